Source: an optimization exercise on an open RTL-to-GDS flow (aim: small area). Production flows keep margins and buffers that such runs may drop.
Only simulation tests tie the RTL to the original design; equivalence was not proved.
Runs are listed by start time; runs that overlapped did not see each other's results, and the first one shown may already differ from the original design.
Some runs may be left out. An edit can pass the tests and still lose a function that they never use.
Power is estimated from default activity; no workload was simulated.

==> design/flow/design.v <==
`timescale 1ns / 1ps
	module clock_divider( input CLK, input [15:0] IN, input RST, output OUT_CLK, output TICK);
		reg [15:0] Counter;
		reg OUT;
		always @(posedge CLK)
			begin
				if (RST)
					begin
						OUT<= 0;
						Counter<=0;
					end
				else
					begin
						Counter<= Counter+1;
						if ( Counter == IN) 
						begin
							Counter<=0;
							OUT<=~ OUT;
						end
					end
			end
		assign OUT_CLK = OUT;
		assign TICK = (Counter == IN) & ~OUT;
	endmodule
`timescale 1ns / 1ps
module transmiter( input CLK, input RST, input [7:0] DATA, output TX, output flag); 
	reg [3:0] Count;	
	wire [15:0] IN = 16'd199; 
	reg TX_register;
	reg k;
	wire Div_CLK;
	wire Div_TICK;
	clock_divider CD1( CLK, IN, RST, Div_CLK, Div_TICK);
	always @(posedge CLK)
		begin
			if (RST)
				begin
					Count<=0;
					TX_register<=1;
					k<=0;
				end
			else if (Div_TICK)
				begin
					case (Count)
						4'b0000 : begin TX_register <= 0;Count<= Count +4'b0001;k<=1; end
						4'b0001 : begin TX_register <= DATA[0];Count<= Count +4'b0001;k<=0; end
						4'b0010 : begin TX_register <= DATA[1];Count<= Count +4'b0001;k<=0; end
						4'b0011 : begin TX_register <= DATA[2];Count<= Count +4'b0001;k<=0; end
						4'b0100 : begin TX_register <= DATA[3];Count<= Count +4'b0001;k<=0; end
						4'b0101 : begin TX_register <= DATA[4];Count<= Count +4'b0001;k<=0; end
						4'b0110 : begin TX_register <= DATA[5];Count<= Count +4'b0001;k<=0; end
						4'b0111 : begin TX_register <= DATA[6];Count<= Count +4'b0001;k<=0; end
						4'b1000 : begin TX_register <= DATA[7];Count<= Count +4'b0001;k<=0; end
						4'b1001 : begin TX_register <= 1;Count <= 0;k<=0;  end
						default : ;
					endcase
				end
		end
		assign TX = TX_register;
		assign flag=k;	
endmodule
`timescale 1ns / 1ps
module UART_Receiver #(parameter g_CLKS_PER_BIT = 400) (
    input        i_Clk,
    input        i_Rst,
    input        i_RX_Serial,
    output       o_RX_DV,
    output [7:0] o_RX_Byte
    );
  localparam [2:0] s_Idle         = 3'd0,
                   s_RX_Start_Bit = 3'd1,
                   s_RX_Data_Bits = 3'd2,
                   s_RX_Stop_Bit  = 3'd3,
                   s_Cleanup      = 3'd4;
  reg [2:0] r_SM_Main;
  reg       r_RX_Data_R;
  reg       r_RX_Data;
  reg [8:0] r_Clk_Count;
  reg [2:0] r_Bit_Index;
  reg [7:0] r_RX_Byte;
  reg       r_RX_DV;
  always @(posedge i_Clk) begin
    if (i_Rst) begin
      r_RX_Data_R <= 1'b0;
      r_RX_Data   <= 1'b0;
    end else begin
      r_RX_Data_R <= i_RX_Serial;
      r_RX_Data   <= r_RX_Data_R;
    end
  end
  always @(posedge i_Clk) begin
    if (i_Rst) begin
      r_SM_Main   <= s_Idle;
      r_Clk_Count <= 0;
      r_Bit_Index <= 0;
      r_RX_Byte   <= 8'b0;
      r_RX_DV     <= 1'b0;
    end else begin
      case (r_SM_Main)
        s_Idle: begin
          r_RX_DV     <= 1'b0;
          r_Clk_Count <= 0;
          r_Bit_Index <= 0;
          if (r_RX_Data == 1'b0)
            r_SM_Main <= s_RX_Start_Bit;
          else
            r_SM_Main <= s_Idle;
        end
        s_RX_Start_Bit: begin
          if (r_Clk_Count == (g_CLKS_PER_BIT-1)/2) begin
            if (r_RX_Data == 1'b0) begin
              r_Clk_Count <= 0;
              r_SM_Main   <= s_RX_Data_Bits;
            end else
              r_SM_Main   <= s_Idle;
          end else begin
            r_Clk_Count <= r_Clk_Count + 1'b1;
            r_SM_Main   <= s_RX_Start_Bit;
          end
        end
        s_RX_Data_Bits: begin
          if (r_Clk_Count < g_CLKS_PER_BIT-1) begin
            r_Clk_Count <= r_Clk_Count + 1'b1;
            r_SM_Main   <= s_RX_Data_Bits;
          end else begin
            r_Clk_Count            <= 0;
            r_RX_Byte[r_Bit_Index] <= r_RX_Data;
            if (r_Bit_Index < 7) begin
              r_Bit_Index <= r_Bit_Index + 1'b1;
              r_SM_Main   <= s_RX_Data_Bits;
            end else begin
              r_Bit_Index <= 0;
              r_SM_Main   <= s_RX_Stop_Bit;
            end
          end
        end
        s_RX_Stop_Bit: begin
          if (r_Clk_Count < g_CLKS_PER_BIT-1) begin
            r_Clk_Count <= r_Clk_Count + 1'b1;
            r_SM_Main   <= s_RX_Stop_Bit;
          end else begin
            r_RX_DV     <= 1'b1;
            r_Clk_Count <= 0;
            r_SM_Main   <= s_Cleanup;
          end
        end
        s_Cleanup: begin
          r_SM_Main <= s_Idle;
          r_RX_DV   <= 1'b0;
        end
        default: r_SM_Main <= s_Idle;
      endcase
    end
  end
  assign o_RX_DV   = r_RX_DV;
  assign o_RX_Byte = r_RX_Byte;
endmodule
`timescale 1ns / 1ps
module speed4motor( serial, received, clk, rst, rst_n, Motor1, Motor2, Motor3, Motor4 );
input clk;
input rst;
input rst_n;
input received;
input wire [7 : 0] serial;
output  [7 : 0] Motor1 ;
output  [7 : 0] Motor2 ;
output  [7 : 0] Motor3 ;
output  [7 : 0] Motor4 ;
reg  [7 : 0] motor1 ;
reg  [7 : 0] motor2 ;
reg  [7 : 0] motor3 ;
reg  [7 : 0] motor4 ;
reg [1 : 0] count;
always @ (posedge clk)
	begin
	if (rst)	begin
		motor1 <= 0;
		motor2 <= 0;
		motor3 <= 0;
		motor4 <= 0;
		count <= 0;
		end
	else if (!rst_n)	begin
		motor1 <= 0;
		motor2 <= 0;
		motor3 <= 0;
		motor4 <= 0;
		end
	else	if(received)	begin
			count <= count + 1 ;
			case (count)
				2'b00 : motor1 <= serial ;
				2'b01 : motor2 <= serial ;
				2'b10 : motor3 <= serial ;
				2'b11 : motor4 <= serial ;
			endcase
			end
	end
assign Motor1 = motor1;
assign Motor2 = motor2;
assign Motor3 = motor3;
assign Motor4 = motor4;
endmodule 
`timescale 1ns / 1ps
module txbuffer( Serial, received, clk, rst, rst_n, motor1, motor2, motor3, motor4
    );
input clk;
input rst;
input rst_n;
input received;
reg    [7 : 0] serial;
output  [7 : 0] Serial;
input wire [7 : 0] motor1 ;
input wire [7 : 0] motor2 ;
input wire [7 : 0] motor3 ;
input wire [7 : 0] motor4 ;
reg [1 : 0] count;
always @ (posedge clk)
	begin
	if (rst)	begin
		serial <=0;
		count <= 0;
		end
	else if (!rst_n)	begin
		serial <=0;
		end
	else	if(received)	begin
			case (count)
				2'b00 : serial <= motor1 ;
				2'b01 : serial <= motor2 ;
				2'b10 : serial <= motor3 ;
				2'b11 : serial <= motor4 ;
			endcase
			count <= count + 1 ;
			end
	end
assign Serial=serial;
endmodule
`timescale 1ns / 1ps
module decoder(clk, rst, quadA, quadB, reset, total);
input clk, rst, quadA, quadB, reset;
output [7:0]total;
reg [7:0] count;
reg [7:0] total;
reg [2:0] quadA_delayed, quadB_delayed;
always @(posedge clk)
	if (rst) quadA_delayed <= 3'b0;
	else quadA_delayed <= {quadA_delayed[1:0], quadA};
always @(posedge clk)
	if (rst) quadB_delayed <= 3'b0;
	else quadB_delayed <= {quadB_delayed[1:0], quadB};
wire count_enable = quadA_delayed[1] ^ quadA_delayed[2] ^ quadB_delayed[1] ^ quadB_delayed[2];
	 reg [17:0] ticker ;
	 wire click1 ;
	 wire click2 ;
always @ (posedge clk)
	begin
	 if(rst || !reset)
		ticker <= 0;
	 else if(ticker == 55609) 								 
		ticker <= 0;
	 else 
		ticker <= ticker + 1;
	end
assign click1 = ((ticker == 55608)||(ticker == 55609) ? 1'b1 : 1'b0);  
assign click2 = ((ticker == 0) ? 1'b1 : 1'b0 ) ; 	  
always @ (posedge clk)
	begin
	 if(rst || !reset)	total <= 0 ;
	 else if(click1)	total <= count ;
	end
always @ (posedge clk)
	if(rst || !reset)	count <= 0;
	else if(click2)	count <= 8'b0 ;
	else
begin
  if(count_enable)
  begin
	 count <= count+1;
  end
end
endmodule
`timescale 1ns / 1ps
module pid(Pwm, enc, set_val, clk, rst, rst_n);
	parameter N = 8;
	output [N-1 : 0] Pwm; 
	input [N-1 : 0] enc; 
	input [N-1 : 0] set_val;
	input clk;
	input rst;
	input rst_n;
	reg [N-1 : 0] pwm; 
	localparam signed [N-1 : 0] k1 = 17 ;				 
	localparam signed [N-1 : 0] k2 = 14 ;				 
	localparam signed [N-1 : 0] k3 = 0  ;				 
	reg signed [N-1 : 0] error;
	integer pwm_mid;
	integer pwm_old ;
	integer e_prev1, e_prev2;
	integer actual ;
	integer pid_sum ;
	integer target ;
always @ (posedge clk)
	begin
	 if (rst)
		begin
			target <= 0;
			actual <= 0;
		end
	 else
		begin
	 if(set_val[N-1])
		begin
			target[31 : N-1] <= {(33 - N){1'b1}};
			target[N-2 : 0] <= set_val[N-2 : 0];
		end
	 else
		begin
			target[31 : N-1] <= {(33 - N){1'b0}};
			target[N-2 : 0] <= set_val[N-2 : 0];
		end
	 if(enc[N-1])
		begin
			actual[31 : N-1] <= {(33 - N){1'b1}};
			actual[N-2 : 0] <= enc[N-2 : 0];
		end
	 else
		begin
			actual[31 : N-1] <= {(33 - N){1'b0}};
			actual[N-2 : 0] <= enc[N-2 : 0];
		end
		end
	end
reg [17:0] ticker ;
wire click ;
always @ (posedge clk)
	begin
	 if(rst || !rst_n)	ticker <= 0;
	 else if(ticker == 55609) 								 
		ticker <= 0;
	 else 
		ticker <= ticker + 1;
	end
assign click = ((ticker == 55608)||(ticker == 55609) ? 1'b1 : 1'b0);  
	localparam integer PID_MAX = 8191;
	localparam integer PID_MIN = -8192;
	always @(*) pid_sum = pwm_old + k1*error - k2*e_prev1 + k3*e_prev2;		 
	always @ (posedge clk)
	begin
		if (rst)
		 begin
			error <= 0;
			pwm_old <= 0;
			e_prev1 <= 0;
			e_prev2 <= 0;
			pwm_mid <= 0;
			pwm <= 0;
		 end
		else
		 begin
		error <= target - actual ;
		if (!rst_n)
		 begin
			pwm_old <= 0;
			e_prev1 <= 0;
			e_prev2 <= 0; 
		 end
		else if (click)
		 begin
			e_prev2 <= e_prev1;
			e_prev1 <= error;
			pwm_old <= pwm_mid;
			if (pid_sum > PID_MAX) pwm_mid <= PID_MAX;
			else if (pid_sum < PID_MIN) pwm_mid <= PID_MIN;
			else pwm_mid <= pid_sum;
			if(pwm_mid[31])	pwm <= 0;
			else if(pwm_mid > 127) pwm <= 127;
			else pwm[N-1 : 0] <= pwm_mid[N-1 : 0] ;
		 end
		 end
	end
	assign Pwm = pwm;
endmodule 
`timescale 1ns / 1ps
module zerobit( insignal,outsignal
    );
	 input [7:0]insignal;
	 output  [7:0]outsignal;
assign outsignal={1'b0, insignal[6:0]};
endmodule
`timescale 1ns / 1ps
module directionbit(insignal1,insignal2,pwmout  );
input  [7:0]insignal1;
input  [7:0]insignal2;
output  [7:0]pwmout;
assign pwmout = {insignal1[7], insignal2[6:0]};
endmodule
`timescale 1ns / 1ps
module pwm(en1,clk,ce,rst,lo,cl, out1,dir);
    input      en1,clk,ce,rst,cl;
	 input [7:0]lo;
	 output out1;
	 output dir;
	 reg [7:0] tmp;
	 reg [7:0] tmp_next;
	 wire [6:0]log = lo[6:0];
	 reg k;	
	 always @(*) begin
		  if(tmp==7'b1111111)
          tmp_next = 8'b00000000;
        else
	       tmp_next = tmp + 1'b1;
	 end
		  always@(posedge clk )begin
		  if (rst) begin
		   tmp <= 8'b00000000;
		   k <= 1'b0;
		  end
		  else if (ce)
		  if(en1)
		  if(~cl)
		  begin
		   tmp <= tmp_next;
			 if(tmp_next<log)
			  k<=1;
			 else k<=0;
		end
		end
	assign out1 = k;
   assign dir=lo[7];
 endmodule
`timescale 1ns / 1ps
module clock(inc, rst, outc, tick);
input inc;
input rst;
output outc;
output tick;
reg [7:0] k;
reg m;
always @(posedge inc)
begin
if (rst) begin
k <= 8'b00000000;
m <= 1'b1;
end
else begin
if (k == 8'b10000000)
m <= ~m;
if (k == 8'b11111111)
k <= 8'b00000000;
else
k <= k + 1'b1;
end
end
assign outc = m;
assign tick = (k == 8'b10000000) & ~m;
endmodule
`timescale 1ns / 1ps
module gatedriver(pwm,a,b,c,h,d);
input [2:0]h;
input pwm;
input d;
output [1:0]a;
output [1:0]b;
output [1:0]c;
reg [1:0]k;
reg [1:0]l;
reg [1:0]m;
wire e=h[0];
wire f=h[1];
wire g=h[2];
always@(*) begin
if(pwm) begin
k[0]=((~d&~f)|(e&f)|(d&~e));
k[1]=((~d&e&~f)|(d&~e&f));
l[0]=((~d&~g)|(f&g)|(d&~f));
l[1]=((~d&f&~g)|(d&~f&g));
m[0]=((~d&~e)|(e&g)|(d&~g));
m[1]=((~d&~e&g)|(d&e&~g));
end
else begin
k=2'b01;
l=2'b01;
m=2'b01;
end
end
assign a=k;
assign b=l;
assign c=m;
endmodule
`timescale 1ns / 1ps
module motormodule(clk, rst, en, setvalue, qa, qb, hall, phase_a, phase_b, phase_c, encoder);
input clk;
input rst;
input en;
input [7:0] setvalue;
input qa, qb;
input [2:0] hall;
output [1:0] phase_a;
output [1:0] phase_b;
output [1:0] phase_c;
output [7:0] encoder;
wire [7:0] setmag;
wire [7:0] pid_pwm;
wire [7:0] duty;
wire pwm_tick;
wire pwm_clk;
wire pwm_out;
wire dir;
pid XLXI_1 (.Pwm(pid_pwm), .enc(encoder), .set_val(setmag), .clk(clk), .rst(rst), .rst_n(en));
zerobit XLXI_2 (.insignal(setvalue), .outsignal(setmag));
directionbit XLXI_3 (.insignal1(setvalue), .insignal2(pid_pwm), .pwmout(duty));
pwm XLXI_4 (.en1(en), .clk(clk), .ce(pwm_tick), .rst(rst), .lo(duty), .cl(1'b0), .out1(pwm_out), .dir(dir));
clock XLXI_5 (.inc(clk), .rst(rst), .outc(pwm_clk), .tick(pwm_tick));
gatedriver XLXI_6 (.pwm(pwm_out), .d(dir), .h(hall), .a(phase_a), .b(phase_b), .c(phase_c));
decoder XLXI_7 (.clk(clk), .rst(rst), .quadA(qa), .quadB(qb), .reset(en), .total(encoder));
endmodule
`timescale 1ns / 1ps
module motorpackage(
    input        inc,
    input        rst,
    input        en,
    input        rxin,
    input        q1a, q1b, q2a, q2b, q3a, q3b, q4a, q4b,
    input  [2:0] hall1, hall2, hall3, hall4, hall5,
    output [1:0] a1, b1, c1,
    output [1:0] a2, b2, c2,
    output [1:0] a3, b3, c3,
    output [1:0] a4, b4, c4,
    output [1:0] a5, b5, c5,
    output       tx
    );
wire       rx_dv;
wire [7:0] rx_byte;
wire [7:0] set1, set2, set3, set4;
wire [7:0] enc1, enc2, enc3, enc4;
wire [7:0] tx_data;
wire       tx_flag;
UART_Receiver XLXI_5 (.i_Clk(inc), .i_Rst(rst), .i_RX_Serial(rxin), .o_RX_DV(rx_dv), .o_RX_Byte(rx_byte));
speed4motor XLXI_6 (.serial(rx_byte), .received(rx_dv), .clk(inc), .rst(rst), .rst_n(en),
                    .Motor1(set1), .Motor2(set2), .Motor3(set3), .Motor4(set4));
txbuffer XLXI_11 (.Serial(tx_data), .received(tx_flag), .clk(inc), .rst(rst), .rst_n(en),
                  .motor1(enc1), .motor2(enc2), .motor3(enc3), .motor4(enc4));
transmiter XLXI_13 (.CLK(inc), .RST(rst), .DATA(tx_data), .TX(tx), .flag(tx_flag));
motormodule XLXI_14 (.setvalue(set4), .clk(inc), .rst(rst), .qa(q4a), .qb(q4b), .en(en), .hall(hall4),
                     .phase_a(a4), .phase_b(b4), .phase_c(c4), .encoder(enc4));
motormodule XLXI_15 (.setvalue(set3), .clk(inc), .rst(rst), .qa(q3a), .qb(q3b), .en(en), .hall(hall3),
                     .phase_a(a3), .phase_b(b3), .phase_c(c3), .encoder(enc3));
motormodule XLXI_17 (.setvalue(set2), .clk(inc), .rst(rst), .qa(q2a), .qb(q2b), .en(en), .hall(hall2),
                     .phase_a(a2), .phase_b(b2), .phase_c(c2), .encoder(enc2));
motormodule XLXI_18 (.setvalue(set1), .clk(inc), .rst(rst), .qa(q1a), .qb(q1b), .en(en), .hall(hall1),
                     .phase_a(a1), .phase_b(b1), .phase_c(c1), .encoder(enc1));
gatedriver XLXI_20 (.pwm(1'b1), .d(1'b1), .h(hall5), .a(a5), .b(b5), .c(c5));
endmodule
==> design/flow/run.sh <==
#!/bin/bash
# synth_recipe.tcl (not shown) runs the flow's synth.tcl, then flattens the netlist and writes it again
# the make line also repeats each setting of config.mk as NAME=value (left out here)
make -C /OpenROAD-flow-scripts/flow DESIGN_CONFIG=/design/flow/config.mk WORK_HOME=/design/flow/orfs CLKGATE_MAP_FILE= SYNTH_SCRIPT=/design/flow/synth_recipe.tcl finish
==> design/flow/config.mk <==
export PLATFORM = sky130hd
export DESIGN_NAME = motorpackage
export DESIGN_NICKNAME = motorpackage
export VERILOG_FILES = /design/flow/design.v
export SDC_FILE = /design/flow/constraint.sdc
export NUM_CORES = 4
export LEC_CHECK = 0
export CAP_MARGIN = 20
export CORE_MARGIN = 2
export CORE_UTILIZATION = 40
export SLEW_MARGIN = 20
==> design/flow/constraint.sdc <==
create_clock -name core_clock -period 10.0 [get_ports {inc}]
set_input_delay 2.0000 -clock core_clock [delete_from_list [all_inputs] [get_ports {inc}]]
set_output_delay 2.0000 -clock core_clock [all_outputs]
set_load 0.01 [all_outputs]
==> results.txt, run 1 <==
Vias/cell - 5.10
Later-pin clock latency in the skew report - 680 ps
Synthesized Nets - 7021
Slew headroom - 30.2%
Ys async rst share - 0%
Measured slew at the worst slew-check pin - 1040 ps
Total gr overflow - 0
Post-route ant nets - 0
Setup crit start kind - register
Max H-tree Level - 3
Synthesized cell area - 51600 um^2
Combinational Power Share - 1.9%
Post-Place Cell Area - 53700 um^2
Synth Instances - 6231
Core ar. - 128000 um^2
Max-slew violations - 0
Boundary Pins - 58
Seq pwr share - 46.9%
RSZ-0062 raised after global routing - false
PD cells - 121 nW/um^2
Number of enable flip-flop cells after synthesis - 0
Fin. Hold Viols - 0
Post-CTS Setup Repair Bufs - 0
Worst IR Drop VDD - 170 uV
Global-route usage over all layers - 17.3%
CP max stage cell - or4b_2
Fraction of layout cells with a size suffix above 1 - 4.14%
Max-cap violations - 0
Synth cell types - 86
Layout area overhead - 10.3%
Top FF cell, synth - dfxtp_1
Detailed-placement wirelength estimate - 83300 um
Critical Path Max Stage Delay - 660 ps
Crit path DAT - 9660 ps
Num Clock Sinks - 805
TritonCTS clock tree - built
Initial core utilization - 40.4%
Sequential area share after synthesis - 31.2%
Synth Area per Inst - 8.28 um^2
Psw - 0.00152 W
Worst hold margin - 433 ps
WL final - 114000 um
Clock-pin slew on the worst setup and hold paths - 60 ps
Port Buf Inserts - 57
Die ar. - 132000 um^2
Hold-fix buffers, CTS - 0
Die Height - 363 um
Clock power frac - 51.2%
P_leak - 24.2 nW
Largest net degree at the start of global routing - 178
Power, Total - 0.00689 W
Post-CTS Resized - 0
Cell mode on critical path - ha_1
Setup TNS - 0 ps
# DRC - 0
RD Place Congestion - 0.889
Clock Skew - 35.3 ps
Avg WL per Cell - 14.4 um
Finished Cell Area - 56900 um^2
Pre-antenna DRT Iters - 7
Row cnt - 131
Internal power - 0.00537 W
Initial antenna violation count - 0
Nets - 6977
Seq cells post-synth - 805
Post-layout minimum cycle time - 9110 ps
Non-Filler Instances - 7925
Clock buffer depth - 3
DRT iter0 DRCs - 2223
Filler cells - 12683
Sw frac - 22.1%
CP max FO - 17
Placed cells - 7755
Total CTS buffers - 92
Worst min-delay path category - reg -> reg
Required time of the critical path - 10540 ps
Die width - 363 um
Peak Freq - 0.110 GHz
Final setup fails - 0
Root buffer cell - clkbuf_16
Class of the most critical setup path - reg -> reg
Synth Warn # - 10
Setup crit end kind - register
First-pass GRT wire length - 194000 um
Vias in the first global route - 39282
Tcrit/Tclk final - 91.1%
Status - finished clean
Via count - 40453
-- kinds of logic after synthesis --
group | share of synthesized area [%]
AND/OR/NAND/NOR | 19.9
multiplexers | 1.24
flip-flops | 31.2
buffers and inverters | 6.42
XOR/XNOR | 7.01
adder cells (fa/ha/maj) | 21.1
AO/OA/AOI/OAI | 13.0
-- path summary, 6_finish.rpt --
path / from / slack (ps) / depth (start not counted) / to
max: XLXI_17.XLXI_1.e_prev1[1] / 890 / 34 / XLXI_17.XLXI_1.pwm_mid[25]
min: XLXI_17.XLXI_7.quadB_delayed[0] / 430 / 1 / XLXI_17.XLXI_7.quadB_delayed[1]
max reg2reg: XLXI_17.XLXI_1.e_prev1[1] / 890 / 34 / XLXI_17.XLXI_1.pwm_mid[25]
min reg2reg: XLXI_17.XLXI_7.quadB_delayed[0] / 430 / 1 / XLXI_17.XLXI_7.quadB_delayed[1]
-- worst max-delay path: cells and delay by family (launching register included) --
family / cells / cell delay (ps)
xor+xnor: 1 / 150
flops: 1 / 410
buf+inv: 4 / 870
fa+ha+maj: 8 / 2830
compound gates: 14 / 2880
simple gates: 7 / 1840
-- metrics by stage --
step                setup WS [ps]  util, %
CTS                           931     44.5
global route                  226     44.5
global placement             1120     42.0
floorplan                    1760        -
finish                        886     44.5
detailed placement            965     42.0
-- synthesized netlist by cell type (20+ instances only) --
| master | n | area [um^2] |
|---|---|---|
| dfxtp_1 | 805 | 16100 |
| nand2_1 | 749 | 2810 |
| inv_1 | 659 | 2470 |
| nor2_1 | 591 | 2220 |
| ha_1 | 583 | 7290 |
| a21oi_1 | 486 | 2430 |
| o21ai_0 | 218 | 1090 |
| xor2_1 | 216 | 1890 |
| clkbuf_1 | 205 | 769 |
| xnor2_1 | 197 | 1730 |
| fa_1 | 180 | 3600 |
| nand3_1 | 173 | 866 |
| nor2b_1 | 128 | 801 |
| nor3_1 | 109 | 546 |
| nand4_1 | 80 | 500 |
| o21a_1 | 77 | 578 |
| a21o_1 | 75 | 563 |
| nor4_1 | 58 | 363 |
| mux2i_1 | 54 | 541 |
| and3_1 | 53 | 332 |
| a211oi_1 | 46 | 345 |
| nand2b_1 | 42 | 263 |
| or2_2 | 39 | 244 |
| or3_1 | 32 | 200 |
| and2_1 | 31 | 194 |
| o21bai_1 | 23 | 173 |
| o211ai_1 | 21 | 158 |
| and4_1 | 20 | 175 |
-- per-layer routing --
layer	track usage, %	vias to the layer above	routed length [um]	part of all wire, %
met1	24.0	18836	56600	49
li1	-	20820	-	-
met5	0	-	0	0
met4	4.47	0	2170	1.9
met2	28.5	653	51200	45
met3	2.11	144	4340	3.8
-- power groups by stage --
stage          registers [W]  clock network (W)  logic (W)
2_1_floorplan        0.00330                  0  0.0000863
3_3_place_gp         0.00330                  0   0.000133
3_5_place_dp         0.00330                  0   0.000135
4_1_cts              0.00323            0.00363   0.000136
5_1_grt              0.00323            0.00376   0.000149
6_report             0.00323            0.00353   0.000133
-- area by class of cell --
cell class              count  area [um^2]  share of cell area [%]
inverters                 659         2470                    4.35
flip-flops and latches    805        16100                    28.3
clock inverters            41          587                    1.03
repair buffers             82          783                    1.38
well taps                1662         2080                    3.65
clock buffers             126         2620                    4.61
diodes                      3         7.51                  0.0132
multi-input cells        4547        32200                    56.7
-- cells in the final DEF, fill, tap and decap left out, types with 180 or more instances in the layout --
cell,count
dfxtp_1,805
nand2_1,748
inv_1,658
nor2_1,590
ha_1,583
a21oi_1,484
o21ai_0,218
xor2_1,216
xnor2_1,197
fa_1,180
==> run 2: changes to the inputs <==
==> design/flow/design.v (replaced) <==
`timescale 1ns / 1ps
module motorpackage(
    input        inc,
    input        rst,
    input        en,
    input        rxin,
    input        q1a, q1b, q2a, q2b, q3a, q3b, q4a, q4b,
    input  [2:0] hall1, hall2, hall3, hall4, hall5,
    output [1:0] a1, b1, c1,
    output [1:0] a2, b2, c2,
    output [1:0] a3, b3, c3,
    output [1:0] a4, b4, c4,
    output [1:0] a5, b5, c5,
    output       tx
    );
localparam [2:0] S_IDLE = 3'd0, S_START = 3'd1, S_DATA = 3'd2, S_STOP = 3'd3, S_CLEAN = 3'd4;
reg       rx_r1, rx_r2;
reg [2:0] rx_sm;
reg [8:0] rx_cnt;       
reg [2:0] rx_idx;
reg [7:0] rx_byte;      
wire rx_end = (rx_cnt == 9'd399);
wire rx_dv  = (rx_sm == S_CLEAN);
always @(posedge inc) begin
    if (rst) begin
        rx_r1 <= 1'b0;
        rx_r2 <= 1'b0;
    end else begin
        rx_r1 <= rxin;
        rx_r2 <= rx_r1;
    end
end
always @(posedge inc) begin
    if (rst) begin
        rx_sm  <= S_IDLE;
        rx_cnt <= 9'd0;
        rx_idx <= 3'd0;
    end else begin
        case (rx_sm)
            S_IDLE: begin
                rx_cnt <= 9'd200;
                rx_idx <= 3'd0;
                if (!rx_r2) rx_sm <= S_START;
            end
            S_START: begin
                if (rx_end) begin
                    rx_cnt <= 9'd0;
                    rx_sm  <= rx_r2 ? S_IDLE : S_DATA;
                end else
                    rx_cnt <= rx_cnt + 1'b1;
            end
            S_DATA: begin
                if (rx_end) begin
                    rx_cnt <= 9'd0;
                    rx_idx <= rx_idx + 1'b1;
                    if (rx_idx == 3'd7) rx_sm <= S_STOP;
                end else
                    rx_cnt <= rx_cnt + 1'b1;
            end
            S_STOP: begin
                if (rx_end) begin
                    rx_cnt <= 9'd0;
                    rx_sm  <= S_CLEAN;
                end else
                    rx_cnt <= rx_cnt + 1'b1;
            end
            default: rx_sm <= S_IDLE;
        endcase
    end
end
always @(posedge inc)
    if (rx_sm == S_DATA && rx_end) rx_byte <= {rx_r2, rx_byte[7:1]};
reg [1:0] set_cnt;
reg [3:0] dir;
reg       dv_d;
reg [6:0] spd [0:3];
always @(posedge inc) begin
    if (rst) set_cnt <= 2'd0;
    else if (en && rx_dv) set_cnt <= set_cnt + 1'b1;
end
always @(posedge inc) dv_d <= rx_dv & en & ~rst;
genvar gi;
generate for (gi = 0; gi < 4; gi = gi + 1) begin : g_set
    always @(posedge inc) begin
        if (rst || !en) dir[gi] <= 1'b0;
        else if (rx_dv && set_cnt == gi) dir[gi] <= rx_byte[7];
    end
    always @(posedge inc) begin
        if (rst || !en) spd[gi] <= 7'd0;
        else if (dv_d && set_cnt == ((gi + 1) & 3)) spd[gi] <= rx_byte[6:0];
    end
end endgenerate
reg [15:0] ticker;
always @(posedge inc) begin
    if (rst || !en || ticker == 16'd55609) ticker <= 16'd0;
    else ticker <= ticker + 1'b1;
end
wire click1 = (ticker[15:1] == 15'd27804);    
wire click2 = (ticker == 16'd0);
reg hz;
always @(posedge inc) begin
    if (rst || !en) hz <= 1'b1;
    else if (click1) hz <= 1'b0;
end
reg [8:0] pdiv;
always @(posedge inc) begin
    if (rst) pdiv <= 9'd0;
    else pdiv <= pdiv + 1'b1;
end
wire pstep = (pdiv == 9'd384) & en;
reg  [6:0] ptmp;
wire [6:0] ptmp_next = ptmp + 1'b1;
always @(posedge inc) begin
    if (rst) ptmp <= 7'd0;
    else if (pstep) ptmp <= ptmp_next;
end
wire [7:0] enc1, enc2, enc3, enc4;
wire [3:0] pwm_out;
mp_chan ch1 (.clk(inc), .rst(rst), .en(en), .qa(q1a), .qb(q1b), .spd(spd[0]),
             .click1(click1), .click2(click2), .hz(hz), .pstep(pstep), .ptmp_next(ptmp_next),
             .enc(enc1), .pwm_out(pwm_out[0]));
mp_chan ch2 (.clk(inc), .rst(rst), .en(en), .qa(q2a), .qb(q2b), .spd(spd[1]),
             .click1(click1), .click2(click2), .hz(hz), .pstep(pstep), .ptmp_next(ptmp_next),
             .enc(enc2), .pwm_out(pwm_out[1]));
mp_chan ch3 (.clk(inc), .rst(rst), .en(en), .qa(q3a), .qb(q3b), .spd(spd[2]),
             .click1(click1), .click2(click2), .hz(hz), .pstep(pstep), .ptmp_next(ptmp_next),
             .enc(enc3), .pwm_out(pwm_out[2]));
mp_chan ch4 (.clk(inc), .rst(rst), .en(en), .qa(q4a), .qb(q4b), .spd(spd[3]),
             .click1(click1), .click2(click2), .hz(hz), .pstep(pstep), .ptmp_next(ptmp_next),
             .enc(enc4), .pwm_out(pwm_out[3]));
mp_gate gd1 (.pwm(pwm_out[0]), .d(dir[0]), .h(hall1), .a(a1), .b(b1), .c(c1));
mp_gate gd2 (.pwm(pwm_out[1]), .d(dir[1]), .h(hall2), .a(a2), .b(b2), .c(c2));
mp_gate gd3 (.pwm(pwm_out[2]), .d(dir[2]), .h(hall3), .a(a3), .b(b3), .c(c3));
mp_gate gd4 (.pwm(pwm_out[3]), .d(dir[3]), .h(hall4), .a(a4), .b(b4), .c(c4));
mp_gate gd5 (.pwm(1'b1),       .d(1'b1),   .h(hall5), .a(a5), .b(b5), .c(c5));
reg [8:0] tdiv;
reg [3:0] tcnt;
reg       tx_reg;
reg [7:0] tser;
reg [1:0] tsel;
wire ttick = (tdiv == 9'd199);
wire tflag = (tcnt == 4'd1);
always @(posedge inc) begin
    if (rst || tdiv == 9'd399) tdiv <= 9'd0;
    else tdiv <= tdiv + 1'b1;
end
always @(posedge inc) begin
    if (rst) begin
        tcnt   <= 4'd0;
        tx_reg <= 1'b1;
    end else if (ttick) begin
        case (tcnt)
            4'd0: begin tx_reg <= 1'b0;         tcnt <= 4'd1; end
            4'd1: begin tx_reg <= tser[0];      tcnt <= 4'd2; end
            4'd2: begin tx_reg <= tser[1];      tcnt <= 4'd3; end
            4'd3: begin tx_reg <= tser[2];      tcnt <= 4'd4; end
            4'd4: begin tx_reg <= tser[3];      tcnt <= 4'd5; end
            4'd5: begin tx_reg <= tser[4];      tcnt <= 4'd6; end
            4'd6: begin tx_reg <= tser[5];      tcnt <= 4'd7; end
            4'd7: begin tx_reg <= tser[6];      tcnt <= 4'd8; end
            4'd8: begin tx_reg <= tser[7];      tcnt <= 4'd9; end
            4'd9: begin tx_reg <= 1'b1;         tcnt <= 4'd0; end
            default: ;
        endcase
    end
end
assign tx = tx_reg;
always @(posedge inc) begin
    if (rst) tsel <= 2'd0;
    else if (en && tflag) tsel <= tsel + 1'b1;
end
always @(posedge inc) begin
    if (!en) tser <= 8'd0;
    else if (tflag) begin
        case (tsel)
            2'd0: tser <= enc1;
            2'd1: tser <= enc2;
            2'd2: tser <= enc3;
            default: tser <= enc4;
        endcase
    end
end
endmodule
module mp_chan(
    input        clk,
    input        rst,
    input        en,
    input        qa, qb,
    input  [6:0] spd,         
    input        click1,
    input        click2,
    input        hz,          
    input        pstep,
    input  [6:0] ptmp_next,
    output [7:0] enc,
    output       pwm_out
    );
reg [2:0] qs;
reg [7:0] cnt, tot;
always @(posedge clk) begin
    if (rst) qs <= 3'd0;
    else qs <= {qs[1:0], qa ^ qb};
end
wire cen = qs[1] ^ qs[2];
always @(posedge clk) begin
    if (rst || !en || click2) cnt <= 8'd0;
    else if (cen) cnt <= cnt + 1'b1;
end
always @(posedge clk) begin
    if (rst || !en) tot <= 8'd0;
    else if (click1) tot <= cnt;
end
assign enc = tot;
reg  [7:0]  err;        
reg  [7:0]  ep;         
reg  [13:0] po;         
reg  [13:0] pm;         
always @(posedge clk) err <= {1'b0, spd} - tot;
wire [14:0] e_x  = {{7{err[7]}}, err};
wire [14:0] p_x  = hz ? 15'd0 : {{7{ep[7]}}, ep};
wire [14:0] o_x  = hz ? 15'd0 : {po[13], po};
wire [14:0] sum  = o_x + (e_x << 4) + e_x - (p_x << 4) + (p_x << 1);
wire [13:0] sat  = (sum[14] != sum[13]) ? {sum[14], {13{~sum[14]}}} : sum[13:0];
always @(posedge clk) begin
    if (rst) begin
        po <= 14'd0;
        pm <= 14'd0;
    end else if (en && click1) begin
        po <= pm;
        pm <= sat;
        ep <= err;
    end
end
wire [6:0] duty = po[13] ? 7'd0 : (|po[12:7]) ? 7'd127 : po[6:0];
reg k;
always @(posedge clk) begin
    if (rst) k <= 1'b0;
    else if (pstep) k <= (ptmp_next < duty);
end
assign pwm_out = k;
endmodule
module mp_gate(
    input        pwm,
    input        d,
    input  [2:0] h,
    output [1:0] a,
    output [1:0] b,
    output [1:0] c
    );
wire e = h[0];
wire f = h[1];
wire g = h[2];
assign a = pwm ? {((~d&e&~f)|(d&~e&f)), ((~d&~f)|(e&f)|(d&~e))} : 2'b01;
assign b = pwm ? {((~d&f&~g)|(d&~f&g)), ((~d&~g)|(f&g)|(d&~f))} : 2'b01;
assign c = pwm ? {((~d&~e&g)|(d&e&~g)), ((~d&~e)|(e&g)|(d&~g))} : 2'b01;
endmodule
==> run 2 against run 1 <==
Compared with the run above:
- synthesized cell count is 59% lower
- critical path depth fell by 19
- synthesized area down 57%
==> results.txt, run 2 <==
Largest net degree at the start of global routing - 91
P_leak - 9.64 nW
Core ar. - 55000 um^2
Register Area - 7870 um^2
Tcrit/Tclk final - 59.7%
Vias/cell - 5.09
# DRC - 0
Finished Cell Area - 24800 um^2
Total gr overflow - 0
Synth cell types - 81
Layout area overhead - 11.4%
CP max stage cell - xor2_1
Initial antenna violation count - 0
Cell mode on critical path - fa_1
Nets - 2847
Top-count cell post-synth - dfxtp_1
Crit path DAT - 6430 ps
Total CTS buffers - 41
CP Buf/Inv Count - 3
PD cells - 126 nW/um^2
Most instantiated cells after synthesis - dfxtp_1, nand2_1, inv_1, nor2_1, a21oi_1
Num Clock Sinks - 373
Class of the most critical setup path - reg -> reg
Top FF cell, synth - dfxtp_1
Final Worst Setup Slack - 4030 ps
Max-slew violations - 0
Worst IR Drop VDD - 147 uV
Slew headroom - 30.9%
Post-Synth XOR/XNOR Area - 5.77%
Root buffer cell - clkbuf_16
WL final - 50200 um
Delay-heaviest family, CP - adder cells
Clock Skew - 10.0 ps
Synthesized Nets - 2840
Top cell type's share of synthesized area - 30.0%
Commonest non-fill, non-tap cells in the layout - dfxtp_1, nand2_1, inv_1, nor2_1, a21oi_1
Later-pin clock latency in the skew report - 570 ps
Post-CTS Setup Repair Bufs - 0
Clock buffer depth - 3
Synth Area in Adders - 20.1%
Global-route usage over all layers - 17.8%
Setup crit end kind - register
Initial core utilization - 40.4%
Port Buf Inserts - 57
Ys async rst share - 0%
Synth Area in Simple Gates - 17.0%
Post-Place Cell Area - 23400 um^2
Register name with the most flops - spd
RR Endpoint - ch1.pm[7]
Core Util, Final - 45.0%
Synth Warn # - 4
Final setup fails - 0
Row cnt - 86
Flip-flop count of the largest register after layout - 28
Crit path capture - ch1.pm[7]
Filler cells - 5385
Measured slew at the worst slew-check pin - 1030 ps
Worst path depth - 15
Fin. Hold Viols - 0
Peak Freq - 0.167 GHz
Commonest non-fill, non-tap cell in the layout - dfxtp_1
Place WS - 4060 ps
Crit path cell chain - buf_4 -> inv_2 -> nand2_1 -> inv_1 -> fa_1 -> fa_1 -> fa_1 -> ha_1 -> o21ai_0 -> o211ai_1 -> a31oi_1 -> o21ai_1 -> xor2_1 -> nand2_1 -> a311oi_1
Synth Area per Inst - 8.77 um^2
Largest registers - spd (28), ticker (16)
Beginning of the critical path - hz
Biggest area consumer among synthesized cells - dfxtp_1
First-pass GRT wire length - 83100 um
Fraction of layout cells with a size suffix above 1 - 4.04%
Sequential area share after synthesis - 35.4%
FF-to-FF setup slack - 4030 ps
Avg WL per Cell - 15.1 um
Setup crit start kind - register
Vias in the first global route - 16473
Status - finished clean
Top post-synthesis cells by area - dfxtp_1, fa_1, ha_1
RR Startpoint - hz
Die width - 240 um
Antenna diodes - 0
RD Place Congestion - 0.848
Pre-antenna DRT Iters - 6
Synthesized cell area - 22200 um^2
Critical Path Max Stage Delay - 810 ps
Synth Instances - 2535
Worst r2r path cells - 15
RSZ-0062 raised after global routing - false
DRT iter0 DRCs - 970
Clock-pin slew on the worst setup and hold paths - 60 ps
Post-layout minimum cycle time - 5970 ps
Area of the multi-input gates - 13000 um^2
Boundary Pins - 58
Via count - 16918
Hold wc startpoint - ch3.qs[0]
Mux cell area share after synthesis - 1.14%
Synth Area in Compound Gates - 14.4%
TritonCTS clock tree - built
Largest family of logic cells by synthesized area - adder cells
Max-cap violations - 0
Number of enable flip-flop cells after synthesis - 40
Die ar. - 57500 um^2
CP max FO - 50
Max H-tree Level - 2
Setup TNS - 0 ps
Post-CTS Resized - 0
Detailed-placement wirelength estimate - 37100 um
Required time of the critical path - 10460 ps
Hold-fix buffers, CTS - 0
Seq cells post-synth - 373
Die Height - 240 um
Worst min-delay path category - reg -> reg
Post-route ant nets - 0
==> run 2: changes by cell type after synthesis, moves of 83 or more <==
cell,delta
dfxtp_1,-472
nand2_1,-437
ha_1,-413
inv_1,-403
nor2_1,-360
a21oi_1,-264
xor2_1,-149
clkbuf_1,-136
xnor2_1,-124
o21ai_0,-118
nand3_1,-111
nor3_1,-83
==> run 2: worst min-delay path by stage <==
stage / endpoint / slack [ps] / cells past startpoint
2_1_floorplan: rx_byte[7] / 410 / 0
3_3_place_gp: ch3.qs[1] / 420 / 1
3_5_place_dp: ch3.qs[1] / 420 / 1
4_1_cts: ch3.qs[1] / 440 / 1
5_1_grt: rx_r2 / 460 / 1
6_report: ch3.qs[1] / 440 / 1
==> run 2: layout make-up <==
class | instances | share of cell area [%]
clock buffer | 51 | 4.51
clock inverter | 24 | 0.986
inverter | 257 | 3.90
multi-input combinational | 1802 | 52.4
sequential | 373 | 31.8
tap | 748 | 3.78
timing repair buffer | 67 | 2.60
==> run 2: stage by stage <==
| step | total power, W | cells | hold slack [ps] |
|---|---|---|---|
| floorplan | 0.00159 | 2535 | 409 |
| global placement | 0.00162 | 3247 | 419 |
| detailed placement | 0.00162 | 3247 | 425 |
| CTS | 0.00316 | 3322 | 439 |
| global route | 0.00322 | 3322 | 458 |
| finish | 0.00312 | 3322 | 435 |
==> run 2: where the power goes <==
| group | total, W | internal, W | switching [W] |
|---|---|---|---|
| combinational | 0.0000678 | 0.0000257 | 0.0000421 |
| clock | 0.00153 | 0.000901 | 0.000628 |
| sequential | 0.00152 | 0.00152 | 0.00000521 |
| total | 0.00312 | 0.00244 | 0.000676 |
==> run 2: metal layers <==
| layer | vias up | global-route usage [%] | part of all wire (%) |
|---|---|---|---|
| met5 | - | 0 | 0 |
| met4 | 0 | 4.70 | 2.1 |
| met3 | 58 | 2.49 | 4.1 |
| met2 | 302 | 29.5 | 46 |
| met1 | 8058 | 24.1 | 47 |
| li1 | 8500 | - | - |
==> run 2: worst register-to-register path: stages (launching register included) <==
cell	delay (ps)
dfxtp_1	310
buf_4	440
inv_2	510
nand2_1	290
inv_1	90
fa_1	570
fa_1	450
fa_1	470
ha_1	360
o21ai_0	240
o211ai_1	120
a31oi_1	360
o21ai_1	120
xor2_1	810
nand2_1	350
a311oi_1	380
==> run 2: logic make-up after synthesis <==
group	Yosys count
simple gates	821
buf+inv	360
flops	373
mux	24
xor+xnor	143
compound gates	519
fa+ha+maj	295
==> run 3: changes to the inputs <==
--- a/design/flow/config.mk
+++ b/design/flow/config.mk
@@ -8,4 +8,6 @@
 export CAP_MARGIN = 20
 export CORE_MARGIN = 2
 export CORE_UTILIZATION = 40
+export CTS_BUF_LIST = sky130_fd_sc_hd__clkbuf_2 sky130_fd_sc_hd__clkbuf_4
+export CTS_CLUSTER_SIZE = 30
 export SLEW_MARGIN = 20
==> run 3 against run 2 <==
Compared with the run above:
- still clean on timing, DRC and antenna
- synthesized cell count is the same
- sequential power is essentially flat
- die area is the same
- combinational power is essentially flat
- via count grew 1.8%
- register-to-register slack is essentially flat
- critical endpoint unchanged
==> results.txt, run 3 <==
Top-count cell post-synth - dfxtp_1
Total gr overflow - 0
Measured slew at the worst slew-check pin - 1030 ps
Clock Skew - 55.0 ps
Clock buffer depth - 3
First-pass GRT wire length - 83700 um
Number of enable flip-flop cells after synthesis - 40
Synth Warn # - 4
P_leak - 9.71 nW
Flip-flop count of the largest register after layout - 28
Row cnt - 86
Port Buf Inserts - 57
Die width - 240 um
Peak Freq - 0.168 GHz
Worst hold margin - 435 ps
Status - finished clean
Top FF cell, synth - dfxtp_1
TritonCTS clock tree - built
WL final - 50700 um
Largest net degree at the start of global routing - 91
# DRC - 0
Top post-synthesis cells by area - dfxtp_1, fa_1, ha_1
Setup crit start kind - register
Via count - 17229
Initial core utilization - 40.4%
Post-route ant nets - 0
Sequential area share after synthesis - 35.4%
Most instantiated cells after synthesis - dfxtp_1, nand2_1, inv_1, nor2_1, a21oi_1
RSZ-0062 raised after global routing - false
Biggest area consumer among synthesized cells - dfxtp_1
RD Place Congestion - 0.848
PD cells - 118 nW/um^2
Fraction of layout cells with a size suffix above 1 - 7.21%
Initial antenna violation count - 2
Worst IR Drop VDD - 106 uV
Detailed-placement wirelength estimate - 37100 um
Final setup fails - 0
Vias in the first global route - 16930
Crit path DAT - 6700 ps
Power, Total - 0.00290 W
Max-slew violations - 0
Pre-antenna DRT Iters - 8
Critical Path Max Stage Delay - 810 ps
Cell mode on critical path - fa_1
Synth Instances - 2535
Layout area overhead - 10.9%
Post-layout minimum cycle time - 5970 ps
Required time of the critical path - 10730 ps
Core ar. - 55000 um^2
Commonest non-fill, non-tap cells in the layout - dfxtp_1, nand2_1, inv_1, nor2_1, a21oi_1
CP Buf/Inv Count - 3
Later-pin clock latency in the skew report - 840 ps
Synth cell types - 81
Commonest non-fill, non-tap cell in the layout - dfxtp_1
Root buffer cell - clkbuf_4
Num Clock Sinks - 373
Slew headroom - 31.3%
Ys async rst share - 0%
Largest registers - spd (28), ticker (16)
Post-CTS Resized - 0
Fin. Hold Viols - 0
Die ar. - 57500 um^2
Avg WL per Cell - 14.8 um
CP max stage cell - xor2_1
Class of the most critical setup path - reg -> reg
Total CTS buffers - 97
Seq cells post-synth - 373
Delay-heaviest family, CP - adder cells
Crit path cell chain - buf_4 -> inv_2 -> nand2_1 -> inv_1 -> fa_1 -> fa_1 -> fa_1 -> ha_1 -> o21ai_0 -> o211ai_1 -> a31oi_1 -> o21ai_1 -> xor2_1 -> nand2_1 -> a311oi_1
Top cell type's share of synthesized area - 30.0%
Post-CTS Setup Repair Bufs - 0
Synth Area per Inst - 8.77 um^2
DRT iter0 DRCs - 972
Nets - 2903
Synthesized cell area - 22200 um^2
Tcrit/Tclk final - 59.7%
Synthesized Nets - 2840
Register name with the most flops - spd
Max H-tree Level - 3
CP max FO - 50
Clock-pin slew on the worst setup and hold paths - 70 ps
Global-route usage over all layers - 18.0%
Setup TNS - 0 ps
Worst min-delay path category - reg -> reg
Die Height - 240 um
Hold-fix buffers, CTS - 0
Setup crit end kind - register
Boundary Pins - 58
Max-cap violations - 0
Vias/cell - 5.03
## run 3: cells by family after synthesis
| kind of cell | count (synthesis) | synth area share (%) |
|---|---|---|
| simple gates | 821 | 17.0 |
| xor+xnor | 143 | 5.77 |
| compound gates | 519 | 14.4 |
| flops | 373 | 35.4 |
| buf+inv | 360 | 6.28 |
| fa+ha+maj | 295 | 20.1 |
| mux | 24 | 1.14 |
## run 3: power breakdown
part | internal, W | switching, W
clock network | 0.000676 | 0.000634
logic | 0.0000257 | 0.0000421
registers | 0.00152 | 0.00000525
## run 3: routing by layer
metal / vias up / GRT usage (%) / part of all wire, %
met5: - / 0 / 0
met4: 0 / 5.70 / 2.2
met3: 82 / 3.53 / 4.4
met2: 308 / 29.6 / 46
met1: 8162 / 23.8 / 47
li1: 8677 / - / -
## run 3: path summary, 6_finish.rpt
path                                 from   endpoint  slack (ps)  depth (start not counted)
worst max-delay path                   hz  ch1.pm[7]        4030                         15
worst min-delay path            ch3.qs[0]  ch3.qs[1]         440                          1
worst max register to register         hz  ch1.pm[7]        4030                         15
worst min register to register  ch3.qs[0]  ch3.qs[1]         440                          1
## run 3: final cells by class
class	instances	area, um^2
sequential	373	7870
timing repair buffer	67	643
antenna	4	10.0
multi-input combinational	1802	13000
inverter	257	965
fill	5448	30300
clock inverter	35	178
tap	748	936
clock buffer	141	1060
## run 3: per-stage QoR
step | setup slack [ps] | area (um^2) | util (%) | instances
2_1_floorplan | 5220 | 22200 | - | 2535
3_3_place_gp | 4230 | 23400 | 42.5 | 3247
3_5_place_dp | 4060 | 23400 | 42.5 | 3247
4_1_cts | 4030 | 24600 | 44.8 | 3423
5_1_grt | 3470 | 24600 | 44.8 | 3427
6_report | 4030 | 24600 | 44.8 | 3427
==> run 4: changes to the inputs <==
--- a/design/flow/config.mk
+++ b/design/flow/config.mk
@@ -8,6 +8,5 @@
 export CAP_MARGIN = 20
 export CORE_MARGIN = 2
 export CORE_UTILIZATION = 40
-export CTS_BUF_LIST = sky130_fd_sc_hd__clkbuf_2 sky130_fd_sc_hd__clkbuf_4
-export CTS_CLUSTER_SIZE = 30
+export CTS_BUF_LIST = sky130_fd_sc_hd__clkbuf_4
 export SLEW_MARGIN = 20
==> run 4 against run 3 <==
Compared with the run above:
- hold slack unchanged
- sequential power about the same
- clock power about the same
- global-route usage unchanged
- clock skew unchanged
- combinational power about the same
- critical path type unchanged
- critical endpoint unchanged
- largest power group unchanged
- highest routed layer unchanged
==> results.txt, run 4 <==
Status - finished clean
Worst IR Drop VDD - 106 uV
Die width - 240 um
First-pass GRT wire length - 83700 um
P_leak - 9.71 nW
# DRC - 0
Crit path DAT - 6700 ps
Measured slew at the worst slew-check pin - 1030 ps
Die Height - 240 um
Finished Cell Area - 24600 um^2
Fin. Hold Viols - 0
Biggest area consumer among synthesized cells - dfxtp_1
Nets - 2903
Initial antenna violation count - 2
Via count - 17229
Worst min-delay path category - reg -> reg
Sequential area share after synthesis - 35.4%
Place WS - 4060 ps
Row cnt - 86
Required time of the critical path - 10730 ps
Largest registers - spd (28), ticker (16)
Core ar. - 55000 um^2
Seq cells post-synth - 373
TritonCTS clock tree - built
Pre-antenna DRT Iters - 8
Num Clock Sinks - 373
Filler cells - 5448
Setup crit start kind - register
Boundary Pins - 58
Clock Skew - 55.0 ps
Synthesized cell area - 22200 um^2
Later-pin clock latency in the skew report - 840 ps
Top cell type's share of synthesized area - 30.0%
Top FF cell, synth - dfxtp_1
Post-route ant nets - 0
Detailed-placement wirelength estimate - 37100 um
Setup crit end kind - register
Clock buffer depth - 3
Total gr overflow - 0
Tcrit/Tclk final - 59.7%
Commonest non-fill, non-tap cells in the layout - dfxtp_1, nand2_1, inv_1, nor2_1, a21oi_1
Most instantiated cells after synthesis - dfxtp_1, nand2_1, inv_1, nor2_1, a21oi_1
Register name with the most flops - spd
Max H-tree Level - 3
Register Area - 7870 um^2
CP max FO - 50
RD Place Congestion - 0.848
Synth Warn # - 4
Initial core utilization - 40.4%
Synth Instances - 2535
Area of the multi-input gates - 13000 um^2
Post-CTS Setup Repair Bufs - 0
Avg WL per Cell - 14.8 um
Top post-synthesis cells by area - dfxtp_1, fa_1, ha_1
Core Util, Final - 44.8%
Post-layout minimum cycle time - 5970 ps
Peak Freq - 0.168 GHz
Largest net degree at the start of global routing - 91
WL final - 50700 um
Clock-pin slew on the worst setup and hold paths - 70 ps
Synth cell types - 81
Post-Place Cell Area - 23400 um^2
Final setup fails - 0
Global-route usage over all layers - 18.0%
DRT iter0 DRCs - 972
Fraction of layout cells with a size suffix above 1 - 7.21%
Slew headroom - 31.3%
Total CTS buffers - 97
Vias/cell - 5.03
Commonest non-fill, non-tap cell in the layout - dfxtp_1
Setup TNS - 0 ps
PD cells - 118 nW/um^2
Vias in the first global route - 16930
Number of enable flip-flop cells after synthesis - 40
Post-CTS Resized - 0
Ys async rst share - 0%
Port Buf Inserts - 57
Max-slew violations - 0
Final Worst Setup Slack - 4030 ps
Die ar. - 57500 um^2
Flip-flop count of the largest register after layout - 28
Top-count cell post-synth - dfxtp_1
Layout area overhead - 10.9%
Synth Area per Inst - 8.77 um^2
Class of the most critical setup path - reg -> reg
Max-cap violations - 0
Root buffer cell - clkbuf_4
RSZ-0062 raised after global routing - false
Hold-fix buffers, CTS - 0
Synthesized Nets - 2840
run 4: cell counts in the layout (fill, tap and decap cells not counted):
No cell type changed its count.
run 4: layer usage:
metal | routed length (um) | up-vias | GRT usage [%]
li1 | - | 8677 | -
met1 | 23800 | 8162 | 23.8
met2 | 23500 | 308 | 29.6
met3 | 2230 | 82 | 3.53
met4 | 1140 | 0 | 5.70
met5 | 0 | - | 0
run 4: cell families (layout without fill, tap and decap cells):
group / Yosys count / after routing / share of synthesized area (%)
XOR/XNOR: 143 / 143 / 5.77
flip-flops: 373 / 373 / 35.4
other: 0 / 4 / 0
adder cells (fa/ha/maj): 295 / 295 / 20.1
AND/OR/NAND/NOR: 821 / 821 / 17.0
multiplexers: 24 / 24 / 1.14
AO/OA/AOI/OAI: 519 / 519 / 14.4
buffers and inverters: 360 / 500 / 6.28
run 4: cell type report:
cell class | instances | area share (%)
Antenna cell | 4 | 0.0406
Clock buffer | 141 | 4.30
Clock inverter | 35 | 0.721
Inverter | 257 | 3.92
Multi-Input combinational cell | 1802 | 52.7
Sequential cell | 373 | 31.9
Tap cell | 748 | 3.80
Timing Repair Buffer | 67 | 2.61
run 4: final timing paths:
path | slack (ps) | end | startpoint | cells past startpoint
worst max register to register | 4030 | ch1.pm[7] | hz | 15
worst min register to register | 440 | ch3.qs[1] | ch3.qs[0] | 1
worst min-delay path | 440 | ch3.qs[1] | ch3.qs[0] | 1
worst max-delay path | 4030 | ch1.pm[7] | hz | 15
run 4: critical path, cell delays in order, from the launching register on:
cell	delay, ps
dfxtp_1	310
buf_4	440
inv_2	500
nand2_1	270
inv_1	90
fa_1	570
fa_1	450
fa_1	470
ha_1	360
o21ai_0	250
o211ai_1	120
a31oi_1	370
o21ai_1	120
xor2_1	810
nand2_1	340
a311oi_1	370
run 4: where the power goes:
group	internal (W)	switching, W	total [W]
logic	0.0000257	0.0000421	0.0000678
registers	0.00152	0.00000525	0.00152
clock network	0.000676	0.000634	0.00131
run 4: metrics by stage:
stage | power [W] | std cells | hold WS, ps
3_3_place_gp | 0.00162 | 3247 | 419
5_1_grt | 0.00303 | 3427 | 457
4_1_cts | 0.00295 | 3423 | 439
2_1_floorplan | 0.00159 | 2535 | 409
3_5_place_dp | 0.00162 | 3247 | 425
6_report | 0.00290 | 3427 | 435
==> run 5: changes to the inputs <==
--- a/design/flow/design.v
+++ b/design/flow/design.v
@@ -19,7 +19,8 @@
 reg [8:0] rx_cnt;       
 reg [2:0] rx_idx;
 reg [7:0] rx_byte;      
-wire rx_end = (rx_cnt == 9'd399);
+wire rx_end = (rx_cnt == 9'h1a8);                          
+wire [8:0] rx_cnt_step = {rx_cnt[7:0], ~(rx_cnt[8] ^ rx_cnt[4])};
 wire rx_dv  = (rx_sm == S_CLEAN);
 always @(posedge inc) begin
     if (rst) begin
@@ -33,12 +34,10 @@
 always @(posedge inc) begin
     if (rst) begin
         rx_sm  <= S_IDLE;
-        rx_cnt <= 9'd0;
-        rx_idx <= 3'd0;
     end else begin
         case (rx_sm)
             S_IDLE: begin
-                rx_cnt <= 9'd200;
+                rx_cnt <= 9'h1d4;                           
                 rx_idx <= 3'd0;
                 if (!rx_r2) rx_sm <= S_START;
             end
@@ -47,7 +46,7 @@
                     rx_cnt <= 9'd0;
                     rx_sm  <= rx_r2 ? S_IDLE : S_DATA;
                 end else
-                    rx_cnt <= rx_cnt + 1'b1;
+                    rx_cnt <= rx_cnt_step;
             end
             S_DATA: begin
                 if (rx_end) begin
@@ -55,14 +54,14 @@
                     rx_idx <= rx_idx + 1'b1;
                     if (rx_idx == 3'd7) rx_sm <= S_STOP;
                 end else
-                    rx_cnt <= rx_cnt + 1'b1;
+                    rx_cnt <= rx_cnt_step;
             end
             S_STOP: begin
                 if (rx_end) begin
                     rx_cnt <= 9'd0;
                     rx_sm  <= S_CLEAN;
                 end else
-                    rx_cnt <= rx_cnt + 1'b1;
+                    rx_cnt <= rx_cnt_step;
             end
             default: rx_sm <= S_IDLE;
         endcase
@@ -91,12 +90,18 @@
     end
 end endgenerate
 reg [15:0] ticker;
-always @(posedge inc) begin
-    if (rst || !en || ticker == 16'd55609) ticker <= 16'd0;
-    else ticker <= ticker + 1'b1;
-end
-wire click1 = (ticker[15:1] == 15'd27804);    
-wire click2 = (ticker == 16'd0);
+reg        tk_last, tk_first;
+wire       tk_pre = (ticker == 16'h812f);                   
+always @(posedge inc) begin
+    if (rst || !en || tk_last) ticker <= 16'd0;
+    else ticker <= {ticker[14:0], ~(ticker[15] ^ ticker[14] ^ ticker[12] ^ ticker[3])};
+end
+always @(posedge inc) begin
+    tk_last  <= tk_pre & en & ~rst;
+    tk_first <= rst | ~en | tk_last;
+end
+wire click1 = tk_pre | tk_last;    
+wire click2 = tk_first;            
 reg hz;
 always @(posedge inc) begin
     if (rst || !en) hz <= 1'b1;
@@ -105,9 +110,9 @@
 reg [8:0] pdiv;
 always @(posedge inc) begin
     if (rst) pdiv <= 9'd0;
-    else pdiv <= pdiv + 1'b1;
-end
-wire pstep = (pdiv == 9'd384) & en;
+    else pdiv <= {pdiv[7:0], ~(pdiv[8] ^ pdiv[4]) ^ (&pdiv[7:0])};    
+end
+wire pstep = (pdiv == 9'h0ab) & en;                        
 reg  [6:0] ptmp;
 wire [6:0] ptmp_next = ptmp + 1'b1;
 always @(posedge inc) begin
@@ -138,11 +143,12 @@
 reg       tx_reg;
 reg [7:0] tser;
 reg [1:0] tsel;
-wire ttick = (tdiv == 9'd199);
+wire ttick = (tdiv == 9'h1a8);         
 wire tflag = (tcnt == 4'd1);
 always @(posedge inc) begin
-    if (rst || tdiv == 9'd399) tdiv <= 9'd0;
-    else tdiv <= tdiv + 1'b1;
+    if (rst) tdiv <= 9'h1d4;               
+    else if (ttick) tdiv <= 9'd0;
+    else tdiv <= {tdiv[7:0], ~(tdiv[8] ^ tdiv[4])};
 end
 always @(posedge inc) begin
     if (rst) begin
@@ -215,11 +221,22 @@
 reg  [7:0]  ep;         
 reg  [13:0] po;         
 reg  [13:0] pm;         
-always @(posedge clk) err <= {1'b0, spd} - tot;
-wire [14:0] e_x  = {{7{err[7]}}, err};
-wire [14:0] p_x  = hz ? 15'd0 : {{7{ep[7]}}, ep};
-wire [14:0] o_x  = hz ? 15'd0 : {po[13], po};
-wire [14:0] sum  = o_x + (e_x << 4) + e_x - (p_x << 4) + (p_x << 1);
+wire [7:0] err_n;
+mp_rca #(8) u_err (.a({1'b0, spd}), .b(~tot), .ci(1'b1), .s(err_n));
+always @(posedge clk) err <= err_n;
+wire [7:0]  p_m = hz ? 8'd0 : ep;
+wire [13:0] o_m = hz ? 14'd0 : po;
+wire [8:0]  t1;
+wire [9:0]  t2;
+mp_rca #(9)  u_t1 (.a({err[7], err}), .b(~{p_m[7], p_m}), .ci(1'b1), .s(t1));
+mp_rca #(10) u_t2 (.a({{2{err[7]}}, err}), .b({p_m[7], p_m, 1'b0}), .ci(1'b0), .s(t2));
+wire [14:0] cx = {o_m[13], o_m};
+wire [14:0] cy = {{2{t1[8]}}, t1, 4'b0};
+wire [14:0] cz = {{5{t2[9]}}, t2};
+wire [14:0] cs = cx ^ cy ^ cz;
+wire [14:0] cc = (cx & cy) | (cz & (cx ^ cy));
+wire [14:0] sum;
+mp_rca #(15) u_sum (.a(cs), .b({cc[13:0], 1'b0}), .ci(1'b0), .s(sum));
 wire [13:0] sat  = (sum[14] != sum[13]) ? {sum[14], {13{~sum[14]}}} : sum[13:0];
 always @(posedge clk) begin
     if (rst) begin
@@ -254,3 +271,17 @@
 assign b = pwm ? {((~d&f&~g)|(d&~f&g)), ((~d&~g)|(f&g)|(d&~f))} : 2'b01;
 assign c = pwm ? {((~d&~e&g)|(d&e&~g)), ((~d&~e)|(e&g)|(d&~g))} : 2'b01;
 endmodule
+module mp_rca #(parameter W = 8) (
+    input  [W-1:0] a,
+    input  [W-1:0] b,
+    input          ci,
+    output [W-1:0] s
+    );
+wire [W:0] c;
+assign c[0] = ci;
+genvar i;
+generate for (i = 0; i < W; i = i + 1) begin : g_bit
+    assign s[i]   = a[i] ^ b[i] ^ c[i];
+    assign c[i+1] = (a[i] & b[i]) | (c[i] & (a[i] ^ b[i]));
+end endgenerate
+endmodule
==> run 5 against run 4 <==
Compared with the run above:
- non-clock buffer count up 7
- power grew 1.4%
- global-route usage up 0.21 points
- critical path depth is 11 higher
- sequential share of layout area is 2.9 points higher
- synthesized area fell by 7.0%
- die area down 6.9%
- design area fell by 6.5%
- first-iteration DRC count fell by 8.3%
- core utilization grew 0.20 points
- synthesized cell count is 13% lower
- final cell count decreased by 12%
==> results.txt, run 5 <==
P_leak - 8.85 nW
Top cell type's share of synthesized area - 31.3%
CP max stage cell - dfxtp_2
Hold Crit Endpoint - tdiv[7]
Post-CTS Setup Repair Bufs - 0
Die ar. - 53500 um^2
Top post-synthesis cells by area - dfxtp_1, fa_1, edfxtp_1
RR Endpoint - ch3.pm[4]
Top FF cell, synth - dfxtp_1
Avg WL per Cell - 15.7 um
Seq cells post-synth - 375
RR Startpoint - hz
Largest registers - spd (28), ticker (16)
Pre-antenna DRT Iters - 5
Detailed-placement wirelength estimate - 32600 um
Max H-tree Level - 3
Layout area overhead - 11.5%
First-pass GRT wire length - 79100 um
Power, Total - 0.00294 W
Largest net degree at the start of global routing - 105
Critical Path Max Stage Delay - 620 ps
Port Buf Inserts - 57
M1 WL - 22100 um
Clock buffer depth - 3
Most instantiated cells after synthesis - dfxtp_1, inv_1, a21oi_1, fa_1, nand2_1
Worst min-delay path category - reg -> reg
Synth Warn # - 4
Commonest non-fill, non-tap cell in the layout - dfxtp_1
Crit path DAT - 9080 ps
Global-route usage over all layers - 18.2%
Initial antenna violation count - 3
Later-pin clock latency in the skew report - 870 ps
Die Height - 231 um
Fin. Hold Viols - 0
Synth cell types - 58
Synthesized cell area - 20700 um^2
Clock-pin slew on the worst setup and hold paths - 70 ps
Peak Freq - 0.119 GHz
CP max FO - 64
DRT iter0 DRCs - 891
Hold depth - 1
Post-route ant nets - 0
WL final - 47300 um
Commonest non-fill, non-tap cells in the layout - dfxtp_1, inv_1, a21oi_1, fa_1, nand2_1
Clock Skew - 46.8 ps
Delay-heaviest family, CP - adder cells
Ys async rst share - 0%
Measured slew at the worst slew-check pin - 1080 ps
Root buffer cell - clkbuf_4
Post-layout minimum cycle time - 8390 ps
PD cells - 128 nW/um^2
CP Buf/Inv Count - 6
Cell mode on critical path - fa_1
Setup TNS - 0 ps
Post-CTS Resized - 0
Fraction of layout cells with a size suffix above 1 - 8.42%
Hold wc startpoint - tdiv[6]
Biggest area consumer among synthesized cells - dfxtp_1
Slew headroom - 28.2%
Die width - 231 um
Synthesized Nets - 2462
Number of enable flip-flop cells after synthesis - 52
Top-count cell post-synth - dfxtp_1
Max-slew violations - 0
RSZ-0062 raised after global routing - false
Tcrit/Tclk final - 83.9%
WL met2 - 22000 um
Vias in the first global route - 15685
Worst r2r path cells - 26
Num Clock Sinks - 375
Flip-flop count of the largest register after layout - 28
TritonCTS clock tree - built
Nets - 2506
FF-to-FF setup slack - 1610 ps
Status - finished clean
Sequential area share after synthesis - 38.8%
RD Place Congestion - 0.819
Setup crit start kind - register
WL met3 - 2130 um
Boundary Pins - 58
Final setup fails - 0
Filler cells - 4906
Core ar. - 51200 um^2
# DRC - 0
Via count - 15464
Worst IR Drop VDD - 82.5 uV
Initial core utilization - 40.4%
Synth Instances - 2203
Hold-fix buffers, CTS - 0
Class of the most critical setup path - reg -> reg
Vias/cell - 5.13
Total gr overflow - 0
Max-cap violations - 0
Top Metal Used - met4
Setup crit end kind - register
Total CTS buffers - 101
Synth Area per Inst - 9.38 um^2
Register name with the most flops - spd
Required time of the critical path - 10680 ps
Row cnt - 83
-- run 5: cell types whose count changed in the layout (fill, tap and decap cells not counted), sizes merged, moves of 30 or more --
cell / delta
fa: +48
nand3: +77
xnor2: -30
xor2: -36
nor2: -158
nand2: -161
nand2b: +35
a211oi: -31
o21ai: +38
inv: -32
ha: -94
o31ai: +50
-- run 5: kinds of logic after synthesis --
group | Yosys count | share of synthesized area [%]
buffers and inverters | 359 | 6.58
multiplexers | 8 | 0.393
AO/OA/AOI/OAI | 484 | 13.3
XOR/XNOR | 80 | 3.66
AND/OR/NAND/NOR | 635 | 16.0
flip-flops | 375 | 38.8
adder cells (fa/ha/maj) | 262 | 21.2
-- run 5: worst max path at each step --
| stage | start | end | slack, ps | cells past startpoint |
|---|---|---|---|---|
| floorplan | hz | ch4.pm[12] | 2110 | 26 |
| global placement | hz | ch4.pm[9] | 1320 | 24 |
| detailed placement | hz | ch4.pm[10] | 1600 | 24 |
| CTS | hz | ch4.pm[9] | 1570 | 24 |
| global route | hz | ch2.pm[3] | 1120 | 26 |
| finish | hz | ch3.pm[4] | 1610 | 26 |
-- run 5: through the flow --
stage | area, um^2 | worst slack (ps) | hold WS [ps] | cells | util (%)
after detailed placement | 21700 | 1600 | 423 | 2823 | 42.5
after global routing | 23000 | 1120 | 460 | 3013 | 45.0
after global placement | 21700 | 1320 | 416 | 2823 | 42.4
after floorplan | 20700 | 2110 | 409 | 2203 | -
final | 23000 | 1610 | 434 | 3014 | 45.0
after CTS | 23000 | 1570 | 433 | 3007 | 44.9
-- run 5: metal layers --
metal	up-vias	GRT usage, %
met5	-	0
met4	0	6.27
met3	94	3.57
met2	295	29.5
met1	7533	24.3
li1	7542	-
-- run 5: power breakdown --
group / internal [W] / switching [W] / total, W / leakage (nW)
Sequential: 0.00153 / 0.00000477 / 0.00154 / 3.09
Clock: 0.000664 / 0.000670 / 0.00133 / 0.755
Combinational: 0.0000260 / 0.0000415 / 0.0000675 / 5.01
Total: 0.00222 / 0.000716 / 0.00294 / 8.85
-- run 5: area by class of cell --
type / count / area, um^2 / area share, %
Antenna cell: 6 / 15.0 / 0.0652
Clock buffer: 143 / 1070 / 4.66
Inverter: 226 / 848 / 3.68
Sequential cell: 375 / 8030 / 34.8
Tap cell: 680 / 851 / 3.69
Timing Repair Buffer: 74 / 728 / 3.16
Multi-Input combinational cell: 1469 / 11300 / 49.1
Clock inverter: 41 / 183 / 0.793
==> run 6: changes to the inputs <==
==> design/flow/flow/run.sh (new file) <==
#!/bin/bash
# Standard layout, with clock tree synthesis told not to add dummy loads.
set -e
cp standard.sh standard_copy.txt
export CTS_ARGS="-sink_clustering_enable -repair_clock_nets -buf_list sky130_fd_sc_hd__clkbuf_4 -dont_use_dummy_load"
bash standard.sh > standard.log 2>&1
==> design/flow/standard.sh (new file) <==
#!/bin/bash
# synth_recipe.tcl (not shown) runs the flow's synth.tcl, then flattens the netlist and writes it again
# the make line also repeats each setting of config.mk as NAME=value (left out here)
make -C /OpenROAD-flow-scripts/flow DESIGN_CONFIG=/design/flow/config.mk WORK_HOME=/design/flow/orfs CLKGATE_MAP_FILE= SYNTH_SCRIPT=/design/flow/synth_recipe.tcl "${@:-finish}"
removed: design/flow/run.sh
==> run 6 against run 5 <==
Compared with the run above:
- global-route usage fell by 0.14 points
- maximum frequency barely moved
- via count shrank 0.62%
- synthesized area unchanged
- count of clock-buffer cells in the layout fell by 42
- first-iteration DRC count rose by 8.1%
- design area fell by 2.2%
- sequential share of layout area increased by 0.78 points
- still clean on timing, DRC and antenna
- setup slack worse by 1.2 ps
- routed wire length decreased by 0.75%
- non-clock buffer count unchanged
- largest power group unchanged
==> results.txt, run 6 <==
Commonest non-fill, non-tap cells in the layout - dfxtp_1, inv_1, a21oi_1, fa_1, nand2_1
Die ar. - 53500 um^2
Delay-heaviest family, CP - adder cells
Synthesized Nets - 2462
Clock buffer depth - 3
Number of enable flip-flop cells after synthesis - 52
Setup crit end kind - register
Max-cap violations - 0
Largest registers - spd (28), ticker (16)
Nets - 2506
Biggest area consumer among synthesized cells - dfxtp_1
Fraction of layout cells with a size suffix above 1 - 6.28%
Seq cells post-synth - 375
Later-pin clock latency in the skew report - 850 ps
WL final - 46900 um
Peak Freq - 0.119 GHz
RD Place Congestion - 0.819
PD cells - 116 nW/um^2
Post-layout minimum cycle time - 8390 ps
Worst min-delay path category - reg -> reg
Fin. Hold Viols - 0
Critical Path Max Stage Delay - 620 ps
Row cnt - 83
Tcrit/Tclk final - 83.9%
# DRC - 0
Layout area overhead - 9.06%
Worst r2r path cells - 26
CP max FO - 64
Top post-synthesis cells by area - dfxtp_1, fa_1, edfxtp_1
Total gr overflow - 0
Worst path depth - 26
Via count - 15368
Vias in the first global route - 15518
Num Clock Sinks - 375
P_leak - 8.56 nW
RSZ-0062 raised after global routing - false
Worst IR Drop VDD - 79.1 uV
CP Buf/Inv Count - 6
Most instantiated cells after synthesis - dfxtp_1, inv_1, a21oi_1, fa_1, nand2_1
Register name with the most flops - spd
Detailed-placement wirelength estimate - 32600 um
Crit path DAT - 9030 ps
Top FF cell, synth - dfxtp_1
Max H-tree Level - 3
Synth Warn # - 4
Required time of the critical path - 10630 ps
Status - finished clean
Vias/cell - 5.25
First-pass GRT wire length - 78500 um
Final setup fails - 0
Max-slew violations - 0
Global-route usage over all layers - 18.1%
Post-CTS Resized - 0
TritonCTS clock tree - built
Avg WL per Cell - 16.0 um
Flip-flop count of the largest register after layout - 28
Die width - 231 um
Post-route ant nets - 0
Post-CTS Setup Repair Bufs - 0
Synth Area per Inst - 9.38 um^2
Top-count cell post-synth - dfxtp_1
Port Buf Inserts - 57
Slew headroom - 28.8%
Synth Instances - 2203
Commonest non-fill, non-tap cell in the layout - dfxtp_1
Measured slew at the worst slew-check pin - 1070 ps
Total CTS buffers - 101
Synthesized cell area - 20700 um^2
Ys async rst share - 0%
Setup TNS - 0 ps
Power, Total - 0.00262 W
Initial core utilization - 40.4%
Cell mode on critical path - fa_1
Largest net degree at the start of global routing - 105
Synth cell types - 58
Hold-fix buffers, CTS - 0
Clock Skew - 101 ps
DRT iter0 DRCs - 963
Core ar. - 51200 um^2
CP max stage cell - dfxtp_2
Sequential area share after synthesis - 38.8%
Root buffer cell - clkbuf_4
Boundary Pins - 58
Die Height - 231 um
Hold depth - 1
Filler cells - 4922
Clock-pin slew on the worst setup and hold paths - 70 ps
Setup crit start kind - register
Pre-antenna DRT Iters - 6
Class of the most critical setup path - reg -> reg
Top cell type's share of synthesized area - 31.3%
Initial antenna violation count - 3
==> run 6: area by class of cell <==
cell class | instances | area [um^2] | share of cell area [%]
multi-input cells | 1469 | 11300 | 50.2
repair buffers | 74 | 728 | 3.23
clock buffers | 101 | 758 | 3.36
inverters | 226 | 848 | 3.76
well taps | 680 | 851 | 3.77
flip-flops and latches | 375 | 8030 | 35.6
diodes | 4 | 10.0 | 0.0444
==> run 6: report_power, final <==
part / internal (W) / leakage [nW] / switching [W]
sequential: 0.00154 / 3.09 / 0.00000475
clock: 0.000453 / 0.465 / 0.000562
combinational: 0.0000260 / 5.01 / 0.0000416
==> run 6: final timing paths <==
| check | startpoint | end | slack [ps] |
|---|---|---|---|
| worst max register to register | hz | ch3.pm[4] | 1610 |
| worst max-delay path | hz | ch3.pm[4] | 1610 |
| worst min register to register | tdiv[6] | tdiv[7] | 420 |
| worst min-delay path | tdiv[6] | tdiv[7] | 420 |
==> run 6: per-stage QoR <==
stage	setup WS (ps)	cell area (um^2)	cells	utilization, %	hold WS (ps)
6_report	1610	22500	2929	44.0	419
5_1_grt	1120	22500	2929	44.0	447
4_1_cts	1540	22500	2924	43.9	411
3_5_place_dp	1600	21700	2823	42.5	423
3_3_place_gp	1320	21700	2823	42.4	416
2_1_floorplan	2110	20700	2203	-	409
==> run 6: logic make-up after synthesis <==
kind of cell / after synthesis / synth area share [%]
and+or+nand+nor: 635 / 16.0
buffers and inverters: 359 / 6.58
AOI/OAI and AO/OA: 484 / 13.3
adders and majority gates: 262 / 21.2
muxes: 8 / 0.393
xor gates and xnor gates: 80 / 3.66
DFF: 375 / 38.8
==> run 6: routing by layer <==
layer	global-route usage [%]	routed length, um	vias to the layer above
met1	24.1	21900	7477
met5	0	0	-
met3	3.48	2090	94
li1	-	-	7468
met2	29.4	21800	329
met4	6.21	1140	0
==> run 7: changes to the inputs <==
==> design/flow/run.sh (new file) <==
#!/bin/bash
# synth_recipe.tcl (not shown) runs the flow's synth.tcl, then flattens the netlist and writes it again
# the make line also repeats each setting of config.mk as NAME=value (left out here)
make -C /OpenROAD-flow-scripts/flow DESIGN_CONFIG=/design/flow/config.mk WORK_HOME=/design/flow/orfs CLKGATE_MAP_FILE= SYNTH_SCRIPT=/design/flow/synth_recipe.tcl finish
--- a/design/flow/config.mk
+++ b/design/flow/config.mk
@@ -5,8 +5,12 @@
 export SDC_FILE = /design/flow/constraint.sdc
 export NUM_CORES = 4
 export LEC_CHECK = 0
+export ABC_AREA = 1
 export CAP_MARGIN = 20
 export CORE_MARGIN = 2
 export CORE_UTILIZATION = 40
-export CTS_BUF_LIST = sky130_fd_sc_hd__clkbuf_4
+export CTS_BUF_LIST = sky130_fd_sc_hd__clkbuf_16
+export CTS_CLUSTER_DIAMETER = 100
+export CTS_CLUSTER_SIZE = 30
+export GPL_TIMING_DRIVEN = 1
 export SLEW_MARGIN = 20
removed: design/flow/flow/run.sh
removed: design/flow/standard.sh
==> run 7 against run 6 <==
Compared with the run above:
- sequential power about the same
- design area decreased by 1.9%
- hold slack got worse by 4.9 ps
- maximum frequency increased by 3.8%
- via count decreased by 2.6%
- register-to-register slack improved by 310 ps
- count of clock-buffer cells in the layout decreased by 84
- critical path depth decreased by 1
- synthesized cell count increased by 17%
- first-iteration DRC count decreased by 2.6%
- flip-flop and latch count unchanged
- final cell count increased by 11%
- critical path type unchanged
- largest cell class unchanged
- highest routed layer is now met5
==> results.txt, run 7 <==
Top-count cell post-synth - inv_1
Later-pin clock latency in the skew report - 540 ps
Synth Instances - 2567
WL final - 43100 um
Clock Skew - 36.8 ps
Synth Area in Adders - 19.8%
Detailed-placement wirelength estimate - 32300 um
P_leak - 10.1 nW
Ys async rst share - 0%
Port Buf Inserts - 57
Initial antenna violation count - 2
Seq cells post-synth - 375
Mux cell area share after synthesis - 0%
Synthesized Nets - 2826
Initial core utilization - 40.3%
Avg WL per Cell - 13.2 um
PD cells - 114 nW/um^2
Die width - 231 um
Number of enable flip-flop cells after synthesis - 52
Top Metal Used - met5
Finished Cell Area - 22100 um^2
Final setup fails - 0
M1 WL - 20600 um
Die ar. - 53100 um^2
RD Place Congestion - 0.837
# DRC - 0
Max-cap violations - 0
Measured slew at the worst slew-check pin - 823 ps
Fin. Hold Viols - 0
Worst IR Drop VDD - 107 uV
Cell mode on critical path - fa_1
WL met3 - 1290 um
Post-CTS Resized - 0
Crit path DAT - 8530 ps
CP max FO - 20
Antenna diodes - 0
Top FF cell, synth - dfxtp_1
Largest registers - spd (28), ticker (16)
Area of the multi-input gates - 10000 um^2
Post-Place Cell Area - 21600 um^2
WL met2 - 20100 um
Total gr overflow - 0
Required time of the critical path - 10450 ps
Commonest non-fill, non-tap cell in the layout - inv_1
Hold-fix buffers, CTS - 0
Max H-tree Level - 1
Row cnt - 83
Critical Path Max Stage Delay - 530 ps
Core ar. - 51000 um^2
Largest net degree at the start of global routing - 119
Flip-flop count of the largest register after layout - 28
Synth cell types - 35
Place WS - 1850 ps
Core Util, Final - 43.3%
Num Clock Sinks - 375
Layout area overhead - 7.67%
Vias in the first global route - 14486
Boundary Pins - 58
Setup crit start kind - register
Peak Freq - 0.124 GHz
Delay-heaviest family, CP - adder cells
Via count - 14967
Filler cells - 5059
Setup crit end kind - register
Post-layout minimum cycle time - 8080 ps
DRT iter0 DRCs - 938
Synthesized cell area - 20500 um^2
Worst min-delay path category - reg -> reg
Top cell type's share of synthesized area - 31.5%
Register Area - 8030 um^2
Class of the most critical setup path - reg -> reg
Tcrit/Tclk final - 80.8%
Global-route usage over all layers - 16.4%
Final Worst Setup Slack - 1920 ps
CP Buf/Inv Count - 5
Status - finished clean
Nets - 2825
RSZ-0062 raised after global routing - false
Synth Area in Compound Gates - 9.35%
Root buffer cell - clkbuf_16
Top post-synthesis cells by area - dfxtp_1, fa_1, inv_1
Clock buffer depth - 3
Setup TNS - 0 ps
Clock-pin slew on the worst setup and hold paths - 110 ps
Post-Synth XOR/XNOR Area - 1.92%
Most instantiated cells after synthesis - inv_1, nor2_1, nand2_1, dfxtp_1, o21ai_0
TritonCTS clock tree - built
First-pass GRT wire length - 71800 um
CP max stage cell - inv_1
Total CTS buffers - 17
Synth Area per Inst - 8.00 um^2
Largest family of logic cells by synthesized area - adder cells
Commonest non-fill, non-tap cells in the layout - inv_1, nor2_1, nand2_1, dfxtp_1, o21ai_0
Sequential area share after synthesis - 39.1%
Max-slew violations - 0
Synth Area in Simple Gates - 17.6%
Register name with the most flops - spd
Vias/cell - 4.60
Pre-antenna DRT Iters - 5
Post-route ant nets - 0
Slew headroom - 45.1%
Biggest area consumer among synthesized cells - dfxtp_1
Fraction of layout cells with a size suffix above 1 - 2.29%
Synth Warn # - 4
Die Height - 231 um
Post-CTS Setup Repair Bufs - 0
-- run 7: changes by cell type in the layout (fill, tap and decap cells not counted), moves of 31 or more --
cell / change
nor2_1: +367
inv_1: +320
nand2_1: +250
nand3_1: -104
clkbuf_4: -101
nor2b_1: -76
a21oi_1: -69
nand2b_1: -53
o31ai_1: -51
and2_1: -39
o21ai_0: +31
-- run 7: routing by layer --
metal / vias to the layer above / track usage [%]
met5: - / 0
met4: 4 / 3.59
met3: 51 / 2.11
met2: 172 / 28.0
met1: 6994 / 22.2
li1: 7746 / -
-- run 7: layout make-up --
cell class / instances / share of cell area (%)
well taps: 680 / 3.85
multi-input cells: 1561 / 45.3
clock inverters: 13 / 0.413
flip-flops and latches: 375 / 36.3
inverters: 542 / 9.21
repair buffers: 69 / 3.00
clock buffers: 17 / 1.92
-- run 7: cell families (layout without fill, tap and decap cells) --
family                     count (synthesis)  in the layout
AOI/OAI and AO/OA                        364            364
xor gates and xnor gates                  45             45
adders and majority gates                232            232
buffers and inverters                    631            641
DFF                                      375            375
and+or+nand+nor                          920            920
-- run 7: worst reg2reg max path: stages (launching register included) --
cell and delay [ps]:
dfxtp_1 330, inv_1 530, nand2_1 200, nor2_1 220
fa_1 450, ha_1 280, inv_1 50, fa_1 390
fa_1 460, fa_1 460, fa_1 460, fa_1 460
fa_1 460, fa_1 460, fa_1 460, fa_1 430
inv_1 90, fa_1 170, inv_1 60, fa_1 400
inv_1 90, fa_1 400, nand2_1 90, nand3_1 340
nor2_1 230, nor2_1 60
-- run 7: worst paths after layout --
check	endpoint	start	depth (start not counted)	slack (ps)
worst max register to register	ch4.pm[2]	hz	25	1920
worst min register to register	ch2.qs[1]	ch2.qs[0]	2	410
worst min-delay path	ch2.qs[1]	ch2.qs[0]	2	410
worst max-delay path	ch4.pm[2]	hz	25	1920
-- run 7: per-stage QoR --
step,instances,power [W],hold WS (ps)
CTS,3257,0.00256,420
global placement,3227,0.00173,392
finish,3257,0.00252,414
detailed placement,3227,0.00174,403
global route,3257,0.00262,439
floorplan,2567,0.00169,388
-- run 7: power by group --
part / internal (W) / switching [W]
clock: 0.000326 / 0.000493
sequential: 0.00156 / 0.0000172
combinational: 0.0000436 / 0.0000861
total: 0.00193 / 0.000596
==> run 8: changes to the inputs <==
--- a/design/flow/config.mk
+++ b/design/flow/config.mk
@@ -8,9 +8,9 @@
 export ABC_AREA = 1
 export CAP_MARGIN = 20
 export CORE_MARGIN = 2
-export CORE_UTILIZATION = 40
+export CORE_UTILIZATION = 60
 export CTS_BUF_LIST = sky130_fd_sc_hd__clkbuf_16
-export CTS_CLUSTER_DIAMETER = 100
-export CTS_CLUSTER_SIZE = 30
+export CTS_CLUSTER_DIAMETER = 80
+export CTS_CLUSTER_SIZE = 25
 export GPL_TIMING_DRIVEN = 1
 export SLEW_MARGIN = 20
==> run 8 against run 7 <==
Compared with the run above:
- sequential power about the same
- still clean on timing, DRC and antenna
- routed wire length decreased by 2.4%
- count of clock-buffer cells in the layout increased by 6
- critical path type unchanged
==> results.txt, run 8 <==
Status - finished clean
CP Buf/Inv Count - 6
Seq cells post-synth - 375
WL final - 42000 um
Commonest non-fill, non-tap cells in the layout - inv_1, nor2_1, nand2_1, dfxtp_1, o21ai_0
Critical Path Max Stage Delay - 520 ps
Area of the multi-input gates - 10000 um^2
Total gr overflow - 0
Boundary Pins - 58
Total CTS buffers - 21
Row cnt - 67
Largest registers - spd (28), ticker (16)
Power, Total - 0.00266 W
Commonest non-fill, non-tap cell in the layout - inv_1
Die Height - 189 um
# DRC - 0
Synth Instances - 2567
DRT iter0 DRCs - 788
First-pass GRT wire length - 70700 um
Cell mode on critical path - fa_1
Post-CTS Resized - 0
Root buffer cell - clkbuf_16
Clock-pin slew on the worst setup and hold paths - 90 ps
Hold-fix buffers, CTS - 0
Avg WL per Cell - 13.9 um
Later-pin clock latency in the skew report - 540 ps
Setup TNS - 0 ps
Initial core utilization - 61.1%
Layout area overhead - 7.08%
Post-route ant nets - 0
Non-Filler Instances - 3030
Top cell type's share of synthesized area - 31.5%
Post-Place Cell Area - 21300 um^2
Global-route usage over all layers - 24.2%
Tcrit/Tclk final - 79.5%
Number of enable flip-flop cells after synthesis - 52
Core ar. - 33600 um^2
Post-Synth XOR/XNOR Area - 1.92%
Finished Cell Area - 22000 um^2
RD Place Congestion - 0.837
Flip-flop count of the largest register after layout - 28
Sequential area share after synthesis - 39.1%
Num Clock Sinks - 375
Fraction of layout cells with a size suffix above 1 - 2.56%
Largest net degree at the start of global routing - 110
Setup crit start kind - register
PD cells - 121 nW/um^2
Clock buffer depth - 3
Top FF cell, synth - dfxtp_1
Max-cap violations - 0
Port Buf Inserts - 57
Worst hold margin - 412 ps
Post-CTS Setup Repair Bufs - 0
Register Area - 8030 um^2
CP max FO - 21
Max H-tree Level - 1
RSZ-0062 raised after global routing - false
Ys async rst share - 0%
CP max stage cell - fa_1
Top-count cell post-synth - inv_1
Synth cell types - 35
Worst IR Drop VDD - 141 uV
Biggest area consumer among synthesized cells - dfxtp_1
Final setup fails - 0
Nets - 2828
Worst min-delay path category - reg -> reg
Top post-synthesis cells by area - dfxtp_1, fa_1, inv_1
Largest family of logic cells by synthesized area - adder cells
Delay-heaviest family, CP - adder cells
Synthesized Nets - 2826
Required time of the critical path - 10440 ps
Synth Warn # - 4
Antenna diodes - 0
Slew headroom - 29.6%
Post-layout minimum cycle time - 7950 ps
Die width - 189 um
Synth Area in Adders - 19.8%
Most instantiated cells after synthesis - inv_1, nor2_1, nand2_1, dfxtp_1, o21ai_0
Initial antenna violation count - 0
Max-slew violations - 0
Crit path DAT - 8390 ps
Placed cells - 2994
Vias in the first global route - 14741
Clock Skew - 18.3 ps
Synthesized cell area - 20500 um^2
Pre-antenna DRT Iters - 6
Measured slew at the worst slew-check pin - 1060 ps
Setup crit end kind - register
P_leak - 10.2 nW
Mux cell area share after synthesis - 0%
Class of the most critical setup path - reg -> reg
Fin. Hold Viols - 0
Synth Area per Inst - 8.00 um^2
Synth Area in Compound Gates - 9.35%
Die ar. - 35700 um^2
Via count - 14951
Detailed-placement wirelength estimate - 31400 um
TritonCTS clock tree - built
Peak Freq - 0.126 GHz
Synth Area in Simple Gates - 17.6%
Register name with the most flops - spd
Filler cells - 2915
Vias/cell - 4.93
-- run 8: cell counts after synthesis --
No cell type changed its count.
-- run 8: cells by family after synthesis --
kind of cell	after synthesis
adder cells (fa/ha/maj)	232
AO/OA/AOI/OAI	364
buffers and inverters	631
XOR/XNOR	45
flip-flops	375
AND/OR/NAND/NOR	920
-- run 8: worst paths after layout --
| check | from | to | slack [ps] | cells after the start |
|---|---|---|---|---|
| worst max-delay path | hz | ch4.pm[7] | 2050 | 26 |
| worst min-delay path | rx_r1 | rx_r2 | 410 | 2 |
| worst max register to register | hz | ch4.pm[7] | 2050 | 26 |
| worst min register to register | rx_r1 | rx_r2 | 410 | 2 |
-- run 8: area by class of cell --
type                       count  area share (%)
inverter                     542            9.26
clock inverter                13           0.501
timing repair buffer          68            3.03
tap                          448            2.55
sequential                   375            36.5
multi-input combinational   1561            45.5
clock buffer                  23            2.62
-- run 8: metrics by stage --
step | worst slack [ps] | util [%]
2_1_floorplan | 2330 | -
3_3_place_gp | 2200 | 63.3
3_5_place_dp | 1990 | 63.3
4_1_cts | 1980 | 65.4
5_1_grt | 1600 | 65.4
6_report | 2050 | 65.4
-- run 8: layer usage --
metal / global-route usage, % / part of all wire [%] / vias up
met5: 0 / 0 / -
li1: - / - / 7759
met2: 41.0 / 47 / 165
met4: 6.01 / 2.5 / 0
met1: 33.9 / 48 / 6970
met3: 1.74 / 2.2 / 57
-- run 8: report_power, final --
group	total, W	switching (W)	internal, W
combinational	0.000127	0.0000828	0.0000438
sequential	0.00157	0.0000171	0.00156
clock	0.000959	0.000526	0.000434
total	0.00266	0.000626	0.00203
-- run 8: worst min-delay path, delay by kind of cell, from the launching register on --
kind | cells | cell delay (ps)
flip-flops | 1 | 310
buffers and inverters | 1 | 40
AND/OR/NAND/NOR | 1 | 40
==> run 9: changes to the inputs <==
--- a/design/flow/design.v
+++ b/design/flow/design.v
@@ -224,7 +224,7 @@
 wire [7:0] err_n;
 mp_rca #(8) u_err (.a({1'b0, spd}), .b(~tot), .ci(1'b1), .s(err_n));
 always @(posedge clk) err <= err_n;
-wire [7:0]  p_m = hz ? 8'd0 : ep;
+wire [7:0]  p_m = ep;
 wire [13:0] o_m = hz ? 14'd0 : po;
 wire [8:0]  t1;
 wire [9:0]  t2;
@@ -245,8 +245,11 @@
     end else if (en && click1) begin
         po <= pm;
         pm <= sat;
-        ep <= err;
-    end
+    end
+end
+always @(posedge clk) begin
+    if (rst || !en) ep <= 8'd0;
+    else if (click1) ep <= err;
 end
 wire [6:0] duty = po[13] ? 7'd0 : (|po[12:7]) ? 7'd127 : po[6:0];
 reg k;
==> design/flow/flow/run.sh (new file) <==
#!/bin/bash
# The standard layout with two placement/CTS options changed:
#  - the port buffers that global placement inserts are the smallest buffer
#    (every input and output port still gets its own buffer);
#  - clock tree synthesis does not add dummy loads.
# make's output goes to standard.log; each ORFS step logs under orfs/logs.
set -euo pipefail
export BUFFER_PORTS_ARGS="-buffer_cell sky130_fd_sc_hd__buf_1"
export CTS_ARGS="-sink_clustering_enable -repair_clock_nets -sink_clustering_size 25 -sink_clustering_max_diameter 80 -buf_list sky130_fd_sc_hd__clkbuf_16 -dont_use_dummy_load"
bash standard.sh > standard.log 2>&1
==> design/flow/standard.sh (new file) <==
#!/bin/bash
# synth_recipe.tcl (not shown) runs the flow's synth.tcl, then flattens the netlist and writes it again
# the make line also repeats each setting of config.mk as NAME=value (left out here)
make -C /OpenROAD-flow-scripts/flow DESIGN_CONFIG=/design/flow/config.mk WORK_HOME=/design/flow/orfs CLKGATE_MAP_FILE= SYNTH_SCRIPT=/design/flow/synth_recipe.tcl "${@:-finish}"
--- a/design/flow/config.mk
+++ b/design/flow/config.mk
@@ -8,7 +8,7 @@
 export ABC_AREA = 1
 export CAP_MARGIN = 20
 export CORE_MARGIN = 2
-export CORE_UTILIZATION = 60
+export CORE_UTILIZATION = 40
 export CTS_BUF_LIST = sky130_fd_sc_hd__clkbuf_16
 export CTS_CLUSTER_DIAMETER = 80
 export CTS_CLUSTER_SIZE = 25
removed: design/flow/run.sh
==> run 9 against run 8 <==
Compared with the run above:
- still clean
- sequential share of layout area down 1.1 points
- flip-flop and latch count did not move
- setup slack better by 510 ps
- die area increased by 49%
- routed wire length rose by 2.4%
- core utilization decreased by 22 points
- synthesized area down 0.10%
- clock power decreased by 4.3%
- sequential power hardly changed
- global-route usage down 7.7 points
- maximum frequency increased by 6.8%
- non-clock buffer count shrank 2
- highest routed layer unchanged
==> results.txt, run 9 <==
Crit path cell chain - ha_1 -> fa_1 -> fa_1 -> fa_1 -> fa_1 -> fa_1 -> fa_1 -> inv_1 -> fa_1 -> fa_1 -> fa_1 -> fa_1 -> fa_1 -> inv_1 -> fa_1 -> inv_1 -> fa_1 -> inv_1 -> fa_1 -> nand2_1 -> nand3_1 -> nor2_1 -> nor2_1
Synth cell types - 38
RD Place Congestion - 0.813
Top post-synthesis cells by area - dfxtp_1, fa_1, inv_1
Status - finished clean
Post-CTS Setup Repair Bufs - 0
Root buffer cell - clkbuf_16
Setup TNS - 0 ps
Ys async rst share - 0%
Largest registers - spd (28), ticker (16)
Worst IR Drop VDD - 106 uV
Port Buf Inserts - 57
Tcrit/Tclk final - 74.4%
Core Util, Final - 43.2%
Top FF cell, synth - dfxtp_1
Synthesized Nets - 2871
WL met2 - 19800 um
Total gr overflow - 0
Flip-flop count of the largest register after layout - 28
DRT iter0 DRCs - 757
WL final - 43000 um
Max H-tree Level - 1
Largest net degree at the start of global routing - 119
Row cnt - 82
CP max FO - 13
Top cell type's share of synthesized area - 34.7%
First-pass GRT wire length - 72400 um
Required time of the critical path - 10440 ps
PD cells - 119 nW/um^2
Filler cells - 5089
Register name with the most flops - spd
Setup crit end kind - register
Vias in the first global route - 14772
Hold wc startpoint - ch3.qs[0]
Hold-fix buffers, CTS - 0
Worst min-delay path category - reg -> reg
Sequential area share after synthesis - 37.6%
Class of the most critical setup path - reg -> reg
Synth Warn # - 4
Setup crit start kind - register
Nets - 2868
Critical Path Max Stage Delay - 520 ps
Clock-pin slew on the worst setup and hold paths - 80 ps
RSZ-0062 raised after global routing - false
P_leak - 9.79 nW
Initial antenna violation count - 0
Vias/cell - 4.61
Die ar. - 53100 um^2
Pre-antenna DRT Iters - 5
RR Startpoint - ch2.ep[0]
# DRC - 0
Fraction of layout cells with a size suffix above 1 - 2.27%
Synth Area per Inst - 7.87 um^2
Top-count cell post-synth - inv_1
Delay-heaviest family, CP - adder cells
Global-route usage over all layers - 16.5%
WL met3 - 1170 um
Die width - 230 um
Boundary Pins - 58
Slew headroom - 35.1%
Beginning of the critical path - ch2.ep[0]
Layout area overhead - 6.02%
Most instantiated cells after synthesis - inv_1, nor2_1, nand2_1, dfxtp_1, o21ai_0
Biggest area consumer among synthesized cells - dfxtp_1
Die Height - 230 um
Peak Freq - 0.134 GHz
Max-cap violations - 0
Seq cells post-synth - 375
Post-layout minimum cycle time - 7440 ps
TritonCTS clock tree - built
Synthesized cell area - 20500 um^2
Commonest non-fill, non-tap cell in the layout - inv_1
Clock Skew - 44.9 ps
Max-slew violations - 0
Total CTS buffers - 24
CP max stage cell - fa_1
Commonest non-fill, non-tap cells in the layout - inv_1, nor2_1, nand2_1, dfxtp_1, o21ai_0
Num Clock Sinks - 375
Avg WL per Cell - 13.2 um
Core ar. - 50400 um^2
Synth Instances - 2604
M1 WL - 21000 um
Later-pin clock latency in the skew report - 560 ps
Measured slew at the worst slew-check pin - 968 ps
Crit path DAT - 7880 ps
Post-route ant nets - 0
Detailed-placement wirelength estimate - 32400 um
Top Metal Used - met4
Clock buffer depth - 3
Fin. Hold Viols - 0
Antenna diodes - 0
Number of enable flip-flop cells after synthesis - 20
CP Buf/Inv Count - 4
Cell mode on critical path - fa_1
Post-CTS Resized - 0
Final setup fails - 0
Via count - 15093
Initial core utilization - 40.7%
## run 9: per-stage QoR
step | total power (W) | instances | worst slack [ps] | area, um^2 | hold slack, ps
after CTS | 0.00263 | 3271 | 2530 | 21700 | 410
after global routing | 0.00270 | 3271 | 2130 | 21700 | 422
final | 0.00259 | 3271 | 2560 | 21700 | 407
after global placement | 0.00171 | 3247 | 2650 | 21100 | 394
after detailed placement | 0.00171 | 3247 | 2560 | 21100 | 401
after floorplan | 0.00168 | 2604 | 3000 | 20500 | 388
## run 9: cell type report
class                      instances  area [um^2]  share of cell area [%]
clock buffer                      24          601                    2.76
inverter                         541         2030                    9.35
multi-input combinational       1593        10300                    47.3
sequential                       375         7710                    35.5
tap                              672          841                    3.87
timing repair buffer              66          287                    1.32
## run 9: worst paths after layout
path	slack [ps]	cells after the start	end
max reg2reg	2560	23	ch2.pm[2]
min	410	2	ch3.qs[1]
min reg2reg	410	2	ch3.qs[1]
max	2560	23	ch2.pm[2]
## run 9: metal layers
metal | vias up | global-route usage (%)
met1 | 6996 | 22.6
li1 | 7861 | -
met2 | 173 | 27.8
met4 | 0 | 3.99
met5 | - | 0
met3 | 63 | 1.84
## run 9: worst reg2reg max path, stage by stage (launching register included)
cell     delay (ps)
dfxtp_1         330
ha_1            220
fa_1            450
fa_1            460
fa_1            460
fa_1            460
fa_1            520
fa_1            490
inv_1            50
fa_1            430
fa_1            400
fa_1            410
fa_1            410
fa_1            370
inv_1            80
fa_1            160
inv_1            50
fa_1            350
inv_1            80
fa_1            420
nand2_1          80
nand3_1         360
nor2_1          240
nor2_1           50
## run 9: power breakdown
group,switching (W),total [W],internal (W)
clock network,0.000493,0.000918,0.000425
logic,0.0000835,0.000120,0.0000364
registers,0.0000171,0.00156,0.00154
total,0.000593,0.00259,0.00200
## run 9: cell families (layout without fill, tap and decap cells)
kind of cell	count (synthesis)	in the layout	share of synthesized area, %
simple gates	897	897	17.3
buf+inv	636	631	12.4
compound gates	415	415	10.6
flops	375	375	37.6
fa+ha+maj	240	240	20.4
xor+xnor	41	41	1.75
==> run 10: changes to the inputs <==
--- a/design/flow/flow/run.sh
+++ b/design/flow/flow/run.sh
@@ -6,5 +6,5 @@
 # make's output goes to standard.log; each ORFS step logs under orfs/logs.
 set -euo pipefail
 export BUFFER_PORTS_ARGS="-buffer_cell sky130_fd_sc_hd__buf_1"
-export CTS_ARGS="-sink_clustering_enable -repair_clock_nets -sink_clustering_size 25 -sink_clustering_max_diameter 80 -buf_list sky130_fd_sc_hd__clkbuf_16 -dont_use_dummy_load"
+export CTS_ARGS="-sink_clustering_enable -repair_clock_nets -sink_clustering_size 30 -sink_clustering_max_diameter 70 -buf_list sky130_fd_sc_hd__clkbuf_16 -dont_use_dummy_load"
 bash standard.sh > standard.log 2>&1
--- a/design/flow/config.mk
+++ b/design/flow/config.mk
@@ -10,7 +10,8 @@
 export CORE_MARGIN = 2
 export CORE_UTILIZATION = 40
 export CTS_BUF_LIST = sky130_fd_sc_hd__clkbuf_16
-export CTS_CLUSTER_DIAMETER = 80
-export CTS_CLUSTER_SIZE = 25
+export CTS_CLUSTER_DIAMETER = 70
+export CTS_CLUSTER_SIZE = 30
 export GPL_TIMING_DRIVEN = 1
+export PLACE_DENSITY = 0.8
 export SLEW_MARGIN = 20
==> run 10 against run 9 <==
Compared with the run above:
- hold slack worse by 26 ps
- final cell count stayed put
- combinational power about the same
- synthesized cell count is the same
- largest power group unchanged
- die area unchanged
- critical path depth stayed put
==> results.txt, run 10 <==
Post-Synth XOR/XNOR Area - 1.75%
RR Endpoint - ch3.pm[6]
Commonest non-fill, non-tap cells in the layout - inv_1, nor2_1, nand2_1, dfxtp_1, o21ai_0
Later-pin clock latency in the skew report - 560 ps
Tcrit/Tclk final - 74.5%
Class of the most critical setup path - reg -> reg
Worst r2r path cells - 23
Num Clock Sinks - 375
Avg WL per Cell - 12.5 um
Hold-fix buffers, CTS - 0
Hold depth - 2
Sw frac - 22.6%
Power, Total - 0.00256 W
Root buffer cell - clkbuf_16
Biggest area consumer among synthesized cells - dfxtp_1
Synth Area in Adders - 20.4%
Post-route ant nets - 0
Hold wc startpoint - ch4.qs[0]
Layout area overhead - 5.91%
Ys async rst share - 0%
Initial core utilization - 40.7%
Clock-pin slew on the worst setup and hold paths - 100 ps
Setup crit end kind - register
Largest registers - spd (28), ticker (16)
Synth Area in Compound Gates - 10.6%
Pre-antenna DRT Iters - 5
Largest net degree at the start of global routing - 120
Total gr overflow - 0
Seq pwr share - 60.7%
Top post-synthesis cells by area - dfxtp_1, fa_1, inv_1
Detailed-placement wirelength estimate - 29900 um
Largest family of logic cells by synthesized area - adder cells
Peak Freq - 0.134 GHz
FF-to-FF setup slack - 2550 ps
Die Height - 230 um
Internal power - 0.00198 W
RSZ-0062 raised after global routing - false
First-pass GRT wire length - 69500 um
Number of enable flip-flop cells after synthesis - 20
Vias/cell - 4.69
TritonCTS clock tree - built
Post-CTS Resized - 0
Measured slew at the worst slew-check pin - 1140 ps
Top-count cell post-synth - inv_1
Boundary Pins - 58
Worst min-delay path category - reg -> reg
Nets - 2868
Status - finished clean
Max H-tree Level - 1
Synth cell types - 38
Top cell type's share of synthesized area - 34.7%
Final setup fails - 0
Slew headroom - 24.0%
Max-cap violations - 0
Total CTS buffers - 23
Mux cell area share after synthesis - 0%
Seq cells post-synth - 375
Via count - 15332
Hold Crit Endpoint - ch4.qs[1]
Global-route usage over all layers - 15.5%
Clock Skew - 52.7 ps
Fin. Hold Viols - 0
Synth Area per Inst - 7.87 um^2
P_leak - 9.78 nW
Synth Area in Simple Gates - 17.3%
Die ar. - 53100 um^2
WL final - 40800 um
Top FF cell, synth - dfxtp_1
Combinational Power Share - 4.7%
Initial antenna violation count - 0
Synth Instances - 2604
Commonest non-fill, non-tap cell in the layout - inv_1
Post-CTS Setup Repair Bufs - 0
Row cnt - 82
PD cells - 118 nW/um^2
Setup crit start kind - register
# DRC - 0
Worst hold margin - 381 ps
Antenna diodes - 0
Setup TNS - 0 ps
Crit path DAT - 7860 ps
Die width - 230 um
Psw - 0.000580 W
CP max FO - 13
Post-layout minimum cycle time - 7450 ps
Clock power frac - 34.6%
Flip-flop count of the largest register after layout - 28
Clock buffer depth - 3
Register name with the most flops - spd
Fraction of layout cells with a size suffix above 1 - 2.27%
Sequential area share after synthesis - 37.6%
Synth Warn # - 4
Filler cells - 4791
Required time of the critical path - 10410 ps
Most instantiated cells after synthesis - inv_1, nor2_1, nand2_1, dfxtp_1, o21ai_0
RD Place Congestion - 0.864
Max-slew violations - 0
Core ar. - 50400 um^2
RR Startpoint - ch3.ep[0]
Worst IR Drop VDD - 153 uV
Synthesized Nets - 2871
Synthesized cell area - 20500 um^2
DRT iter0 DRCs - 1087
Vias in the first global route - 14669
Port Buf Inserts - 57
run 10: final cells by class:
| type | count | area (um^2) | share of cell area [%] |
|---|---|---|---|
| repair buffers | 67 | 290 | 1.34 |
| multi-input cells | 1593 | 10300 | 47.3 |
| inverters | 541 | 2030 | 9.36 |
| flip-flops and latches | 375 | 7710 | 35.5 |
| well taps | 672 | 841 | 3.87 |
| clock buffers | 23 | 576 | 2.65 |
run 10: metal layers:
metal / wire length [um] / vias to the layer above / track usage, %
li1: - / 7865 / -
met3: 1680 / 56 / 1.24
met4: 900 / 0 / 3.85
met1: 18600 / 7150 / 20.9
met5: 0 / - / 0
met2: 19600 / 261 / 26.9
run 10: through the flow:
step	cells	setup slack (ps)	util, %	area [um^2]
global placement	3248	2730	42.0	21100
CTS	3271	2530	43.1	21700
detailed placement	3248	2560	42.0	21100
global route	3271	2100	43.1	21700
finish	3271	2550	43.1	21700
floorplan	2604	3000	-	20500
run 10: worst max-delay path, stage by stage (launching register included):
cell     delay, ps
dfxtp_1        330
ha_1           220
fa_1           450
fa_1           460
fa_1           460
fa_1           460
fa_1           500
fa_1           490
inv_1           60
fa_1           430
fa_1           400
fa_1           390
fa_1           390
fa_1           360
inv_1           70
fa_1           180
inv_1           50
fa_1           360
inv_1           70
fa_1           440
nand2_1         90
nand3_1        370
nor2_1         210
nor2_1          60
run 10: how the worst max path moves through the flow:
stage / startpoint / to / cells after the start
after floorplan: ch1.ep[0] / ch1.pm[10] / 24
after global placement: ch1.ep[0] / ch1.pm[1] / 23
after detailed placement: ch3.ep[0] / ch3.pm[3] / 23
after CTS: ch1.err[1] / ch1.pm[12] / 23
after global routing: ch1.err[1] / ch1.pm[4] / 23
final: ch3.ep[0] / ch3.pm[6] / 23
run 10: logic make-up (layout without fill, tap and decap cells):
| kind of cell | after synthesis | after routing |
|---|---|---|
| adders and majority gates | 240 | 240 |
| xor gates and xnor gates | 41 | 41 |
| buffers and inverters | 636 | 631 |
| and+or+nand+nor | 897 | 897 |
| DFF | 375 | 375 |
| AOI/OAI and AO/OA | 415 | 415 |
run 10: power groups by stage:
stage / registers [W] / clock network, W / logic [W]
after detailed placement: 0.00159 / 0 / 0.000121
after CTS: 0.00155 / 0.000909 / 0.000121
after floorplan: 0.00158 / 0 / 0.0000951
after global routing: 0.00156 / 0.000962 / 0.000141
final: 0.00155 / 0.000888 / 0.000121
after global placement: 0.00159 / 0 / 0.000118
==> run 11: changes to the inputs <==
==> design/flow/flow/run.sh (replaced) <==
#!/bin/bash
# Layout flow: the standard synthesis, then the combinational logic of
# its netlist re-mapped for area (flow/remap.sh: registers, adder cells and
# names kept), then the standard layout steps with two options changed:
#  - the port buffers inserted at placement are the smallest buffer
#    (every input and output port still gets its own buffer);
#  - clock tree synthesis adds no dummy loads.
# Logs: standard_synth.log and standard.log (make), remap.log (yosys),
# and each ORFS step's own log under orfs/logs.
set -euo pipefail
HERE=$(pwd)
R=$HERE/orfs/results/sky130hd/motorpackage/base
LIB=$FLOW_HOME/platforms/sky130hd/lib/sky130_fd_sc_hd__tt_025C_1v80.lib
YOSYS=$FLOW_HOME/../tools/install/yosys/bin/yosys
[ -x "$YOSYS" ] || YOSYS=$(command -v yosys)

export BUFFER_PORTS_ARGS="-buffer_cell sky130_fd_sc_hd__buf_1"
export CTS_ARGS="-sink_clustering_enable -repair_clock_nets -sink_clustering_size 25 -sink_clustering_max_diameter 80 -buf_list sky130_fd_sc_hd__clkbuf_16 -dont_use_dummy_load"

bash standard.sh synth > standard_synth.log 2>&1
cp "$R/1_2_yosys.v" "$HERE/1_2_yosys_standard.v"
bash flow/remap.sh "$HERE/1_2_yosys_standard.v" "$R/1_2_yosys.v" "$LIB" "$YOSYS" "$HERE/remap.log"
rm -f "$R/1_synth.odb" "$R/1_synth.sdc"
bash standard.sh > standard.log 2>&1
==> design/flow/flow/remap.sh (new file) <==
#!/bin/bash
# Re-maps the combinational logic of the standard synthesis netlist for
# area with ABC's area mapper (amap).  Registers, full/half adder cells and
# port names are kept as the standard synthesis made them.
# usage: remap.sh IN.v OUT.v LIBERTY YOSYS LOGFILE
set -euo pipefail
IN=$1; OUT=$2; LIB=$3; YOSYS=$4; LOG=$5
# cells the mapper may not use: ORFS's dont-use list plus clock, delay,
# tie, and special-purpose cells
DU=""
for c in $(grep -o 'cell *( *"\?sky130_fd_sc_hd__[a-z0-9_]*' "$LIB" | sed 's/.*(\s*"\?//' \
           | grep -E 'lpflow|probe|clk|dly|diode|tap|fill|decap|conb|macro|buf_16|bufbuf|sdf|sedf|dfb|dfr|dfs|dlx|dlr|dlc|einv|ebuf'); do
  DU="$DU -dont_use $c"
done
KEEP=$(grep -o 'sky130_fd_sc_hd__\(df\|edf\|fa_\|ha_\|conb_\)[a-z0-9_]*' "$IN" | sort -u | tr '\n' ' ')
cat > remap.ys <<EOS
read_liberty -ignore_miss_func $LIB
read_verilog $IN
hierarchy -top motorpackage
setattr -mod -set keep_hierarchy 1 $KEEP
flatten
opt_clean
tee -o remap_before.txt stat -liberty $LIB
abc -liberty $LIB $DU -script +strash;dch;amap;topo
opt_clean -purge
hilomap -singleton -hicell sky130_fd_sc_hd__conb_1 HI -locell sky130_fd_sc_hd__conb_1 LO
insbuf -buf sky130_fd_sc_hd__buf_1 A X
opt_clean -purge
tee -o remap_after.txt stat -liberty $LIB
select motorpackage
write_verilog -noattr -nohex -nodec -selected $OUT
EOS
"$YOSYS" -s remap.ys > "$LOG" 2>&1
--- a/design/flow/config.mk
+++ b/design/flow/config.mk
@@ -10,8 +10,7 @@
 export CORE_MARGIN = 2
 export CORE_UTILIZATION = 40
 export CTS_BUF_LIST = sky130_fd_sc_hd__clkbuf_16
-export CTS_CLUSTER_DIAMETER = 70
-export CTS_CLUSTER_SIZE = 30
+export CTS_CLUSTER_DIAMETER = 80
+export CTS_CLUSTER_SIZE = 25
 export GPL_TIMING_DRIVEN = 1
-export PLACE_DENSITY = 0.8
 export SLEW_MARGIN = 20
==> run 11 against run 10 <==
Compared with the run above:
- routed wire length rose by 1.9%
- final cell count is 19% lower
- critical path depth down 1
- die area decreased by 7.8%
- power is 0.36% lower
- synthesized cell count decreased by 25%
==> results.txt, run 11 <==
Core Util, Final - 44.1%
Worst hold margin - 401 ps
WL final - 41500 um
Detailed-placement wirelength estimate - 29800 um
Post-route ant nets - 0
Placed cells - 2619
Max H-tree Level - 1
Post-CTS Resized - 0
Die ar. - 48900 um^2
CP max FO - 13
Tcrit/Tclk final - 78.0%
Nets - 2303
Post-CTS Setup Repair Bufs - 0
Clock-pin slew on the worst setup and hold paths - 100 ps
Commonest non-fill, non-tap cells in the layout - dfxtp_1, inv_1, nor2_1, fa_1, a21oi_1
Measured slew at the worst slew-check pin - 1060 ps
Initial antenna violation count - 0
RD Place Congestion - 0.838
Num Clock Sinks - 375
Max-slew violations - 0
Peak Freq - 0.128 GHz
Final setup fails - 0
Psw - 0.000587 W
Max-cap violations - 0
FF-to-FF setup slack - 2200 ps
Vias in the first global route - 13629
Synthesized cell area - 18900 um^2
Clock Skew - 41.6 ps
Vias/cell - 5.12
Synth Area per Inst - 9.72 um^2
Synth Instances - 1941
Synthesized Nets - 2208
Clock power frac - 34.5%
First-pass GRT wire length - 69300 um
Internal power - 0.00197 W
Via count - 13531
Boundary Pins - 58
Setup crit start kind - register
Non-Filler Instances - 2641
Antenna diodes - 0
Worst min-delay path category - reg -> reg
Pre-antenna DRT Iters - 7
Core ar. - 46600 um^2
Class of the most critical setup path - reg -> reg
Fraction of layout cells with a size suffix above 1 - 2.16%
P_leak - 7.78 nW
Largest net degree at the start of global routing - 94
Port Buf Inserts - 57
Combinational Power Share - 4.8%
Finished Cell Area - 20500 um^2
Root buffer cell - clkbuf_16
Flip-flop count of the largest register after layout - 28
Total gr overflow - 0
Avg WL per Cell - 15.7 um
TritonCTS clock tree - built
Setup TNS - 0 ps
Worst IR Drop VDD - 115 uV
Post-Place Cell Area - 20000 um^2
Sw frac - 23.0%
Required time of the critical path - 10380 ps
Hold-fix buffers, CTS - 0
Slew headroom - 29.1%
Largest registers - spd (28), ticker (16)
Crit path DAT - 8180 ps
Global-route usage over all layers - 17.1%
Row cnt - 79
Synth Warn # - 4
Post-layout minimum cycle time - 7800 ps
# DRC - 0
Fin. Hold Viols - 0
Die Height - 221 um
Layout area overhead - 8.79%
Total CTS buffers - 22
Setup crit end kind - register
Commonest non-fill, non-tap cell in the layout - dfxtp_1
DRT iter0 DRCs - 754
Initial core utilization - 40.5%
Clock buffer depth - 3
Die width - 221 um
Later-pin clock latency in the skew report - 560 ps
Seq pwr share - 60.7%
PD cells - 124 nW/um^2
RSZ-0062 raised after global routing - false
Status - finished clean
Register name with the most flops - spd
-- run 11: cell count changes in the layout (fill, tap and decap cells not counted), sizes merged, moves of 17 or more --
cell,before,now
nand2,371,62
o21a,0,53
o221a,0,77
nand4,21,4
nor2,450,229
xor2,24,4
a21oi,167,110
o21ai,218,105
nand3,35,11
nor3,8,79
inv,538,349
xnor2,17,0
a211oi,7,63
nor2b,0,58
-- run 11: routing by layer --
metal  vias to the layer above  track usage, %  wire (um)
met1                      6489            23.9      20100
met3                        47            1.73       1300
met5                         -               0          0
met4                         0            3.94        895
li1                       6776               -          -
met2                       219            28.6      19200
-- run 11: critical path, stage by stage (launching register included) --
cell	delay [ps]
dfxtp_1	350
ha_1	230
fa_1	460
fa_1	460
fa_1	460
fa_1	460
fa_1	500
fa_1	490
inv_1	50
fa_1	430
fa_1	390
fa_1	390
fa_1	390
fa_1	360
inv_1	70
fa_1	150
inv_1	60
fa_1	350
inv_1	70
fa_1	420
a21oi_1	820
o21a_1	230
nor3_1	50
-- run 11: final cells by class --
cell class              instances  area (um^2)
clock buffers                  22          551
repair buffers                 71          323
fillers                      4419        26000
well taps                     607          759
inverters                     350         1320
multi-input cells            1216         9870
flip-flops and latches        375         7710
-- run 11: path summary, 6_finish.rpt --
check / depth (start not counted) / end / start
hold reg to reg: 2 / tdiv[8] / tdiv[7]
setup reg to reg: 22 / ch3.pm[12] / ch3.ep[0]
hold / removal: 2 / tdiv[8] / tdiv[7]
setup / recovery: 22 / ch3.pm[12] / ch3.ep[0]
-- run 11: power groups by stage --
stage | sequential (W) | clock (W) | combinational, W
floorplan | 0.00158 | 0 | 0.0000801
global placement | 0.00159 | 0 | 0.000118
CTS | 0.00155 | 0.000915 | 0.000122
global route | 0.00156 | 0.000956 | 0.000141
finish | 0.00155 | 0.000880 | 0.000123
detailed placement | 0.00159 | 0 | 0.000121
-- run 11: stage by stage --
step,total power (W),setup slack [ps]
after floorplan,0.00166,1320
after global placement,0.00170,2320
after detailed placement,0.00171,2250
after CTS,0.00259,2160
after global routing,0.00265,1800
final,0.00255,2200
==> run 12: changes to the inputs <==
--- a/design/flow/design.v
+++ b/design/flow/design.v
@@ -202,7 +202,7 @@
     output       pwm_out
     );
 reg [2:0] qs;
-reg [7:0] cnt, tot;
+reg [7:0] cnt, tot_n;    
 always @(posedge clk) begin
     if (rst) qs <= 3'd0;
     else qs <= {qs[1:0], qa ^ qb};
@@ -213,16 +213,16 @@
     else if (cen) cnt <= cnt + 1'b1;
 end
 always @(posedge clk) begin
-    if (rst || !en) tot <= 8'd0;
-    else if (click1) tot <= cnt;
-end
-assign enc = tot;
+    if (rst || !en) tot_n <= 8'hff;
+    else if (click1) tot_n <= ~cnt;
+end
+assign enc = ~tot_n;
 reg  [7:0]  err;        
 reg  [7:0]  ep;         
 reg  [13:0] po;         
 reg  [13:0] pm;         
 wire [7:0] err_n;
-mp_rca #(8) u_err (.a({1'b0, spd}), .b(~tot), .ci(1'b1), .s(err_n));
+mp_rca #(8) u_err (.a({1'b0, spd}), .b(tot_n), .ci(1'b1), .s(err_n));
 always @(posedge clk) err <= err_n;
 wire [7:0]  p_m = ep;
 wire [13:0] o_m = hz ? 14'd0 : po;
==> run 12 against run 11 <==
Compared with the run above:
- design area is 0.73% lower
- count of clock-buffer cells in the layout stayed put
- critical endpoint is now ch4.pm[11]
- hold slack better by 5.0 ps
- sequential share of layout area is 0.28 points higher
- setup slack worse by 62 ps
==> results.txt, run 12 <==
Worst r2r path cells - 22
Post-route ant nets - 0
Synthesized cell area - 18700 um^2
Core ar. - 46400 um^2
Commonest non-fill, non-tap cell in the layout - dfxtp_1
Top Metal Used - met4
Hold wc startpoint - ch2.qs[0]
Clock buffer depth - 3
Required time of the critical path - 10380 ps
Fin. Hold Viols - 0
# DRC - 0
Synth Area per Inst - 9.83 um^2
Synth Instances - 1905
Clock power frac - 34.5%
RSZ-0062 raised after global routing - false
TritonCTS clock tree - built
Max H-tree Level - 1
Worst IR Drop VDD - 106 uV
First-pass GRT wire length - 68700 um
Power, Total - 0.00254 W
Seq pwr share - 61.1%
Row cnt - 79
Max-slew violations - 0
Global-route usage over all layers - 17.5%
PD cells - 125 nW/um^2
Measured slew at the worst slew-check pin - 1080 ps
Register name with the most flops - spd
RD Place Congestion - 0.847
DRT iter0 DRCs - 806
FF-to-FF setup slack - 2140 ps
Die width - 220 um
Hold Crit Endpoint - ch2.qs[1]
Largest net degree at the start of global routing - 76
P_leak - 7.65 nW
Setup crit end kind - register
Num Clock Sinks - 375
M1 WL - 19900 um
RR Endpoint - ch4.pm[11]
RR Startpoint - ch4.ep[0]
Max-cap violations - 0
Tcrit/Tclk final - 78.6%
Clock-pin slew on the worst setup and hold paths - 90 ps
Combinational Power Share - 4.5%
Vias/cell - 5.14
Antenna diodes - 0
Post-CTS Setup Repair Bufs - 0
Fraction of layout cells with a size suffix above 1 - 2.15%
Total CTS buffers - 22
Initial core utilization - 40.4%
Sw frac - 22.6%
Die Height - 220 um
WL met2 - 19300 um
Final setup fails - 0
Initial antenna violation count - 0
WL final - 41400 um
Synth Warn # - 4
Root buffer cell - clkbuf_16
Vias in the first global route - 13259
Post-layout minimum cycle time - 7860 ps
Psw - 0.000576 W
Setup crit start kind - register
Later-pin clock latency in the skew report - 540 ps
Worst min-delay path category - reg -> reg
Die ar. - 48600 um^2
Slew headroom - 27.3%
Synthesized Nets - 2172
Status - finished clean
Avg WL per Cell - 15.9 um
Crit path DAT - 8250 ps
Hold depth - 1
Via count - 13388
Commonest non-fill, non-tap cells in the layout - dfxtp_1, inv_1, nor2_1, fa_1, a21oi_1
Clock Skew - 38.1 ps
Flip-flop count of the largest register after layout - 28
Boundary Pins - 58
Setup TNS - 0 ps
Post-CTS Resized - 0
Detailed-placement wirelength estimate - 30000 um
Hold-fix buffers, CTS - 0
Class of the most critical setup path - reg -> reg
WL met3 - 1310 um
Layout area overhead - 8.81%
Port Buf Inserts - 57
Peak Freq - 0.127 GHz
Pre-antenna DRT Iters - 5
CP max FO - 13
Largest registers - spd (28), ticker (16)
Internal power - 0.00197 W
Total gr overflow - 0
Nets - 2265
-- run 12: routing by layer --
layer | global-route usage [%] | up-vias
met3 | 1.77 | 47
met5 | 0 | -
met1 | 24.5 | 6445
met4 | 3.74 | 0
met2 | 29.3 | 198
li1 | - | 6698
-- run 12: how the worst max path moves through the flow --
stage,from,to,cells past startpoint
floorplan,ticker[14],ch1.pm[0],11
global placement,ch4.ep[0],ch4.pm[2],22
CTS,ch1.err[1],ch1.pm[2],22
detailed placement,ch1.err[1],ch1.pm[4],22
global route,ch4.ep[0],ch4.pm[11],22
finish,ch4.ep[0],ch4.pm[11],22
-- run 12: power by group through the flow --
stage	clock, W	sequential, W	combinational, W
global placement	0	0.00159	0.000109
floorplan	0	0.00158	0.0000734
CTS	0.000908	0.00155	0.000113
finish	0.000876	0.00155	0.000113
detailed placement	0	0.00159	0.000113
global route	0.000953	0.00156	0.000131
-- run 12: worst max-delay path, cell delays in order (launching register included) --
cell and delay [ps]:
dfxtp_1 340, ha_1 220, fa_1 380, fa_1 380
fa_1 480, inv_1 50, fa_1 490, fa_1 420
fa_1 460, fa_1 460, fa_1 460, fa_1 460
fa_1 460, fa_1 420, inv_1 80, fa_1 170
inv_1 50, fa_1 400, inv_1 70, fa_1 430
a21oi_1 750, o21a_1 230, nor3_1 50
-- run 12: area by class of cell --
cell class / instances / area, um^2
clock buffer: 22 / 551
fill: 4400 / 26000
inverter: 322 / 1210
multi-input combinational: 1208 / 9840
sequential: 375 / 7710
tap: 607 / 759
timing repair buffer: 69 / 308
-- run 12: stage by stage --
step / hold slack, ps / instances / utilization [%] / area (um^2) / setup slack, ps
floorplan: 409 / 1905 / - / 18700 / 968
global placement: 421 / 2581 / 42.8 / 19800 / 2180
detailed placement: 428 / 2581 / 42.8 / 19800 / 2080
CTS: 408 / 2603 / 43.9 / 20400 / 2020
global route: 419 / 2603 / 44.0 / 20400 / 1720
finish: 406 / 2603 / 44.0 / 20400 / 2140
==> run 13: changes to the inputs <==
--- a/design/flow/flow/run.sh
+++ b/design/flow/flow/run.sh
@@ -15,7 +15,7 @@
 [ -x "$YOSYS" ] || YOSYS=$(command -v yosys)
 
 export BUFFER_PORTS_ARGS="-buffer_cell sky130_fd_sc_hd__buf_1"
-export CTS_ARGS="-sink_clustering_enable -repair_clock_nets -sink_clustering_size 25 -sink_clustering_max_diameter 80 -buf_list sky130_fd_sc_hd__clkbuf_16 -dont_use_dummy_load"
+export CTS_ARGS="-sink_clustering_enable -repair_clock_nets -sink_clustering_size 30 -sink_clustering_max_diameter 90 -buf_list sky130_fd_sc_hd__clkbuf_16 -dont_use_dummy_load"
 
 bash standard.sh synth > standard_synth.log 2>&1
 cp "$R/1_2_yosys.v" "$HERE/1_2_yosys_standard.v"
==> run 13 against run 12 <==
Compared with the run above:
- still clean on timing, DRC and antenna
- clock power shrank 7.2%
- highest routed layer unchanged
- flip-flop and latch count is the same
- global-route usage is essentially flat
- synthesized cell count is the same
- largest cell class unchanged
- sequential power is essentially flat
==> results.txt, run 13 <==
Flip-flop count of the largest register after layout - 28
Synth Area per Inst - 9.83 um^2
Post-CTS Resized - 0
Final setup fails - 0
P_leak - 7.61 nW
Total CTS buffers - 19
Peak Freq - 0.127 GHz
Vias in the first global route - 13223
Class of the most critical setup path - reg -> reg
Initial core utilization - 40.4%
Avg WL per Cell - 15.9 um
Root buffer cell - clkbuf_16
Synth Instances - 1905
Worst min-delay path category - reg -> reg
Pre-antenna DRT Iters - 5
Die Height - 220 um
Clock-pin slew on the worst setup and hold paths - 110 ps
Filler cells - 4410
Setup TNS - 0 ps
Tcrit/Tclk final - 79.0%
Psw - 0.000563 W
Hold wc startpoint - ch1.cnt[4]
Combinational Power Share - 4.6%
Synth Warn # - 4
CP max FO - 13
WL final - 41300 um
Required time of the critical path - 10380 ps
Max H-tree Level - 1
RSZ-0062 raised after global routing - false
Commonest non-fill, non-tap cells in the layout - dfxtp_1, inv_1, nor2_1, fa_1, a21oi_1
Non-Filler Instances - 2600
Largest net degree at the start of global routing - 76
DRT iter0 DRCs - 738
# DRC - 0
Max-slew violations - 0
TritonCTS clock tree - built
Clock buffer depth - 3
Register name with the most flops - spd
Port Buf Inserts - 57
PD cells - 122 nW/um^2
Sw frac - 22.7%
Boundary Pins - 58
Measured slew at the worst slew-check pin - 1150 ps
Max-cap violations - 0
Num Clock Sinks - 375
Global-route usage over all layers - 17.5%
Placed cells - 2581
Fin. Hold Viols - 0
Gr busiest metal - met2
RR Startpoint - ch4.ep[0]
Synthesized Nets - 2172
Setup crit start kind - register
Vias/cell - 5.17
Clock Skew - 62.4 ps
Seq pwr share - 62.6%
Row cnt - 79
Hold-fix buffers, CTS - 0
Post-route ant nets - 0
RD Place Congestion - 0.847
Via count - 13430
Post-CTS Setup Repair Bufs - 0
Post-layout minimum cycle time - 7900 ps
Later-pin clock latency in the skew report - 550 ps
Layout area overhead - 8.40%
Synthesized cell area - 18700 um^2
Detailed-placement wirelength estimate - 30000 um
Largest registers - spd (28), ticker (16)
Fraction of layout cells with a size suffix above 1 - 2.01%
Met1 Track Usage GR - 24.4%
Internal power - 0.00192 W
Nets - 2262
Setup crit end kind - register
Met3 usage - 1.88%
First-pass GRT wire length - 68600 um
Commonest non-fill, non-tap cell in the layout - dfxtp_1
Status - finished clean
Die width - 220 um
Clock power frac - 32.8%
Total gr overflow - 0
Die ar. - 48600 um^2
Initial antenna violation count - 0
Core ar. - 46400 um^2
Beginning of the critical path - ch4.ep[0]
Slew headroom - 22.6%
Worst IR Drop VDD - 107 uV
GR Util met2 - 29.4%
Crit path DAT - 8280 ps
Antenna diodes - 0
[run 13: changes by cell type in the layout (fill, tap and decap cells not counted)]
cell       change
clkbuf_16      -3
[run 13: metal layers]
metal	wire length (um)	share of wire, %
met2	19400	47
met5	0	0
met3	1350	3.3
met1	19900	48
met4	632	1.5
[run 13: final cells by class]
cell class	instances	area (um^2)	share of cell area, %
Multi-Input combinational cell	1208	9840	48.5
Sequential cell	375	7710	38.0
Inverter	322	1210	5.95
Tap cell	607	759	3.74
Clock buffer	19	475	2.34
Timing Repair Buffer	69	308	1.52
[run 13: critical path: stages (launching register included)]
cell and delay (ps):
dfxtp_1 350, ha_1 220, fa_1 380, fa_1 380
fa_1 480, inv_1 50, fa_1 490, fa_1 420
fa_1 460, fa_1 460, fa_1 460, fa_1 460
fa_1 460, fa_1 420, inv_1 80, fa_1 170
inv_1 50, fa_1 400, inv_1 70, fa_1 420
a21oi_1 780, o21a_1 240, nor3_1 50
[run 13: final timing paths]
path	cells past startpoint	to	slack (ps)
worst max-delay path	22	ch4.pm[11]	2100
worst max register to register	22	ch4.pm[11]	2100
worst min-delay path	1	ch1.tot_n[4]	360
worst min register to register	1	ch1.tot_n[4]	360
[run 13: metrics by stage]
step                utilization [%]  total power (W)  hold WS [ps]  instance area (um^2)  setup WS, ps
detailed placement             42.8          0.00170           428                 19800          2080
floorplan                         -          0.00166           409                 18700           968
global route                   43.8          0.00259           394                 20300          1670
global placement               42.8          0.00170           421                 19800          2180
finish                         43.8          0.00248           363                 20300          2100
CTS                            43.8          0.00252           368                 20300          2020
[run 13: power groups by stage]
stage	Combinational (W)	Sequential (W)	Clock (W)
floorplan	0.0000734	0.00158	0
global placement	0.000109	0.00159	0
detailed placement	0.000113	0.00159	0
CTS	0.000113	0.00155	0.000848
global route	0.000131	0.00156	0.000897
finish	0.000113	0.00155	0.000813
==> run 14: changes to the inputs <==
--- a/design/flow/flow/run.sh
+++ b/design/flow/flow/run.sh
@@ -15,7 +15,7 @@
 [ -x "$YOSYS" ] || YOSYS=$(command -v yosys)
 
 export BUFFER_PORTS_ARGS="-buffer_cell sky130_fd_sc_hd__buf_1"
-export CTS_ARGS="-sink_clustering_enable -repair_clock_nets -sink_clustering_size 30 -sink_clustering_max_diameter 90 -buf_list sky130_fd_sc_hd__clkbuf_16 -dont_use_dummy_load"
+export CTS_ARGS="-sink_clustering_enable -repair_clock_nets -sink_clustering_size 25 -sink_clustering_max_diameter 80 -buf_list sky130_fd_sc_hd__clkbuf_16 -dont_use_dummy_load"
 
 bash standard.sh synth > standard_synth.log 2>&1
 cp "$R/1_2_yosys.v" "$HERE/1_2_yosys_standard.v"
--- a/design/flow/config.mk
+++ b/design/flow/config.mk
@@ -6,11 +6,11 @@
 export NUM_CORES = 4
 export LEC_CHECK = 0
 export ABC_AREA = 1
-export CAP_MARGIN = 20
+export CAP_MARGIN = 5
 export CORE_MARGIN = 2
 export CORE_UTILIZATION = 40
 export CTS_BUF_LIST = sky130_fd_sc_hd__clkbuf_16
 export CTS_CLUSTER_DIAMETER = 80
 export CTS_CLUSTER_SIZE = 25
 export GPL_TIMING_DRIVEN = 1
-export SLEW_MARGIN = 20
+export SLEW_MARGIN = 5
==> run 14 against run 13 <==
Compared with the run above:
- clock skew shrank 25 ps
- largest cell class unchanged
- critical path type unchanged
- power up 2.5%
- routed wire length up 0.38%
- combinational power hardly changed
==> results.txt, run 14 <==
Status - finished clean
Measured slew at the worst slew-check pin - 1130 ps
Sw frac - 22.6%
Beginning of the critical path - ch1.err[1]
Clock buffer depth - 3
Num Clock Sinks - 375
Global-route usage over all layers - 17.5%
Commonest non-fill, non-tap cells in the layout - dfxtp_1, inv_1, nor2_1, fa_1, a21oi_1
Hold wc startpoint - ch2.qs[0]
PD cells - 125 nW/um^2
Combinational Power Share - 4.5%
RD Place Congestion - 0.847
Avg WL per Cell - 15.9 um
Worst min-delay path category - reg -> reg
Required time of the critical path - 10370 ps
Clock Skew - 37.6 ps
Initial antenna violation count - 0
RR Startpoint - ch1.err[1]
Synth Instances - 1905
TritonCTS clock tree - built
Worst IR Drop VDD - 106 uV
Power, Total - 0.00254 W
Finished Cell Area - 20400 um^2
Flip-flop count of the largest register after layout - 28
Synthesized cell area - 18700 um^2
Fin. Hold Viols - 0
Largest registers - spd (28), ticker (16)
P_leak - 7.65 nW
Final Worst Setup Slack - 2050 ps
Layout area overhead - 8.77%
Nets - 2265
Initial core utilization - 40.4%
Post-Place Cell Area - 19800 um^2
Place WS - 2080 ps
Critical Path Max Stage Delay - 850 ps
Hold-fix buffers, CTS - 0
Post-CTS Setup Repair Bufs - 0
Clock-pin slew on the worst setup and hold paths - 100 ps
Setup TNS - 0 ps
Total CTS buffers - 22
First-pass GRT wire length - 68700 um
Total gr overflow - 0
Setup crit end kind - register
Row cnt - 79
Slew headroom - 24.2%
Die width - 220 um
Tcrit/Tclk final - 79.5%
Clock power frac - 34.4%
Synth Area per Inst - 9.83 um^2
Via count - 13423
RSZ-0062 raised after global routing - false
Crit path cell chain - ha_1 -> fa_1 -> fa_1 -> fa_1 -> fa_1 -> fa_1 -> fa_1 -> inv_1 -> fa_1 -> fa_1 -> fa_1 -> fa_1 -> fa_1 -> inv_1 -> fa_1 -> inv_1 -> fa_1 -> inv_1 -> fa_1 -> a21oi_1 -> o21a_1 -> nor3_1
Seq pwr share - 61.1%
Root buffer cell - clkbuf_16
Peak Freq - 0.126 GHz
# DRC - 0
Post-CTS Resized - 0
Port Buf Inserts - 57
Die Height - 220 um
CP max stage cell - a21oi_1
Psw - 0.000575 W
Detailed-placement wirelength estimate - 30000 um
Final setup fails - 0
Antenna diodes - 0
Vias/cell - 5.16
Max-slew violations - 0
Pre-antenna DRT Iters - 5
Crit path DAT - 8320 ps
Boundary Pins - 58
Die ar. - 48600 um^2
Post-route ant nets - 0
Synthesized Nets - 2172
Max-cap violations - 0
Class of the most critical setup path - reg -> reg
WL final - 41500 um
DRT iter0 DRCs - 827
Core ar. - 46400 um^2
Post-layout minimum cycle time - 7950 ps
Commonest non-fill, non-tap cell in the layout - dfxtp_1
Later-pin clock latency in the skew report - 540 ps
Synth Warn # - 4
Max H-tree Level - 1
Largest net degree at the start of global routing - 76
Cell mode on critical path - fa_1
Register name with the most flops - spd
Fraction of layout cells with a size suffix above 1 - 2.05%
CP max FO - 13
Setup crit start kind - register
Internal power - 0.00197 W
Vias in the first global route - 13259
-- run 14: power by group through the flow --
stage           logic, W  clock network [W]  registers [W]
2_1_floorplan  0.0000734                  0        0.00158
3_3_place_gp    0.000109                  0        0.00159
3_5_place_dp    0.000113                  0        0.00159
4_1_cts         0.000113           0.000908        0.00155
5_1_grt         0.000131           0.000953        0.00156
6_report        0.000114           0.000875        0.00155
-- run 14: routing by layer --
layer | track usage [%] | vias up | wire (um)
li1 | - | 6698 | -
met1 | 24.5 | 6476 | 19900
met2 | 29.3 | 199 | 19300
met3 | 1.77 | 50 | 1390
met4 | 3.74 | 0 | 831
met5 | 0 | - | 0
-- run 14: path summary, 6_finish.rpt --
check               to  slack [ps]  cells after the start
max          ch1.pm[1]        2050                     22
min          ch2.qs[1]         410                      1
max reg2reg  ch1.pm[1]        2050                     22
min reg2reg  ch2.qs[1]         410                      1
-- run 14: critical path: cells and delay by family, from the launching register on --
kind            cells  cell delay (ps)
fa+ha+maj          15             6010
flops               1              360
compound gates      2             1080
simple gates        1               50
buf+inv             4              270
-- run 14: final cells by class --
class / instances / area (um^2)
multi-input combinational: 1208 / 9830
sequential: 375 / 7710
timing repair buffer: 69 / 308
inverter: 322 / 1210
fill: 4403 / 26000
clock buffer: 22 / 551
tap: 607 / 759
-- run 14: stage by stage --
| step | utilization, % | hold slack [ps] | instances |
|---|---|---|---|
| floorplan | - | 409 | 1905 |
| global placement | 42.8 | 421 | 2581 |
| detailed placement | 42.8 | 428 | 2581 |
| CTS | 43.9 | 408 | 2603 |
| global route | 43.9 | 419 | 2603 |
| finish | 43.9 | 405 | 2603 |
==> run 15: changes to the inputs <==
==> design/flow/flow/remap.sh (replaced) <==
#!/bin/bash
# Re-maps the combinational logic of the standard synthesis netlist
# (adder cells included) for area with ABC's area mapper (amap, repeated).
# Registers and port names are kept as the standard synthesis made them.
# usage: remap.sh IN.v OUT.v LIBERTY YOSYS LOGFILE
set -euo pipefail
IN=$1; OUT=$2; LIB=$3; YOSYS=$4; LOG=$5
# cells the mapper may not use: ORFS's dont-use list plus clock, delay,
# tie, and special-purpose cells
DU=""
for c in $(grep -o 'cell *( *"\?sky130_fd_sc_hd__[a-z0-9_]*' "$LIB" | sed 's/.*(\s*"\?//' \
           | grep -E 'lpflow|probe|clk|dly|diode|tap|fill|decap|conb|macro|buf_16|bufbuf|sdf|sedf|dfb|dfr|dfs|dlx|dlr|dlc|einv|ebuf'); do
  DU="$DU -dont_use $c"
done
KEEP=$(grep -o 'sky130_fd_sc_hd__\(df\|edf\|conb_\)[a-z0-9_]*' "$IN" | sort -u | tr '\n' ' ')
cat > remap.ys <<EOS
read_liberty -ignore_miss_func $LIB
read_verilog $IN
hierarchy -top motorpackage
setattr -mod -set keep_hierarchy 1 $KEEP
flatten
opt_clean
tee -o remap_before.txt stat -liberty $LIB
abc -liberty $LIB $DU -script +strash;dch;amap;strash;dch;amap;strash;dch;amap;strash;dch;amap;strash;dch;amap;strash;dch;amap;topo
opt_clean -purge
hilomap -singleton -hicell sky130_fd_sc_hd__conb_1 HI -locell sky130_fd_sc_hd__conb_1 LO
insbuf -buf sky130_fd_sc_hd__buf_1 A X
opt_clean -purge
tee -o remap_after.txt stat -liberty $LIB
select motorpackage
write_verilog -noattr -nohex -nodec -selected $OUT
EOS
"$YOSYS" -s remap.ys > "$LOG" 2>&1
--- a/design/flow/config.mk
+++ b/design/flow/config.mk
@@ -6,11 +6,11 @@
 export NUM_CORES = 4
 export LEC_CHECK = 0
 export ABC_AREA = 1
-export CAP_MARGIN = 5
+export CAP_MARGIN = 20
 export CORE_MARGIN = 2
 export CORE_UTILIZATION = 40
 export CTS_BUF_LIST = sky130_fd_sc_hd__clkbuf_16
 export CTS_CLUSTER_DIAMETER = 80
 export CTS_CLUSTER_SIZE = 25
 export GPL_TIMING_DRIVEN = 1
-export SLEW_MARGIN = 5
+export SLEW_MARGIN = 20
==> run 15 against run 14 <==
Compared with the run above:
- largest power group unchanged
- hold slack improved by 32 ps
- critical path type unchanged
- largest cell class unchanged
- die area decreased by 2.7%
- maximum frequency increased by 19%
- first-iteration DRC count increased by 24%
- sequential power about the same
==> results.txt, run 15 <==
Setup crit end kind - register
Clock power frac - 33.7%
Setup crit start kind - register
Post-CTS Setup Repair Bufs - 0
Max-slew violations - 0
Initial core utilization - 40.3%
RD Place Congestion - 0.842
DRT iter0 DRCs - 1028
Seq pwr share - 61.5%
Hold-fix buffers, CTS - 0
Crit path DAT - 7160 ps
Vias in the first global route - 15721
CP Buf/Inv Count - 3
Worst min-delay path category - reg -> reg
TritonCTS clock tree - built
CP max FO - 11
Clock-pin slew on the worst setup and hold paths - 100 ps
Synth Warn # - 4
Commonest non-fill, non-tap cells in the layout - nor2_1, dfxtp_1, nand2_1, o21ai_0, inv_1
Max-cap violations - 0
Later-pin clock latency in the skew report - 550 ps
Die Height - 217 um
Nets - 2661
Antenna diodes - 0
Root buffer cell - clkbuf_16
Worst IR Drop VDD - 129 uV
Die ar. - 47300 um^2
Die width - 217 um
Detailed-placement wirelength estimate - 33800 um
Measured slew at the worst slew-check pin - 1040 ps
Required time of the critical path - 10470 ps
Avg WL per Cell - 14.5 um
Num Clock Sinks - 375
Global-route usage over all layers - 19.5%
Synth Instances - 2540
PD cells - 127 nW/um^2
Via count - 17407
Tcrit/Tclk final - 66.8%
Largest registers - spd (28), ticker (16)
Port Buf Inserts - 57
Register name with the most flops - spd
Cell mode on critical path - nor2_1
Class of the most critical setup path - reg -> reg
Combinational Power Share - 4.8%
Max H-tree Level - 1
Delay-heaviest family, CP - compound AO/OA/AOI/OAI gates
Row cnt - 78
Total CTS buffers - 21
First-pass GRT wire length - 76900 um
Peak Freq - 0.150 GHz
Total gr overflow - 0
Core ar. - 45200 um^2
Initial antenna violation count - 0
Flip-flop count of the largest register after layout - 28
P_leak - 7.50 nW
# DRC - 0
Fraction of layout cells with a size suffix above 1 - 1.71%
CP max stage cell - dfxtp_1
Fin. Hold Viols - 0
Post-layout minimum cycle time - 6680 ps
Sw frac - 22.7%
Clock Skew - 44.8 ps
Boundary Pins - 58
Critical Path Max Stage Delay - 380 ps
Post-route ant nets - 0
Status - finished clean
WL final - 47000 um
Final setup fails - 0
Clock buffer depth - 3
Slew headroom - 29.9%
Synthesized Nets - 2567
Post-CTS Resized - 0
Layout area overhead - 8.98%
Setup TNS - 0 ps
Commonest non-fill, non-tap cell in the layout - nor2_1
Synthesized cell area - 18200 um^2
Largest net degree at the start of global routing - 88
RSZ-0062 raised after global routing - false
Placed cells - 3211
Internal power - 0.00195 W
Pre-antenna DRT Iters - 8
Vias/cell - 5.39
Psw - 0.000575 W
Non-Filler Instances - 3232
Synth Area per Inst - 7.17 um^2
-- run 15: metal layers --
metal | global-route usage [%] | vias to the layer above | routed length (um)
met4 | 5.07 | 0 | 1100
met2 | 33.0 | 309 | 21400
li1 | - | 9139 | -
met1 | 26.3 | 7899 | 22600
met5 | 0 | - | 0
met3 | 2.48 | 60 | 1840
-- run 15: final cells by class --
cell class                 count  area [um^2]
clock buffer                  21          526
fill                        4601        25300
inverter                     244          916
multi-input combinational   1921         9630
sequential                   375         7710
tap                          600          751
timing repair buffer          71          323
-- run 15: path summary, 6_finish.rpt --
| check | end | start | slack [ps] | cells after the start |
|---|---|---|---|---|
| setup / recovery | ch1.pm[9] | ch1.err[0] | 3320 | 35 |
| hold / removal | pdiv[7] | pdiv[6] | 440 | 2 |
| setup reg to reg | ch1.pm[9] | ch1.err[0] | 3320 | 35 |
| hold reg to reg | pdiv[7] | pdiv[6] | 440 | 2 |
-- run 15: power by group through the flow --
stage / clock network [W] / logic, W / registers (W)
5_1_grt: 0.000938 / 0.000137 / 0.00156
6_report: 0.000852 / 0.000122 / 0.00156
3_3_place_gp: 0 / 0.000117 / 0.00159
2_1_floorplan: 0 / 0.0000795 / 0.00159
3_5_place_dp: 0 / 0.000122 / 0.00159
4_1_cts: 0.000884 / 0.000122 / 0.00155
-- run 15: per-stage QoR --
step | cell area [um^2] | hold slack, ps | utilization, % | setup WS (ps) | power [W]
floorplan | 18200 | 408 | - | 1730 | 0.00166
global placement | 19300 | 421 | 42.8 | 3780 | 0.00170
detailed placement | 19300 | 424 | 42.8 | 3370 | 0.00171
CTS | 19900 | 438 | 43.9 | 3350 | 0.00256
global route | 19900 | 455 | 43.9 | 2390 | 0.00264
finish | 19900 | 437 | 43.9 | 3320 | 0.00253
-- run 15: worst reg2reg max path: cells and delay by family, from the launching register on --
kind,cells,cell delay [ps]
buf+inv,3,530
simple gates,15,1360
compound gates,17,4370
flops,1,380
==> run 16: changes to the inputs <==
--- a/design/flow/design.v
+++ b/design/flow/design.v
@@ -90,14 +90,16 @@
     end
 end endgenerate
 reg [15:0] ticker;
-reg        tk_last, tk_first;
-wire       tk_pre = (ticker == 16'h812f);                   
+reg        tk_pre, tk_last, tk_first, tk_b;
+wire       tk_m1 = (ticker == 16'hc097);                    
 always @(posedge inc) begin
     if (rst || !en || tk_last) ticker <= 16'd0;
     else ticker <= {ticker[14:0], ~(ticker[15] ^ ticker[14] ^ ticker[12] ^ ticker[3])};
 end
 always @(posedge inc) begin
+    tk_pre   <= tk_m1 & en & ~rst;
     tk_last  <= tk_pre & en & ~rst;
+    tk_b     <= tk_last & en & ~rst;
     tk_first <= rst | ~en | tk_last;
 end
 wire click1 = tk_pre | tk_last;    
@@ -121,18 +123,21 @@
 end
 wire [7:0] enc1, enc2, enc3, enc4;
 wire [3:0] pwm_out;
-mp_chan ch1 (.clk(inc), .rst(rst), .en(en), .qa(q1a), .qb(q1b), .spd(spd[0]),
-             .click1(click1), .click2(click2), .hz(hz), .pstep(pstep), .ptmp_next(ptmp_next),
-             .enc(enc1), .pwm_out(pwm_out[0]));
-mp_chan ch2 (.clk(inc), .rst(rst), .en(en), .qa(q2a), .qb(q2b), .spd(spd[1]),
-             .click1(click1), .click2(click2), .hz(hz), .pstep(pstep), .ptmp_next(ptmp_next),
-             .enc(enc2), .pwm_out(pwm_out[1]));
-mp_chan ch3 (.clk(inc), .rst(rst), .en(en), .qa(q3a), .qb(q3b), .spd(spd[2]),
-             .click1(click1), .click2(click2), .hz(hz), .pstep(pstep), .ptmp_next(ptmp_next),
-             .enc(enc3), .pwm_out(pwm_out[2]));
-mp_chan ch4 (.clk(inc), .rst(rst), .en(en), .qa(q4a), .qb(q4b), .spd(spd[3]),
-             .click1(click1), .click2(click2), .hz(hz), .pstep(pstep), .ptmp_next(ptmp_next),
-             .enc(enc4), .pwm_out(pwm_out[3]));
+wire [7:0] tot1_n, tot2_n, tot3_n, tot4_n;
+mp_dec dec1 (.clk(inc), .rst(rst), .en(en), .qa(q1a), .qb(q1b), .click1(click1), .click2(click2), .tot_n(tot1_n));
+mp_dec dec2 (.clk(inc), .rst(rst), .en(en), .qa(q2a), .qb(q2b), .click1(click1), .click2(click2), .tot_n(tot2_n));
+mp_dec dec3 (.clk(inc), .rst(rst), .en(en), .qa(q3a), .qb(q3b), .click1(click1), .click2(click2), .tot_n(tot3_n));
+mp_dec dec4 (.clk(inc), .rst(rst), .en(en), .qa(q4a), .qb(q4b), .click1(click1), .click2(click2), .tot_n(tot4_n));
+assign enc1 = ~tot1_n;
+assign enc2 = ~tot2_n;
+assign enc3 = ~tot3_n;
+assign enc4 = ~tot4_n;
+mp_pair pid12 (.clk(inc), .rst(rst), .en(en), .tk_m1(tk_m1), .tk_pre(tk_pre), .tk_last(tk_last),
+               .tk_b(tk_b), .hz(hz), .spd_x(spd[0]), .tot_x_n(tot1_n), .spd_y(spd[1]), .tot_y_n(tot2_n),
+               .pstep(pstep), .ptmp_next(ptmp_next), .k_x(pwm_out[0]), .k_y(pwm_out[1]));
+mp_pair pid34 (.clk(inc), .rst(rst), .en(en), .tk_m1(tk_m1), .tk_pre(tk_pre), .tk_last(tk_last),
+               .tk_b(tk_b), .hz(hz), .spd_x(spd[2]), .tot_x_n(tot3_n), .spd_y(spd[3]), .tot_y_n(tot4_n),
+               .pstep(pstep), .ptmp_next(ptmp_next), .k_x(pwm_out[2]), .k_y(pwm_out[3]));
 mp_gate gd1 (.pwm(pwm_out[0]), .d(dir[0]), .h(hall1), .a(a1), .b(b1), .c(c1));
 mp_gate gd2 (.pwm(pwm_out[1]), .d(dir[1]), .h(hall2), .a(a2), .b(b2), .c(c2));
 mp_gate gd3 (.pwm(pwm_out[2]), .d(dir[2]), .h(hall3), .a(a3), .b(b3), .c(c3));
@@ -187,22 +192,17 @@
     end
 end
 endmodule
-module mp_chan(
+module mp_dec(
     input        clk,
     input        rst,
     input        en,
     input        qa, qb,
-    input  [6:0] spd,         
     input        click1,
     input        click2,
-    input        hz,          
-    input        pstep,
-    input  [6:0] ptmp_next,
-    output [7:0] enc,
-    output       pwm_out
+    output [7:0] tot_n        
     );
-reg [2:0] qs;
-reg [7:0] cnt, tot_n;    
+reg [2:0] qs;             
+reg [7:0] cnt, tot_r;
 always @(posedge clk) begin
     if (rst) qs <= 3'd0;
     else qs <= {qs[1:0], qa ^ qb};
@@ -213,23 +213,47 @@
     else if (cen) cnt <= cnt + 1'b1;
 end
 always @(posedge clk) begin
-    if (rst || !en) tot_n <= 8'hff;
-    else if (click1) tot_n <= ~cnt;
+    if (rst || !en) tot_r <= 8'hff;
+    else if (click1) tot_r <= ~cnt;
 end
-assign enc = ~tot_n;
-reg  [7:0]  err;        
-reg  [7:0]  ep;         
-reg  [13:0] po;         
-reg  [13:0] pm;         
-wire [7:0] err_n;
-mp_rca #(8) u_err (.a({1'b0, spd}), .b(tot_n), .ci(1'b1), .s(err_n));
-always @(posedge clk) err <= err_n;
-wire [7:0]  p_m = ep;
-wire [13:0] o_m = hz ? 14'd0 : po;
+assign tot_n = tot_r;
+endmodule
+module mp_pair(
+    input        clk,
+    input        rst,
+    input        en,
+    input        tk_m1,       
+    input        tk_pre,      
+    input        tk_last,     
+    input        tk_b,        
+    input        hz,          
+    input  [6:0] spd_x,       
+    input  [7:0] tot_x_n,     
+    input  [6:0] spd_y,
+    input  [7:0] tot_y_n,
+    input        pstep,
+    input  [6:0] ptmp_next,
+    output       k_x,
+    output       k_y
+    );
+wire [7:0] ex_n, ey_n;
+mp_rca #(8) u_ex (.a({1'b0, spd_x}), .b(tot_x_n), .ci(1'b1), .s(ex_n));
+mp_rca #(8) u_ey (.a({1'b0, spd_y}), .b(tot_y_n), .ci(1'b1), .s(ey_n));
+reg [7:0] ex, ey;
+always @(posedge clk) ex <= ex_n;
+always @(posedge clk) if (!tk_last) ey <= ey_n;
+reg  [7:0]  epx, epy;       
+reg  [13:0] pox, poy;       
+reg  [13:0] pmx, pmy;       
+reg  [6:0]  wy;             
+wire [13:0] o_in = tk_m1 ? poy : tk_b ? pmy : pox;
+wire [7:0]  e_in = tk_m1 ? ey_n : tk_b ? ey : ex;
+wire [7:0]  p_in = (tk_m1 | tk_b) ? epy : epx;
+wire [13:0] o_m = hz ? 14'd0 : o_in;
 wire [8:0]  t1;
 wire [9:0]  t2;
-mp_rca #(9)  u_t1 (.a({err[7], err}), .b(~{p_m[7], p_m}), .ci(1'b1), .s(t1));
-mp_rca #(10) u_t2 (.a({{2{err[7]}}, err}), .b({p_m[7], p_m, 1'b0}), .ci(1'b0), .s(t2));
+mp_rca #(9)  u_t1 (.a({e_in[7], e_in}), .b(~{p_in[7], p_in}), .ci(1'b1), .s(t1));
+mp_rca #(10) u_t2 (.a({{2{e_in[7]}}, e_in}), .b({p_in[7], p_in, 1'b0}), .ci(1'b0), .s(t2));
 wire [14:0] cx = {o_m[13], o_m};
 wire [14:0] cy = {{2{t1[8]}}, t1, 4'b0};
 wire [14:0] cz = {{5{t2[9]}}, t2};
@@ -238,26 +262,54 @@
 wire [14:0] sum;
 mp_rca #(15) u_sum (.a(cs), .b({cc[13:0], 1'b0}), .ci(1'b0), .s(sum));
 wire [13:0] sat  = (sum[14] != sum[13]) ? {sum[14], {13{~sum[14]}}} : sum[13:0];
+wire click1 = tk_pre | tk_last;
 always @(posedge clk) begin
     if (rst) begin
-        po <= 14'd0;
-        pm <= 14'd0;
+        pox <= 14'd0;
+        pmx <= 14'd0;
     end else if (en && click1) begin
-        po <= pm;
-        pm <= sat;
+        pox <= pmx;
+        pmx <= sat;
     end
 end
 always @(posedge clk) begin
-    if (rst || !en) ep <= 8'd0;
-    else if (click1) ep <= err;
+    if (rst || !en) epx <= 8'd0;
+    else if (click1) epx <= ex;
 end
-wire [6:0] duty = po[13] ? 7'd0 : (|po[12:7]) ? 7'd127 : po[6:0];
-reg k;
 always @(posedge clk) begin
-    if (rst) k <= 1'b0;
-    else if (pstep) k <= (ptmp_next < duty);
+    if (rst) poy <= 14'd0;
+    else if (tk_m1) poy <= sat;
+end
+always @(posedge clk) begin
+    if (rst) pmy <= 14'd0;
+    else if (tk_last && !en) pmy <= poy;
+    else if (tk_b) pmy <= sat;
+end
+always @(posedge clk) begin
+    if (rst || !en) epy <= 8'd0;
+    else if (tk_m1) epy <= ey_n;
+    else if (tk_b) epy <= ey;
+end
+wire [6:0] duty_x = pox[13] ? 7'd0 : (|pox[12:7]) ? 7'd127 : pox[6:0];
+wire [6:0] cl_pm  = pmy[13] ? 7'd0 : (|pmy[12:7]) ? 7'd127 : pmy[6:0];
+wire [6:0] cl_po  = poy[13] ? 7'd0 : (|poy[12:7]) ? 7'd127 : poy[6:0];
+always @(posedge clk) begin
+    if (rst) wy <= 7'd0;
+    else if (en && tk_pre) wy <= cl_pm;
+    else if (en && tk_last) wy <= cl_po;
+end
+reg kx, ky;
+always @(posedge clk) begin
+    if (rst) begin
+        kx <= 1'b0;
+        ky <= 1'b0;
+    end else if (pstep) begin
+        kx <= (ptmp_next < duty_x);
+        ky <= (ptmp_next < wy);
+    end
 end
-assign pwm_out = k;
+assign k_x = kx;
+assign k_y = ky;
 endmodule
 module mp_gate(
     input        pwm,
==> run 16 against run 15 <==
Compared with the run above:
- still clean
- setup slack worse by 1500 ps
- flip-flop and latch count up 16
- clock power is 2.7% higher
- combinational power is 4% higher
- clock skew is 31 ps higher
- design area is 3.1% lower
- power rose by 4.1%
- global-route usage up 1.3 points
- hold slack got worse by 15 ps
- synthesized area decreased by 3.6%
- non-clock buffer count increased by 9
- count of clock-buffer cells in the layout is the same
- critical path type unchanged
- largest cell class unchanged
- largest power group unchanged
==> results.txt, run 16 <==
Worst min-delay path category - reg -> reg
Cell mode on critical path - nor2_1
Worst hold margin - 423 ps
Clock Skew - 75.9 ps
CP max stage cell - nor2b_1
Setup crit start kind - register
Class of the most critical setup path - reg -> reg
Max H-tree Level - 1
Antenna diodes - 0
Setup TNS - 0 ps
RSZ-0062 raised after global routing - false
Slew headroom - 40.3%
Clock buffer depth - 3
Max-slew violations - 0
Hold Crit Endpoint - ticker[9]
Max-cap violations - 0
Initial core utilization - 40.7%
Measured slew at the worst slew-check pin - 893 ps
Flip-flop count of the largest register after layout - 28
Initial antenna violation count - 0
Non-Filler Instances - 2970
Post-CTS Setup Repair Bufs - 0
WL final - 48300 um
Peak Freq - 0.122 GHz
CP max FO - 54
Final setup fails - 0
Critical Path Max Stage Delay - 700 ps
Filler cells - 4362
P_leak - 6.90 nW
Vias/cell - 5.58
Met1 Track Usage GR - 28.1%
# DRC - 0
Fraction of layout cells with a size suffix above 1 - 2.22%
Met3 usage - 2.58%
First-pass GRT wire length - 77500 um
Register name with the most flops - spd
RR Startpoint - ticker[11]
Die ar. - 45600 um^2
Synthesized cell area - 17600 um^2
Avg WL per Cell - 16.3 um
Global-route usage over all layers - 20.9%
Synth Instances - 2284
Crit path DAT - 8610 ps
Hold-fix buffers, CTS - 0
Die Height - 214 um
Register Area - 8190 um^2
Synthesized Nets - 2311
Setup crit end kind - register
Layout area overhead - 9.57%
Worst r2r path cells - 39
PD cells - 137 nW/um^2
Placed cells - 2949
Core ar. - 43200 um^2
Boundary Pins - 58
Core Util, Final - 44.6%
Post-route ant nets - 0
Required time of the critical path - 10430 ps
Hold depth - 2
Root buffer cell - clkbuf_16
Post-CTS Resized - 0
Vias in the first global route - 15068
Hold wc startpoint - ticker[8]
Total CTS buffers - 21
Num Clock Sinks - 391
Area of the multi-input gates - 8520 um^2
Final Worst Setup Slack - 1820 ps
Row cnt - 76
Synth Area per Inst - 7.69 um^2
Status - finished clean
DRT iter0 DRCs - 1380
FF-to-FF setup slack - 1820 ps
Post-layout minimum cycle time - 8180 ps
Clock-pin slew on the worst setup and hold paths - 100 ps
GR Util met2 - 34.6%
Place WS - 1930 ps
TritonCTS clock tree - built
Fin. Hold Viols - 0
Later-pin clock latency in the skew report - 560 ps
Pre-antenna DRT Iters - 8
Tcrit/Tclk final - 81.8%
Gr busiest metal - met2
Worst IR Drop VDD - 106 uV
RR Endpoint - pid34.pmy[4]
Port Buf Inserts - 57
Via count - 16560
Commonest non-fill, non-tap cells in the layout - nor2_1, dfxtp_1, inv_1, o22ai_1, o21ai_0
Die width - 214 um
Detailed-placement wirelength estimate - 33900 um
Commonest non-fill, non-tap cell in the layout - nor2_1
Synth Warn # - 5
Largest net degree at the start of global routing - 86
RD Place Congestion - 0.839
Total gr overflow - 0
Nets - 2414
Largest registers - spd (28), ticker (16)
[run 16: layout make-up]
type | count | area share (%)
Tap cell | 585 | 3.80
Clock buffer | 21 | 2.73
Inverter | 239 | 4.66
Timing Repair Buffer | 80 | 2.03
Multi-Input combinational cell | 1654 | 44.2
Sequential cell | 391 | 42.5
[run 16: critical path: cells and delay by family (launching register included)]
family | cells | cell delay [ps]
buffers and inverters | 6 | 1300
AO/OA/AOI/OAI | 17 | 3470
AND/OR/NAND/NOR | 16 | 2880
flip-flops | 1 | 320
[run 16: how the worst max path moves through the flow]
stage                    start             to  slack [ps]  cells after the start
floorplan            ticker[9]   pid12.pmy[0]         640                     36
global placement    ticker[11]  pid12.pmy[11]        2060                     40
detailed placement  ticker[11]  pid12.pmy[11]        1930                     42
CTS                 ticker[11]  pid12.pmy[12]        1850                     42
global route        ticker[11]   pid12.pmy[5]         780                     42
finish              ticker[11]   pid34.pmy[4]        1820                     39
[run 16: routing by layer]
| layer | wire length [um] | up-vias |
|---|---|---|
| met5 | 0 | - |
| met4 | 1700 | 0 |
| met3 | 2570 | 98 |
| met2 | 21700 | 440 |
| met1 | 22300 | 7641 |
| li1 | - | 8381 |
[run 16: per-stage QoR]
stage                     total power, W  area (um^2)
after CTS                        0.00266        19200
final                            0.00263        19200
after floorplan                  0.00174        17600
after global placement           0.00179        18700
after detailed placement         0.00179        18700
after global routing             0.00273        19200
[run 16: report_power, final]
group	total (W)	switching (W)	internal, W	leakage [nW]
logic	0.000127	0.0000879	0.0000391	3.39
registers	0.00163	0.0000160	0.00161	3.25
clock network	0.000875	0.000499	0.000376	0.259
total	0.00263	0.000603	0.00203	6.90
==> run 17: changes to the inputs <==
--- a/design/flow/config.mk
+++ b/design/flow/config.mk
@@ -8,7 +8,7 @@
 export ABC_AREA = 1
 export CAP_MARGIN = 20
 export CORE_MARGIN = 2
-export CORE_UTILIZATION = 40
+export CORE_UTILIZATION = 60
 export CTS_BUF_LIST = sky130_fd_sc_hd__clkbuf_16
 export CTS_CLUSTER_DIAMETER = 80
 export CTS_CLUSTER_SIZE = 25
==> run 17 against run 16 <==
Compared with the run above:
- still clean
- count of clock-buffer cells in the layout down 1
- synthesized area unchanged
- non-clock buffer count down 1
- hold slack better by 17 ps
- critical path depth down 1
- sequential share of layout area up 0.63 points
- clock power down 4.2%
- final cell count down 6.8%
- routed wire length down 5.6%
- largest power group unchanged
- highest routed layer unchanged
==> results.txt, run 17 <==
Vias in the first global route - 15093
Max-slew violations - 0
Vias/cell - 6.03
WL met2 - 21100 um
Commonest non-fill, non-tap cells in the layout - nor2_1, dfxtp_1, inv_1, o22ai_1, o21ai_0
Non-Filler Instances - 2767
Finished Cell Area - 19000 um^2
Antenna diodes - 0
Flip-flop count of the largest register after layout - 28
Hold wc startpoint - pdiv[1]
Clock Skew - 84.4 ps
M1 WL - 20600 um
Post-CTS Setup Repair Bufs - 0
Post-route ant nets - 0
Place WS - 2010 ps
Post-CTS Resized - 0
Cell mode on critical path - nor2_1
Avg WL per Cell - 16.5 um
P_leak - 6.89 nW
Peak Freq - 0.122 GHz
Worst IR Drop VDD - 122 uV
Max-cap violations - 0
First-pass GRT wire length - 74700 um
Layout area overhead - 7.97%
Detailed-placement wirelength estimate - 32200 um
Nets - 2412
Final Worst Setup Slack - 1770 ps
Post-Place Cell Area - 18500 um^2
Beginning of the critical path - ticker[11]
Synthesized Nets - 2311
Die ar. - 30700 um^2
Slew headroom - 26.8%
Critical Path Max Stage Delay - 540 ps
Die width - 175 um
Placed cells - 2747
Setup TNS - 0 ps
Setup crit end kind - register
Register name with the most flops - spd
Fraction of layout cells with a size suffix above 1 - 2.18%
Hold-fix buffers, CTS - 0
Setup crit start kind - register
Core ar. - 28800 um^2
Root buffer cell - clkbuf_16
Clock power frac - 32.3%
Internal power - 0.00201 W
RSZ-0062 raised after global routing - false
WL met3 - 2580 um
Seq pwr share - 62.8%
Max H-tree Level - 1
Port Buf Inserts - 57
Required time of the critical path - 10370 ps
Top Metal Used - met4
Clock buffer depth - 3
DRT iter0 DRCs - 1697
Post-layout minimum cycle time - 8230 ps
Largest net degree at the start of global routing - 88
Synth Area per Inst - 7.69 um^2
Die Height - 175 um
PD cells - 137 nW/um^2
Final setup fails - 0
Commonest non-fill, non-tap cell in the layout - nor2_1
Boundary Pins - 58
RD Place Congestion - 0.945
Clock-pin slew on the worst setup and hold paths - 90 ps
CP max FO - 53
Num Clock Sinks - 391
CP max stage cell - nand2_1
Fin. Hold Viols - 0
Synth Instances - 2284
Status - finished clean
Total CTS buffers - 20
Via count - 16688
Global-route usage over all layers - 29.2%
Initial core utilization - 61.0%
TritonCTS clock tree - built
Psw - 0.000582 W
RR Startpoint - ticker[11]
Pre-antenna DRT Iters - 8
Combinational Power Share - 4.9%
Synth Warn # - 5
Measured slew at the worst slew-check pin - 1100 ps
WL final - 45600 um
Class of the most critical setup path - reg -> reg
Worst min-delay path category - reg -> reg
Later-pin clock latency in the skew report - 560 ps
Largest registers - spd (28), ticker (16)
Sw frac - 22.5%
Total gr overflow - 0
# DRC - 0
Row cnt - 62
Initial antenna violation count - 0
Tcrit/Tclk final - 82.3%
Synthesized cell area - 17600 um^2
Crit path DAT - 8600 ps
==> run 17: path summary, 6_finish.rpt <==
path         cells after the start  slack, ps            to
min reg2reg                      2        440       pdiv[2]
max reg2reg                     38       1770  pid12.pmy[3]
max                             38       1770  pid12.pmy[3]
min                              2        440       pdiv[2]
==> run 17: metrics by stage <==
step	total power, W	hold slack [ps]	util (%)
floorplan	0.00174	406	-
CTS	0.00260	439	65.9
finish	0.00259	439	65.9
global placement	0.00178	417	64.2
detailed placement	0.00179	425	64.2
global route	0.00267	454	65.9
==> run 17: power by group through the flow <==
stage / clock network (W) / logic, W / registers, W
5_1_grt: 0.000899 / 0.000142 / 0.00163
4_1_cts: 0.000848 / 0.000125 / 0.00163
6_report: 0.000838 / 0.000126 / 0.00163
2_1_floorplan: 0 / 0.0000823 / 0.00166
3_3_place_gp: 0 / 0.000120 / 0.00166
3_5_place_dp: 0 / 0.000124 / 0.00167
==> run 17: critical path, delay by kind of cell, from the launching register on <==
| kind | cells | cell delay [ps] |
|---|---|---|
| AO/OA/AOI/OAI | 15 | 3580 |
| flip-flops | 1 | 320 |
| AND/OR/NAND/NOR | 17 | 2710 |
| buffers and inverters | 6 | 1400 |
==> run 17: layer usage <==
layer  up-vias  global-route usage [%]
li1       8385                       -
met1      7610                    39.3
met2       600                    49.7
met3        93                    2.79
met4         0                    8.92
met5         -                       0
==> run 17: area by class of cell <==
class | count | area (um^2)
Fill cell | 2480 | 9810
Multi-Input combinational cell | 1654 | 8520
Sequential cell | 391 | 8190
Inverter | 239 | 897
Clock buffer | 20 | 500
Tap cell | 384 | 480
Timing Repair Buffer | 79 | 383
==> run 18: changes to the inputs <==
--- a/design/flow/flow/run.sh
+++ b/design/flow/flow/run.sh
@@ -15,7 +15,7 @@
 [ -x "$YOSYS" ] || YOSYS=$(command -v yosys)
 
 export BUFFER_PORTS_ARGS="-buffer_cell sky130_fd_sc_hd__buf_1"
-export CTS_ARGS="-sink_clustering_enable -repair_clock_nets -sink_clustering_size 25 -sink_clustering_max_diameter 80 -buf_list sky130_fd_sc_hd__clkbuf_16 -dont_use_dummy_load"
+export CTS_ARGS="-sink_clustering_enable -repair_clock_nets -sink_clustering_size 30 -sink_clustering_max_diameter 90 -buf_list sky130_fd_sc_hd__clkbuf_16 -dont_use_dummy_load"
 
 bash standard.sh synth > standard_synth.log 2>&1
 cp "$R/1_2_yosys.v" "$HERE/1_2_yosys_standard.v"
--- a/design/flow/config.mk
+++ b/design/flow/config.mk
@@ -8,7 +8,7 @@
 export ABC_AREA = 1
 export CAP_MARGIN = 20
 export CORE_MARGIN = 2
-export CORE_UTILIZATION = 60
+export CORE_UTILIZATION = 40
 export CTS_BUF_LIST = sky130_fd_sc_hd__clkbuf_16
 export CTS_CLUSTER_DIAMETER = 80
 export CTS_CLUSTER_SIZE = 25
==> run 18 against run 17 <==
Compared with the run above:
- core utilization decreased by 21 points
- power about the same
- critical path type unchanged
- sequential power about the same
- critical endpoint is now pid12.pmy[5]
- sequential share of layout area decreased by 0.52 points
- still clean on timing, DRC and antenna
- synthesized cell count unchanged
- count of clock-buffer cells in the layout decreased by 1
- largest power group unchanged
- routed wire length increased by 6.2%
- synthesized area unchanged
- hold slack got worse by 4.1 ps
==> results.txt, run 18 <==
Status - finished clean
Clock Skew - 59.5 ps
Cell mode on critical path - nor2_1
Commonest non-fill, non-tap cells in the layout - nor2_1, dfxtp_1, inv_1, o22ai_1, o21ai_0
Crit path DAT - 8560 ps
Total gr overflow - 0
Synth Instances - 2284
Worst min-delay path category - reg -> reg
RSZ-0062 raised after global routing - false
Layout area overhead - 9.29%
Die Height - 214 um
Max-cap violations - 0
Port Buf Inserts - 57
PD cells - 135 nW/um^2
Avg WL per Cell - 16.3 um
Class of the most critical setup path - reg -> reg
Fraction of layout cells with a size suffix above 1 - 2.14%
# DRC - 0
Required time of the critical path - 10390 ps
Critical Path Max Stage Delay - 540 ps
CP max stage cell - buf_4
Vias in the first global route - 15067
Setup crit end kind - register
Measured slew at the worst slew-check pin - 892 ps
Root buffer cell - clkbuf_16
Detailed-placement wirelength estimate - 33900 um
Boundary Pins - 58
Clock buffer depth - 3
Synth Warn # - 5
First-pass GRT wire length - 77400 um
Nets - 2412
Num Clock Sinks - 391
Worst IR Drop VDD - 107 uV
Area of the multi-input gates - 8520 um^2
Hold-fix buffers, CTS - 0
Via count - 16532
Filler cells - 4371
Vias/cell - 5.57
Commonest non-fill, non-tap cell in the layout - nor2_1
TritonCTS clock tree - built
Clock-pin slew on the worst setup and hold paths - 110 ps
Register name with the most flops - spd
Setup TNS - 0 ps
Row cnt - 76
Post-route ant nets - 0
Synthesized Nets - 2311
Delay-heaviest family, CP - compound AO/OA/AOI/OAI gates
CP Buf/Inv Count - 9
Post-CTS Setup Repair Bufs - 0
Peak Freq - 0.123 GHz
Initial antenna violation count - 0
WL final - 48400 um
Synth Area per Inst - 7.69 um^2
Antenna diodes - 0
Synthesized cell area - 17600 um^2
RD Place Congestion - 0.839
Die ar. - 45600 um^2
Global-route usage over all layers - 20.9%
Largest registers - spd (28), ticker (16)
Max-slew violations - 0
Core ar. - 43200 um^2
Total CTS buffers - 19
CP max FO - 54
Final setup fails - 0
Max H-tree Level - 1
Worst hold margin - 435 ps
Initial core utilization - 40.7%
Largest net degree at the start of global routing - 86
Pre-antenna DRT Iters - 9
Fin. Hold Viols - 0
Later-pin clock latency in the skew report - 550 ps
Slew headroom - 40.5%
DRT iter0 DRCs - 1370
Power, Total - 0.00259 W
Post-CTS Resized - 0
Core Util, Final - 44.5%
Post-layout minimum cycle time - 8160 ps
Register Area - 8190 um^2
P_leak - 6.87 nW
Setup crit start kind - register
Flip-flop count of the largest register after layout - 28
Tcrit/Tclk final - 81.6%
Die width - 214 um
-- run 18: worst min-delay path, stage by stage, from the launching register on --
cell and delay [ps]:
dfxtp_1 310, inv_1 60, nor2_1 40
-- run 18: metal layers --
metal / global-route usage, % / share of wire (%) / wire, um
met1: 28.0 / 47 / 22600
met3: 2.87 / 5.3 / 2550
met5: 0 / 0 / 0
met2: 34.6 / 45 / 21600
met4: 7.28 / 3.4 / 1650
-- run 18: worst paths after layout --
check	from	to	slack, ps	depth (start not counted)
setup / recovery	ticker[11]	pid12.pmy[5]	1840	42
hold / removal	ticker[8]	ticker[9]	440	2
setup reg to reg	ticker[11]	pid12.pmy[5]	1840	42
hold reg to reg	ticker[8]	ticker[9]	440	2
-- run 18: cell type report --
class | count | area share (%)
multi-input cells | 1654 | 44.4
well taps | 585 | 3.81
repair buffers | 80 | 2.03
flip-flops and latches | 391 | 42.6
clock buffers | 19 | 2.48
inverters | 239 | 4.67
-- run 18: per-stage QoR --
stage                     cell area [um^2]  worst slack (ps)  cells
after floorplan                      17600               644   2284
after global placement               18700              2060   2949
after detailed placement             18700              1930   2949
after CTS                            19200              1840   2968
after global routing                 19200               769   2968
final                                19200              1840   2968
-- run 18: report_power, final --
part / leakage, nW / internal [W] / switching (W)
Clock: 0.234 / 0.000343 / 0.000494
Sequential: 3.25 / 0.00161 / 0.0000159
Combinational: 3.39 / 0.0000391 / 0.0000874
==> run 19: changes to the inputs <==
--- a/design/flow/design.v
+++ b/design/flow/design.v
@@ -86,7 +86,8 @@
     end
     always @(posedge inc) begin
         if (rst || !en) spd[gi] <= 7'd0;
-        else if (dv_d && set_cnt == ((gi + 1) & 3)) spd[gi] <= rx_byte[6:0];
+        else if ((gi & 1) ? (rx_dv && set_cnt == gi) : (dv_d && set_cnt == ((gi + 1) & 3)))
+            spd[gi] <= rx_byte[6:0];
     end
 end endgenerate
 reg [15:0] ticker;
@@ -229,7 +230,7 @@
     input        hz,          
     input  [6:0] spd_x,       
     input  [7:0] tot_x_n,     
-    input  [6:0] spd_y,
+    input  [6:0] spd_y,       
     input  [7:0] tot_y_n,
     input        pstep,
     input  [6:0] ptmp_next,
@@ -241,14 +242,15 @@
 mp_rca #(8) u_ey (.a({1'b0, spd_y}), .b(tot_y_n), .ci(1'b1), .s(ey_n));
 reg [7:0] ex, ey;
 always @(posedge clk) ex <= ex_n;
-always @(posedge clk) if (!tk_last) ey <= ey_n;
+always @(posedge clk) if (!(tk_pre | tk_last)) ey <= ey_n;
 reg  [7:0]  epx, epy;       
 reg  [13:0] pox, poy;       
 reg  [13:0] pmx, pmy;       
 reg  [6:0]  wy;             
 wire [13:0] o_in = tk_m1 ? poy : tk_b ? pmy : pox;
-wire [7:0]  e_in = tk_m1 ? ey_n : tk_b ? ey : ex;
-wire [7:0]  p_in = (tk_m1 | tk_b) ? epy : epx;
+wire        sel_y = tk_m1 | tk_b;
+wire [7:0]  e_in = sel_y ? ey : ex;
+wire [7:0]  p_in = sel_y ? epy : epx;
 wire [13:0] o_m = hz ? 14'd0 : o_in;
 wire [8:0]  t1;
 wire [9:0]  t2;
@@ -287,8 +289,7 @@
 end
 always @(posedge clk) begin
     if (rst || !en) epy <= 8'd0;
-    else if (tk_m1) epy <= ey_n;
-    else if (tk_b) epy <= ey;
+    else if (sel_y) epy <= ey;
 end
 wire [6:0] duty_x = pox[13] ? 7'd0 : (|pox[12:7]) ? 7'd127 : pox[6:0];
 wire [6:0] cl_pm  = pmy[13] ? 7'd0 : (|pmy[12:7]) ? 7'd127 : pmy[6:0];
--- a/design/flow/flow/run.sh
+++ b/design/flow/flow/run.sh
@@ -15,7 +15,7 @@
 [ -x "$YOSYS" ] || YOSYS=$(command -v yosys)
 
 export BUFFER_PORTS_ARGS="-buffer_cell sky130_fd_sc_hd__buf_1"
-export CTS_ARGS="-sink_clustering_enable -repair_clock_nets -sink_clustering_size 30 -sink_clustering_max_diameter 90 -buf_list sky130_fd_sc_hd__clkbuf_16 -dont_use_dummy_load"
+export CTS_ARGS="-sink_clustering_enable -repair_clock_nets -sink_clustering_size 25 -sink_clustering_max_diameter 80 -buf_list sky130_fd_sc_hd__clkbuf_16 -dont_use_dummy_load"
 
 bash standard.sh synth > standard_synth.log 2>&1
 cp "$R/1_2_yosys.v" "$HERE/1_2_yosys_standard.v"
--- a/design/flow/config.mk
+++ b/design/flow/config.mk
@@ -8,7 +8,7 @@
 export ABC_AREA = 1
 export CAP_MARGIN = 20
 export CORE_MARGIN = 2
-export CORE_UTILIZATION = 40
+export CORE_UTILIZATION = 60
 export CTS_BUF_LIST = sky130_fd_sc_hd__clkbuf_16
 export CTS_CLUSTER_DIAMETER = 80
 export CTS_CLUSTER_SIZE = 25
==> run 19 against run 18 <==
Compared with the run above:
- still clean
- sequential share of layout area rose by 0.72 points
- register-to-register slack got worse by 200 ps
- highest routed layer unchanged
- via count rose by 0.30%
- largest cell class unchanged
- design area down 1.7%
- critical endpoint is now pid12.pmy[4]
==> results.txt, run 19 <==
Status - finished clean
Total gr overflow - 0
Post-layout minimum cycle time - 8360 ps
Max H-tree Level - 1
Class of the most critical setup path - reg -> reg
Root buffer cell - clkbuf_16
Commonest non-fill, non-tap cells in the layout - nor2_1, dfxtp_1, inv_1, o21ai_0, o22ai_1
Commonest non-fill, non-tap cell in the layout - nor2_1
RR Endpoint - pid12.pmy[4]
Avg WL per Cell - 16.7 um
Fraction of layout cells with a size suffix above 1 - 2.12%
Final setup fails - 0
Clock buffer depth - 3
Initial antenna violation count - 0
Row cnt - 62
Global-route usage over all layers - 29.4%
Critical Path Max Stage Delay - 510 ps
Worst IR Drop VDD - 206 uV
Largest registers - spd (28), ticker (16)
Worst min-delay path category - reg -> reg
WL final - 45800 um
Layout area overhead - 7.92%
Antenna diodes - 0
Required time of the critical path - 10370 ps
Crit path DAT - 8730 ps
Boundary Pins - 58
Synthesized cell area - 17500 um^2
Hold-fix buffers, CTS - 0
Setup TNS - 0 ps
CP max FO - 25
Post-CTS Resized - 0
CP max stage cell - or4_1
Num Clock Sinks - 391
Setup crit end kind - register
Nets - 2388
P_leak - 6.87 nW
Measured slew at the worst slew-check pin - 1040 ps
Setup crit start kind - register
RR Startpoint - ticker[14]
Port Buf Inserts - 57
DRT iter0 DRCs - 1547
Vias in the first global route - 15037
Total CTS buffers - 19
Hold Crit Endpoint - pdiv[4]
Synthesized Nets - 2286
Via count - 16581
Core ar. - 28700 um^2
Die Height - 175 um
Clock-pin slew on the worst setup and hold paths - 90 ps
Initial core utilization - 61.0%
Hold wc startpoint - pdiv[3]
Hold depth - 2
Die width - 175 um
Die ar. - 30500 um^2
Synth Warn # - 5
Fin. Hold Viols - 0
Slew headroom - 30.2%
Worst r2r path cells - 36
Flip-flop count of the largest register after layout - 28
Register name with the most flops - spd
Tcrit/Tclk final - 83.6%
First-pass GRT wire length - 74800 um
Max-cap violations - 0
Pre-antenna DRT Iters - 6
Post-CTS Setup Repair Bufs - 0
RD Place Congestion - 0.904
Vias/cell - 6.04
Peak Freq - 0.120 GHz
Later-pin clock latency in the skew report - 530 ps
# DRC - 0
RSZ-0062 raised after global routing - false
Post-route ant nets - 0
Max-slew violations - 0
TritonCTS clock tree - built
Power, Total - 0.00255 W
FF-to-FF setup slack - 1640 ps
PD cells - 135 nW/um^2
Clock Skew - 39.9 ps
Detailed-placement wirelength estimate - 32700 um
Synth Area per Inst - 7.74 um^2
Synth Instances - 2259
Largest net degree at the start of global routing - 86
Cell mode on critical path - o21ai_0
==> run 19: worst max-delay path: cells and delay by family, from the launching register on <==
kind | cells | cell delay, ps
AOI/OAI and AO/OA | 20 | 4710
and+or+nand+nor | 10 | 1510
buffers and inverters | 6 | 1610
DFF | 1 | 350
==> run 19: power breakdown <==
group / internal, W / leakage [nW] / switching [W] / total, W
clock network: 0.000342 / 0.234 / 0.000471 / 0.000813
registers: 0.00161 / 3.25 / 0.0000129 / 0.00162
logic: 0.0000343 / 3.38 / 0.0000818 / 0.000116
total: 0.00199 / 6.87 / 0.000566 / 0.00255
==> run 19: metal layers <==
layer  part of all wire (%)  up-vias  track usage (%)
met1                     44     7570             38.8
met2                     46      597             50.0
li1                       -     8295                -
met5                      0        -                0
met3                    6.3      119             3.37
met4                    3.9        0             10.9
==> run 19: how the worst max path moves through the flow <==
stage	startpoint	endpoint	slack (ps)	depth (start not counted)
2_1_floorplan	ticker[14]	pid34.pmx[4]	600	37
3_3_place_gp	ticker[14]	pid12.pmy[1]	2040	36
3_5_place_dp	ticker[14]	pid12.pmy[1]	1810	36
4_1_cts	ticker[14]	pid12.pmy[1]	1730	36
5_1_grt	ticker[14]	pid12.pmy[4]	510	36
6_report	ticker[14]	pid12.pmy[4]	1640	36
==> run 19: area by class of cell <==
type	instances	area, um^2
Fill cell	2547	9820
Multi-Input combinational cell	1618	8400
Sequential cell	391	8190
Inverter	250	938
Tap cell	384	480
Clock buffer	19	475
Timing Repair Buffer	81	398
==> run 19: metrics by stage <==
step / cells / instance area (um^2) / hold WS [ps] / utilization [%] / setup WS, ps
detailed placement: 2724 / 18400 / 425 / 64.1 / 1810
CTS: 2743 / 18900 / 440 / 65.8 / 1730
global route: 2743 / 18900 / 455 / 65.8 / 505
floorplan: 2259 / 17500 / 410 / - / 602
global placement: 2724 / 18400 / 418 / 64.1 / 2040
finish: 2743 / 18900 / 435 / 65.8 / 1640
==> run 20: changes to the inputs <==
--- a/design/flow/config.mk
+++ b/design/flow/config.mk
@@ -8,7 +8,7 @@
 export ABC_AREA = 1
 export CAP_MARGIN = 20
 export CORE_MARGIN = 2
-export CORE_UTILIZATION = 60
+export CORE_UTILIZATION = 75
 export CTS_BUF_LIST = sky130_fd_sc_hd__clkbuf_16
 export CTS_CLUSTER_DIAMETER = 80
 export CTS_CLUSTER_SIZE = 25
==> run 20 against run 19 <==
Compared with the run above:
- critical path depth rose by 5
- sequential share of layout area rose by 0.18 points
- power rose by 0.22%
- maximum frequency barely moved
- combinational power rose by 3%
- via count rose by 4.9%
- non-clock buffer count rose by 2
- global-route usage rose by 8.7 points
- core utilization rose by 17 points
- synthesized cell count did not move
- hold slack improved by 8.6 ps
- critical path type unchanged
- largest cell class unchanged
==> results.txt, run 20 <==
Critical Path Max Stage Delay - 650 ps
Via count - 17400
Required time of the critical path - 10440 ps
Post-layout minimum cycle time - 8360 ps
RD Place Congestion - 0.933
Core Util, Final - 82.5%
Setup crit start kind - register
Hold depth - 2
Commonest non-fill, non-tap cells in the layout - nor2_1, dfxtp_1, inv_1, o21ai_0, o22ai_1
Die Height - 157 um
Register Area - 8190 um^2
RSZ-0062 raised after global routing - false
Vias/cell - 6.51
Peak Freq - 0.120 GHz
Measured slew at the worst slew-check pin - 1020 ps
Vias in the first global route - 16016
Initial core utilization - 76.8%
Post-CTS Resized - 0
Hold Crit Endpoint - ticker[7]
Synthesized Nets - 2286
Crit path DAT - 8810 ps
Flip-flop count of the largest register after layout - 28
Synth Warn # - 5
Status - finished clean
First-pass GRT wire length - 76300 um
Delay-heaviest family, CP - compound AO/OA/AOI/OAI gates
Hold wc startpoint - ticker[6]
Antenna diodes - 0
Filler cells - 1534
Hold-fix buffers, CTS - 0
PD cells - 136 nW/um^2
Row cnt - 55
Setup TNS - 0 ps
Port Buf Inserts - 57
Pre-antenna DRT Iters - 9
CP max stage cell - inv_1
Post-CTS Setup Repair Bufs - 0
Boundary Pins - 58
Commonest non-fill, non-tap cell in the layout - nor2_1
Root buffer cell - clkbuf_16
P_leak - 6.87 nW
Cell mode on critical path - nor2_1
Layout area overhead - 7.47%
Initial antenna violation count - 0
Tcrit/Tclk final - 83.6%
DRT iter0 DRCs - 2064
Core ar. - 22800 um^2
Die ar. - 24600 um^2
Detailed-placement wirelength estimate - 33200 um
TritonCTS clock tree - built
WL final - 48100 um
Synth Area per Inst - 7.74 um^2
FF-to-FF setup slack - 1640 ps
RR Endpoint - pid34.pmx[7]
Total CTS buffers - 19
Worst min-delay path category - reg -> reg
Setup crit end kind - register
Largest net degree at the start of global routing - 97
Slew headroom - 31.6%
Register name with the most flops - spd
Worst r2r path cells - 41
Clock buffer depth - 3
# DRC - 0
Area of the multi-input gates - 8400 um^2
Largest registers - spd (28), ticker (16)
Max-slew violations - 0
Clock Skew - 38.8 ps
CP Buf/Inv Count - 5
Clock-pin slew on the worst setup and hold paths - 90 ps
Nets - 2390
Final setup fails - 0
Synth Instances - 2259
Fin. Hold Viols - 0
Max-cap violations - 0
Avg WL per Cell - 18.0 um
Later-pin clock latency in the skew report - 530 ps
Global-route usage over all layers - 38.2%
Num Clock Sinks - 391
RR Startpoint - ticker[14]
Class of the most critical setup path - reg -> reg
Worst IR Drop VDD - 192 uV
Die width - 157 um
Fraction of layout cells with a size suffix above 1 - 2.12%
CP max FO - 31
Max H-tree Level - 1
Synthesized cell area - 17500 um^2
Total gr overflow - 0
Post-route ant nets - 0
[run 20: area by class of cell]
type	count	area share (%)
tap	313	2.08
multi-input combinational	1618	44.7
sequential	391	43.5
clock buffer	19	2.53
timing repair buffer	83	2.20
inverter	250	4.99
[run 20: worst min-delay path, delay by kind of cell, from the launching register on]
kind | cells | cell delay (ps)
and+or+nand+nor | 1 | 40
buffers and inverters | 1 | 60
DFF | 1 | 310
[run 20: layer usage]
metal  GRT usage (%)  wire, um  up-vias
met1            47.1     18600     7933
li1                -         -     8317
met3            6.48      4740      187
met2            64.7     22500      963
met5               0         0        -
met4            19.0      2290        0
[run 20: worst max-delay path by stage]
stage / start / end / slack [ps] / depth (start not counted)
after floorplan: ticker[14] / pid34.pmx[4] / 600 / 37
after global placement: ticker[14] / pid34.pmx[7] / 2320 / 39
after detailed placement: ticker[14] / pid34.pmx[7] / 1910 / 40
after CTS: ticker[14] / pid34.pmx[7] / 1820 / 40
after global routing: ticker[14] / pid34.pmx[7] / 640 / 41
final: ticker[14] / pid34.pmx[7] / 1640 / 41
[run 20: metrics by stage]
step	total power [W]	area (um^2)	std cells	hold WS [ps]	worst slack, ps
finish	0.00256	18800	2674	444	1640
global route	0.00262	18800	2674	458	638
floorplan	0.00173	17500	2259	410	602
global placement	0.00177	18300	2655	415	2320
detailed placement	0.00177	18300	2655	426	1910
CTS	0.00255	18800	2674	444	1820
[run 20: power by group]
group | leakage [nW] | total, W | internal, W | switching (W)
sequential | 3.25 | 0.00162 | 0.00161 | 0.0000148
clock | 0.234 | 0.000813 | 0.000342 | 0.000471
combinational | 3.39 | 0.000120 | 0.0000345 | 0.0000852
total | 6.87 | 0.00256 | 0.00199 | 0.000571

## static timing again, ports no longer ideal
The flow's constraints put no driver on any port. The routed layouts listed below were extracted and timed again, unchanged, in two steps. Step 1, drivers: a clkbuf_16 drives inc and a buf_2 each remaining input, both assumed. Step 2 adds t to the input delays and takes it off the output delays; t is the mean of the earliest and latest rising clock arrival at the registers after step 1. Input paths then give back, and output paths get back, about the clock's delay inside the block. a / b / c = ideal / step 1 / step 2; a / b = the first two.
| run | t (ns) | setup slack, ns | hold WS [ns] |
|---|---|---|---|
| run 1 | 0.741 | 0.886 / 0.886 / 0.886 | 0.433 / 0.433 / 0.433 |
| run 2 | 0.617 | 4.027 / 4.027 / 4.027 | 0.435 / 0.435 / 0.435 |
| run 3 | 0.869 | 4.035 / 4.035 / 4.035 | 0.435 / 0.435 / 0.435 |
| run 4 | 0.869 | 4.035 / 4.035 / 4.035 | 0.435 / 0.435 / 0.435 |
| run 5 | 0.895 | 1.609 / 1.609 / 1.609 | 0.434 / 0.434 / 0.434 |
| run 6 | 0.854 | 1.608 / 1.608 / 1.608 | 0.419 / 0.419 / 0.419 |
| run 7 | 0.583 | 1.917 / 1.917 / 1.917 | 0.414 / 0.414 / 0.414 |
| run 8 | 0.587 | 2.054 / 2.054 / 2.054 | 0.412 / 0.412 / 0.412 |
| run 9 | 0.599 | 2.563 / 2.563 / 2.563 | 0.407 / 0.407 / 0.407 |
| run 10 | 0.588 | 2.552 / 2.552 / 2.552 | 0.381 / 0.381 / 0.381 |
| run 11 | 0.589 | 2.200 / 2.200 / 2.200 | 0.401 / 0.401 / 0.401 |
| run 12 | 0.584 | 2.138 / 2.138 / 2.138 | 0.406 / 0.406 / 0.406 |
| run 13 | 0.576 | 2.100 / 2.100 / 2.100 | 0.363 / 0.363 / 0.363 |
| run 14 | 0.586 | 2.054 / 2.054 / 2.054 | 0.405 / 0.405 / 0.405 |
| run 15 | 0.589 | 3.316 / 3.316 / 3.316 | 0.437 / 0.437 / 0.437 |
| run 16 | 0.573 | 1.823 / 1.823 / 1.823 | 0.423 / 0.423 / 0.423 |
| run 17 | 0.571 | 1.773 / 1.773 / 1.773 | 0.439 / 0.439 / 0.439 |
| run 18 | 0.575 | 1.837 / 1.837 / 1.837 | 0.435 / 0.435 / 0.435 |
| run 19 | 0.562 | 1.636 / 1.636 / 1.636 | 0.435 / 0.435 / 0.435 |
| run 20 | 0.562 | 1.636 / 1.636 / 1.636 | 0.444 / 0.444 / 0.444 |
After both steps setup and hold are still met in every run listed.
